From an optimization exercise on the open Yosys and OpenROAD flow, aimed at small area, a short achievable clock period and few clock cycles; shortcuts taken in it are not production practice.
RTL that was checked went through simulation tests only; none was proved equivalent to the original.
Order is by start time. A run may have started before the one above it ended, and the first run may already hold edits.
Not every run is shown, and edits may drop behaviour that the tests do not exercise.
Function not checked in runs 2 to 10: the RTL went through the layout flow alone.
Power is estimated from default activity; no workload was simulated.

===== run.sh =====
#!/bin/bash
# synth_recipe.tcl (not shown) runs the flow's synth.tcl, then flattens the netlist and writes it again
# the make line also repeats each setting of config.mk as NAME=value (left out here)
make -C /OpenROAD-flow-scripts/flow DESIGN_CONFIG=/design/flow/config.mk WORK_HOME=/design/flow/orfs CLKGATE_MAP_FILE= SYNTH_SCRIPT=/design/flow/synth_recipe.tcl finish

===== config.mk =====
export PLATFORM = sky130hd
export DESIGN_NAME = axi_stream_insert_header
export DESIGN_NICKNAME = axi_stream_insert_header
export VERILOG_FILES = /design/flow/design.v
export SDC_FILE = /design/flow/constraint.sdc
export NUM_CORES = 4
export LEC_CHECK = 0
export CAP_MARGIN = 20
export CORE_MARGIN = 2
export CORE_UTILIZATION = 40
export PLACE_DENSITY = 0.6
export SLEW_MARGIN = 20

===== constraint.sdc =====
create_clock -name core_clock -period 5.0 [get_ports {clk}]
set_input_delay 1.0000 -clock core_clock [delete_from_list [all_inputs] [get_ports {clk}]]
set_output_delay 1.0000 -clock core_clock [all_outputs]
set_load 0.01 [all_outputs]

===== design.v =====
module axi_stream_insert_header #(
    parameter DATA_WD = 64,
    parameter DATA_BYTE_WD = DATA_WD / 8,
    parameter BYTE_CNT_WD = $clog2(DATA_BYTE_WD)
) (
    input                       clk             ,
    input                       rst_n           ,
    input                       valid_in        ,
    input [DATA_WD-1 : 0]       data_in         ,
    input [DATA_BYTE_WD-1 : 0]  keep_in         ,
    input                       last_in         ,
    output                      ready_in        ,
    output                      valid_out       ,
    output [DATA_WD-1 : 0]      data_out        ,
    output [DATA_BYTE_WD-1 : 0] keep_out        ,
    output                      last_out        ,
    input                       ready_out       ,
    input                       valid_insert    ,
    input [DATA_WD-1 : 0]       data_insert     ,
    input [DATA_BYTE_WD-1 : 0]  keep_insert     ,
    input [BYTE_CNT_WD : 0]     byte_insert_cnt ,
    output                      ready_insert
    );
    localparam S_HDR  = 2'd0;  
    localparam S_BODY = 2'd1;  
    localparam S_TAIL = 2'd2;  
    reg                       r_valid_out ;
    reg  [DATA_WD-1 : 0]      r_data_out  ;
    reg  [DATA_BYTE_WD-1 : 0] r_keep_out  ;
    reg                       r_last_out  ;
    assign valid_out = r_valid_out;
    assign data_out  = r_data_out ;
    assign keep_out  = r_keep_out ;
    assign last_out  = r_last_out ;
    reg [1:0]               state    ;
    reg [DATA_WD-1:0]       carry    ;  
    reg [BYTE_CNT_WD:0]     hdr_cnt  ;  
    reg [BYTE_CNT_WD:0]     tail_cnt ;  
    wire out_free = !r_valid_out || ready_out;
    assign ready_insert = (state == S_HDR);
    assign ready_in     = (state == S_BODY) && out_free;
    wire shake_insert = valid_insert && ready_insert;
    wire shake_in     = valid_in && ready_in;
    wire emit_tail    = (state == S_TAIL) && out_free;
    reg [BYTE_CNT_WD:0] in_cnt;
    integer k;
    always @(*) begin
        in_cnt = 0;
        for (k = 0; k < DATA_BYTE_WD; k = k + 1)
            in_cnt = in_cnt + keep_in[k];
    end
    wire [BYTE_CNT_WD+1:0] total = hdr_cnt + in_cnt;
    wire last_fits = (total <= DATA_BYTE_WD);
    wire [2*DATA_WD-1:0] cat    = {carry, data_in};
    wire [2*DATA_WD-1:0] sh     = cat << ((DATA_BYTE_WD - hdr_cnt) * 8);
    wire [DATA_WD-1:0]   merged = sh[2*DATA_WD-1 -: DATA_WD];
    function [DATA_BYTE_WD-1:0] top_keep;
        input [BYTE_CNT_WD+1:0] n;
        top_keep = ~({DATA_BYTE_WD{1'b1}} >> n);
    endfunction
    always @(posedge clk or negedge rst_n) begin
        if (!rst_n)
            state <= S_HDR;
        else begin
            case (state)
                S_HDR:  if (shake_insert) state <= S_BODY;
                S_BODY: if (shake_in && last_in) state <= last_fits ? S_HDR : S_TAIL;
                S_TAIL: if (emit_tail) state <= S_HDR;
                default: state <= S_HDR;
            endcase
        end
    end
    always @(posedge clk) begin
        if (shake_insert) begin
            carry   <= data_insert;
            hdr_cnt <= byte_insert_cnt;
        end
        else if (shake_in) begin
            carry    <= data_in;
            tail_cnt <= total - DATA_BYTE_WD;
        end
    end
    always @(posedge clk or negedge rst_n) begin
        if (!rst_n)
            r_valid_out <= 1'b0;
        else if (out_free)
            r_valid_out <= shake_in || emit_tail;
    end
    always @(posedge clk) begin
        if (shake_in) begin
            r_data_out <= merged;
            r_last_out <= last_in && last_fits;
            r_keep_out <= (last_in && last_fits) ? top_keep(total) : {DATA_BYTE_WD{1'b1}};
        end
        else if (emit_tail) begin
            r_data_out <= merged;
            r_last_out <= 1'b1;
            r_keep_out <= top_keep(tail_cnt);
        end
    end
endmodule

==> impl_metrics.json, run 1 <==
{
  "slew_viol_final": 0,
  "seqPwrFrac": 0.335,
  "htree_levels": 4,
  "drive_above_1_share": 0.167,
  "tightest_slew_ns": 1.04,
  "grtUsageTotal": 0.235,
  "ys_warn_count": 1,
  "initial_utilization": 0.407,
  "clock_latency_ns": 0.43,
  "preCtsSetupSlack_ns": -0.0301,
  "crit_chain": "clkdlybuf4s50_1 -> fa_1 -> inv_1 -> fa_1 -> fa_1 -> inv_1 -> fa_1 -> fa_1 -> a21o_1 -> a21oi_1 -> nand3_1 -> nor2_1 -> a22oi_1",
  "relSlewSlack": 0.306,
  "cp_common_cell": "fa_1",
  "period_needed_ns": 4.61,
  "fp-row-count": 58,
  "grt_pass1_vias": 7701,
  "num_vias": 8364,
  "wire_per_inst_um": 22.5,
  "rsz0062_at_grt": "false",
  "maxCapViolations": 0,
  "status": "finished clean",
  "crit_arrival_ns": 4.77,
  "ys.flop_type": "edfxtp_1",
  "total_power_w": 0.00661,
  "antenna_cells": 0,
  "syn_nets": 1041,
  "ios": 230,
  "comb_power_share": 0.463,
  "hold_viol_final": 0,
  "viasPerCell": 6.00,
  "pwr-share-clk": 0.202,
  "cts_resized": 0,
  "grt_overflow": 0,
  "syn_avg_cell_area_um2": 11.7,
  "yosys_register_bits": 148,
  "fp.dieH_um": 164,
  "syn_area_um2": 10200,
  "fp.dieW_um": 164,
  "min_period_over_period": 0.921,
  "cts_buffers": 17,
  "path_max_fanout": 4,
  "intPower_w": 0.00414,
  "clk_pin_slew_ns": 0.06,
  "cp_data_required_time_ns": 5.16,
  "vdd_drop_max_v": 0.000315,
  "die-area_um2": 26900,
  "clock_sinks": 148,
  "synth-async-reset-ratio": 0.0203,
  "placement.io_buffers": 221,
  "netlist_instances": 875,
  "criticalPathCategory": "input pin to flip-flop",
  "ctsHoldBuffers": 0,
  "worst_setup_path_end_kind": "flip-flop",
  "post_cts_buffers": 0,
  "synth_cell_types": 53,
  "fmaxAchievable_ghz": 0.217,
  "synth-edff-count": 145,
  "p_leak_nw": 4.61,
  "cts_tree": "yes",
  "first_pass_iters": 5,
  "hold-worst-slack_ns": 0.518,
  "reg2reg_depth": 11,
  "slowest_delay_ns": 0.54,
  "coreArea_um2": 25100,
  "switching_share": 0.373,
  "hpwl_mm": 22.4,
  "fin_nets": 1216,
  "crit_path_top_delay_cell": "fa_1",
  "min_delay_path_depth": 1,
  "setup_viol": 0,
  "grt_start_max_net_pins": 141,
  "drtIter0Drc": 1070,
  "place.gp.congestion": 0.891,
  "ys_seq_area_frac": 0.433,
  "grt_pass1_wl_mm": 47.5,
  "drtAntennaViolNets": 0,
  "setup_slack_ns": 0.393,
  "switching_power_w": 0.00247,
  "wl_mm": 31.3,
  "power.density_nw_per_um2": 500,
  "grt_antenna_before_repair": 0,
  "cts_buffer_depth": 2,
  "hold_path_class": "flip-flop to flip-flop",
  "drc": 0,
  "cts_root_buffer": "clkbuf_16",
  "start_kind": "input pin",
  "syn2layout_area_growth_pct": 29.4,
  "finClkSkew_ns": 0.0105
}
[kinds of logic after synthesis]
group,Yosys count,synth area share
AND/OR/NAND/NOR,166,0.0773
AO/OA/AOI/OAI,253,0.164
flip-flops,148,0.433
multiplexers,189,0.252
XOR/XNOR,4,0.00600
buffers and inverters,103,0.0489
adder cells (fa/ha/maj),12,0.0184
[layout make-up]
| cell class | instances | area, um2 |
|---|---|---|
| clock buffers | 18 | 439 |
| clock inverters | 14 | 164 |
| fillers | 2226 | 11900 |
| inverters | 20 | 75.1 |
| multi-input cells | 624 | 5330 |
| flip-flops and latches | 148 | 4430 |
| well taps | 330 | 413 |
| repair buffers | 239 | 2380 |
[sequential cells by signal (all words and copies together) (netlist names)]
signal	count
state	2
r_valid_out	1
r_data_out	64
hdr_cnt	4
r_last_out	1
r_keep_out	8
tail_cnt	4
carry	64
[cell usage in the layout (no fill, tap or decap), types with 20 or more instances in the layout]
cell type / Yosys / layout
o21ai_0: 51 / 51
mux2_2: 76 / 76
edfxtp_1: 145 / 145
nand2_1: 72 / 72
mux4_2: 38 / 38
clkdlybuf4s50_1: 0 / 221
mux2i_1: 68 / 68
a211oi_1: 23 / 23
inv_1: 20 / 20
a21oi_1: 60 / 59
[critical path: cells and delay by family]
family,cells,cell delay (ns)
adder cells (fa/ha/maj),5,2.35
AO/OA/AOI/OAI,3,0.51
AND/OR/NAND/NOR,2,0.39
buffers and inverters,3,0.53
[per-stage QoR]
step	cell area (um2)	std cells	setup TNS, ns	utilization
after floorplan	10200	875	0	-
after global placement	12600	1361	-0.0100	0.503
after detailed placement	12600	1361	-0.0392	0.503
after CTS	13200	1393	0	0.527
after global routing	13200	1393	0	0.527
final	13200	1393	0	0.527
[power by group through the flow]
stage	Sequential, W	Combinational (W)	Clock [W]
after floorplan	0.00228	0.00180	0
after detailed placement	0.00224	0.00301	0
after global routing	0.00227	0.00330	0.00140
after global placement	0.00223	0.00300	0
after CTS	0.00222	0.00302	0.00135
final	0.00222	0.00306	0.00133
[Yosys cell counts (20+ instances only)]
cell type  count  area share
a211oi_1      23       0.017
edfxtp_1     145        0.43
o21ai_0       51       0.025
mux2i_1       68       0.067
a21oi_1       60       0.029
nand2_1       72       0.026
clkbuf_1      30       0.011
mux4_2        38       0.084
buf_2         37       0.018
mux2_2        76       0.084
inv_1         20      0.0073
[worst paths after layout]
check,slack [ns],to,from
min in group asynchronous,0.75,state[0]$_DFFE_PN0P_,rst_n
setup reg to reg,1.17,r_keep_out[3]$_DFFE_PP_,hdr_cnt[0]$_DFFE_PP_
setup / recovery,0.39,r_keep_out[3]$_DFFE_PP_,keep_in[0]
hold reg to reg,0.52,state[0]$_DFFE_PN0P_,state[1]$_DFFE_PN0P_
hold / removal,0.52,state[0]$_DFFE_PN0P_,state[1]$_DFFE_PN0P_
max in group asynchronous,4.11,state[1]$_DFFE_PN0P_,rst_n
[per-layer routing]
metal,vias up,global-route usage,share of wire
met5,-,0,0
met4,0,0.0526,0.013
met3,23,0.0563,0.099
met2,465,0.297,0.39
met1,4040,0.394,0.50
li1,3836,-,-
Testbench counts, summed over its fixed seeds: cycles 14,354.
==> inputs of run 2 (changes only) <==
==> design.v (replaced) <==
module axi_stream_insert_header #(
    parameter DATA_WD = 64,
    parameter DATA_BYTE_WD = DATA_WD / 8,
    parameter BYTE_CNT_WD = $clog2(DATA_BYTE_WD)
) (
    input                       clk             ,
    input                       rst_n           ,
    input                       valid_in        ,
    input [DATA_WD-1 : 0]       data_in         ,
    input [DATA_BYTE_WD-1 : 0]  keep_in         ,
    input                       last_in         ,
    output                      ready_in        ,
    output                      valid_out       ,
    output [DATA_WD-1 : 0]      data_out        ,
    output [DATA_BYTE_WD-1 : 0] keep_out        ,
    output                      last_out        ,
    input                       ready_out       ,
    input                       valid_insert    ,
    input [DATA_WD-1 : 0]       data_insert     ,
    input [DATA_BYTE_WD-1 : 0]  keep_insert     ,
    input [BYTE_CNT_WD : 0]     byte_insert_cnt ,
    output                      ready_insert
    );
    reg                       in_pkt ;  
    reg                       tail   ;  
    reg  [DATA_WD-1:0]        carry  ;  
    reg  [DATA_BYTE_WD-1:0]   mask   ;  
    reg  [BYTE_CNT_WD-1:0]    rot    ;  
    reg  [DATA_BYTE_WD-1:0]   keep_r ;  
    function [DATA_WD-1:0] rot_data;
        input [DATA_WD-1:0]     d;
        input [BYTE_CNT_WD-1:0] r;
        rot_data = {d, d} >> (r * 8);
    endfunction
    function [DATA_BYTE_WD-1:0] rot_keep;
        input [DATA_BYTE_WD-1:0] k;
        input [BYTE_CNT_WD-1:0]  r;
        rot_keep = {k, k} >> r;
    endfunction
    wire [DATA_WD-1:0] lane_mask;
    genvar g;
    generate
        for (g = 0; g < DATA_BYTE_WD; g = g + 1) begin : g_mask
            assign lane_mask[g*8 +: 8] = {8{mask[g]}};
        end
    endgenerate
    wire fits = ~|(keep_in & mask);
    wire idle = !in_pkt && !tail;
    assign ready_in     = in_pkt && ready_out;
    assign valid_out    = tail || (in_pkt && valid_in);
    assign ready_insert = idle || (ready_out && (tail || (in_pkt && valid_in && last_in && fits)));
    assign data_out = rot_data((carry & lane_mask) | (data_in & ~lane_mask), rot);
    assign keep_out = tail ? rot_keep(keep_r & mask, rot) :
                      last_in ? rot_keep(keep_in | mask, rot) : {DATA_BYTE_WD{1'b1}};
    assign last_out = tail || (last_in && fits);
    wire shake_insert = valid_insert && ready_insert;
    wire shake_in     = valid_in && ready_in;
    always @(posedge clk or negedge rst_n) begin
        if (!rst_n) begin
            in_pkt <= 1'b0;
            tail   <= 1'b0;
        end
        else begin
            if (shake_insert)
                in_pkt <= 1'b1;
            else if (shake_in && last_in)
                in_pkt <= 1'b0;
            if (shake_in && last_in && !fits)
                tail <= 1'b1;
            else if (ready_out)
                tail <= 1'b0;
        end
    end
    always @(posedge clk) begin
        if (shake_insert) begin
            carry <= data_insert;
            mask  <= ~({DATA_BYTE_WD{1'b1}} << byte_insert_cnt);
            rot   <= byte_insert_cnt[BYTE_CNT_WD-1:0];
        end
        else if (shake_in) begin
            carry  <= data_in;
            keep_r <= keep_in;
        end
    end
endmodule
==> run 2 against run 1 <==
Effect of this change:
- highest routed layer unchanged
- utilization fell by 1.7 points
- critical path depth shrank 8
- sequential share of layout area down 12 points
- cell count up 7.7%
- flip-flop and latch count shrank 63
- clock skew is 0.0027 ns lower
- largest cell class unchanged
- global-route usage grew 6.5 points
- critical endpoint is now data_out[10]
==> impl_metrics.json, run 2 <==
{
  "ys_seq_area_frac": 0.271,
  "synth_top_family_by_area": "compound AO/OA/AOI/OAI gates",
  "viasPerCell": 6.72,
  "fin_nets": 1330,
  "netlist_instances": 1052,
  "synth-edff-count": 83,
  "finClkSkew_ns": 0.00786,
  "criticalPathCategory": "flip-flop to primary output",
  "switching_power_w": 0.00217,
  "grt_pass1_vias": 9280,
  "max_flop_register": "carry",
  "cts_buffer_depth": 2,
  "synthXorXnorAreaFrac": 0,
  "place.gp.congestion": 0.920,
  "seqPwrFrac": 0.237,
  "layout_commonest_cell": "clkdlybuf4s50_1",
  "slew_viol_final": 0,
  "hold_path_class": "flip-flop to flip-flop",
  "clock_latency_ns": 0.36,
  "wire_per_inst_um": 25.1,
  "synth.area.mux_share": 0.188,
  "syn_area_um2": 9400,
  "min_period_over_period": 0.843,
  "largest_register_ff_count": 64,
  "ys.flop_type": "edfxtp_1",
  "p_leak_nw": 4.30,
  "coreArea_um2": 23300,
  "synth_area_leader_cell": "edfxtp_1",
  "postLayoutCoreUtil": 0.510,
  "intPower_w": 0.00285,
  "fp-row-count": 56,
  "hold_viol_final": 0,
  "tightest_slew_ns": 1.04,
  "top_regs": "carry x64, keep_r x8, mask x8",
  "drtAntennaViolNets": 0,
  "hpwl_mm": 25.9,
  "grtUsageTotal": 0.300,
  "ios": 230,
  "synth_fa_ha_area_frac": 0,
  "maxCapViolations": 0,
  "vdd_drop_max_v": 0.000519,
  "wl_mm": 37.7,
  "drtIter0Drc": 1280,
  "clk_pin_slew_ns": 0.07,
  "pwr-share-clk": 0.163,
  "fmaxAchievable_ghz": 0.237,
  "comb_power_share": 0.600,
  "synth_area_leaders": "edfxtp_1, mux2i_1, mux2_2",
  "start_kind": "flip-flop",
  "yosys-top-cells-count": "mux2i_1, nand2_1, edfxtp_1, buf_2, nand4_1",
  "initial_utilization": 0.404,
  "syn_avg_cell_area_um2": 8.93,
  "die-area_um2": 24700,
  "cts_resized": 0,
  "yosysMostFrequentCell": "mux2i_1",
  "setup_viol": 0,
  "ys_warn_count": 1,
  "synth_cell_types": 56,
  "syn2layout_area_growth_pct": 26.2,
  "synth_compound_area_frac": 0.308,
  "clock_sinks": 85,
  "grt_start_max_net_pins": 89,
  "post_cts_buffers": 0,
  "htree_levels": 3,
  "fp.dieH_um": 157,
  "power.density_nw_per_um2": 423,
  "setup_tns_ns": 0,
  "synth-async-reset-ratio": 0.0235,
  "cts_buffers": 9,
  "drc": 0,
  "grt_antenna_before_repair": 0,
  "cts_tree": "yes",
  "path_max_fanout": 40,
  "syn_nets": 1206,
  "relSlewSlack": 0.301,
  "yosys_register_bits": 85,
  "cp_data_required_time_ns": 4.00,
  "synth-simple-area-share": 0.130,
  "num_vias": 10100,
  "fp.dieW_um": 157,
  "worst_setup_path_end_kind": "primary output",
  "grt_overflow": 0,
  "placement.io_buffers": 221,
  "grt_pass1_wl_mm": 56.6,
  "antenna_cells": 0,
  "yosysTopAreaCellShare": 0.265,
  "cts_root_buffer": "clkbuf_16",
  "period_needed_ns": 4.21,
  "drive_above_1_share": 0.111,
  "switching_share": 0.432,
  "ctsHoldBuffers": 0,
  "status": "finished clean",
  "crit_arrival_ns": 3.21,
  "rsz0062_at_grt": "false",
  "first_pass_iters": 5,
  "layout_common_cells": "clkdlybuf4s50_1, mux2i_1, nand2_1"
}
==> run 2: routing by layer <==
metal	track usage	share of wire	up-vias
met2	0.466	0.46	550
li1	-	-	4547
met1	0.418	0.43	4921
met5	0	0	-
met4	0.103	0.031	0
met3	0.0589	0.084	62
==> run 2: cell families after synthesis <==
group	count (synthesis)
compound gates	371
simple gates	247
buf+inv	192
mux	157
flops	85
==> run 2: worst max-delay path: stages (launching register included) <==
cell and delay, ns:
edfxtp_1 0.68, nand2b_2 0.78, o22ai_1 0.22, a211o_1 0.32, mux2i_1 0.25, clkdlybuf4s50_1 0.59
==> run 2: worst paths after layout <==
path	from	endpoint	slack, ns	cells after the start
worst max-delay path	rot[0]$_DFFE_PP_	data_out[10]	0.79	5
worst min-delay path	in_pkt$_DFFE_PN0P_	in_pkt$_DFFE_PN0P_	0.55	2
worst max register to register	tail$_DFFE_PN0P_	keep_r[3]$_DFFE_PP_	1.78	5
worst min register to register	in_pkt$_DFFE_PN0P_	in_pkt$_DFFE_PN0P_	0.55	2
max in group asynchronous	rst_n	tail$_DFFE_PN0P_	4.08	1
min in group asynchronous	rst_n	in_pkt$_DFFE_PN0P_	0.80	1
==> run 2: cell type report <==
class	instances	area, um2
Clock inverter	7	121
Inverter	58	218
Sequential cell	85	2540
Timing Repair Buffer	247	2430
Tap cell	319	399
Fill cell	2203	11400
Clock buffer	9	225
Multi-Input combinational cell	775	5930
==> run 2: power by group through the flow <==
stage / combinational (W) / sequential, W / clock [W]
detailed placement: 0.00296 / 0.00121 / 0
finish: 0.00301 / 0.00119 / 0.000816
global route: 0.00320 / 0.00121 / 0.000850
global placement: 0.00295 / 0.00120 / 0
floorplan: 0.00181 / 0.00113 / 0
CTS: 0.00297 / 0.00119 / 0.000824
==> run 2: per-stage QoR <==
stage / power, W / instance area (um2) / setup WS (ns) / hold WS (ns) / std cells
5_1_grt: 0.00526 / 11900 / 0.661 / 0.608 / 1500
3_5_place_dp: 0.00416 / 11500 / 0.821 / 0.526 / 1484
6_report: 0.00502 / 11900 / 0.786 / 0.548 / 1500
4_1_cts: 0.00498 / 11900 / 0.815 / 0.547 / 1500
3_3_place_gp: 0.00415 / 11500 / 0.817 / 0.532 / 1484
2_1_floorplan: 0.00294 / 9400 / 1.13 / 0.484 / 1052
==> inputs of run 3 (changes only) <==
--- a/design.v
+++ b/design.v
@@ -23,26 +23,37 @@
     );
-    reg                       in_pkt ;  
-    reg                       tail   ;  
-    reg  [DATA_WD-1:0]        carry  ;  
-    reg  [DATA_BYTE_WD-1:0]   mask   ;  
-    reg  [BYTE_CNT_WD-1:0]    rot    ;  
-    reg  [DATA_BYTE_WD-1:0]   keep_r ;  
-    function [DATA_WD-1:0] rot_data;
-        input [DATA_WD-1:0]     d;
-        input [BYTE_CNT_WD-1:0] r;
-        rot_data = {d, d} >> (r * 8);
-    endfunction
-    function [DATA_BYTE_WD-1:0] rot_keep;
-        input [DATA_BYTE_WD-1:0] k;
-        input [BYTE_CNT_WD-1:0]  r;
-        rot_keep = {k, k} >> r;
-    endfunction
-    wire [DATA_WD-1:0] lane_mask;
-    genvar g;
-    generate
-        for (g = 0; g < DATA_BYTE_WD; g = g + 1) begin : g_mask
-            assign lane_mask[g*8 +: 8] = {8{mask[g]}};
+    localparam NB = DATA_BYTE_WD;
+    reg                 in_pkt ;  
+    reg                 tail   ;  
+    reg  [DATA_WD-1:0]  carry  ;  
+    reg  [NB:0]         hsel   ;  
+    reg  [NB-1:0]       tkeep  ;  
+    integer h, j;
+    reg [NB-1:0] mask;
+    always @(*) begin
+        for (j = 0; j < NB; j = j + 1) begin
+            mask[j] = 1'b0;
+            for (h = j + 1; h <= NB; h = h + 1)
+                mask[j] = mask[j] | hsel[h];
         end
-    endgenerate
+    end
     wire fits = ~|(keep_in & mask);
+    reg [DATA_WD-1:0] merged;
+    reg [NB-1:0]      last_keep;
+    reg [NB-1:0]      tail_keep;
+    always @(*) begin
+        merged    = {DATA_WD{1'b0}};
+        last_keep = {NB{1'b0}};
+        tail_keep = {NB{1'b0}};
+        for (h = 0; h <= NB; h = h + 1)
+            for (j = 0; j < NB; j = j + 1)
+                if (j + h >= NB) begin
+                    merged[j*8 +: 8] = merged[j*8 +: 8] | ({8{hsel[h]}} & carry[(j+h-NB)*8 +: 8]);
+                    last_keep[j]     = last_keep[j] | hsel[h];
+                    tail_keep[j]     = tail_keep[j] | (hsel[h] & keep_in[j+h-NB]);
+                end
+                else begin
+                    merged[j*8 +: 8] = merged[j*8 +: 8] | ({8{hsel[h]}} & data_in[(j+h)*8 +: 8]);
+                    last_keep[j]     = last_keep[j] | (hsel[h] & keep_in[j+h]);
+                end
+    end
     wire idle = !in_pkt && !tail;
@@ -51,5 +62,4 @@
     assign ready_insert = idle || (ready_out && (tail || (in_pkt && valid_in && last_in && fits)));
-    assign data_out = rot_data((carry & lane_mask) | (data_in & ~lane_mask), rot);
-    assign keep_out = tail ? rot_keep(keep_r & mask, rot) :
-                      last_in ? rot_keep(keep_in | mask, rot) : {DATA_BYTE_WD{1'b1}};
+    assign data_out = merged;
+    assign keep_out = tail ? tkeep : (last_in ? last_keep : {NB{1'b1}});
     assign last_out = tail || (last_in && fits);
@@ -76,8 +86,8 @@
             carry <= data_insert;
-            mask  <= ~({DATA_BYTE_WD{1'b1}} << byte_insert_cnt);
-            rot   <= byte_insert_cnt[BYTE_CNT_WD-1:0];
+            for (h = 0; h <= NB; h = h + 1)
+                hsel[h] <= (byte_insert_cnt == h);
         end
         else if (shake_in) begin
-            carry  <= data_in;
-            keep_r <= keep_in;
+            carry <= data_in;
+            tkeep <= tail_keep;
         end
==> flow/run.sh (new file) <==
#!/bin/bash
# Standard ORFS layout, with every port buffered by the smallest buffer cell
# (the resizer may still upsize it) instead of the default choice.
set -euo pipefail
bash standard.sh "BUFFER_PORTS_ARGS=-buffer_cell sky130_fd_sc_hd__buf_1" finish > standard_flow.log 2>&1
==> standard.sh (new file) <==
#!/bin/bash
# synth_recipe.tcl (not shown) runs the flow's synth.tcl, then flattens the netlist and writes it again
# the make line also repeats each setting of config.mk as NAME=value (left out here)
make -C /OpenROAD-flow-scripts/flow DESIGN_CONFIG=/design/flow/config.mk WORK_HOME=/design/flow/orfs CLKGATE_MAP_FILE= SYNTH_SCRIPT=/design/flow/synth_recipe.tcl "${@:-finish}"
--- a/config.mk
+++ b/config.mk
@@ -7,2 +7,3 @@
 export LEC_CHECK = 0
+export ABC_AREA = 1
 export CAP_MARGIN = 20
removed: run.sh
==> run 3 against run 2 <==
Effect of this change:
- register-to-register slack better by 0.05 ns
- cell count shrank 3.6%
- largest cell class unchanged
- wire length is 22% lower
- synthesized cell count grew 2.7%
- first-iteration DRC count up 6.0%
- maximum frequency grew 20%
- power decreased by 33%
- critical path depth up 1
- worst setup slack better by 0.70 ns
- combinational power decreased by 54%
- count of clock-buffer cells in the layout stayed put
- largest power group unchanged
- final area fell by 28%
==> impl_metrics.json, run 3 <==
{
  "layout_common_cells": "nand2_1, buf_1, nand4_1",
  "synth_cell_types": 35,
  "setup_tns_ns": 0,
  "syn_area_um2": 7530,
  "clk_pin_slew_ns": 0.07,
  "fmaxAchievable_ghz": 0.284,
  "yosys_register_bits": 83,
  "drtIter0Drc": 1357,
  "clock_sinks": 83,
  "post_cts_buffers": 0,
  "clock_latency_ns": 0.36,
  "crit_chain": "buf_4 -> buf_4 -> a22o_1 -> a21oi_1 -> nand4_1 -> buf_1",
  "top_usage_layer": "met1",
  "period_needed_ns": 3.52,
  "path_max_fanout": 39,
  "finClkSkew_ns": 0.00710,
  "drive_above_1_share": 0.0347,
  "maxCapViolations": 0,
  "n_fill_cell": 1992,
  "grt_pass1_vias": 7762,
  "top_regs": "carry x64, hsel x9, tkeep x8",
  "initial_utilization": 0.405,
  "viasPerCell": 6.10,
  "cts_tree": "yes",
  "hold_path_class": "input pin to async pin",
  "yosysMostFrequentCell": "nand2_1",
  "hold-worst-slack_ns": 0.410,
  "wire_per_inst_um": 20.3,
  "cp_common_cell": "buf_4",
  "crit_cells": 6,
  "syn_avg_cell_area_um2": 6.98,
  "drc": 0,
  "grt_antenna_before_repair": 0,
  "start_kind": "flip-flop",
  "die-area_um2": 19900,
  "ctsHoldBuffers": 0,
  "htree_levels": 3,
  "cts_buffers": 9,
  "worstReg2RegEnd": "carry[61]$_DFFE_PP_",
  "worst_setup_path_end_kind": "primary output",
  "crit_family": "buffers and inverters",
  "netlist_instances": 1080,
  "hold_viol_final": 0,
  "crit_arrival_ns": 2.52,
  "place.gp.congestion": 0.903,
  "first_pass_iters": 6,
  "reg2reg_depth": 12,
  "setup_viol": 0,
  "synth-async-reset-ratio": 0.0241,
  "cp_data_required_time_ns": 4.00,
  "drtAntennaViolNets": 0,
  "grtUsageTotal": 0.289,
  "ys.flop_type": "edfxtp_1",
  "p_leak_nw": 3.32,
  "min_period_over_period": 0.704,
  "ys_warn_count": 1,
  "syn2layout_area_growth_pct": 13.7,
  "cts_resized": 0,
  "cts_root_buffer": "clkbuf_16",
  "relSlewSlack": 0.435,
  "multi_input_area_um2": 4400,
  "synth_area_leader_cell": "edfxtp_1",
  "grt_util_met3": 0.0523,
  "ys_seq_area_frac": 0.330,
  "syn_nets": 1234,
  "fp-row-count": 50,
  "max_flop_register": "carry",
  "grt_start_max_net_pins": 73,
  "slowest_delay_ns": 0.74,
  "rrSetupSlack_ns": 1.83,
  "antenna_cells": 0,
  "cts_buffer_depth": 2,
  "grtUsageMet1": 0.474,
  "tightest_slew_ns": 0.848,
  "timing.critical_path.buf_inv": 3,
  "num_vias": 8822,
  "synth_area_leaders": "edfxtp_1, nand2_1, a22o_1",
  "slew_viol_final": 0,
  "register_area_um2": 2480,
  "hpwl_mm": 19.6,
  "synth-edff-count": 81,
  "fp.dieH_um": 141,
  "rr_startpoint": "hsel[8]$_DFFE_PP_",
  "grt_use_met2": 0.380,
  "power.density_nw_per_um2": 393,
  "rsz0062_at_grt": "false",
  "placement.io_buffers": 221,
  "yosys-top-cells-count": "nand2_1, nand4_1, edfxtp_1, a22o_1, a221oi_1",
  "grt_pass1_wl_mm": 45.7,
  "yosysTopAreaCellShare": 0.323,
  "status": "finished clean",
  "fp.dieW_um": 141,
  "largest_register_ff_count": 64,
  "layout_commonest_cell": "nand2_1",
  "ios": 230,
  "coreArea_um2": 18600,
  "crit_path_top_delay_cell": "edfxtp_1",
  "grt_overflow": 0,
  "criticalPathCategory": "flip-flop to primary output",
  "vdd_drop_max_v": 0.000199,
  "fin_nets": 1361,
  "wl_mm": 29.4
}
[run 3: cell types whose count changed in the layout (fill, tap and decap cells not counted), sizes merged, moves of 54 or more]
| cell | change |
|---|---|
| nand3 | +63 |
| o32ai | -54 |
| o311ai | -55 |
| a31oi | -54 |
| nand2 | +349 |
| mux2i | -96 |
| a22o | +72 |
| a221oi | +66 |
| buf | +208 |
| clkdlybuf4s50 | -220 |
[run 3: cell type report]
cell class / count / area share
multi-input cells: 847 / 0.513
inverters: 30 / 0.0131
clock buffers: 9 / 0.0263
repair buffers: 236 / 0.112
flip-flops and latches: 83 / 0.290
clock inverters: 7 / 0.0118
well taps: 234 / 0.0342
[run 3: worst max path at each step]
stage                 startpoint                   to  slack (ns)
6_report       hsel[1]$_DFFE_PP_         data_out[45]        1.48
5_1_grt        hsel[1]$_DFFE_PP_         data_out[37]        1.33
4_1_cts        hsel[1]$_DFFE_PP_         data_out[37]        1.53
3_5_place_dp          keep_in[4]  carry[54]$_DFFE_PP_        1.38
3_3_place_gp          keep_in[4]  carry[43]$_DFFE_PP_        1.42
2_1_floorplan         keep_in[4]   carry[0]$_DFFE_PP_        0.97
[run 3: routing by layer]
metal / share of wire / vias to the layer above
li1: - / 4158
met1: 0.47 / 4016
met2: 0.40 / 606
met3: 0.11 / 42
met4: 0.019 / 0
met5: 0 / -
[run 3: logic make-up (layout without fill, tap and decap cells)]
| kind of cell | after synthesis | after routing | synth area share |
|---|---|---|---|
| simple gates | 629 | 629 | 0.361 |
| buf+inv | 150 | 282 | 0.0872 |
| flops | 83 | 83 | 0.330 |
| compound gates | 218 | 218 | 0.222 |
[run 3: through the flow]
step           cell area (um2)  std cells  worst slack (ns)  power (W)   util
2_1_floorplan             7530       1080             0.968    0.00218      -
3_3_place_gp              8240       1430              1.42    0.00259  0.444
3_5_place_dp              8240       1430              1.38    0.00260  0.444
4_1_cts                   8570       1446              1.53    0.00335  0.461
5_1_grt                   8570       1446              1.33    0.00357  0.461
6_report                  8570       1446              1.48    0.00337  0.461
[run 3: report_power, final]
group / internal, W / switching (W)
Clock: 0.000441 / 0.000313
Sequential: 0.00101 / 0.000224
Combinational: 0.000451 / 0.000932
Total: 0.00190 / 0.00147
[run 3: worst register-to-register path, delay by kind of cell, from the launching register on]
family | cells | cell delay, ns
simple gates | 11 | 1.79
buf+inv | 1 | 0.35
flops | 1 | 0.67
==> inputs of run 4 (changes only) <==
==> design.v: back to that of run 2 <==
==> run 4 against run 3 <==
Effect of this change:
- synthesized area is 0.30% lower
- sequential share of layout area grew 0.53 points
- worst hold slack gained 0.015 ns
- maximum frequency fell by 0.27%
- cell count grew 15%
- combinational power grew about 40%
- via count down 1.8%
- highest routed layer unchanged
- final area increased by 0.57%
- power increased by 11%
- synthesized cell count increased by 17%
- sequential power shrank 9%
==> impl_metrics.json, run 4 <==
{
  "syn_area_um2": 7510,
  "antenna_cells": 0,
  "period_needed_ns": 3.53,
  "synth-edff-count": 83,
  "rrSetupSlack_ns": 1.79,
  "crit_arrival_ns": 2.53,
  "seqPwrFrac": 0.301,
  "grt_antenna_before_repair": 0,
  "yosysTopAreaCellShare": 0.332,
  "ctsHoldBuffers": 0,
  "switching_share": 0.472,
  "rr_startpoint": "mask[0]$_DFFE_PP_",
  "syn_avg_cell_area_um2": 5.93,
  "reg2reg_depth": 9,
  "yosys_register_bits": 85,
  "vdd_drop_max_v": 0.000224,
  "hold_path_class": "input pin to async pin",
  "power.density_nw_per_um2": 433,
  "rsz0062_at_grt": "false",
  "wire_per_inst_um": 16.1,
  "largest_register_ff_count": 64,
  "finClkSkew_ns": 0.00972,
  "cts_resized": 0,
  "drive_above_1_share": 0.0251,
  "num_vias": 8663,
  "fp.dieH_um": 141,
  "layout_commonest_cell": "nand2_1",
  "slew_viol_final": 0,
  "switching_power_w": 0.00176,
  "cts_buffers": 9,
  "max_flop_register": "carry",
  "cts_root_buffer": "clkbuf_16",
  "ys_seq_area_frac": 0.338,
  "synth_area_leaders": "edfxtp_1, nand2_1, nand3_1",
  "setup_viol": 0,
  "synth_area_leader_cell": "edfxtp_1",
  "pwr-share-clk": 0.182,
  "fin_nets": 1581,
  "path_max_fanout": 13,
  "grt_use_met2": 0.393,
  "p_leak_nw": 4.46,
  "top_usage_layer": "met1",
  "min_period_over_period": 0.706,
  "cp_data_required_time_ns": 4.00,
  "worstReg2RegEnd": "keep_r[5]$_DFFE_PP_",
  "place.gp.congestion": 0.883,
  "cts_tree": "yes",
  "grt_overflow": 0,
  "grt_pass1_vias": 7334,
  "status": "finished clean",
  "htree_levels": 3,
  "clock_latency_ns": 0.35,
  "post_cts_buffers": 0,
  "drc": 0,
  "coreArea_um2": 18600,
  "grtUsageMet1": 0.398,
  "drtIter0Drc": 770,
  "setup_tns_ns": 0,
  "netlist_instances": 1266,
  "total_power_w": 0.00373,
  "hpwl_mm": 20.5,
  "clock_sinks": 85,
  "fmaxAchievable_ghz": 0.283,
  "clk_pin_slew_ns": 0.07,
  "worst_setup_path_end_kind": "primary output",
  "yosysMostFrequentCell": "nand2_1",
  "die-area_um2": 19900,
  "cts_buffer_depth": 2,
  "ios": 230,
  "fp-row-count": 50,
  "layout_common_cells": "nand2_1, nand3_1, buf_1",
  "ys_warn_count": 1,
  "grt_pass1_wl_mm": 40.6,
  "drtAntennaViolNets": 0,
  "maxCapViolations": 0,
  "grt_start_max_net_pins": 81,
  "top_regs": "carry x64, keep_r x8, mask x8",
  "intPower_w": 0.00197,
  "initial_utilization": 0.404,
  "grt_util_met3": 0.0448,
  "criticalPathCategory": "flip-flop to primary output",
  "comb_power_share": 0.517,
  "syn2layout_area_growth_pct": 14.7,
  "start_kind": "flip-flop",
  "placement.io_buffers": 221,
  "yosys-top-cells-count": "nand2_1, nand3_1, inv_1, edfxtp_1, a21oi_1",
  "postLayoutCoreUtil": 0.464,
  "viasPerCell": 5.20,
  "syn_nets": 1420,
  "wl_mm": 26.9,
  "synth-async-reset-ratio": 0.0235,
  "grtUsageTotal": 0.266,
  "synth_cell_types": 17,
  "ys.flop_type": "edfxtp_1",
  "relSlewSlack": 0.394,
  "fp.dieW_um": 141,
  "tightest_slew_ns": 0.908,
  "hold_viol_final": 0,
  "first_pass_iters": 6
}
run 4: changes by cell type in the layout (fill, tap and decap cells not counted), sizes merged, moves of 5 or more:
| cell | change |
|---|---|
| inv | +60 |
| a22o | -74 |
| buf | -5 |
| nand2 | +208 |
| nand3 | +209 |
| a221oi | -68 |
| a21oi | +18 |
| o22ai | -8 |
| nand4 | -94 |
| nor3 | -7 |
run 4: worst max-delay path by stage:
stage                                to         startpoint
global route                data_out[0]  mask[7]$_DFFE_PP_
finish                     data_out[56]  mask[6]$_DFFE_PP_
detailed placement  keep_r[3]$_DFFE_PP_         keep_in[0]
CTS                        data_out[62]   rot[0]$_DFFE_PP_
global placement    keep_r[2]$_DFFE_PP_          ready_out
floorplan            carry[0]$_DFFE_PP_          ready_out
run 4: cell families after synthesis:
kind of cell | Yosys count | share of synthesized area
buf+inv | 171 | 0.0976
flops | 85 | 0.338
simple gates | 939 | 0.517
compound gates | 71 | 0.0473
run 4: worst max-delay path, cell delays in order, from the launching register on:
cell,delay [ns]
edfxtp_1,0.65
inv_1,0.28
a21oi_1,0.62
nand2_1,0.15
nand3_1,0.12
nand2_1,0.10
nand2_1,0.07
nand2_1,0.07
buf_1,0.12
run 4: power groups by stage:
stage | clock (W) | combinational [W] | sequential (W)
after floorplan | 0 | 0.00140 | 0.00110
after global placement | 0 | 0.00188 | 0.00113
after detailed placement | 0 | 0.00191 | 0.00114
after CTS | 0.000686 | 0.00191 | 0.00112
after global routing | 0.000708 | 0.00218 | 0.00114
final | 0.000677 | 0.00193 | 0.00112
run 4: area by class of cell:
type                       count  area, um2
clock inverter                 7       73.8
inverter                      90        338
timing repair buffer         231        906
fill                        2064       9960
clock buffer                   9        225
tap                          234        293
sequential                    85       2540
multi-input combinational   1010       4240
run 4: stage by stage:
stage,instances,hold WS [ns],cell area (um2),worst slack [ns]
finish,1666,0.426,8620,1.47
global route,1666,0.425,8620,1.32
CTS,1666,0.423,8620,1.56
detailed placement,1650,0.570,8320,1.41
global placement,1650,0.554,8320,1.43
floorplan,1266,0.517,7510,1.43
run 4: metal layers:
metal  wire length [um]  vias to the layer above  share of wire
li1                   -                     4401              -
met1              12400                     3847           0.46
met2              11400                      384           0.42
met3               2480                       31          0.092
met4                629                        0          0.023
met5                  0                        -              0
==> inputs of run 5 (changes only) <==
--- a/config.mk
+++ b/config.mk
@@ -12,2 +12,3 @@
 export PLACE_DENSITY = 0.6
+export SETUP_SLACK_MARGIN = 2.5
 export SLEW_MARGIN = 20
==> run 5 against run 4 <==
Effect of this change:
- non-clock buffer count is 40 higher
- synthesized cell count stayed put
- power is 20% higher
- sequential share of layout area is 5.7 points lower
- first-iteration DRC count is 1.4% lower
- largest cell class unchanged
- synthesized area stayed put
- combinational power is about 40% higher
- flip-flop and latch count stayed put
- highest routed layer unchanged
- critical path depth is 1 higher
- via count is 5.2% higher
- final area is 24% higher
==> impl_metrics.json, run 5 <==
{
  "cts_root_buffer": "clkbuf_16",
  "tightest_slew_ns": 0.683,
  "criticalPathCategory": "flip-flop to primary output",
  "hold_viol_final": 0,
  "yosysTopAreaCellShare": 0.332,
  "yosys_register_bits": 85,
  "ys_seq_area_frac": 0.338,
  "period_needed_ns": 3.04,
  "postLayoutCoreUtil": 0.575,
  "clk_pin_slew_ns": 0.08,
  "reg2reg_depth": 11,
  "syn_area_um2": 7510,
  "maxCapViolations": 0,
  "first_pass_iters": 5,
  "crit_arrival_ns": 2.04,
  "layout_common_cells": "nand2_1, nand3_1, buf_1",
  "drtAntennaViolNets": 0,
  "top_regs": "carry x64, keep_r x8, mask x8",
  "ios": 230,
  "clock_latency_ns": 0.36,
  "setup_tns_ns": 0,
  "vdd_drop_max_v": 0.000208,
  "layout_commonest_cell": "nand2_1",
  "wire_per_inst_um": 17.5,
  "cts_buffer_depth": 2,
  "fp-row-count": 50,
  "drive_above_1_share": 0.258,
  "power.density_nw_per_um2": 420,
  "setup.worst_path.start": "mask[1]$_DFFE_PP_",
  "slowest_delay_ns": 0.48,
  "placement.io_buffers": 221,
  "netlist_instances": 1266,
  "drc": 0,
  "antenna_cells": 0,
  "register_area_um2": 2540,
  "clock_sinks": 85,
  "start_kind": "flip-flop",
  "synth_area_leaders": "edfxtp_1, nand2_1, nand3_1",
  "ys.flop_type": "edfxtp_1",
  "fmaxAchievable_ghz": 0.329,
  "grt_pass1_vias": 7737,
  "viasPerCell": 5.34,
  "grt_start_max_net_pins": 81,
  "synth-edff-count": 83,
  "worst_setup_path_end_kind": "primary output",
  "finClkSkew_ns": 0.0141,
  "hold_path_class": "input pin to async pin",
  "drtIter0Drc": 759,
  "rsz0062_at_grt": "true",
  "path_max_fanout": 4,
  "yosysMostFrequentCell": "nand2_1",
  "synth-async-reset-ratio": 0.0235,
  "slew_viol_final": 0,
  "largest_register_ff_count": 64,
  "total_power_w": 0.00449,
  "setup_viol": 0,
  "n_fill_cell": 1838,
  "htree_levels": 3,
  "yosys-top-cells-count": "nand2_1, nand3_1, inv_1, edfxtp_1, a21oi_1",
  "syn_avg_cell_area_um2": 5.93,
  "hpwl_mm": 20.4,
  "grtUsageTotal": 0.284,
  "p_leak_nw": 5.14,
  "cp_data_required_time_ns": 4.00,
  "fp.dieH_um": 141,
  "cts_tree": "yes",
  "synth_area_leader_cell": "edfxtp_1",
  "rr_startpoint": "mask[4]$_DFFE_PP_",
  "fp.dieW_um": 141,
  "grt_pass1_wl_mm": 43.2,
  "status": "finished clean",
  "grt_overflow": 0,
  "wl_mm": 29.9,
  "syn_nets": 1420,
  "cts_buffers": 9,
  "grt_antenna_before_repair": 0,
  "die-area_um2": 19900,
  "syn2layout_area_growth_pct": 42.3,
  "synth_cell_types": 17,
  "relSlewSlack": 0.544,
  "crit_path_top_delay_cell": "edfxtp_1",
  "worstReg2RegEnd": "carry[6]$_DFFE_PP_",
  "max_flop_register": "carry",
  "rrSetupSlack_ns": 2.71,
  "coreArea_um2": 18600,
  "fin_nets": 1623,
  "initial_utilization": 0.404,
  "ctsHoldBuffers": 0,
  "num_vias": 9116,
  "multi_input_area_um2": 5450,
  "crit_chain": "clkinvlp_4 -> buf_12 -> a21oi_4 -> nand2_2 -> nand3_2 -> nand2_2 -> nand2_1 -> nand2_1 -> clkbuf_2",
  "min_period_over_period": 0.609,
  "place.gp.congestion": 0.891,
  "ys_warn_count": 1
}
-- run 5: cell counts after synthesis --
No cell type changed its count.
-- run 5: metrics by stage --
stage / setup WS, ns / area [um2] / hold WS, ns / instances
after floorplan: 2.38 / 7930 / 0.624 / 1266
after global placement: 1.53 / 8720 / 0.656 / 1649
after detailed placement: 1.50 / 8720 / 0.656 / 1649
after CTS: 1.99 / 9800 / 0.410 / 1697
after global routing: 1.86 / 10700 / 0.406 / 1708
final: 1.96 / 10700 / 0.403 / 1708
-- run 5: worst max-delay path by stage --
stage	end	slack (ns)	cells after the start
final	data_out[9]	1.96	9
after global routing	data_out[28]	1.86	9
after CTS	ready_insert	1.99	9
after detailed placement	ready_insert	1.50	9
after global placement	ready_insert	1.53	9
after floorplan	carry[0]$_DFFE_PP_	2.38	10
-- run 5: critical path: cells and delay by family (launching register included) --
family,cells,cell delay [ns]
buffers and inverters,3,0.58
AOI/OAI and AO/OA,1,0.24
and+or+nand+nor,5,0.38
DFF,1,0.48
-- run 5: repair_timing --
action | CTS | global route
cloned | 3 | 3
buffers inserted | 29 | 8
pin swaps | 28 | 60
resized for setup | 123 | 226
setup endpoints to repair | 147 | 213
-- run 5: cells by family after synthesis --
| kind of cell | synth area share |
|---|---|
| buffers and inverters | 0.0976 |
| flip-flops | 0.338 |
| AO/OA/AOI/OAI | 0.0473 |
| AND/OR/NAND/NOR | 0.517 |
-- run 5: cell type report --
type | count | share of cell area
Tap cell | 234 | 0.0274
Timing Repair Buffer | 271 | 0.157
Clock inverter | 7 | 0.00761
Clock buffer | 9 | 0.0211
Multi-Input combinational cell | 1011 | 0.509
Inverter | 90 | 0.0390
Timing Repair inverter | 1 | 0.000819
Sequential cell | 85 | 0.238
-- run 5: metal layers --
layer | wire (um) | track usage
met5 | 0 | 0
met4 | 686 | 0.0784
met2 | 13100 | 0.424
met1 | 13200 | 0.424
met3 | 2880 | 0.0472
-- run 5: power by group --
part / switching (W) / internal, W
sequential: 0.0000700 / 0.00104
clock: 0.000332 / 0.000355
combinational: 0.00175 / 0.000950
total: 0.00215 / 0.00234
==> inputs of run 6 (changes only) <==
--- a/config.mk
+++ b/config.mk
@@ -12,3 +12,3 @@
 export PLACE_DENSITY = 0.6
-export SETUP_SLACK_MARGIN = 2.5
+export SETUP_SLACK_MARGIN = 3.0
 export SLEW_MARGIN = 20
==> run 6 against run 5 <==
Effect of this change:
- count of clock-buffer cells in the layout is the same
- global-route usage grew 3.5 points
- final area grew 12%
- combinational power grew 21%
- non-clock buffer count grew 32
- worst setup slack gained 0.032 ns
- still clean on timing, DRC and antenna
==> impl_metrics.json, run 6 <==
{
  "finClkSkew_ns": 0.00897,
  "min_period_over_period": 0.602,
  "crit_arrival_ns": 2.01,
  "drive_above_1_share": 0.336,
  "first_pass_iters": 7,
  "netlist_instances": 1266,
  "fp.dieW_um": 141,
  "ys_seq_area_frac": 0.338,
  "setup.worst_path.start": "rot[0]$_DFFE_PP_",
  "drtIter0Drc": 890,
  "register_area_um2": 2540,
  "yosys-top-cells-count": "nand2_1, nand3_1, inv_1, edfxtp_1, a21oi_1",
  "largest_register_ff_count": 64,
  "pwr-share-clk": 0.136,
  "grt_start_max_net_pins": 81,
  "rr_startpoint": "mask[5]$_DFFE_PP_",
  "status": "finished clean",
  "fp.dieH_um": 141,
  "placement.io_buffers": 221,
  "crit_path_top_delay_cell": "edfxtp_1",
  "cts_buffers": 9,
  "clk_pin_slew_ns": 0.07,
  "syn_area_um2": 7510,
  "top_regs": "carry x64, keep_r x8, mask x8",
  "clock_latency_ns": 0.36,
  "synth_fa_ha_area_frac": 0,
  "period_needed_ns": 3.01,
  "synth_area_leaders": "edfxtp_1, nand2_1, nand3_1",
  "num_vias": 9454,
  "htree_levels": 3,
  "slew_viol_final": 0,
  "drc": 0,
  "synthXorXnorAreaFrac": 0,
  "cts_tree": "yes",
  "layout_common_cells": "nand2_1, nand3_1, nand2_2",
  "tightest_slew_ns": 0.667,
  "setup_tns_ns": 0,
  "syn_avg_cell_area_um2": 5.93,
  "criticalPathCategory": "flip-flop to primary output",
  "cts_buffer_depth": 2,
  "wl_mm": 32.3,
  "ios": 230,
  "coreArea_um2": 18600,
  "place.gp.congestion": 0.943,
  "drtAntennaViolNets": 0,
  "layout_commonest_cell": "nand2_1",
  "power.density_nw_per_um2": 423,
  "synth_area_leader_cell": "edfxtp_1",
  "cts_root_buffer": "clkbuf_16",
  "yosysTopAreaCellShare": 0.332,
  "wire_per_inst_um": 18.5,
  "synth.area.mux_share": 0,
  "grt_antenna_before_repair": 0,
  "grtUsageTotal": 0.319,
  "ys.flop_type": "edfxtp_1",
  "ctsHoldBuffers": 0,
  "crit_chain": "buf_4 -> buf_4 -> nand3_1 -> nand3_1 -> nand3_1 -> nand3_2 -> nand2_1 -> inv_1 -> buf_2",
  "max_flop_register": "carry",
  "cp_data_required_time_ns": 4.00,
  "switching_power_w": 0.00237,
  "syn2layout_area_growth_pct": 59.3,
  "n_fill_cell": 1668,
  "synth-simple-area-share": 0.517,
  "maxCapViolations": 0,
  "relSlewSlack": 0.555,
  "reg2reg_depth": 13,
  "hold_path_class": "input pin to async pin",
  "slowest_delay_ns": 0.53,
  "yosys_register_bits": 85,
  "grt_pass1_wl_mm": 47.8,
  "synth_compound_area_frac": 0.0473,
  "synth_cell_types": 17,
  "initial_utilization": 0.404,
  "comb_power_share": 0.643,
  "synth-async-reset-ratio": 0.0235,
  "rsz0062_at_grt": "true",
  "switching_share": 0.469,
  "syn_nets": 1420,
  "fp-row-count": 50,
  "synth_top_family_by_area": "simple AND/OR/NAND/NOR gates",
  "grt_overflow": 0,
  "path_max_fanout": 10,
  "synth-edff-count": 83,
  "setup_viol": 0,
  "worst_setup_path_end_kind": "primary output",
  "die-area_um2": 19900,
  "hold-worst-slack_ns": 0.408,
  "antenna_cells": 0,
  "seqPwrFrac": 0.221,
  "multi_input_area_um2": 6070,
  "viasPerCell": 5.41,
  "fin_nets": 1662,
  "clock_sinks": 85,
  "start_kind": "flip-flop",
  "ys_warn_count": 1,
  "intPower_w": 0.00269,
  "vdd_drop_max_v": 0.000239,
  "hpwl_mm": 21.0,
  "yosysMostFrequentCell": "nand2_1",
  "grt_pass1_vias": 8393,
  "hold_viol_final": 0,
  "cp_common_cell": "nand3_1",
  "fmaxAchievable_ghz": 0.332,
  "p_leak_nw": 5.64
}
## run 6: cell families after synthesis
logic type	count (synthesis)
buffers and inverters	171
AND/OR/NAND/NOR	939
AO/OA/AOI/OAI	71
flip-flops	85
## run 6: routing by layer
metal | global-route usage | share of wire | wire, um
met3 | 0.0540 | 0.095 | 3060
met5 | 0 | 0 | 0
met4 | 0.0858 | 0.029 | 924
met2 | 0.492 | 0.44 | 14300
met1 | 0.463 | 0.43 | 14000
## run 6: power by group through the flow
| stage | sequential (W) | combinational (W) | clock [W] |
|---|---|---|---|
| final | 0.00112 | 0.00326 | 0.000689 |
| after global routing | 0.00113 | 0.00349 | 0.000718 |
| after CTS | 0.00111 | 0.00305 | 0.000693 |
| after detailed placement | 0.00114 | 0.00224 | 0 |
| after global placement | 0.00114 | 0.00221 | 0 |
| after floorplan | 0.00109 | 0.00171 | 0 |
## run 6: final cells by class
cell class / count / share of cell area
clock inverter: 7 / 0.00617
multi-input combinational: 1017 / 0.508
inverter: 90 / 0.0353
tap: 234 / 0.0245
timing repair buffer: 303 / 0.194
clock buffer: 9 / 0.0188
sequential: 85 / 0.213
timing repair inverter: 2 / 0.00146
## run 6: path summary, 6_finish.rpt
path	end	slack [ns]
setup reg to reg	carry[41]$_DFFE_PP_	2.61
setup / recovery	keep_out[6]	1.99
hold / removal	in_pkt$_DFFE_PN0P_	0.41
max in group asynchronous	tail$_DFFE_PN0P_	4.46
hold reg to reg	in_pkt$_DFFE_PN0P_	0.76
min in group core_clock	in_pkt$_DFFE_PN0P_	0.76
## run 6: repair_timing
item                                    in CTS  in global routing
buffers inserted                            47                 10
pin swaps                                   94                 44
endpoints found under the setup margin     224                223
gates cloned                                19                  1
gates resized for setup                    258                128
## run 6: per-stage QoR
stage	instance area (um2)	worst slack (ns)	power (W)	utilization	cells
floorplan	8590	2.44	0.00281	-	1266
global placement	9380	1.50	0.00335	0.505	1653
detailed placement	9390	1.60	0.00338	0.505	1654
CTS	11400	2.03	0.00486	0.616	1736
global route	12000	1.93	0.00534	0.644	1747
finish	12000	1.99	0.00506	0.644	1747
## run 6: worst max-delay path: cells and delay by family, from the launching register on
| kind | cells | cell delay [ns] |
|---|---|---|
| flops | 1 | 0.53 |
| buf+inv | 4 | 0.55 |
| simple gates | 5 | 0.56 |
==> inputs of run 7 (changes only) <==
--- a/design.v
+++ b/design.v
@@ -23,17 +23,19 @@
     );
-    reg                       in_pkt ;  
-    reg                       tail   ;  
-    reg  [DATA_WD-1:0]        carry  ;  
-    reg  [DATA_BYTE_WD-1:0]   mask   ;  
-    reg  [BYTE_CNT_WD-1:0]    rot    ;  
-    reg  [DATA_BYTE_WD-1:0]   keep_r ;  
-    function [DATA_WD-1:0] rot_data;
-        input [DATA_WD-1:0]     d;
-        input [BYTE_CNT_WD-1:0] r;
-        rot_data = {d, d} >> (r * 8);
+    localparam NB = DATA_BYTE_WD;
+    reg                 in_pkt ;  
+    reg                 tail   ;  
+    reg  [DATA_WD-1:0]  carry  ;  
+    reg  [BYTE_CNT_WD:0] hcnt  ;  
+    reg  [NB-1:0]       tkeep  ;  
+    wire [NB-1:0] mask = ~({NB{1'b1}} << hcnt);
+    wire [BYTE_CNT_WD-1:0] rot = hcnt[BYTE_CNT_WD-1:0];
+    function [DATA_WD-1:0] rotr;
+        input [DATA_WD-1:0] d;
+        input integer       n;
+        rotr = (d >> (n * 8)) | (d << (DATA_WD - n * 8));
     endfunction
-    function [DATA_BYTE_WD-1:0] rot_keep;
-        input [DATA_BYTE_WD-1:0] k;
-        input [BYTE_CNT_WD-1:0]  r;
-        rot_keep = {k, k} >> r;
+    function [NB-1:0] rotk;
+        input [NB-1:0] k;
+        input integer  n;
+        rotk = (k >> n) | (k << (NB - n));
     endfunction
@@ -42,3 +44,3 @@
     generate
-        for (g = 0; g < DATA_BYTE_WD; g = g + 1) begin : g_mask
+        for (g = 0; g < NB; g = g + 1) begin : g_mask
             assign lane_mask[g*8 +: 8] = {8{mask[g]}};
@@ -46,2 +48,11 @@
     endgenerate
+    wire [DATA_WD-1:0] s0 = (carry & lane_mask) | (data_in & ~lane_mask);
+    wire [DATA_WD-1:0] s1 = rot[0] ? rotr(s0, 1) : s0;
+    wire [DATA_WD-1:0] s2 = rot[1] ? rotr(s1, 2) : s1;
+    wire [DATA_WD-1:0] s3 = rot[2] ? rotr(s2, 4) : s2;
+    wire [NB-1:0] k0 = keep_in | mask;
+    wire [NB-1:0] k1 = rot[0] ? rotk(k0, 1) : k0;
+    wire [NB-1:0] k2 = rot[1] ? rotk(k1, 2) : k1;
+    wire [NB-1:0] k3 = rot[2] ? rotk(k2, 4) : k2;
+    wire [NB-1:0] tail_keep = keep_in << (NB - hcnt);
     wire fits = ~|(keep_in & mask);
@@ -51,5 +62,4 @@
     assign ready_insert = idle || (ready_out && (tail || (in_pkt && valid_in && last_in && fits)));
-    assign data_out = rot_data((carry & lane_mask) | (data_in & ~lane_mask), rot);
-    assign keep_out = tail ? rot_keep(keep_r & mask, rot) :
-                      last_in ? rot_keep(keep_in | mask, rot) : {DATA_BYTE_WD{1'b1}};
+    assign data_out = s3;
+    assign keep_out = tail ? tkeep : (last_in ? k3 : {NB{1'b1}});
     assign last_out = tail || (last_in && fits);
@@ -73,12 +83,13 @@
     end
+    wire ld_hdr  = shake_insert;
+    wire ld_in   = shake_in && !shake_insert;
+    wire ld_hold = !shake_insert && !shake_in;
+    always @(posedge clk)
+        carry <= ({DATA_WD{ld_hdr}} & data_insert) | ({DATA_WD{ld_in}} & data_in) |
+                 ({DATA_WD{ld_hold}} & carry);
     always @(posedge clk) begin
-        if (shake_insert) begin
-            carry <= data_insert;
-            mask  <= ~({DATA_BYTE_WD{1'b1}} << byte_insert_cnt);
-            rot   <= byte_insert_cnt[BYTE_CNT_WD-1:0];
-        end
-        else if (shake_in) begin
-            carry  <= data_in;
-            keep_r <= keep_in;
-        end
+        if (shake_insert)
+            hcnt <= byte_insert_cnt;
+        if (shake_in)
+            tkeep <= tail_keep;
     end
==> flow/run.sh (replaced) <==
#!/bin/bash
# The standard ORFS layout, with two changes:
# - synthesis maps the logic with an area-oriented ABC script (flow/area.abc);
#   registers, flattening and names are synth_recipe.tcl's, unchanged;
# - every port is buffered with the smallest buffer cell (the resizer may
#   still upsize it) instead of the default choice.
set -euo pipefail
W=$PWD
bash standard.sh \
  "SYNTH_SCRIPT=$W/flow/my_synth.tcl" \
  "MY_ABC_SCRIPT=$W/flow/area.abc" \
  "FLOW_SYNTH_TCL=$W/synth_recipe.tcl" \
  "BUFFER_PORTS_ARGS=-buffer_cell sky130_fd_sc_hd__buf_1" \
  finish > standard_flow.log 2>&1
==> flow/area.abc (new file) <==
strash
dch
map -a
amap
topo
stime -c
==> flow/my_synth.tcl (new file) <==
# The standard flow's synthesis script (synth_recipe.tcl), with ABC mapping the logic by
# the area-oriented script in MY_ABC_SCRIPT instead of ORFS's own script.
proc abc {args} {
  set i [lsearch -exact $args -script]
  if { $i >= 0 } { lset args [expr { $i + 1 }] $::env(MY_ABC_SCRIPT) }
  set i [lsearch -exact $args -D]
  if { $i >= 0 } { set args [lreplace $args $i [expr { $i + 1 }]] }
  puts "abc (own script): $args"
  yosys abc {*}$args
}
source $::env(FLOW_SYNTH_TCL)
--- a/config.mk
+++ b/config.mk
@@ -7,3 +7,2 @@
 export LEC_CHECK = 0
-export ABC_AREA = 1
 export CAP_MARGIN = 20
@@ -12,3 +11,2 @@
 export PLACE_DENSITY = 0.6
-export SETUP_SLACK_MARGIN = 3.0
 export SLEW_MARGIN = 20
==> run 7 against run 6 <==
Effect of this change:
- count of clock-buffer cells in the layout grew 3
- die area shrank 30%
- first-iteration DRC count shrank 4.4%
- still clean
- flip-flop and latch count fell by 7
- highest routed layer unchanged
- final area shrank 44%
- clock power hardly changed
- wire length decreased by 31%
- sequential share of layout area is 3.8 points higher
- sequential power shrank 4%
- synthesized cell count fell by 48%
- critical endpoint is now carry[26]$_DFF_P_
- cell count decreased by 38%
- largest cell class unchanged
- maximum frequency shrank 34%
==> impl_metrics.json, run 7 <==
{
  "wl_mm": 22.4,
  "htree_levels": 3,
  "timing.critical_path.buf_inv": 7,
  "maxCapViolations": 0,
  "grt_start_max_net_pins": 82,
  "n_fill_cell": 1282,
  "grt_antenna_before_repair": 0,
  "drc": 0,
  "grt_pass1_vias": 6547,
  "multi_input_area_um2": 3220,
  "grtUsageTotal": 0.311,
  "setup_viol": 0,
  "fin_cells": 1085,
  "power.density_nw_per_um2": 583,
  "largest_register_ff_count": 64,
  "placed_cells": 1069,
  "relSlewSlack": 0.475,
  "wire_per_inst_um": 20.7,
  "drtIter0Drc": 851,
  "path_max_fanout": 70,
  "cts_buffer_depth": 2,
  "worst_setup_path_end_kind": "flip-flop",
  "min_period_over_period": 0.909,
  "grt_pass1_wl_mm": 34.2,
  "syn2layout_area_growth_pct": 29.9,
  "yosysTopAreaCellShare": 0.247,
  "grt_overflow": 0,
  "fmaxAchievable_ghz": 0.220,
  "ys_seq_area_frac": 0.325,
  "yosysMostFrequentCell": "o22ai_1",
  "layout_commonest_cell": "buf_1",
  "viasPerCell": 6.46,
  "top_regs": "carry x64, tkeep x8, hcnt x4",
  "crit_path_top_delay_cell": "clkinv_1",
  "grt_use_met2": 0.505,
  "yosys_register_bits": 78,
  "placement.io_buffers": 221,
  "syn_avg_cell_area_um2": 7.89,
  "crit_chain": "nor2_1 -> buf_4 -> clkinvlp_4 -> o21ai_1 -> clkinv_1 -> a22o_1 -> nor4_1 -> clkinv_1 -> o21ai_2 -> nand2_2 -> clkinv_8 -> nor2_4 -> buf_4 -> a222oi_1 -> clkinv_1",
  "grtUsageMet1": 0.404,
  "tightest_slew_ns": 0.788,
  "clock_latency_ns": 0.35,
  "place_area_um2": 6440,
  "ios": 230,
  "fin_nets": 1066,
  "layout_common_cells": "buf_1, o22ai_1, clkinv_1",
  "cts_tree": "yes",
  "synth-edff-count": 12,
  "first_pass_iters": 10,
  "cts_root_buffer": "clkbuf_16",
  "setup_tns_ns": 0,
  "rrSetupSlack_ns": 0.45,
  "fin_area_um2": 6750,
  "hold_viol_final": 0,
  "cts_buffers": 9,
  "fp-row-count": 41,
  "syn_nets": 817,
  "clock_sinks": 78,
  "fp.dieH_um": 118,
  "slowest_delay_ns": 0.45,
  "preCtsSetupSlack_ns": 0.360,
  "period_needed_ns": 4.55,
  "drtAntennaViolNets": 0,
  "switching_power_w": 0.00178,
  "cp_data_required_time_ns": 5.23,
  "crit_arrival_ns": 4.77,
  "synth-async-reset-ratio": 0.0256,
  "yosys-top-cells-count": "o22ai_1, clkinv_1, nor2_1, a222oi_1, dfxtp_1",
  "register_area_um2": 1690,
  "synth_area_leaders": "dfxtp_1, o22ai_1, a222oi_1",
  "criticalPathCategory": "flip-flop to flip-flop",
  "rsz0062_at_grt": "false",
  "hold_path_class": "input pin to async pin",
  "pwr-share-clk": 0.175,
  "status": "finished clean",
  "grt_util_met3": 0.0620,
  "num_vias": 7009,
  "die-area_um2": 13900,
  "slew_viol_final": 0,
  "ys_warn_count": 1,
  "syn_area_um2": 5200,
  "switching_share": 0.452,
  "coreArea_um2": 12700,
  "seqPwrFrac": 0.274,
  "clk_pin_slew_ns": 0.06,
  "antenna_cells": 0,
  "drive_above_1_share": 0.0515,
  "ys.flop_type": "dfxtp_1",
  "synth_cell_types": 24,
  "initial_utilization": 0.410,
  "finClkSkew_ns": 0.00543,
  "setup_slack_ns": 0.453,
  "intPower_w": 0.00215,
  "cp_common_cell": "clkinv_1",
  "postLayoutCoreUtil": 0.533,
  "start_kind": "flip-flop",
  "max_flop_register": "carry",
  "comb_power_share": 0.551,
  "top_usage_layer": "met2",
  "netlist_instances": 659,
  "fp.dieW_um": 118,
  "vdd_drop_max_v": 0.000241,
  "p_leak_nw": 2.28,
  "hpwl_mm": 14.9,
  "place.gp.congestion": 0.876,
  "synth_area_leader_cell": "dfxtp_1",
  "crit_family": "buffers and inverters"
}
==> run 7: metrics by stage <==
step,hold WS [ns],power [W]
2_1_floorplan,0.432,0.00256
3_3_place_gp,0.441,0.00315
3_5_place_dp,0.448,0.00321
4_1_cts,0.413,0.00391
5_1_grt,0.427,0.00420
6_report,0.421,0.00393
==> run 7: final cells by class <==
| type | instances | share of cell area |
|---|---|---|
| clock buffers | 12 | 0.0382 |
| clock inverters | 4 | 0.00649 |
| inverters | 89 | 0.0536 |
| multi-input cells | 492 | 0.477 |
| flip-flops and latches | 78 | 0.251 |
| well taps | 172 | 0.0319 |
| repair buffers | 238 | 0.142 |
==> run 7: power groups by stage <==
stage                     logic [W]  registers [W]  clock network [W]
final                       0.00217        0.00108           0.000688
after global placement      0.00208        0.00107                  0
after detailed placement    0.00214        0.00108                  0
after global routing        0.00238        0.00110           0.000723
after CTS                   0.00214        0.00107           0.000700
after floorplan             0.00147        0.00109                  0
==> run 7: metal layers <==
layer  vias to the layer above  wire, um
li1                       3278         -
met1                      3290      9290
met2                       397     10300
met3                        44      2250
met4                         0       613
met5                         -         0
==> run 7: kinds of logic (layout without fill, tap and decap cells) <==
kind of cell	after synthesis	in the layout	share of synthesized area
simple gates	106	106	0.0802
buf+inv	89	343	0.0643
fa+ha+maj	4	4	0.00963
compound gates	382	382	0.520
flops	78	78	0.325
==> run 7: final timing paths <==
check	from	to	cells past startpoint
hold / removal	rst_n	in_pkt$_DFFE_PN0P_	1
setup reg to reg	hcnt[2]$_DFFE_PN_	carry[26]$_DFF_P_	15
min in group core_clock	carry[11]$_DFF_P_	carry[11]$_DFF_P_	2
hold reg to reg	carry[11]$_DFF_P_	carry[11]$_DFF_P_	2
max in group asynchronous	rst_n	tail$_DFFE_PN0P_	1
setup / recovery	hcnt[2]$_DFFE_PN_	carry[26]$_DFF_P_	15
==> run 7: timing repair <==
item	CTS	global route
hold buffers	0	0
resized for setup	0	1
setup endpoints to repair	0	42
buffers inserted	0	0
==> inputs of run 8 (changes only) <==
--- a/config.mk
+++ b/config.mk
@@ -11,2 +11,3 @@
 export PLACE_DENSITY = 0.6
+export SETUP_SLACK_MARGIN = 1.5
 export SLEW_MARGIN = 20
==> run 8 against run 7 <==
Effect of this change:
- sequential power about the same
- synthesized cell count unchanged
- combinational power increased by 35%
- critical path depth decreased by 2
==> impl_metrics.json, run 8 <==
{
  "status": "finished clean",
  "cp_data_required_time_ns": 4.00,
  "yosys-top-cells-count": "o22ai_1, clkinv_1, nor2_1, a222oi_1, dfxtp_1",
  "fp.dieW_um": 118,
  "setup_viol": 0,
  "crit_arrival_ns": 2.74,
  "viasPerCell": 6.71,
  "hold_path_class": "input pin to async pin",
  "wire_per_inst_um": 23.9,
  "maxCapViolations": 0,
  "p_leak_nw": 2.97,
  "grt_start_max_net_pins": 82,
  "reg2reg_depth": 19,
  "synth_cell_types": 24,
  "ctsHoldBuffers": 0,
  "total_power_w": 0.00475,
  "rrSetupSlack_ns": 1.46,
  "ys_seq_area_frac": 0.325,
  "drtAntennaViolNets": 0,
  "intPower_w": 0.00259,
  "power.density_nw_per_um2": 573,
  "clock_sinks": 78,
  "clk_pin_slew_ns": 0.07,
  "hold_viol_final": 0,
  "drtIter0Drc": 1243,
  "rsz0062_at_grt": "true",
  "wl_mm": 27.6,
  "top_regs": "carry x64, tkeep x8, hcnt x4",
  "antenna_cells": 0,
  "drc": 0,
  "crit_path_end": "data_out[52]",
  "syn_avg_cell_area_um2": 7.89,
  "finClkSkew_ns": 0.0129,
  "setup.worst_path.start": "hcnt[1]$_DFFE_PN_",
  "yosys_register_bits": 78,
  "slowest_delay_ns": 0.47,
  "ys_warn_count": 1,
  "synth_fa_ha_area_frac": 0.00963,
  "netlist_instances": 659,
  "criticalPathCategory": "flip-flop to primary output",
  "rr_startpoint": "hcnt[1]$_DFFE_PN_",
  "synth.area.mux_share": 0,
  "yosysMostFrequentCell": "o22ai_1",
  "fmaxAchievable_ghz": 0.267,
  "vdd_drop_max_v": 0.000240,
  "largest_register_ff_count": 64,
  "path_max_fanout": 5,
  "crit_chain": "inv_2 -> ha_4 -> clkinv_4 -> ha_4 -> nor2_4 -> clkinv_4 -> a22oi_2 -> nand2_1 -> o21ai_2 -> nor2_1 -> a21oi_2 -> o22ai_1 -> buf_1",
  "layout_commonest_cell": "buf_1",
  "seqPwrFrac": 0.232,
  "fp.dieH_um": 118,
  "yosysTopAreaCellShare": 0.247,
  "fp-row-count": 41,
  "min_period_over_period": 0.748,
  "first_pass_iters": 9,
  "pwr-share-clk": 0.151,
  "ios": 230,
  "layout_common_cells": "buf_1, o22ai_1, clkinv_1",
  "coreArea_um2": 12700,
  "worstReg2RegEnd": "carry[43]$_DFF_P_",
  "switching_power_w": 0.00216,
  "synthXorXnorAreaFrac": 0,
  "grt_antenna_before_repair": 0,
  "grt_overflow": 0,
  "synth-edff-count": 12,
  "initial_utilization": 0.410,
  "cts_buffer_depth": 2,
  "synth_compound_area_frac": 0.520,
  "ys.flop_type": "dfxtp_1",
  "start_kind": "flip-flop",
  "n_fill_cell": 1128,
  "relSlewSlack": 0.422,
  "worst_setup_path_end_kind": "primary output",
  "num_vias": 7751,
  "clock_latency_ns": 0.35,
  "setup_tns_ns": 0,
  "synth-simple-area-share": 0.0802,
  "synth_top_family_by_area": "compound AO/OA/AOI/OAI gates",
  "grt_pass1_vias": 6892,
  "slew_viol_final": 0,
  "cts_tree": "yes",
  "fin_nets": 1136,
  "syn_area_um2": 5200,
  "syn_nets": 817,
  "cts_root_buffer": "clkbuf_16",
  "hpwl_mm": 15.1,
  "syn2layout_area_growth_pct": 59.3,
  "grtUsageTotal": 0.333,
  "drive_above_1_share": 0.259,
  "crit_path_top_delay_cell": "edfxtp_1",
  "tightest_slew_ns": 0.867,
  "period_needed_ns": 3.74,
  "place.gp.congestion": 0.883,
  "placement.io_buffers": 221,
  "synth-async-reset-ratio": 0.0256,
  "cts_buffers": 9,
  "synth_area_leaders": "dfxtp_1, o22ai_1, a222oi_1",
  "synth_area_leader_cell": "dfxtp_1",
  "htree_levels": 3,
  "max_flop_register": "carry",
  "switching_share": 0.454,
  "die-area_um2": 13900,
  "grt_pass1_wl_mm": 36.8,
  "comb_power_share": 0.617
}
run 8: worst min-delay path by stage:
stage,end,cells past startpoint
finish,tail$_DFFE_PN0P_,1
global route,tail$_DFFE_PN0P_,1
CTS,in_pkt$_DFFE_PN0P_,1
detailed placement,carry[38]$_DFF_P_,2
global placement,carry[25]$_DFF_P_,2
floorplan,carry[0]$_DFF_P_,2
run 8: critical path, delay by kind of cell (launching register included):
kind | cells | cell delay, ns
compound gates | 4 | 0.67
buf+inv | 4 | 0.53
flops | 1 | 0.47
fa+ha+maj | 2 | 0.32
simple gates | 3 | 0.39
run 8: power by group through the flow:
stage	Sequential (W)	Clock, W	Combinational, W
6_report	0.00110	0.000719	0.00293
5_1_grt	0.00113	0.000744	0.00312
4_1_cts	0.00109	0.000717	0.00241
3_5_place_dp	0.00108	0	0.00214
3_3_place_gp	0.00107	0	0.00209
2_1_floorplan	0.00109	0	0.00147
run 8: kinds of logic after synthesis:
family                   Yosys count
AO/OA/AOI/OAI                    382
adder cells (fa/ha/maj)            4
buffers and inverters             89
flip-flops                        78
AND/OR/NAND/NOR                  106
run 8: area by class of cell:
class / count / area [um2] / area share
clock buffers: 13 / 282 / 0.0340
multi-input cells: 496 / 3780 / 0.456
flip-flops and latches: 78 / 1690 / 0.204
repair buffers: 299 / 1820 / 0.220
inverters: 89 / 410 / 0.0496
repair inverters: 5 / 43.8 / 0.00529
clock inverters: 3 / 40.0 / 0.00484
well taps: 172 / 215 / 0.0260
run 8: stage by stage:
stage / hold slack (ns) / setup WS (ns) / std cells / utilization / area (um2)
detailed placement: 0.449 / 0.625 / 1069 / 0.508 / 6440
floorplan: 0.432 / -1.17 / 659 / - / 5260
CTS: 0.431 / 1.31 / 1111 / 0.590 / 7470
global placement: 0.443 / 0.703 / 1069 / 0.508 / 6440
global route: 0.439 / 1.15 / 1155 / 0.654 / 8280
finish: 0.435 / 1.26 / 1155 / 0.654 / 8280
run 8: what timing repair did:
item | in CTS | in global routing
pin swaps | 29 | 71
endpoints found under the hold margin | 0 | 0
endpoints found under the setup margin | 142 | 138
buffers inserted | 19 | 26
gates resized for setup | 125 | 97
gates cloned | 7 | 18
run 8: per-layer routing:
metal | global-route usage | routed length, um | vias to the layer above
met5 | 0 | 0 | -
met4 | 0.142 | 1240 | 0
met3 | 0.0727 | 3750 | 94
met2 | 0.527 | 12300 | 623
met1 | 0.438 | 10300 | 3614
li1 | - | - | 3420
==> inputs of run 9 (changes only) <==
--- a/config.mk
+++ b/config.mk
@@ -11,3 +11,3 @@
 export PLACE_DENSITY = 0.6
-export SETUP_SLACK_MARGIN = 1.5
+export SETUP_SLACK_MARGIN = 2.0
 export SLEW_MARGIN = 20
==> run 9 against run 8 <==
Effect of this change:
- final area rose by 0.15%
- first-iteration DRC count grew 1.5%
- clock skew decreased by 0.0029 ns
- die area unchanged
- critical path type unchanged
- cell count fell by 1.0%
- non-clock buffer count down 10
- worst hold slack worse by 0.0026 ns
- highest routed layer unchanged
==> impl_metrics.json, run 9 <==
{
  "status": "finished clean",
  "die-area_um2": 13900,
  "cp_data_required_time_ns": 4.00,
  "antenna_cells": 0,
  "synth-edff-count": 12,
  "wire_per_inst_um": 23.9,
  "place_area_um2": 6440,
  "grt_pass1_vias": 7088,
  "clock_sinks": 78,
  "synthXorXnorAreaFrac": 0,
  "synth-simple-area-share": 0.0802,
  "setup_tns_ns": 0,
  "hold_path_class": "input pin to async pin",
  "yosys-top-cells-count": "o22ai_1, clkinv_1, nor2_1, a222oi_1, dfxtp_1",
  "synth_area_leaders": "dfxtp_1, o22ai_1, a222oi_1",
  "viasPerCell": 6.76,
  "relSlewSlack": 0.423,
  "n_fill_cell": 1127,
  "rsz0062_at_grt": "true",
  "ys_seq_area_frac": 0.325,
  "vdd_drop_max_v": 0.000237,
  "placement.io_buffers": 221,
  "setup_slack_ns": 1.24,
  "tightest_slew_ns": 0.866,
  "synth_top_family_by_area": "compound AO/OA/AOI/OAI gates",
  "clk_pin_slew_ns": 0.07,
  "slew_viol_final": 0,
  "top_regs": "carry x64, tkeep x8, hcnt x4",
  "crit_chain": "buf_6 -> buf_12 -> ha_4 -> o21ai_4 -> clkinv_4 -> a22oi_1 -> nand2_1 -> o21ai_0 -> nor2_1 -> a21oi_2 -> o22ai_1 -> buf_1",
  "finClkSkew_ns": 0.00998,
  "synth.area.mux_share": 0,
  "preCtsSetupSlack_ns": 0.625,
  "fin_nets": 1124,
  "synth_compound_area_frac": 0.520,
  "grt_pass1_wl_mm": 39.1,
  "layout_commonest_cell": "buf_1",
  "synth_area_leader_cell": "dfxtp_1",
  "yosysTopAreaCellShare": 0.247,
  "worst_setup_path_end_kind": "primary output",
  "place.gp.congestion": 0.883,
  "wl_mm": 27.4,
  "netlist_instances": 659,
  "cts_tree": "yes",
  "criticalPathCategory": "flip-flop to primary output",
  "htree_levels": 3,
  "largest_register_ff_count": 64,
  "drtIter0Drc": 1262,
  "clock_latency_ns": 0.35,
  "grtUsageTotal": 0.358,
  "syn_area_um2": 5200,
  "syn_nets": 817,
  "num_vias": 7726,
  "setup_viol": 0,
  "yosys_register_bits": 78,
  "grt_start_max_net_pins": 82,
  "start_kind": "flip-flop",
  "fp.dieW_um": 118,
  "coreArea_um2": 12700,
  "hold_viol_final": 0,
  "power.density_nw_per_um2": 574,
  "crit_path_top_delay_cell": "edfxtp_1",
  "fmaxAchievable_ghz": 0.266,
  "fin_area_um2": 8290,
  "slowest_delay_ns": 0.47,
  "drive_above_1_share": 0.253,
  "hpwl_mm": 15.1,
  "crit_family": "compound AO/OA/AOI/OAI gates",
  "cts_buffers": 9,
  "cts_buffer_depth": 2,
  "ios": 230,
  "drc": 0,
  "layout_common_cells": "buf_1, o22ai_1, clkinv_1",
  "max_flop_register": "carry",
  "p_leak_nw": 2.97,
  "grt_overflow": 0,
  "grt_antenna_before_repair": 0,
  "ys.flop_type": "dfxtp_1",
  "timing.critical_path.buf_inv": 4,
  "first_pass_iters": 9,
  "syn2layout_area_growth_pct": 59.6,
  "synth-async-reset-ratio": 0.0256,
  "min_period_over_period": 0.753,
  "path_max_fanout": 5,
  "syn_avg_cell_area_um2": 7.89,
  "cts_root_buffer": "clkbuf_16",
  "ys_warn_count": 1,
  "period_needed_ns": 3.76,
  "synth_cell_types": 24,
  "yosysMostFrequentCell": "o22ai_1",
  "hold-worst-slack_ns": 0.433,
  "fp-row-count": 41,
  "drtAntennaViolNets": 0,
  "initial_utilization": 0.410,
  "synth_fa_ha_area_frac": 0.00963,
  "crit_arrival_ns": 2.76,
  "fp.dieH_um": 118,
  "maxCapViolations": 0,
  "postLayoutCoreUtil": 0.654
}
run 9: cell counts after synthesis:
Identical to the previous run, type by type.
run 9: where the power goes:
group          switching [W]  internal, W
registers           0.000172     0.000928
logic                0.00170      0.00124
clock network       0.000279     0.000443
run 9: worst register-to-register path, stage by stage, from the launching register on:
cell and delay (ns):
edfxtp_1 0.47, buf_6 0.17, buf_12 0.12, ha_4 0.17, o21ai_4 0.25, clkinv_4 0.16, a22o_1 0.27, nor4_4 0.19
clkinv_2 0.13, o21ai_4 0.16, buf_6 0.12, nand2_4 0.06, clkinv_8 0.08, nor2_4 0.11, buf_12 0.21, a222oi_1 0.34
clkinv_1 0.14
run 9: final cells by class:
type                            count  area, um2  area share
Tap cell                          172        215      0.0260
Multi-Input combinational cell    494       3750       0.452
Clock inverter                      3       40.0     0.00483
Timing Repair inverter              5       46.3     0.00558
Inverter                           89        413      0.0498
Sequential cell                    78       1690       0.204
Clock buffer                       13        282      0.0339
Timing Repair Buffer              289       1850       0.224
run 9: final timing paths:
kind	slack, ns	start	to	depth (start not counted)
min in group core_clock	0.47	carry[10]$_DFF_P_	carry[10]$_DFF_P_	2
worst max register to register	1.71	hcnt[1]$_DFFE_PN_	carry[4]$_DFF_P_	16
max in group asynchronous	4.43	rst_n	tail$_DFFE_PN0P_	1
worst min register to register	0.47	carry[10]$_DFF_P_	carry[10]$_DFF_P_	2
worst max-delay path	1.24	hcnt[1]$_DFFE_PN_	data_out[26]	12
worst min-delay path	0.43	rst_n	in_pkt$_DFFE_PN0P_	1
run 9: logic make-up after synthesis:
kind of cell,after synthesis
AND/OR/NAND/NOR,106
flip-flops,78
AO/OA/AOI/OAI,382
adder cells (fa/ha/maj),4
buffers and inverters,89
run 9: what timing repair did:
action | CTS | global route
pin swaps | 43 | 51
setup endpoints to repair | 143 | 142
resized for setup | 164 | 66
cloned | 16 | 7
setup buffers | 28 | 7
hold buffers | 0 | 0
run 9: through the flow:
| step | instances | power (W) |
|---|---|---|
| 6_report | 1143 | 0.00476 |
| 5_1_grt | 1143 | 0.00501 |
| 4_1_cts | 1129 | 0.00447 |
| 3_5_place_dp | 1069 | 0.00322 |
| 3_3_place_gp | 1069 | 0.00317 |
| 2_1_floorplan | 659 | 0.00256 |
run 9: routing by layer:
metal	wire (um)	global-route usage	vias to the layer above
met5	0	0	-
met4	1190	0.164	0
met3	3460	0.0693	91
met2	12100	0.557	622
met1	10600	0.479	3609
li1	-	-	3404
==> inputs of run 10 (changes only) <==
--- a/design.v
+++ b/design.v
@@ -27,6 +27,5 @@
     reg  [DATA_WD-1:0]  carry  ;  
-    reg  [BYTE_CNT_WD:0] hcnt  ;  
-    reg  [NB-1:0]       tkeep  ;  
-    wire [NB-1:0] mask = ~({NB{1'b1}} << hcnt);
-    wire [BYTE_CNT_WD-1:0] rot = hcnt[BYTE_CNT_WD-1:0];
+    reg  [NB-1:0]       mask   ;  
+    reg  [BYTE_CNT_WD-1:0] rot ;  
+    reg  [NB-2:0]       tkeep  ;  
     function [DATA_WD-1:0] rotr;
@@ -56,3 +55,6 @@
     wire [NB-1:0] k3 = rot[2] ? rotk(k2, 4) : k2;
-    wire [NB-1:0] tail_keep = keep_in << (NB - hcnt);
+    wire [NB-1:0] k0t = keep_in & mask;
+    wire [NB-1:0] k1t = rot[0] ? rotk(k0t, 1) : k0t;
+    wire [NB-1:0] k2t = rot[1] ? rotk(k1t, 2) : k1t;
+    wire [NB-1:0] tail_keep = rot[2] ? rotk(k2t, 4) : k2t;
     wire fits = ~|(keep_in & mask);
@@ -63,3 +65,3 @@
     assign data_out = s3;
-    assign keep_out = tail ? tkeep : (last_in ? k3 : {NB{1'b1}});
+    assign keep_out = tail ? {1'b1, tkeep} : (last_in ? k3 : {NB{1'b1}});
     assign last_out = tail || (last_in && fits);
@@ -90,6 +92,8 @@
     always @(posedge clk) begin
-        if (shake_insert)
-            hcnt <= byte_insert_cnt;
+        if (shake_insert) begin
+            mask <= ~({NB{1'b1}} << byte_insert_cnt);
+            rot  <= byte_insert_cnt[BYTE_CNT_WD-1:0];
+        end
         if (shake_in)
-            tkeep <= tail_keep;
+            tkeep <= tail_keep[NB-2:0];
     end
--- a/config.mk
+++ b/config.mk
@@ -11,3 +11,2 @@
 export PLACE_DENSITY = 0.6
-export SETUP_SLACK_MARGIN = 2.0
 export SLEW_MARGIN = 20
==> run 10 against run 9 <==
Effect of this change:
- still clean
- via count down 11%
- worst hold slack lost 0.0096 ns
- utilization is 13 points lower
- cell count fell by 11%
- synthesized area down 2.9%
- sequential power increased by 6%
- critical path type unchanged
- highest routed layer is now met5
==> impl_metrics.json, run 10 <==
{
  "synth_cell_types": 18,
  "drtIter0Drc": 947,
  "period_needed_ns": 4.08,
  "clk_pin_slew_ns": 0.07,
  "cp_data_required_time_ns": 4.00,
  "yosys-top-cells-count": "o22ai_1, clkinv_1, a222oi_1, dfxtp_1, edfxtp_1",
  "rrSetupSlack_ns": 1.05,
  "post_cts_buffers": 0,
  "initial_utilization": 0.405,
  "die-area_um2": 13500,
  "placed_cells": 998,
  "cts_resized": 0,
  "maxCapViolations": 0,
  "setup_viol": 0,
  "crit_arrival_ns": 3.08,
  "grt_pass1_vias": 6060,
  "fp.dieH_um": 116,
  "layout_commonest_cell": "o22ai_1",
  "htree_levels": 3,
  "synth-edff-count": 18,
  "syn_area_um2": 5050,
  "ys.flop_type": "dfxtp_1",
  "max_flop_register": "carry",
  "antenna_cells": 0,
  "syn2layout_area_growth_pct": 29.3,
  "drive_above_1_share": 0.0415,
  "start_kind": "flip-flop",
  "grtUsageTotal": 0.312,
  "fin_nets": 992,
  "vdd_drop_max_v": 0.000363,
  "hold_path_class": "input pin to async pin",
  "cts_buffer_depth": 2,
  "place.gp.congestion": 0.964,
  "synth_area_leader_cell": "o22ai_1",
  "fin_area_um2": 6530,
  "viasPerCell": 6.74,
  "grt_pass1_wl_mm": 32.2,
  "total_power_w": 0.00384,
  "clock_latency_ns": 0.35,
  "netlist_instances": 592,
  "rsz0062_at_grt": "false",
  "top_regs": "carry x64, mask x8, tkeep x7",
  "ctsHoldBuffers": 0,
  "worst_setup_path_end_kind": "primary output",
  "ys_warn_count": 1,
  "cts_tree": "yes",
  "fp-row-count": 41,
  "place_area_um2": 6210,
  "cts_root_buffer": "clkbuf_16",
  "yosysTopAreaCellShare": 0.348,
  "yosysMostFrequentCell": "o22ai_1",
  "grt_start_max_net_pins": 83,
  "clock_sinks": 84,
  "hold_viol_final": 0,
  "first_pass_iters": 10,
  "min_period_over_period": 0.815,
  "cts_buffers": 9,
  "wl_mm": 21.8,
  "syn_avg_cell_area_um2": 8.53,
  "slew_viol_final": 0,
  "power.density_nw_per_um2": 589,
  "fmaxAchievable_ghz": 0.245,
  "syn_nets": 746,
  "n_fill_cell": 1296,
  "largest_register_ff_count": 64,
  "ios": 230,
  "register_area_um2": 1870,
  "setup_slack_ns": 0.924,
  "drtAntennaViolNets": 0,
  "num_vias": 6843,
  "synth_area_leaders": "o22ai_1, dfxtp_1, a222oi_1",
  "tightest_slew_ns": 1.01,
  "status": "finished clean",
  "grt_overflow": 0,
  "fin_cells": 1015,
  "fp.dieW_um": 116,
  "preCtsSetupSlack_ns": 1.13,
  "placement.io_buffers": 221,
  "hpwl_mm": 15.2,
  "synth-async-reset-ratio": 0.0238,
  "criticalPathCategory": "flip-flop to primary output",
  "multi_input_area_um2": 2870,
  "drc": 0,
  "coreArea_um2": 12500,
  "ys_seq_area_frac": 0.371,
  "grt_antenna_before_repair": 1,
  "p_leak_nw": 2.03,
  "relSlewSlack": 0.323,
  "path_max_fanout": 10,
  "wire_per_inst_um": 21.5,
  "setup_tns_ns": 0,
  "finClkSkew_ns": 0.00694,
  "layout_common_cells": "o22ai_1, buf_1, clkinv_1",
  "yosys_register_bits": 84
}
run 10: cell count changes after synthesis, sizes merged, moves of 4 or more:
cell and change:
o22ai +130, nor2 -55, a21oi -42, a22oi -40
o21ai -20, nand2 -15, a22o -11, o22a -11
or2 +8, edfxtp +6, clkinv -4, ha -4
nor3 -4
run 10: per-layer routing:
metal	global-route usage	wire length, um	up-vias
met3	0.0618	2140	41
met4	0.129	630	2
li1	-	-	3148
met1	0.420	9170	3235
met2	0.493	9850	417
met5	0	13	-
run 10: area by class of cell:
type                       count  share of cell area
tap                          172              0.0330
multi-input combinational    423               0.440
clock buffer                   9              0.0345
clock inverter                 7              0.0113
inverter                      85              0.0493
timing repair buffer         235               0.145
sequential                    84               0.287
run 10: logic make-up (layout without fill, tap and decap cells):
logic type / count (synthesis) / after routing / share of synthesized area
AOI/OAI and AO/OA: 383 / 383 / 0.530
buffers and inverters: 85 / 336 / 0.0632
DFF: 84 / 84 / 0.371
and+or+nand+nor: 40 / 40 / 0.0362
run 10: worst max-delay path: stages, from the launching register on:
cell and delay [ns]:
edfxtp_1 0.67, clkinv_1 0.41, nor2b_1 0.15, nor2_1 0.11, nand3_1 0.08, a2111oi_0 0.71
clkinv_1 0.19, o21ai_0 0.25, buf_1 0.18
run 10: power by group:
| group | total (W) | switching, W | internal (W) |
|---|---|---|---|
| clock network | 0.000688 | 0.000299 | 0.000389 |
| logic | 0.00198 | 0.00124 | 0.000743 |
| registers | 0.00117 | 0.000177 | 0.000996 |
run 10: final timing paths:
kind | cells after the start | end | startpoint
max in group asynchronous | 1 | in_pkt$_DFFE_PN0P_ | rst_n
worst min-delay path | 1 | tail$_DFFE_PN0P_ | rst_n
worst min register to register | 2 | carry[27]$_DFF_P_ | carry[27]$_DFF_P_
min in group core_clock | 2 | carry[27]$_DFF_P_ | carry[27]$_DFF_P_
worst max register to register | 13 | carry[3]$_DFF_P_ | mask[5]$_DFFE_PN_
worst max-delay path | 8 | ready_insert | mask[5]$_DFFE_PN_
run 10: per-stage QoR:
stage	hold slack, ns	util
final	0.423	0.524
after global placement	0.444	0.498
after global routing	0.422	0.524
after detailed placement	0.449	0.498
after floorplan	0.433	-
after CTS	0.415	0.522
==> inputs of run 11 (changes only) <==
--- a/design.v
+++ b/design.v
@@ -29,3 +29,3 @@
     reg  [BYTE_CNT_WD-1:0] rot ;  
-    reg  [NB-2:0]       tkeep  ;  
+    reg  [NB-2:0]       keep_r ;  
     function [DATA_WD-1:0] rotr;
@@ -51,3 +51,3 @@
     wire [DATA_WD-1:0] s3 = rot[2] ? rotr(s2, 4) : s2;
-    wire [NB-1:0] k0 = keep_in | mask;
+    wire [NB-1:0] k0 = tail ? ({1'b1, keep_r} & mask) : (keep_in | mask);
     wire [NB-1:0] k1 = rot[0] ? rotk(k0, 1) : k0;
@@ -55,6 +55,2 @@
     wire [NB-1:0] k3 = rot[2] ? rotk(k2, 4) : k2;
-    wire [NB-1:0] k0t = keep_in & mask;
-    wire [NB-1:0] k1t = rot[0] ? rotk(k0t, 1) : k0t;
-    wire [NB-1:0] k2t = rot[1] ? rotk(k1t, 2) : k1t;
-    wire [NB-1:0] tail_keep = rot[2] ? rotk(k2t, 4) : k2t;
     wire fits = ~|(keep_in & mask);
@@ -65,3 +61,3 @@
     assign data_out = s3;
-    assign keep_out = tail ? {1'b1, tkeep} : (last_in ? k3 : {NB{1'b1}});
+    assign keep_out = k3;
     assign last_out = tail || (last_in && fits);
@@ -97,3 +93,3 @@
         if (shake_in)
-            tkeep <= tail_keep[NB-2:0];
+            keep_r <= keep_in[NB-2:0];
     end
--- a/config.mk
+++ b/config.mk
@@ -11,2 +11,4 @@
 export PLACE_DENSITY = 0.6
+export SETUP_SLACK_MARGIN = 2.0
 export SLEW_MARGIN = 20
+export TNS_END_PERCENT = 0
==> run 11 against run 10 <==
Effect of this change:
- worst hold slack improved by 0.0079 ns
- flip-flop and latch count did not move
- via count rose by 1.4%
- power rose by 11%
- non-clock buffer count rose by 13
- die area fell by 3.7%
- critical path depth fell by 2
- combinational power rose by 24%
- final area rose by 15%
- wire length rose by 11%
- worst setup slack improved by 1.0 ns
- clock power fell by 8.3%
- largest cell class unchanged
- highest routed layer is now met4
==> impl_metrics.json, run 11 <==
{
  "drtAntennaViolNets": 0,
  "cts_tree": "yes",
  "ctsHoldBuffers": 0,
  "coreArea_um2": 11900,
  "tightest_slew_ns": 0.901,
  "antenna_cells": 0,
  "netlist_instances": 571,
  "syn_nets": 725,
  "yosys_register_bits": 84,
  "ys_warn_count": 1,
  "fp.dieW_um": 114,
  "status": "finished clean",
  "initial_utilization": 0.407,
  "die-area_um2": 13000,
  "cts_root_buffer": "clkbuf_16",
  "max_flop_register": "carry",
  "slew_viol_final": 0,
  "synth_area_leaders": "o22ai_1, dfxtp_1, a222oi_1",
  "hold-worst-slack_ns": 0.431,
  "vdd_drop_max_v": 0.000251,
  "grt_pass1_wl_mm": 33.1,
  "wire_per_inst_um": 24.5,
  "cp_data_required_time_ns": 4.00,
  "p_leak_nw": 2.55,
  "finClkSkew_ns": 0.00814,
  "synth_cell_types": 16,
  "power.density_nw_per_um2": 568,
  "layout_commonest_cell": "buf_1",
  "synth_area_leader_cell": "o22ai_1",
  "drtIter0Drc": 1308,
  "largest_register_ff_count": 64,
  "maxCapViolations": 0,
  "relSlewSlack": 0.398,
  "hold_viol_final": 0,
  "placement.io_buffers": 221,
  "ys.flop_type": "dfxtp_1",
  "criticalPathCategory": "input pin to primary output",
  "start_kind": "input pin",
  "synth-edff-count": 18,
  "path_max_fanout": 2,
  "grt_start_max_net_pins": 74,
  "yosysTopAreaCellShare": 0.351,
  "htree_levels": 3,
  "viasPerCell": 7.03,
  "grtUsageTotal": 0.327,
  "crit_arrival_ns": 2.05,
  "hpwl_mm": 14.1,
  "syn2layout_area_growth_pct": 54.6,
  "ys_seq_area_frac": 0.386,
  "layout_common_cells": "buf_1, o22ai_1, o22ai_2",
  "place.gp.congestion": 0.887,
  "fin_nets": 989,
  "yosysMostFrequentCell": "o22ai_1",
  "yosys-top-cells-count": "o22ai_1, clkinv_1, a222oi_1, dfxtp_1",
  "syn_avg_cell_area_um2": 8.50,
  "worst_setup_path_end_kind": "primary output",
  "drc": 0,
  "grt_overflow": 0,
  "min_period_over_period": 0.609,
  "first_pass_iters": 8,
  "ios": 230,
  "synth-async-reset-ratio": 0.0238,
  "clk_pin_slew_ns": 0.06,
  "rsz0062_at_grt": "true",
  "grt_antenna_before_repair": 0,
  "clock_latency_ns": 0.34,
  "grt_pass1_vias": 6210,
  "setup_viol": 0,
  "cts_buffers": 9,
  "hold_path_class": "input pin to async pin",
  "postLayoutCoreUtil": 0.630,
  "num_vias": 6936,
  "cts_buffer_depth": 2,
  "drive_above_1_share": 0.271,
  "fp.dieH_um": 114,
  "fmaxAchievable_ghz": 0.328,
  "period_needed_ns": 3.05,
  "syn_area_um2": 4850,
  "top_regs": "carry x64, mask x8, keep_r x7",
  "wl_mm": 24.2,
  "clock_sinks": 84,
  "fp-row-count": 40
}
run 11: cell types whose count changed in the layout (fill, tap and decap cells not counted), sizes merged, moves of 7 or more:
cell	previous run	this run
o221ai	8	0
o21ai	6	18
or2	8	0
inv	4	15
clkbuf	9	28
o21a	7	0
o22ai	281	272
run 11: kinds of logic after synthesis:
family / synth area share
and+or+nand+nor: 0.0242
DFF: 0.386
AOI/OAI and AO/OA: 0.520
buffers and inverters: 0.0696
run 11: worst paths after layout:
path / start / to / depth (start not counted) / slack, ns
worst min register to register: carry[38]$_DFF_P_ / carry[38]$_DFF_P_ / 2 / 0.46
worst max register to register: mask[0]$_DFFE_PN_ / carry[46]$_DFF_P_ / 11 / 2.17
worst max-delay path: data_in[25] / data_out[33] / 6 / 1.95
min in group core_clock: carry[38]$_DFF_P_ / carry[38]$_DFF_P_ / 2 / 0.46
worst min-delay path: rst_n / in_pkt$_DFFE_PN0P_ / 1 / 0.43
max in group asynchronous: rst_n / tail$_DFFE_PN0P_ / 1 / 4.43
run 11: layout make-up:
class	instances	area, um2
Inverter	90	407
Sequential cell	84	1870
Timing Repair Buffer	248	1180
Clock buffer	13	260
Multi-Input combinational cell	399	3560
Clock inverter	3	12.5
Tap cell	147	184
Timing Repair inverter	3	26.3
Fill cell	1037	4410
run 11: where the power goes:
group	switching [W]	total [W]	internal, W	leakage [nW]
sequential	0.000195	0.00119	0.000991	0.723
clock	0.000270	0.000631	0.000360	0.135
combinational	0.00148	0.00245	0.000967	1.70
run 11: timing repair:
| item | 4_1_cts | 5_1_grt |
|---|---|---|
| setup buffers | 8 | 6 |
| resized for setup | 32 | 231 |
| gates cloned | 2 | 4 |
| endpoints found under the setup margin | 149 | 148 |
| pin swaps | 2 | 43 |
run 11: metrics by stage:
step	worst slack [ns]	cell area [um2]	setup TNS (ns)	power, W	cells
floorplan	-0.00322	4850	-0.00644	0.00245	571
global placement	1.04	5970	0	0.00301	951
detailed placement	0.970	5970	0	0.00307	951
CTS	1.90	6410	0	0.00376	977
global route	1.90	7500	0	0.00450	987
finish	1.95	7500	0	0.00426	987
run 11: worst max-delay path, stage by stage:
cell	delay, ns
buf_1	0.15
o22ai_2	0.14
o22ai_2	0.24
o22ai_2	0.11
o22ai_1	0.21
buf_2	0.18
run 11: layer usage:
| metal | wire length [um] | global-route usage | vias to the layer above | share of wire |
|---|---|---|---|---|
| li1 | - | - | 3059 | - |
| met1 | 9170 | 0.433 | 3279 | 0.38 |
| met2 | 11400 | 0.516 | 522 | 0.47 |
| met3 | 2740 | 0.0699 | 76 | 0.11 |
| met4 | 858 | 0.141 | 0 | 0.036 |
| met5 | 0 | 0 | - | 0 |
Testbench counts for the RTL of run 11, summed over its fixed seeds: cycles 11,954.
==> inputs of run 12 (changes only) <==
==> flow/run.sh (replaced) <==
#!/bin/bash
# The standard ORFS layout (standard.sh), with these changes:
# - synthesis maps the logic with an area-oriented ABC script (flow/area.abc);
#   registers, flattening and names are synth_recipe.tcl's, unchanged;
# - every port is buffered with the smallest buffer cell (the resizer may
#   still upsize it) instead of the default choice;
# - clock tree: clkbuf_8 buffers and no dummy loads;
# - timing repair up to CTS aims for PRE_MARGIN ns of setup slack on the worst
#   path only; after global routing it only repairs up to POST_MARGIN.
set -euo pipefail
W=$PWD
PRE_MARGIN=${PRE_MARGIN:-2.0}
POST_MARGIN=${POST_MARGIN:-1.0}
COMMON=(
  "SYNTH_SCRIPT=$W/flow/my_synth.tcl"
  "MY_ABC_SCRIPT=$W/flow/area.abc"
  "FLOW_SYNTH_TCL=$W/synth_recipe.tcl"
  "BUFFER_PORTS_ARGS=-buffer_cell sky130_fd_sc_hd__buf_1"
  "CTS_ARGS=-sink_clustering_enable -repair_clock_nets -dont_use_dummy_load -buf_list sky130_fd_sc_hd__clkbuf_8 -root_buf sky130_fd_sc_hd__clkbuf_8"
  "TNS_END_PERCENT=0"
)
bash standard.sh "${COMMON[@]}" "SETUP_SLACK_MARGIN=$PRE_MARGIN" cts > flow_to_cts.log 2>&1
bash standard.sh "${COMMON[@]}" "SETUP_SLACK_MARGIN=$POST_MARGIN" finish > flow_to_finish.log 2>&1
--- a/config.mk
+++ b/config.mk
@@ -11,4 +11,2 @@
 export PLACE_DENSITY = 0.6
-export SETUP_SLACK_MARGIN = 2.0
 export SLEW_MARGIN = 20
-export TNS_END_PERCENT = 0
==> run 12 against run 11 <==
Effect of this change:
- critical path depth shrank 2
- register-to-register slack lost 0.13 ns
- still clean
- synthesized area unchanged
- largest cell class unchanged
==> impl_metrics.json, run 12 <==
{
  "seqPwrFrac": 0.322,
  "synth_fa_ha_area_frac": 0,
  "tightest_slew_ns": 0.905,
  "slew_viol_final": 0,
  "syn_nets": 725,
  "grt_pass1_wl_mm": 33.2,
  "relSlewSlack": 0.396,
  "criticalPathCategory": "flip-flop to primary output",
  "ys_seq_area_frac": 0.386,
  "yosysTopAreaCellShare": 0.351,
  "syn_avg_cell_area_um2": 8.50,
  "comb_power_share": 0.567,
  "drc": 0,
  "layout_commonest_cell": "o22ai_1",
  "synth-edff-count": 18,
  "grt_start_max_net_pins": 74,
  "synth_area_leaders": "o22ai_1, dfxtp_1, a222oi_1",
  "htree_levels": 3,
  "antenna_cells": 0,
  "path_max_fanout": 72,
  "syn_area_um2": 4850,
  "synth_top_family_by_area": "compound AO/OA/AOI/OAI gates",
  "placement.io_buffers": 221,
  "synth_compound_area_frac": 0.520,
  "setup_viol": 0,
  "drive_above_1_share": 0.0656,
  "wire_per_inst_um": 22.6,
  "grt_pass1_vias": 6215,
  "fin_cells": 970,
  "fp-row-count": 40,
  "ys_warn_count": 1,
  "place.gp.congestion": 0.887,
  "finClkSkew_ns": 0.0200,
  "coreArea_um2": 11900,
  "switching_share": 0.468,
  "total_power_w": 0.00355,
  "syn2layout_area_growth_pct": 29.0,
  "clk_pin_slew_ns": 0.09,
  "routed.top_layer": "met4",
  "yosys-top-cells-count": "o22ai_1, clkinv_1, a222oi_1, dfxtp_1",
  "postLayoutCoreUtil": 0.526,
  "drtIter0Drc": 964,
  "die-area_um2": 13000,
  "crit_arrival_ns": 2.17,
  "fin_nets": 979,
  "p_leak_nw": 1.98,
  "cp_data_required_time_ns": 4.00,
  "synth-async-reset-ratio": 0.0238,
  "vdd_drop_max_v": 0.000223,
  "hold-worst-slack_ns": 0.394,
  "netlist_instances": 571,
  "hold_viol_final": 0,
  "grt_overflow": 0,
  "synth-simple-area-share": 0.0242,
  "grt_antenna_before_repair": 0,
  "min_period_over_period": 0.634,
  "rsz0062_at_grt": "false",
  "hpwl_mm": 14.1,
  "period_needed_ns": 3.17,
  "first_pass_iters": 6,
  "drtAntennaViolNets": 0,
  "power.density_nw_per_um2": 568,
  "layout_common_cells": "o22ai_1, buf_1, clkinv_1",
  "cts_root_buffer": "clkbuf_8",
  "maxCapViolations": 0,
  "clock_sinks": 84,
  "max_flop_register": "carry",
  "status": "finished clean",
  "synth.area.mux_share": 0,
  "rr_startpoint": "mask[5]$_DFFE_PN_",
  "cts_buffers": 9,
  "hold_path_class": "input pin to async pin",
  "intPower_w": 0.00189,
  "cts_buffer_depth": 2,
  "grtUsageTotal": 0.327,
  "worst_setup_path_end_kind": "primary output",
  "viasPerCell": 6.78,
  "synthXorXnorAreaFrac": 0,
  "start_kind": "flip-flop",
  "pwr-share-clk": 0.111,
  "switching_power_w": 0.00166,
  "top_regs": "carry x64, mask x8, keep_r x7",
  "clock_latency_ns": 0.37,
  "ios": 230,
  "routed-wl-met3_mm": 2.23,
  "placed_cells": 951,
  "wl_mm": 22.0,
  "yosysMostFrequentCell": "o22ai_1",
  "yosys_register_bits": 84,
  "initial_utilization": 0.407,
  "fp.dieH_um": 114,
  "cts_tree": "yes",
  "synth_cell_types": 16,
  "largest_register_ff_count": 64,
  "num_vias": 6579,
  "synth_area_leader_cell": "o22ai_1",
  "met1_length_mm": 8.95,
  "fp.dieW_um": 114,
  "setup.worst_path.start": "rot[1]$_DFFE_PN_",
  "ys.flop_type": "dfxtp_1",
  "ctsHoldBuffers": 0,
  "setup_tns_ns": 0,
  "wl_met2_mm": 10.1,
  "fmaxAchievable_ghz": 0.316
}
## run 12: cell types whose count changed in the layout (fill, tap and decap cells not counted), moves of 6 or more
| cell | previous run | this run |
|---|---|---|
| buf_2 | 14 | 2 |
| clkbuf_8 | 3 | 9 |
| clkbuf_2 | 13 | 0 |
| buf_1 | 190 | 219 |
| o22ai_2 | 101 | 5 |
| clkbuf_16 | 10 | 0 |
| o22ai_1 | 160 | 267 |
| o22ai_4 | 11 | 0 |
| o21ai_2 | 9 | 1 |
## run 12: cell type report
class	count	area [um2]
tap	147	184
clock buffer	9	124
inverter	90	373
fill	1200	5650
multi-input combinational	399	2720
sequential	84	1870
timing repair buffer	241	986
## run 12: logic make-up (layout without fill, tap and decap cells)
family / after synthesis / count (layout)
flops: 84 / 84
buf+inv: 90 / 340
compound gates: 368 / 368
simple gates: 29 / 31
## run 12: routing by layer
metal	track usage	vias up
met5	0	-
met2	0.535	406
met3	0.0535	51
met1	0.434	3096
li1	-	3026
met4	0.130	0
## run 12: through the flow
| stage | area (um2) | worst slack, ns |
|---|---|---|
| 6_report | 6260 | 1.83 |
| 5_1_grt | 6260 | 1.70 |
| 4_1_cts | 6260 | 1.90 |
| 3_5_place_dp | 5970 | 0.970 |
| 3_3_place_gp | 5970 | 1.04 |
| 2_1_floorplan | 4850 | -0.00322 |
## run 12: power groups by stage
stage	combinational, W	clock (W)	sequential [W]
CTS	0.00198	0.000396	0.00114
floorplan	0.00128	0	0.00117
global route	0.00220	0.000424	0.00118
finish	0.00202	0.000393	0.00114
global placement	0.00186	0	0.00115
detailed placement	0.00191	0	0.00116
## run 12: critical path: stages (launching register included)
cell      delay [ns]
edfxtp_1        0.41
buf_4           0.62
o22ai_1         0.26
o22ai_1         0.32
buf_1           0.19
## run 12: worst paths after layout
check,slack [ns],depth (start not counted),to
hold reg to reg,0.46,2,carry[7]$_DFF_P_
setup reg to reg,2.04,11,carry[46]$_DFF_P_
hold / removal,0.39,1,in_pkt$_DFFE_PN0P_
min in group core_clock,0.46,2,carry[7]$_DFF_P_
setup / recovery,1.83,4,data_out[24]
max in group asynchronous,4.47,1,tail$_DFFE_PN0P_
## run 12: repair_timing
action,CTS,global route
resized for setup,32,0
buffers inserted,8,0
hold endpoints to repair,0,0
setup endpoints to repair,149,0
==> inputs of run 13 (changes only) <==
--- a/flow/run.sh
+++ b/flow/run.sh
@@ -12,3 +12,3 @@
 PRE_MARGIN=${PRE_MARGIN:-2.0}
-POST_MARGIN=${POST_MARGIN:-1.0}
+POST_MARGIN=${POST_MARGIN:-0}
 COMMON=(
==> run 13 against run 12 <==
Effect of this change:
- utilization did not move
- register-to-register slack barely moved
- wire length did not move
- largest cell class unchanged
- highest routed layer unchanged
==> impl_metrics.json, run 13 <==
{
  "fin_cells": 970,
  "syn2layout_area_growth_pct": 29.0,
  "grtUsageTotal": 0.327,
  "synth_area_leaders": "o22ai_1, dfxtp_1, a222oi_1",
  "grt_overflow": 0,
  "min_period_over_period": 0.634,
  "worst_setup_path_end_kind": "primary output",
  "relSlewSlack": 0.396,
  "antenna_cells": 0,
  "crit_arrival_ns": 2.17,
  "setup_slack_ns": 1.83,
  "preCtsSetupSlack_ns": 0.970,
  "cts_buffer_depth": 2,
  "synth_cell_types": 16,
  "total_power_w": 0.00355,
  "yosysMostFrequentCell": "o22ai_1",
  "seqPwrFrac": 0.322,
  "switching_power_w": 0.00166,
  "postLayoutCoreUtil": 0.526,
  "multi_input_area_um2": 2720,
  "path_max_fanout": 72,
  "fp.dieH_um": 114,
  "drive_above_1_share": 0.0656,
  "max_flop_register": "carry",
  "rsz0062_at_grt": "false",
  "drc": 0,
  "placement.io_buffers": 221,
  "htree_levels": 3,
  "clock_latency_ns": 0.37,
  "vdd_drop_max_v": 0.000223,
  "layout_commonest_cell": "o22ai_1",
  "grt_pass1_vias": 6215,
  "drtAntennaViolNets": 0,
  "intPower_w": 0.00189,
  "crit_family": "buffers and inverters",
  "layout_common_cells": "o22ai_1, buf_1, clkinv_1",
  "cp_data_required_time_ns": 4.00,
  "comb_power_share": 0.567,
  "criticalPathCategory": "flip-flop to primary output",
  "top_regs": "carry x64, mask x8, keep_r x7",
  "register_area_um2": 1870,
  "fin_nets": 979,
  "wl_mm": 22.0,
  "setup_viol": 0,
  "status": "finished clean",
  "ios": 230,
  "hold-worst-slack_ns": 0.394,
  "finClkSkew_ns": 0.0200,
  "clock_sinks": 84,
  "cts_buffers": 9,
  "p_leak_nw": 1.98,
  "pwr-share-clk": 0.111,
  "fmaxAchievable_ghz": 0.316,
  "yosys-top-cells-count": "o22ai_1, clkinv_1, a222oi_1, dfxtp_1",
  "crit_chain": "buf_4 -> o22ai_1 -> o22ai_1 -> buf_1",
  "maxCapViolations": 0,
  "timing.critical_path.buf_inv": 2,
  "ctsHoldBuffers": 0,
  "syn_nets": 725,
  "cts_tree": "yes",
  "synth-edff-count": 18,
  "slowest_delay_ns": 0.62,
  "slew_viol_final": 0,
  "syn_area_um2": 4850,
  "placed_cells": 951,
  "coreArea_um2": 11900,
  "fp.dieW_um": 114,
  "wire_per_inst_um": 22.6,
  "hpwl_mm": 14.1,
  "cts_root_buffer": "clkbuf_8",
  "synth-async-reset-ratio": 0.0238,
  "syn_avg_cell_area_um2": 8.50,
  "clk_pin_slew_ns": 0.09,
  "viasPerCell": 6.78,
  "ys_seq_area_frac": 0.386,
  "tightest_slew_ns": 0.905,
  "first_pass_iters": 6,
  "cp_common_cell": "o22ai_1",
  "die-area_um2": 13000,
  "ys_warn_count": 1,
  "hold_viol_final": 0,
  "netlist_instances": 571,
  "num_vias": 6579,
  "grt_start_max_net_pins": 74,
  "ys.flop_type": "dfxtp_1",
  "switching_share": 0.468,
  "yosys_register_bits": 84,
  "yosysTopAreaCellShare": 0.351,
  "largest_register_ff_count": 64,
  "n_fill_cell": 1200,
  "place.gp.congestion": 0.887,
  "period_needed_ns": 3.17,
  "hold_path_class": "input pin to async pin",
  "grt_pass1_wl_mm": 33.2,
  "start_kind": "flip-flop",
  "power.density_nw_per_um2": 568,
  "grt_antenna_before_repair": 0,
  "synth_area_leader_cell": "o22ai_1",
  "initial_utilization": 0.407,
  "drtIter0Drc": 964,
  "rrSetupSlack_ns": 2.04,
  "fp-row-count": 40,
  "crit_path_top_delay_cell": "buf_4"
}
[run 13: cell counts in the layout (fill, tap and decap cells not counted)]
No cell type changed its count.
[run 13: power by group through the flow]
stage | Clock (W) | Sequential [W] | Combinational [W]
finish | 0.000393 | 0.00114 | 0.00202
global route | 0.000424 | 0.00118 | 0.00220
CTS | 0.000396 | 0.00114 | 0.00198
detailed placement | 0 | 0.00116 | 0.00191
global placement | 0 | 0.00115 | 0.00186
floorplan | 0 | 0.00117 | 0.00128
[run 13: cell type report]
type                       instances  share of cell area
inverter                          90              0.0596
tap                              147              0.0294
timing repair buffer             241               0.158
clock buffer                       9              0.0198
multi-input combinational        399               0.435
sequential                        84               0.299
[run 13: metal layers]
layer | up-vias | global-route usage | part of all wire
li1 | 3026 | - | -
met1 | 3096 | 0.434 | 0.41
met2 | 406 | 0.535 | 0.46
met3 | 51 | 0.0535 | 0.10
met4 | 0 | 0.130 | 0.033
met5 | - | 0 | 0
[run 13: cell families after synthesis]
kind of cell           share of synthesized area
AOI/OAI and AO/OA                          0.520
DFF                                        0.386
and+or+nand+nor                           0.0242
buffers and inverters                     0.0696
[run 13: timing repair]
action	in CTS	in global routing
resized for setup	32	0
setup buffers	8	0
setup endpoints to repair	149	0
[run 13: worst reg2reg max path: stages (launching register included)]
cell and delay [ns]:
edfxtp_1 0.42, clkinv_2 0.23, o22ai_1 0.19, nor4_4 0.36, clkinv_2 0.10, o21ai_2 0.16, nand2_1 0.17, clkinv_8 0.22
nor2_4 0.16, buf_4 0.30, a222oi_1 0.41, clkinv_1 0.11
[run 13: per-stage QoR]
stage,setup TNS [ns],area (um2)
floorplan,-0.00644,4850
global placement,0,5970
detailed placement,0,5970
CTS,0,6260
global route,0,6260
finish,0,6260
[run 13: final timing paths]
kind	start	end	cells after the start
worst max-delay path	rot[1]$_DFFE_PN_	data_out[24]	4
worst min register to register	carry[7]$_DFF_P_	carry[7]$_DFF_P_	2
worst min-delay path	rst_n	in_pkt$_DFFE_PN0P_	1
worst max register to register	mask[5]$_DFFE_PN_	carry[46]$_DFF_P_	11
max in group asynchronous	rst_n	tail$_DFFE_PN0P_	1
min in group core_clock	carry[7]$_DFF_P_	carry[7]$_DFF_P_	2
==> inputs of run 14 (changes only) <==
--- a/flow/run.sh
+++ b/flow/run.sh
@@ -11,3 +11,3 @@
 W=$PWD
-PRE_MARGIN=${PRE_MARGIN:-2.0}
+PRE_MARGIN=${PRE_MARGIN:-2.3}
 POST_MARGIN=${POST_MARGIN:-0}
==> run 14 against run 13 <==
Effect of this change:
- still clean on timing, DRC and antenna
- via count rose by 2.0%
- global-route usage rose by 0.74 points
- count of clock-buffer cells in the layout did not move
- die area did not move
- clock skew fell by 0.0032 ns
- synthesized cell count did not move
- critical path depth rose by 2
- non-clock buffer count rose by 3
- maximum frequency rose by 3.4%
- critical endpoint is now data_out[33]
- largest power group unchanged
- highest routed layer unchanged
==> impl_metrics.json, run 14 <==
{
  "cts_tree": "yes",
  "yosysTopAreaCellShare": 0.351,
  "p_leak_nw": 2.21,
  "finClkSkew_ns": 0.0168,
  "maxCapViolations": 0,
  "min_period_over_period": 0.613,
  "ys_warn_count": 1,
  "fp.dieH_um": 114,
  "drtIter0Drc": 948,
  "cp_data_required_time_ns": 4.00,
  "max_flop_register": "carry",
  "die-area_um2": 13000,
  "reg2reg_depth": 12,
  "grt_start_max_net_pins": 74,
  "n_fill_cell": 1119,
  "fp-row-count": 40,
  "wl_mm": 22.5,
  "syn2layout_area_growth_pct": 39.3,
  "coreArea_um2": 11900,
  "switching_share": 0.469,
  "yosys-top-cells-count": "o22ai_1, clkinv_1, a222oi_1, dfxtp_1",
  "worst_setup_path_end_kind": "primary output",
  "criticalPathCategory": "input pin to primary output",
  "path_max_fanout": 2,
  "clock_latency_ns": 0.37,
  "synth_cell_types": 16,
  "synth-edff-count": 18,
  "first_pass_iters": 8,
  "vdd_drop_max_v": 0.000224,
  "top_regs": "carry x64, mask x8, keep_r x7",
  "slew_viol_final": 0,
  "hold_viol_final": 0,
  "layout_common_cells": "o22ai_1, buf_1, clkinv_1",
  "syn_nets": 725,
  "period_needed_ns": 3.06,
  "crit_arrival_ns": 2.06,
  "rsz0062_at_grt": "false",
  "fin_cells": 973,
  "ios": 230,
  "total_power_w": 0.00375,
  "grtUsageTotal": 0.335,
  "cts_root_buffer": "clkbuf_8",
  "intPower_w": 0.00199,
  "relSlewSlack": 0.397,
  "layout_commonest_cell": "o22ai_1",
  "setup_tns_ns": 0,
  "largest_register_ff_count": 64,
  "grt_pass1_vias": 6395,
  "yosys_register_bits": 84,
  "hold_path_class": "input pin to async pin",
  "status": "finished clean",
  "grt_overflow": 0,
  "viasPerCell": 6.89,
  "ys.flop_type": "dfxtp_1",
  "start_kind": "input pin",
  "comb_power_share": 0.585,
  "netlist_instances": 571,
  "hpwl_mm": 14.1,
  "fp.dieW_um": 114,
  "clk_pin_slew_ns": 0.09,
  "hold-worst-slack_ns": 0.396,
  "rr_startpoint": "mask[6]$_DFFE_PN_",
  "ys_seq_area_frac": 0.386,
  "yosysMostFrequentCell": "o22ai_1",
  "wire_per_inst_um": 23.1,
  "rrSetupSlack_ns": 2.04,
  "grt_antenna_before_repair": 0,
  "cts_buffer_depth": 2,
  "grt_pass1_wl_mm": 34.1,
  "ctsHoldBuffers": 0,
  "switching_power_w": 0.00176,
  "seqPwrFrac": 0.310,
  "synth_area_leader_cell": "o22ai_1",
  "pwr-share-clk": 0.105,
  "syn_avg_cell_area_um2": 8.50,
  "antenna_cells": 0,
  "postLayoutCoreUtil": 0.567,
  "placed_cells": 951,
  "power.density_nw_per_um2": 555,
  "htree_levels": 3,
  "syn_area_um2": 4850,
  "fin_nets": 982,
  "drtAntennaViolNets": 0,
  "tightest_slew_ns": 0.904,
  "clock_sinks": 84,
  "fmaxAchievable_ghz": 0.326,
  "initial_utilization": 0.407,
  "synth-async-reset-ratio": 0.0238,
  "setup_viol": 0,
  "drive_above_1_share": 0.172,
  "cts_buffers": 9,
  "synth_area_leaders": "o22ai_1, dfxtp_1, a222oi_1",
  "placement.io_buffers": 221,
  "num_vias": 6708,
  "worstReg2RegEnd": "carry[46]$_DFF_P_",
  "place.gp.congestion": 0.887,
  "drc": 0
}
## run 14: cell counts after synthesis
No cell type changed its count.
## run 14: area by class of cell
cell class              count  area [um2]  share of cell area
clock buffers               9         124              0.0183
multi-input cells         399        3100               0.459
flip-flops and latches     84        1870               0.277
repair buffers            244        1070               0.158
inverters                  90         408              0.0604
well taps                 147         184              0.0272
## run 14: cells by family (layout without fill, tap and decap cells)
family,after synthesis,count (layout),share of synthesized area
and+or+nand+nor,29,31,0.0242
AOI/OAI and AO/OA,368,368,0.520
DFF,84,84,0.386
buffers and inverters,90,343,0.0696
## run 14: repair_timing
item / in CTS / in global routing
resized for setup: 143 / 0
setup buffers: 11 / 0
setup endpoints to repair: 149 / 0
## run 14: worst max path at each step
stage                           start  slack (ns)  cells after the start           endpoint
finish                    data_in[49]        1.94                      6       data_out[33]
floorplan            rot[0]$_DFFE_PN_      -0.003                      5        keep_out[1]
detailed placement         keep_in[6]        0.97                     11  carry[51]$_DFF_P_
CTS                        data_in[3]        2.00                      6       data_out[51]
global placement           keep_in[6]        1.04                     11  carry[38]$_DFF_P_
global route        mask[0]$_DFFE_PN_        1.83                      6       data_out[17]
## run 14: metrics by stage
step / setup slack (ns) / instance area (um2)
after global routing: 1.83 / 6760
after CTS: 2.00 / 6760
after floorplan: -0.00322 / 4850
final: 1.94 / 6760
after global placement: 1.04 / 5970
after detailed placement: 0.970 / 5970
## run 14: worst max-delay path, stage by stage
cell	delay, ns
buf_1	0.09
o22ai_1	0.12
o22ai_1	0.29
o22ai_2	0.12
o22ai_1	0.26
buf_2	0.18
## run 14: power by group through the flow
stage / sequential [W] / clock [W] / combinational, W
global placement: 0.00115 / 0 / 0.00186
global route: 0.00119 / 0.000424 / 0.00238
finish: 0.00116 / 0.000392 / 0.00220
floorplan: 0.00117 / 0 / 0.00128
detailed placement: 0.00116 / 0 / 0.00191
CTS: 0.00115 / 0.000396 / 0.00215
## run 14: layer usage
metal | GRT usage | part of all wire | vias to the layer above | wire length [um]
met1 | 0.431 | 0.40 | 3181 | 8930
li1 | - | - | 3032 | -
met5 | 0 | 0 | - | 0
met2 | 0.548 | 0.46 | 444 | 10400
met3 | 0.0646 | 0.11 | 51 | 2410
met4 | 0.144 | 0.032 | 0 | 728
==> inputs of run 15 (changes only) <==
--- a/flow/run.sh
+++ b/flow/run.sh
@@ -11,3 +11,3 @@
 W=$PWD
-PRE_MARGIN=${PRE_MARGIN:-2.3}
+PRE_MARGIN=${PRE_MARGIN:-1.7}
 POST_MARGIN=${POST_MARGIN:-0}
==> run 15 against run 14 <==
Effect of this change:
- sequential power about the same
- count of clock-buffer cells in the layout stayed put
- global-route usage decreased by 0.89 points
- largest cell class unchanged
- sequential share of layout area up 2.5 points
- largest power group unchanged
- maximum frequency shrank 11%
- worst setup slack worse by 0.37 ns
- highest routed layer unchanged
- register-to-register slack lost 0.40 ns
- cell count is 0.41% lower
- first-iteration DRC count is 12% higher
- wire length fell by 2.7%
- power decreased by 5.9%
- final area fell by 8.4%
==> impl_metrics.json, run 15 <==
{
  "status": "finished clean",
  "crit_chain": "buf_1 -> a22o_1 -> nor4_1 -> clkinv_1 -> o21ai_0 -> nand2_1 -> clkinv_4 -> nor2_4 -> buf_4 -> a222oi_1 -> clkinv_1",
  "switching_share": 0.468,
  "period_needed_ns": 3.43,
  "first_pass_iters": 9,
  "hpwl_mm": 14.1,
  "pwr-share-clk": 0.112,
  "maxCapViolations": 0,
  "seqPwrFrac": 0.323,
  "slew_viol_final": 0,
  "postLayoutCoreUtil": 0.520,
  "cts_buffers": 9,
  "tightest_slew_ns": 0.961,
  "ys_warn_count": 1,
  "start_kind": "input pin",
  "syn2layout_area_growth_pct": 27.5,
  "slowest_delay_ns": 0.45,
  "timing.critical_path.buf_inv": 5,
  "fin_nets": 978,
  "antenna_cells": 0,
  "grt_antenna_before_repair": 0,
  "total_power_w": 0.00353,
  "clock_sinks": 84,
  "power.density_nw_per_um2": 571,
  "fp.dieH_um": 114,
  "yosys_register_bits": 84,
  "setup_viol": 0,
  "crit_arrival_ns": 3.67,
  "cts_buffer_depth": 2,
  "p_leak_nw": 1.94,
  "min_period_over_period": 0.687,
  "hold_viol_final": 0,
  "netlist_instances": 571,
  "hold_path_class": "input pin to async pin",
  "drtAntennaViolNets": 0,
  "fp-row-count": 40,
  "htree_levels": 3,
  "top_regs": "carry x64, mask x8, keep_r x7",
  "syn_avg_cell_area_um2": 8.50,
  "grt_overflow": 0,
  "vdd_drop_max_v": 0.000223,
  "syn_nets": 725,
  "syn_area_um2": 4850,
  "initial_utilization": 0.407,
  "rsz0062_at_grt": "false",
  "largest_register_ff_count": 64,
  "cts_tree": "yes",
  "setup_slack_ns": 1.57,
  "placement.io_buffers": 221,
  "num_vias": 6607,
  "setup_tns_ns": 0,
  "preCtsSetupSlack_ns": 0.970,
  "layout_commonest_cell": "o22ai_1",
  "viasPerCell": 6.82,
  "yosysTopAreaCellShare": 0.351,
  "wl_mm": 21.8,
  "grt_start_max_net_pins": 74,
  "synth_area_leader_cell": "o22ai_1",
  "grt_pass1_vias": 6207,
  "die-area_um2": 13000,
  "ios": 230,
  "clk_pin_slew_ns": 0.09,
  "cp_data_required_time_ns": 5.23,
  "wire_per_inst_um": 22.5,
  "grtUsageTotal": 0.326,
  "crit_family": "buffers and inverters",
  "grt_pass1_wl_mm": 33.1,
  "finClkSkew_ns": 0.0172,
  "clock_latency_ns": 0.37,
  "fp.dieW_um": 114,
  "criticalPathCategory": "input pin to flip-flop",
  "cts_root_buffer": "clkbuf_8",
  "yosysMostFrequentCell": "o22ai_1",
  "intPower_w": 0.00188,
  "synth-edff-count": 18,
  "drtIter0Drc": 1059,
  "drive_above_1_share": 0.0523,
  "path_max_fanout": 38,
  "ys.flop_type": "dfxtp_1",
  "coreArea_um2": 11900,
  "place.gp.congestion": 0.887,
  "fmaxAchievable_ghz": 0.291,
  "synth_cell_types": 16,
  "yosys-top-cells-count": "o22ai_1, clkinv_1, a222oi_1, dfxtp_1",
  "layout_common_cells": "o22ai_1, buf_1, clkinv_1",
  "crit_path_top_delay_cell": "nor4_1",
  "ys_seq_area_frac": 0.386,
  "drc": 0,
  "switching_power_w": 0.00165,
  "synth-async-reset-ratio": 0.0238,
  "cp_common_cell": "clkinv_1",
  "relSlewSlack": 0.359,
  "max_flop_register": "carry",
  "worst_setup_path_end_kind": "flip-flop",
  "synth_area_leaders": "o22ai_1, dfxtp_1, a222oi_1",
  "comb_power_share": 0.565
}
-- run 15: cell counts after synthesis --
No cell type changed its count.
-- run 15: cell families (layout without fill, tap and decap cells) --
logic type	after synthesis	in the layout	share of synthesized area
AO/OA/AOI/OAI	368	368	0.520
AND/OR/NAND/NOR	29	31	0.0242
flip-flops	84	84	0.386
buffers and inverters	90	339	0.0696
-- run 15: cell type report --
type	instances	area (um2)
Sequential cell	84	1870
Fill cell	1202	5720
Inverter	90	354
Clock buffer	9	124
Tap cell	147	184
Timing Repair Buffer	240	972
Multi-Input combinational cell	399	2680
-- run 15: power by group through the flow --
stage	combinational, W	sequential (W)	clock [W]
after floorplan	0.00128	0.00117	0
after global placement	0.00186	0.00115	0
after detailed placement	0.00191	0.00116	0
after CTS	0.00197	0.00113	0.000396
after global routing	0.00218	0.00117	0.000424
final	0.00199	0.00114	0.000396
-- run 15: worst reg2reg max path, stage by stage (launching register included) --
cell and delay [ns]:
edfxtp_1 0.40, clkinv_1 0.32, o22ai_1 0.16, nor4_1 0.49, clkinv_1 0.15, o21ai_0 0.26
nand2_1 0.15, clkinv_4 0.31, nor2_4 0.19, buf_4 0.31, a222oi_1 0.41, clkinv_1 0.10
-- run 15: routing by layer --
layer  wire length (um)  GRT usage  part of all wire  vias to the layer above
met3               2400     0.0535              0.11                       50
li1                   -          -                 -                     3030
met1               8790      0.431              0.40                     3094
met2               9980      0.532              0.46                      433
met4                678      0.131             0.031                        0
met5                  0          0                 0                        -
-- run 15: path summary, 6_finish.rpt --
kind	startpoint	to	slack [ns]	cells after the start
min in group core_clock	carry[7]$_DFF_P_	carry[7]$_DFF_P_	0.46	2
max in group asynchronous	rst_n	tail$_DFFE_PN0P_	4.48	1
worst min-delay path	rst_n	in_pkt$_DFFE_PN0P_	0.40	1
worst max register to register	mask[5]$_DFFE_PN_	carry[51]$_DFF_P_	1.64	11
worst max-delay path	keep_in[6]	carry[51]$_DFF_P_	1.57	11
worst min register to register	carry[7]$_DFF_P_	carry[7]$_DFF_P_	0.46	2
-- run 15: through the flow --
step	cells	cell area, um2	hold WS (ns)
finish	969	6190	0.396
global placement	951	5970	0.444
global route	969	6190	0.397
CTS	969	6190	0.396
detailed placement	951	5970	0.448
floorplan	571	4850	0.433
-- run 15: repair_timing --
item	CTS	global route
resized for setup	9	0
buffers inserted	7	0
hold buffers	0	0
endpoints found under the setup margin	136	0
==> inputs of run 16 (changes only) <==
--- a/flow/run.sh
+++ b/flow/run.sh
@@ -11,3 +11,3 @@
 W=$PWD
-PRE_MARGIN=${PRE_MARGIN:-1.7}
+PRE_MARGIN=${PRE_MARGIN:-2.0}
 POST_MARGIN=${POST_MARGIN:-0}
--- a/config.mk
+++ b/config.mk
@@ -9,4 +9,4 @@
 export CORE_MARGIN = 2
-export CORE_UTILIZATION = 40
-export PLACE_DENSITY = 0.6
+export CORE_UTILIZATION = 55
+export PLACE_DENSITY = 0.75
 export SLEW_MARGIN = 20
==> run 16 against run 15 <==
Effect of this change:
- sequential share of layout area shrank 0.35 points
- clock power is essentially flat
- power grew 0.93%
- non-clock buffer count shrank 2
- combinational power is essentially flat
- synthesized cell count is the same
- global-route usage grew 6.3 points
- critical path depth shrank 8
- worst hold slack gained 0.0019 ns
==> impl_metrics.json, run 16 <==
{
  "status": "finished clean",
  "fp.dieW_um": 97.9,
  "power.density_nw_per_um2": 569,
  "die-area_um2": 9590,
  "num_vias": 6681,
  "grt_pass1_vias": 6050,
  "place.gp.congestion": 0.895,
  "grt_overflow": 0,
  "drive_above_1_share": 0.0892,
  "rsz0062_at_grt": "false",
  "hold_viol_final": 0,
  "crit_family": "buffers and inverters",
  "synth_area_leaders": "o22ai_1, dfxtp_1, a222oi_1",
  "htree_levels": 3,
  "viasPerCell": 7.21,
  "period_needed_ns": 3.20,
  "drtIter0Drc": 1034,
  "wire_per_inst_um": 21.3,
  "grt_start_max_net_pins": 74,
  "max_flop_register": "carry",
  "syn_area_um2": 4850,
  "tightest_slew_ns": 0.947,
  "fin_nets": 974,
  "path_max_fanout": 72,
  "grtUsageTotal": 0.389,
  "setup_viol": 0,
  "ios": 230,
  "cts_buffers": 9,
  "min_period_over_period": 0.640,
  "initial_utilization": 0.562,
  "slowest_delay_ns": 0.73,
  "vdd_drop_max_v": 0.000274,
  "synth_area_leader_cell": "o22ai_1",
  "ctsHoldBuffers": 0,
  "place_area_um2": 5880,
  "setup_slack_ns": 1.80,
  "fin_area_um2": 6260,
  "crit_arrival_ns": 2.20,
  "syn2layout_area_growth_pct": 29.1,
  "hpwl_mm": 12.9,
  "clk_pin_slew_ns": 0.09,
  "wl_mm": 19.7,
  "finClkSkew_ns": 0.0233,
  "p_leak_nw": 2.01,
  "yosysMostFrequentCell": "o22ai_1",
  "cp_data_required_time_ns": 4.00,
  "slew_viol_final": 0,
  "ys.flop_type": "dfxtp_1",
  "drtAntennaViolNets": 0,
  "placement.io_buffers": 221,
  "relSlewSlack": 0.369,
  "postLayoutCoreUtil": 0.725,
  "yosys-top-cells-count": "o22ai_1, clkinv_1, a222oi_1, dfxtp_1",
  "antenna_cells": 0,
  "cts_root_buffer": "clkbuf_8",
  "ys_warn_count": 1,
  "yosysTopAreaCellShare": 0.351,
  "largest_register_ff_count": 64,
  "syn_nets": 725,
  "maxCapViolations": 0,
  "ys_seq_area_frac": 0.386,
  "grt_pass1_wl_mm": 30.3,
  "preCtsSetupSlack_ns": 1.11,
  "layout_commonest_cell": "o22ai_1",
  "timing.critical_path.buf_inv": 2,
  "fmaxAchievable_ghz": 0.312,
  "rrSetupSlack_ns": 2.11,
  "netlist_instances": 571,
  "yosys_register_bits": 84,
  "hold_path_class": "input pin to async pin",
  "start_kind": "flip-flop",
  "fp-row-count": 34,
  "fp.dieH_um": 97.9,
  "coreArea_um2": 8640,
  "crit_chain": "clkinv_2 -> o22ai_1 -> buf_1",
  "cts_buffer_depth": 2,
  "synth_cell_types": 16,
  "grt_antenna_before_repair": 0,
  "top_regs": "carry x64, mask x8, keep_r x7",
  "criticalPathCategory": "flip-flop to primary output",
  "synth-edff-count": 18,
  "synth-async-reset-ratio": 0.0238,
  "layout_common_cells": "o22ai_1, buf_1, clkinv_1",
  "cts_tree": "yes",
  "syn_avg_cell_area_um2": 8.50,
  "clock_latency_ns": 0.37,
  "worst_setup_path_end_kind": "primary output",
  "first_pass_iters": 7,
  "crit_path_top_delay_cell": "clkinv_2",
  "clock_sinks": 84,
  "drc": 0
}
run 16: layout make-up:
cell class / instances / area, um2
Clock buffer: 9 / 124
Fill cell: 734 / 2370
Tap cell: 108 / 135
Sequential cell: 84 / 1870
Inverter: 90 / 368
Multi-Input combinational cell: 397 / 2800
Timing Repair Buffer: 238 / 970
run 16: worst reg2reg max path, cell delays in order (launching register included):
cell and delay, ns:
edfxtp_1 0.42, buf_4 0.22, nand2_1 0.07, o21ai_1 0.09, nor4_4 0.32, clkinv_2 0.11, o21ai_2 0.16, nand2_1 0.13
clkinv_4 0.27, nor2_4 0.06, buf_4 0.35, a222oi_1 0.46, clkinv_1 0.13
run 16: where the power goes:
| part | leakage (nW) | internal (W) | switching, W | total, W |
|---|---|---|---|---|
| clock network | 0.0647 | 0.000162 | 0.000234 | 0.000396 |
| logic | 1.22 | 0.000750 | 0.00127 | 0.00202 |
| registers | 0.723 | 0.000988 | 0.000160 | 0.00115 |
run 16: worst paths after layout:
path                       cells past startpoint               from                  to
max                                            3   rot[2]$_DFFE_PN_        data_out[19]
min                                            1              rst_n  in_pkt$_DFFE_PN0P_
max reg2reg                                   12  mask[3]$_DFFE_PN_   carry[35]$_DFF_P_
min reg2reg                                    2   carry[5]$_DFF_P_    carry[5]$_DFF_P_
max in group asynchronous                      1              rst_n    tail$_DFFE_PN0P_
min in group core_clock                        2   carry[5]$_DFF_P_    carry[5]$_DFF_P_
run 16: metal layers:
| layer | global-route usage | up-vias | part of all wire |
|---|---|---|---|
| met1 | 0.501 | 3096 | 0.37 |
| met5 | 0 | - | 0 |
| met2 | 0.632 | 496 | 0.46 |
| met4 | 0.199 | 0 | 0.056 |
| li1 | - | 3012 | - |
| met3 | 0.0623 | 77 | 0.11 |
run 16: cells by family (layout without fill, tap and decap cells):
kind of cell           Yosys count  count (layout)  share of synthesized area
DFF                             84              84                      0.386
and+or+nand+nor                 29              29                     0.0242
AOI/OAI and AO/OA              368             368                      0.520
buffers and inverters           90             337                     0.0696
run 16: metrics by stage:
step	hold WS (ns)	setup TNS, ns	power, W	cells
6_report	0.398	0	0.00356	926
5_1_grt	0.405	0	0.00377	926
4_1_cts	0.415	0	0.00350	926
3_5_place_dp	0.447	0	0.00304	906
3_3_place_gp	0.441	0	0.00297	906
2_1_floorplan	0.433	-0.00644	0.00245	571
run 16: timing repair:
item | CTS | global route
hold endpoints to repair | 0 | 0
resized for setup | 57 | 0
endpoints found under the setup margin | 149 | 0
buffers inserted | 11 | 0
==> inputs of run 17 (changes only) <==
--- a/flow/run.sh
+++ b/flow/run.sh
@@ -12,3 +12,3 @@
 PRE_MARGIN=${PRE_MARGIN:-2.0}
-POST_MARGIN=${POST_MARGIN:-0}
+POST_MARGIN=${POST_MARGIN:-1.8}
 COMMON=(
--- a/config.mk
+++ b/config.mk
@@ -9,4 +9,4 @@
 export CORE_MARGIN = 2
-export CORE_UTILIZATION = 55
-export PLACE_DENSITY = 0.75
+export CORE_UTILIZATION = 40
+export PLACE_DENSITY = 0.6
 export SLEW_MARGIN = 20
==> run 17 against run 16 <==
Effect of this change:
- still clean
- utilization decreased by 20 points
- final area increased by 0.48%
- wire length increased by 11%
- global-route usage decreased by 6.1 points
==> impl_metrics.json, run 17 <==
{
  "drive_above_1_share": 0.0692,
  "hold_viol_final": 0,
  "fin_area_um2": 6290,
  "wire_per_inst_um": 22.5,
  "cts_root_buffer": "clkbuf_8",
  "syn2layout_area_growth_pct": 29.7,
  "layout_commonest_cell": "o22ai_1",
  "cp_data_required_time_ns": 4.00,
  "grt_pass1_wl_mm": 33.2,
  "yosys-top-cells-count": "o22ai_1, clkinv_1, a222oi_1, dfxtp_1",
  "yosys_register_bits": 84,
  "fin_nets": 980,
  "largest_register_ff_count": 64,
  "grt_overflow": 0,
  "synth_area_leader_cell": "o22ai_1",
  "tightest_slew_ns": 0.888,
  "clk_pin_slew_ns": 0.09,
  "place.gp.congestion": 0.887,
  "relSlewSlack": 0.407,
  "drtIter0Drc": 966,
  "p_leak_nw": 1.99,
  "syn_nets": 725,
  "maxCapViolations": 0,
  "grt_pass1_vias": 6215,
  "fp.dieW_um": 114,
  "place_area_um2": 5970,
  "syn_area_um2": 4850,
  "ys_seq_area_frac": 0.386,
  "switching_share": 0.466,
  "viasPerCell": 6.87,
  "num_vias": 6672,
  "cts_buffers": 9,
  "status": "finished clean",
  "grt_start_max_net_pins": 74,
  "min_period_over_period": 0.634,
  "grtUsageTotal": 0.327,
  "rsz0062_at_grt": "true",
  "ys.flop_type": "dfxtp_1",
  "clock_sinks": 84,
  "criticalPathCategory": "input pin to primary output",
  "postLayoutCoreUtil": 0.528,
  "antenna_cells": 0,
  "period_needed_ns": 3.17,
  "preCtsSetupSlack_ns": 0.970,
  "hpwl_mm": 14.1,
  "cts_buffer_depth": 2,
  "crit_arrival_ns": 2.17,
  "comb_power_share": 0.570,
  "fp-row-count": 40,
  "clock_latency_ns": 0.37,
  "path_max_fanout": 2,
  "layout_common_cells": "o22ai_1, buf_1, clkinv_1",
  "setup_slack_ns": 1.83,
  "cts_tree": "yes",
  "syn_avg_cell_area_um2": 8.50,
  "first_pass_iters": 5,
  "worst_setup_path_end_kind": "primary output",
  "pwr-share-clk": 0.110,
  "top_regs": "carry x64, mask x8, keep_r x7",
  "yosysTopAreaCellShare": 0.351,
  "synth_cell_types": 16,
  "total_power_w": 0.00357,
  "ys_warn_count": 1,
  "fmaxAchievable_ghz": 0.315,
  "yosysMostFrequentCell": "o22ai_1",
  "htree_levels": 3,
  "max_flop_register": "carry",
  "seqPwrFrac": 0.320,
  "synth-async-reset-ratio": 0.0238,
  "coreArea_um2": 11900,
  "initial_utilization": 0.407,
  "netlist_instances": 571,
  "intPower_w": 0.00191,
  "drtAntennaViolNets": 0,
  "wl_mm": 21.9,
  "synth-edff-count": 18,
  "die-area_um2": 13000,
  "grt_antenna_before_repair": 0,
  "drc": 0,
  "ios": 230,
  "fp.dieH_um": 114,
  "switching_power_w": 0.00166,
  "finClkSkew_ns": 0.0177,
  "slew_viol_final": 0,
  "placement.io_buffers": 221,
  "synth_area_leaders": "o22ai_1, dfxtp_1, a222oi_1",
  "setup_tns_ns": 0,
  "power.density_nw_per_um2": 567,
  "ctsHoldBuffers": 0,
  "setup_viol": 0,
  "vdd_drop_max_v": 0.000224,
  "hold_path_class": "input pin to async pin",
  "start_kind": "input pin"
}
-- run 17: final timing paths --
kind                              startpoint                  to  slack (ns)  cells after the start
max                              data_in[40]         data_out[0]        1.83                      6
max reg2reg                mask[6]$_DFFE_PN_   carry[43]$_DFF_P_        2.10                     11
min in group core_clock     carry[7]$_DFF_P_    carry[7]$_DFF_P_        0.46                      2
min                                    rst_n  in_pkt$_DFFE_PN0P_        0.40                      1
max in group asynchronous              rst_n    tail$_DFFE_PN0P_        4.47                      1
min reg2reg                 carry[7]$_DFF_P_    carry[7]$_DFF_P_        0.46                      2
-- run 17: final cells by class --
| cell class | count | area [um2] |
|---|---|---|
| flip-flops and latches | 84 | 1870 |
| multi-input cells | 399 | 2730 |
| inverters | 90 | 387 |
| clock buffers | 9 | 124 |
| repair buffers | 242 | 1000 |
| fillers | 1195 | 5620 |
| well taps | 147 | 184 |
-- run 17: repair_timing --
item	4_1_cts	5_1_grt
resized for setup	32	5
gates cloned	2	0
buffers inserted	8	1
pin swaps	2	1
endpoints found under the setup margin	149	49
-- run 17: routing by layer --
| layer | global-route usage | up-vias | wire length, um | part of all wire |
|---|---|---|---|---|
| li1 | - | 3032 | - | - |
| met1 | 0.434 | 3129 | 8830 | 0.40 |
| met2 | 0.535 | 453 | 9960 | 0.45 |
| met3 | 0.0535 | 58 | 2320 | 0.11 |
| met4 | 0.130 | 0 | 782 | 0.036 |
| met5 | 0 | - | 0 | 0 |
-- run 17: kinds of logic (layout without fill, tap and decap cells) --
logic type | Yosys count | count (layout) | share of synthesized area
flops | 84 | 84 | 0.386
buf+inv | 90 | 341 | 0.0696
simple gates | 29 | 31 | 0.0242
compound gates | 368 | 368 | 0.520
-- run 17: through the flow --
step | hold slack, ns | cells
2_1_floorplan | 0.433 | 571
3_3_place_gp | 0.444 | 951
3_5_place_dp | 0.448 | 951
4_1_cts | 0.396 | 970
5_1_grt | 0.397 | 971
6_report | 0.396 | 971
-- run 17: worst max-delay path, stage by stage --
cell,delay [ns]
buf_1,0.13
o22ai_1,0.11
o22ai_1,0.29
o22ai_1,0.15
o22ai_1,0.29
buf_1,0.19
-- run 17: power by group through the flow --
stage | Combinational (W) | Clock (W) | Sequential [W]
CTS | 0.00198 | 0.000396 | 0.00114
detailed placement | 0.00191 | 0 | 0.00116
floorplan | 0.00128 | 0 | 0.00117
finish | 0.00204 | 0.000393 | 0.00114
global route | 0.00222 | 0.000424 | 0.00117
global placement | 0.00186 | 0 | 0.00115
==> inputs of run 18 (changes only) <==
--- a/flow/run.sh
+++ b/flow/run.sh
@@ -12,3 +12,3 @@
 PRE_MARGIN=${PRE_MARGIN:-2.0}
-POST_MARGIN=${POST_MARGIN:-1.8}
+POST_MARGIN=${POST_MARGIN:-0}
 COMMON=(
@@ -19,3 +19,3 @@
   "CTS_ARGS=-sink_clustering_enable -repair_clock_nets -dont_use_dummy_load -buf_list sky130_fd_sc_hd__clkbuf_8 -root_buf sky130_fd_sc_hd__clkbuf_8"
-  "TNS_END_PERCENT=0"
+  "TNS_END_PERCENT=5"
 )
==> run 18 against run 17 <==
Effect of this change:
- sequential power hardly changed
- first-iteration DRC count decreased by 12%
- flip-flop and latch count is the same
- worst hold slack about the same
- final area shrank 0.18%
- critical path depth is the same
- maximum frequency is 0.43% higher
- largest power group unchanged
- still clean on timing, DRC and antenna
- largest cell class unchanged
- clock skew is 0.017 ns higher
- non-clock buffer count shrank 7
- via count decreased by 3.3%
==> impl_metrics.json, run 18 <==
{
  "grt_pass1_wl_mm": 31.1,
  "max_flop_register": "carry",
  "yosys_register_bits": 84,
  "drive_above_1_share": 0.0735,
  "synth_area_leader_cell": "o22ai_1",
  "place.gp.congestion": 0.913,
  "start_kind": "input pin",
  "top_regs": "carry x64, mask x8, keep_r x7",
  "coreArea_um2": 11900,
  "criticalPathCategory": "input pin to primary output",
  "syn2layout_area_growth_pct": 29.5,
  "maxCapViolations": 0,
  "rrSetupSlack_ns": 2.05,
  "total_power_w": 0.00356,
  "tightest_slew_ns": 0.753,
  "drtIter0Drc": 850,
  "fin_nets": 972,
  "yosys-top-cells-count": "o22ai_1, clkinv_1, a222oi_1, dfxtp_1",
  "die-area_um2": 13000,
  "setup_slack_ns": 1.84,
  "rsz0062_at_grt": "false",
  "drc": 0,
  "clock_sinks": 84,
  "cts_buffers": 9,
  "ys.flop_type": "dfxtp_1",
  "viasPerCell": 6.70,
  "min_period_over_period": 0.632,
  "syn_area_um2": 4850,
  "p_leak_nw": 1.99,
  "fin_area_um2": 6280,
  "syn_avg_cell_area_um2": 8.50,
  "first_pass_iters": 6,
  "cts_tree": "yes",
  "largest_register_ff_count": 64,
  "layout_commonest_cell": "o22ai_1",
  "synth_area_leaders": "o22ai_1, dfxtp_1, a222oi_1",
  "htree_levels": 3,
  "grt_pass1_vias": 5907,
  "switching_share": 0.466,
  "crit_path_top_delay_cell": "o22ai_1",
  "intPower_w": 0.00190,
  "placed_cells": 944,
  "placement.io_buffers": 221,
  "layout_common_cells": "o22ai_1, buf_1, clkinv_1",
  "worst_setup_path_end_kind": "primary output",
  "fp-row-count": 40,
  "wl_met2_mm": 9.61,
  "crit_family": "compound AO/OA/AOI/OAI gates",
  "wire_per_inst_um": 21.6,
  "cp_common_cell": "o22ai_1",
  "relSlewSlack": 0.498,
  "routed.top_layer": "met4",
  "fp.dieW_um": 114,
  "synth-edff-count": 18,
  "timing.critical_path.buf_inv": 2,
  "clock_latency_ns": 0.39,
  "drtAntennaViolNets": 0,
  "status": "finished clean",
  "ys_warn_count": 1,
  "ys_seq_area_frac": 0.386,
  "cts_root_buffer": "clkbuf_8",
  "cts_buffer_depth": 2,
  "hold_viol_final": 0,
  "power.density_nw_per_um2": 566,
  "finClkSkew_ns": 0.0349,
  "yosysTopAreaCellShare": 0.351,
  "slew_viol_final": 0,
  "antenna_cells": 0,
  "crit_arrival_ns": 2.16,
  "seqPwrFrac": 0.322,
  "met1_length_mm": 8.68,
  "fmaxAchievable_ghz": 0.317,
  "slowest_delay_ns": 0.34,
  "fin_cells": 963,
  "vdd_drop_max_v": 0.000243,
  "comb_power_share": 0.566,
  "clk_pin_slew_ns": 0.08,
  "hpwl_mm": 13.9,
  "grtUsageTotal": 0.310,
  "routed-wl-met3_mm": 1.83,
  "setup_viol": 0,
  "place_area_um2": 5960,
  "hold_path_class": "input pin to async pin",
  "switching_power_w": 0.00166,
  "synth-async-reset-ratio": 0.0238,
  "yosysMostFrequentCell": "o22ai_1",
  "crit_chain": "buf_1 -> o22ai_1 -> o22ai_1 -> o22ai_1 -> o22ai_1 -> buf_1",
  "syn_nets": 725,
  "fp.dieH_um": 114,
  "grt_antenna_before_repair": 0,
  "path_max_fanout": 2,
  "initial_utilization": 0.407,
  "preCtsSetupSlack_ns": 1.16,
  "pwr-share-clk": 0.112,
  "synth_cell_types": 16,
  "num_vias": 6449,
  "cp_data_required_time_ns": 4.00,
  "hold-worst-slack_ns": 0.396,
  "period_needed_ns": 3.16,
  "grt_overflow": 0,
  "wl_mm": 20.8,
  "grt_start_max_net_pins": 79,
  "ios": 230,
  "netlist_instances": 571
}
## run 18: cell counts after synthesis
Identical to the previous run, type by type.
## run 18: power groups by stage
| stage | combinational, W | sequential [W] | clock (W) |
|---|---|---|---|
| global placement | 0.00186 | 0.00116 | 0 |
| finish | 0.00201 | 0.00115 | 0.000398 |
| CTS | 0.00199 | 0.00114 | 0.000402 |
| global route | 0.00221 | 0.00117 | 0.000427 |
| detailed placement | 0.00190 | 0.00117 | 0 |
| floorplan | 0.00129 | 0.00117 | 0 |
## run 18: area by class of cell
| cell class | count | area (um2) |
|---|---|---|
| fillers | 1222 | 5630 |
| multi-input cells | 398 | 2740 |
| flip-flops and latches | 84 | 1870 |
| repair buffers | 235 | 972 |
| inverters | 90 | 393 |
| well taps | 147 | 184 |
| clock buffers | 9 | 124 |
## run 18: per-layer routing
metal  GRT usage  up-vias
met4       0.158        0
li1            -     3017
met2       0.489      340
met5           0        -
met1       0.402     3051
met3      0.0635       41
## run 18: cell families after synthesis
family,synth area share
flops,0.386
simple gates,0.0242
compound gates,0.520
buf+inv,0.0696
## run 18: metrics by stage
stage / TNS [ns] / utilization
after floorplan: -0.00644 / -
after global placement: 0 / 0.500
after detailed placement: 0 / 0.500
after CTS: 0 / 0.528
after global routing: 0 / 0.528
final: 0 / 0.528
## run 18: path summary, 6_finish.rpt
check	end	cells past startpoint	startpoint
setup / recovery	data_out[16]	6	data_in[0]
hold / removal	tail$_DFFE_PN0P_	1	rst_n
setup reg to reg	carry[47]$_DFF_P_	11	mask[5]$_DFFE_PN_
hold reg to reg	carry[60]$_DFF_P_	2	carry[60]$_DFF_P_
max in group asynchronous	tail$_DFFE_PN0P_	1	rst_n
min in group core_clock	carry[60]$_DFF_P_	2	carry[60]$_DFF_P_
## run 18: worst register-to-register path, stage by stage, from the launching register on
cell       delay (ns)
edfxtp_1         0.44
clkinv_2         0.21
o22ai_2          0.14
nor4_2           0.35
clkinv_1         0.14
o21ai_2          0.17
nand2_2          0.17
clkinv_16        0.20
nor2_4           0.27
buf_12           0.24
a222oi_1         0.38
clkinv_1         0.11
## run 18: repair_timing
| action | CTS | global route |
|---|---|---|
| endpoints found under the setup margin | 138 | 0 |
| hold buffers | 0 | 0 |
| setup buffers | 9 | 0 |
| gates resized for setup | 45 | 0 |
==> inputs of run 19 (changes only) <==
--- a/flow/run.sh
+++ b/flow/run.sh
@@ -19,3 +19,3 @@
   "CTS_ARGS=-sink_clustering_enable -repair_clock_nets -dont_use_dummy_load -buf_list sky130_fd_sc_hd__clkbuf_8 -root_buf sky130_fd_sc_hd__clkbuf_8"
-  "TNS_END_PERCENT=5"
+  "TNS_END_PERCENT=10"
 )
==> run 19 against run 18 <==
Effect of this change:
- combinational power is essentially flat
- worst hold slack did not move
- flip-flop and latch count did not move
- power unchanged
- critical path depth unchanged
- sequential power is essentially flat
- wire length unchanged
- critical path type unchanged
- cell count unchanged
- clock skew is the same
- utilization unchanged
- worst setup slack did not move
- maximum frequency stayed put
==> impl_metrics.json, run 19 <==
{
  "status": "finished clean",
  "grt_pass1_wl_mm": 31.1,
  "drc": 0,
  "cts_buffer_depth": 2,
  "fp-row-count": 40,
  "die-area_um2": 13000,
  "initial_utilization": 0.407,
  "tightest_slew_ns": 0.753,
  "top_regs": "carry x64, mask x8, keep_r x7",
  "wl_mm": 20.8,
  "place.gp.congestion": 0.913,
  "fp.dieH_um": 114,
  "finClkSkew_ns": 0.0349,
  "setup.worst_path.start": "data_in[0]",
  "multi_input_area_um2": 2740,
  "relSlewSlack": 0.498,
  "syn_area_um2": 4850,
  "htree_levels": 3,
  "synth_compound_area_frac": 0.520,
  "yosys-top-cells-count": "o22ai_1, clkinv_1, a222oi_1, dfxtp_1",
  "power.density_nw_per_um2": 566,
  "synth_top_family_by_area": "compound AO/OA/AOI/OAI gates",
  "cts_root_buffer": "clkbuf_8",
  "hold_viol_final": 0,
  "fmaxAchievable_ghz": 0.317,
  "grt_antenna_before_repair": 0,
  "grt_overflow": 0,
  "p_leak_nw": 1.99,
  "synthXorXnorAreaFrac": 0,
  "first_pass_iters": 6,
  "ios": 230,
  "wire_per_inst_um": 21.6,
  "clk_pin_slew_ns": 0.08,
  "slowest_delay_ns": 0.34,
  "ys_warn_count": 1,
  "crit_family": "compound AO/OA/AOI/OAI gates",
  "viasPerCell": 6.70,
  "clock_sinks": 84,
  "crit_path_top_delay_cell": "o22ai_1",
  "rrSetupSlack_ns": 2.05,
  "rr_startpoint": "mask[5]$_DFFE_PN_",
  "yosysMostFrequentCell": "o22ai_1",
  "synth_fa_ha_area_frac": 0,
  "yosys_register_bits": 84,
  "cts_buffers": 9,
  "vdd_drop_max_v": 0.000243,
  "drive_above_1_share": 0.0735,
  "postLayoutCoreUtil": 0.528,
  "syn_avg_cell_area_um2": 8.50,
  "netlist_instances": 571,
  "hold_path_class": "input pin to async pin",
  "register_area_um2": 1870,
  "place_area_um2": 5960,
  "fin_cells": 963,
  "yosysTopAreaCellShare": 0.351,
  "worst_setup_path_end_kind": "primary output",
  "worstReg2RegEnd": "carry[47]$_DFF_P_",
  "antenna_cells": 0,
  "layout_commonest_cell": "o22ai_1",
  "synth-edff-count": 18,
  "crit_arrival_ns": 2.16,
  "rsz0062_at_grt": "false",
  "path_max_fanout": 2,
  "timing.critical_path.buf_inv": 2,
  "max_flop_register": "carry",
  "criticalPathCategory": "input pin to primary output",
  "fin_area_um2": 6280,
  "coreArea_um2": 11900,
  "min_period_over_period": 0.632,
  "synth_area_leaders": "o22ai_1, dfxtp_1, a222oi_1",
  "cp_common_cell": "o22ai_1",
  "grtUsageTotal": 0.310,
  "ctsHoldBuffers": 0,
  "grt_pass1_vias": 5907,
  "reg2reg_depth": 11,
  "fin_nets": 972,
  "maxCapViolations": 0,
  "layout_common_cells": "o22ai_1, buf_1, clkinv_1",
  "syn_nets": 725,
  "synth-async-reset-ratio": 0.0238,
  "crit_chain": "buf_1 -> o22ai_1 -> o22ai_1 -> o22ai_1 -> o22ai_1 -> buf_1",
  "slew_viol_final": 0,
  "placed_cells": 944,
  "ys_seq_area_frac": 0.386,
  "setup_viol": 0,
  "synth_area_leader_cell": "o22ai_1",
  "hold-worst-slack_ns": 0.396,
  "total_power_w": 0.00356,
  "ys.flop_type": "dfxtp_1",
  "placement.io_buffers": 221,
  "period_needed_ns": 3.16,
  "grt_start_max_net_pins": 79,
  "cp_data_required_time_ns": 4.00,
  "fp.dieW_um": 114,
  "synth.area.mux_share": 0,
  "synth-simple-area-share": 0.0242,
  "drtIter0Drc": 850,
  "syn2layout_area_growth_pct": 29.5,
  "n_fill_cell": 1222,
  "largest_register_ff_count": 64,
  "cts_tree": "yes",
  "hpwl_mm": 13.9,
  "drtAntennaViolNets": 0,
  "num_vias": 6449,
  "clock_latency_ns": 0.39,
  "synth_cell_types": 16,
  "start_kind": "input pin"
}
run 19: cell counts after synthesis:
No cell type changed its count.
run 19: area by class of cell:
class,count,share of cell area
timing repair buffer,235,0.155
clock buffer,9,0.0197
inverter,90,0.0625
sequential,84,0.298
tap,147,0.0293
multi-input combinational,398,0.436
run 19: how the worst max path moves through the flow:
stage / endpoint / slack, ns / cells after the start
2_1_floorplan: keep_out[1] / -0.003 / 5
3_3_place_gp: carry[60]$_DFF_P_ / 1.24 / 11
3_5_place_dp: carry[38]$_DFF_P_ / 1.16 / 11
4_1_cts: data_out[16] / 1.94 / 6
5_1_grt: keep_out[5] / 1.73 / 8
6_report: data_out[16] / 1.84 / 6
run 19: what timing repair did:
| action | 4_1_cts | 5_1_grt |
|---|---|---|
| endpoints found under the setup margin | 138 | 0 |
| setup buffers | 9 | 0 |
| gates resized for setup | 45 | 0 |
run 19: logic make-up (layout without fill, tap and decap cells):
| group | after synthesis | after routing |
|---|---|---|
| flops | 84 | 84 |
| simple gates | 29 | 30 |
| compound gates | 368 | 368 |
| buf+inv | 90 | 334 |
run 19: power by group:
part | switching [W] | total (W) | internal [W]
Combinational | 0.00126 | 0.00201 | 0.000749
Clock | 0.000236 | 0.000398 | 0.000161
Sequential | 0.000157 | 0.00115 | 0.000988
run 19: metal layers:
metal,GRT usage,share of wire
met1,0.402,0.42
met2,0.489,0.46
met3,0.0635,0.088
met4,0.158,0.034
met5,0,0
run 19: worst reg2reg max path, stage by stage, from the launching register on:
cell       delay, ns
edfxtp_1        0.44
clkinv_2        0.21
o22ai_2         0.14
nor4_2          0.35
clkinv_1        0.14
o21ai_2         0.17
nand2_2         0.17
clkinv_16       0.20
nor2_4          0.27
buf_12          0.24
a222oi_1        0.38
clkinv_1        0.11
run 19: per-stage QoR:
step	setup TNS [ns]	setup WS, ns
floorplan	-0.00644	-0.00322
global placement	0	1.24
detailed placement	0	1.16
CTS	0	1.94
global route	0	1.73
finish	0	1.84
==> inputs of run 20 (changes only) <==
--- a/flow/run.sh
+++ b/flow/run.sh
@@ -19,3 +19,3 @@
   "CTS_ARGS=-sink_clustering_enable -repair_clock_nets -dont_use_dummy_load -buf_list sky130_fd_sc_hd__clkbuf_8 -root_buf sky130_fd_sc_hd__clkbuf_8"
-  "TNS_END_PERCENT=10"
+  "TNS_END_PERCENT=5"
 )
--- a/config.mk
+++ b/config.mk
@@ -9,4 +9,4 @@
 export CORE_MARGIN = 2
-export CORE_UTILIZATION = 40
-export PLACE_DENSITY = 0.6
+export CORE_UTILIZATION = 55
+export PLACE_DENSITY = 0.75
 export SLEW_MARGIN = 20
==> run 20 against run 19 <==
Effect of this change:
- flip-flop and latch count is the same
- register-to-register slack barely moved
- wire length fell by 4.3%
- synthesized area unchanged
- via count is 4.6% higher
- critical endpoint is now keep_out[7]
- worst hold slack gained 0.013 ns
==> impl_metrics.json, run 20 <==
{
  "synth-async-reset-ratio": 0.0238,
  "yosysTopAreaCellShare": 0.351,
  "grt_antenna_before_repair": 0,
  "slew_viol_final": 0,
  "syn_avg_cell_area_um2": 8.50,
  "fin_nets": 977,
  "wl_mm": 19.9,
  "synth-edff-count": 18,
  "multi_input_area_um2": 2700,
  "drtAntennaViolNets": 0,
  "layout_commonest_cell": "o22ai_1",
  "die-area_um2": 9590,
  "top_regs": "carry x64, mask x8, keep_r x7",
  "initial_utilization": 0.562,
  "hold_path_class": "input pin to async pin",
  "p_leak_nw": 1.98,
  "yosys-top-cells-count": "o22ai_1, clkinv_1, a222oi_1, dfxtp_1",
  "num_vias": 6746,
  "fmaxAchievable_ghz": 0.320,
  "grt_overflow": 0,
  "clk_pin_slew_ns": 0.08,
  "seqPwrFrac": 0.326,
  "rrSetupSlack_ns": 2.04,
  "ys_warn_count": 1,
  "fp-row-count": 34,
  "power.density_nw_per_um2": 567,
  "netlist_instances": 571,
  "fp.dieW_um": 97.9,
  "n_fill_cell": 740,
  "tightest_slew_ns": 0.730,
  "drive_above_1_share": 0.0682,
  "reg2reg_depth": 12,
  "hpwl_mm": 12.8,
  "grtUsageTotal": 0.396,
  "placed_cells": 906,
  "coreArea_um2": 8640,
  "vdd_drop_max_v": 0.000483,
  "grt_start_max_net_pins": 74,
  "min_period_over_period": 0.625,
  "yosys_register_bits": 84,
  "pwr-share-clk": 0.111,
  "cts_buffers": 9,
  "place.gp.congestion": 0.920,
  "cp_data_required_time_ns": 4.00,
  "layout_common_cells": "o22ai_1, buf_1, clkinv_1",
  "first_pass_iters": 10,
  "register_area_um2": 1870,
  "cts_buffer_depth": 2,
  "worst_setup_path_end_kind": "primary output",
  "drc": 0,
  "cts_tree": "yes",
  "drtIter0Drc": 1036,
  "syn_area_um2": 4850,
  "start_kind": "input pin",
  "intPower_w": 0.00189,
  "ys_seq_area_frac": 0.386,
  "switching_power_w": 0.00163,
  "wire_per_inst_um": 21.5,
  "ios": 230,
  "finClkSkew_ns": 0.0267,
  "rr_startpoint": "mask[3]$_DFFE_PN_",
  "grt_pass1_vias": 6138,
  "crit_arrival_ns": 2.12,
  "yosysMostFrequentCell": "o22ai_1",
  "setup.worst_path.start": "keep_in[5]",
  "viasPerCell": 7.26,
  "criticalPathCategory": "input pin to primary output",
  "clock_latency_ns": 0.37,
  "rsz0062_at_grt": "false",
  "worstReg2RegEnd": "carry[21]$_DFF_P_",
  "synth_area_leaders": "o22ai_1, dfxtp_1, a222oi_1",
  "hold_viol_final": 0,
  "largest_register_ff_count": 64,
  "antenna_cells": 0,
  "syn2layout_area_growth_pct": 28.0,
  "relSlewSlack": 0.514,
  "synth_cell_types": 16,
  "max_flop_register": "carry",
  "postLayoutCoreUtil": 0.719,
  "fp.dieH_um": 97.9,
  "period_needed_ns": 3.12,
  "grt_pass1_wl_mm": 30.5,
  "comb_power_share": 0.563,
  "clock_sinks": 84,
  "htree_levels": 3,
  "setup_viol": 0,
  "cts_root_buffer": "clkbuf_8",
  "path_max_fanout": 2,
  "fin_cells": 929,
  "ys.flop_type": "dfxtp_1",
  "synth_area_leader_cell": "o22ai_1",
  "switching_share": 0.464,
  "syn_nets": 725,
  "placement.io_buffers": 221,
  "status": "finished clean",
  "maxCapViolations": 0
}
-- run 20: worst max-delay path, stage by stage --
cell,delay (ns)
buf_1,0.15
clkinv_1,0.12
o21ai_1,0.18
o32ai_1,0.13
o22a_1,0.22
o22ai_1,0.15
buf_1,0.17
-- run 20: cell families after synthesis --
logic type,synth area share
AOI/OAI and AO/OA,0.520
buffers and inverters,0.0696
DFF,0.386
and+or+nand+nor,0.0242
-- run 20: worst max path at each step --
stage / end / slack (ns) / cells after the start
after CTS: keep_out[4] / 1.93 / 7
after global routing: carry[52]$_DFF_P_ / 1.69 / 12
final: keep_out[7] / 1.88 / 7
after floorplan: keep_out[1] / -0.003 / 5
after detailed placement: carry[59]$_DFF_P_ / 1.34 / 11
after global placement: carry[37]$_DFF_P_ / 1.38 / 11
-- run 20: area by class of cell --
class | count | area share
multi-input cells | 397 | 0.436
flip-flops and latches | 84 | 0.302
repair buffers | 240 | 0.160
inverters | 90 | 0.0599
well taps | 108 | 0.0218
clock buffers | 9 | 0.0200
repair inverters | 1 | 0.00141
-- run 20: power groups by stage --
stage,combinational (W),sequential (W),clock [W]
floorplan,0.00129,0.00117,0
global placement,0.00179,0.00116,0
detailed placement,0.00185,0.00118,0
CTS,0.00194,0.00114,0.000385
global route,0.00216,0.00117,0.000406
finish,0.00198,0.00115,0.000390
-- run 20: layer usage --
metal / part of all wire / track usage / vias to the layer above
li1: - / - / 3034
met1: 0.36 / 0.513 / 3097
met2: 0.46 / 0.641 / 523
met3: 0.13 / 0.0680 / 92
met4: 0.047 / 0.198 / 0
met5: 0 / 0 / -
-- run 20: repair_timing --
item,CTS,global route
resized for setup,32,0
hold buffers,0,0
buffers inserted,13,0
endpoints found under the setup margin,138,0
-- run 20: per-stage QoR --
stage / TNS [ns] / hold WS, ns / total power [W] / setup WS (ns) / cell area [um2]
after floorplan: -0.00644 / 0.433 / 0.00246 / -0.00322 / 4890
after global placement: 0 / 0.443 / 0.00295 / 1.38 / 5900
after detailed placement: 0 / 0.447 / 0.00302 / 1.34 / 5900
after CTS: 0 / 0.420 / 0.00346 / 1.93 / 6210
after global routing: 0 / 0.419 / 0.00373 / 1.69 / 6210
final: 0 / 0.409 / 0.00352 / 1.88 / 6210

-- static timing again, ports no longer ideal --
Ports are ideal in the flow. The routed layouts listed here were re-timed in OpenROAD.
Step 1 (the two cells are an assumption about what drives the block):
set clk [get_ports {clk}]
set_driving_cell -lib_cell sky130_fd_sc_hd__clkbuf_16 $clk
set_driving_cell -lib_cell sky130_fd_sc_hd__buf_2 [delete_from_list [all_inputs] $clk]
Step 2, shift: input delay + t, output delay - t, t = (earliest + latest rising clock arrival at the registers) / 2. This alone moves slack from input paths to output paths.
Slacks: ideal / step 1 / step 2; pairs: ideal / step 1.
run	t, ns	setup WS [ns]	worst slew at a driven data input, ns
run 1	0.474	0.393 / 0.424 / -0.051	0.04
run 2	0.405	0.786 / 0.739 / 0.784	0.05
run 3	0.400	1.481 / 1.437 / 1.372	0.06
run 4	0.384	1.471 / 1.429 / 1.341	0.06
run 5	0.393	1.957 / 1.915 / 2.011	0.07
run 6	0.400	1.989 / 1.947 / 2.025	0.06
run 7	0.387	0.453 / 0.453 / 0.453	0.06
run 8	0.386	1.258 / 1.217 / 1.464	0.08
run 9	0.388	1.236 / 1.195 / 1.583	0.08
run 10	0.384	0.924 / 0.884 / 1.048	0.08
run 11	0.377	1.953 / 1.919 / 1.690	0.06
run 12	0.395	1.831 / 1.794 / 1.508	0.06
run 13	0.395	1.831 / 1.794 / 1.508	0.06
run 14	0.397	1.936 / 1.889 / 1.618	0.06
run 15	0.396	1.565 / 1.532 / 1.178	0.06
run 16	0.394	1.799 / 1.764 / 1.572	0.05
run 17	0.395	1.829 / 1.800 / 1.563	0.06
run 18	0.406	1.842 / 1.807 / 1.586	0.06
run 19	0.406	1.842 / 1.807 / 1.586	0.06
run 20	0.389	1.876 / 1.852 / 1.534	0.07
Met with ideal ports but missed after step 2: setup timing in run 1. For run 1, which loses most, drivers alone change the setup slack by +0.031 ns; drivers and shift together by -0.444 ns.
